Background: an optimization exercise with open tools, aiming at small area and a short achievable clock period. Do not read the settings as production practice.
RTL that was checked went through simulation tests only; none was proved equivalent to the original.
The runs stand in the order in which they began. Some may have run side by side, so a run need not build on the results above it, and the first need not be the original design.
The series may have gaps, and a smaller design here may also do less where the tests do not look.
Function not checked in runs 2 and 3: the RTL went through the layout flow alone.
In runs 4 to 8 the design's own scripts or RTL, not TritonCTS, make the clock network.
The clock input has no modelled driver; a real chip could not lean on it and would need a root buffer or a full tree.
No activity file was given, so power comes from the tool's default toggle rates.

==> flow/design.v <==
module m21 (
  input   wire sel,
  input   wire a,
  input   wire b,
  output  wire o
);
  assign o = sel ? b : a;
endmodule
module m21x8 (
  input   wire sel,
  input   wire [7:0] a,
  input   wire [7:0] b,
  output  wire [7:0] o
);
genvar index;
  generate
    for (index = 0; index < 8;index = index + 1)
      begin: m21_slice
        m21 m21 (
                  .sel(sel),
                  .a(a[index]),
                  .b(b[index]),
                  .o(o[index])
                );
        end
    endgenerate
endmodule  
module m21x40 (
  input   wire sel,
  input   wire [39:0] a,
  input   wire [39:0] b,
  output  wire [39:0] o
);
genvar index;
  generate
    for (index = 0; index < 5;index = index + 1)
      begin: m21x8_slice
        m21x8 m21x8 (
                  .sel(sel),
                  .a(a[7 + (index * 8) : index * 8]),
                  .b(b[7 + (index * 8) : index * 8]),
                  .o(o[7 + (index * 8) : index * 8])
                );
        end
    endgenerate
endmodule  
module m21x48 (
  input   wire sel,
  input   wire [47:0] a,
  input   wire [47:0] b,
  output  wire [47:0] o
);
genvar index;
  generate
    for (index = 0; index < 6;index = index + 1)
      begin: m21x8_slice
        m21x8 m21x8 (
                  .sel(sel),
                  .a(a[7 + (index * 8) : index * 8]),
                  .b(b[7 + (index * 8) : index * 8]),
                  .o(o[7 + (index * 8) : index * 8])
                );
        end
    endgenerate
endmodule  
module input_flow_handler
	(
		input	wire clka,
		input	wire rsta,
		input	wire diff_pair_p,
		input	wire diff_pair_n,
		output	wire pipe_en
	);
        reg	diff_pair_p_reg;
        reg	diff_pair_n_reg;
        wire	pipe_enable;
always @(posedge clka)
	begin
		if (rsta)
			begin
				diff_pair_p_reg <= 1'b1;
				diff_pair_n_reg <= 1'b0;
 			end
		else
			begin
				if (pipe_enable)
					begin
						diff_pair_p_reg <= ~diff_pair_p_reg;
						diff_pair_n_reg <= ~diff_pair_n_reg;
					end
			end
	end
    assign 	pipe_enable = ((diff_pair_p ^ diff_pair_p_reg) & (diff_pair_n ^ diff_pair_n_reg)) ? 1'b1 : 1'b0;
    assign	pipe_en     = pipe_enable;
endmodule 
module output_flow_handler
	(
		input	wire clka,
		input	wire rsta,
		input	wire toggle,
		output	wire diff_pair_p,
    output	wire diff_pair_n
	);
reg	diff_pair_p_reg;
reg	diff_pair_n_reg;
always @(posedge clka)
	begin
		if (rsta)
			begin
				diff_pair_p_reg <= 1'b1;
				diff_pair_n_reg <= 1'b0;
 			end
		else
			begin
				if (toggle)
					begin
						diff_pair_p_reg <= ~diff_pair_p_reg;
						diff_pair_n_reg <= ~diff_pair_n_reg;
					end
			end
	end
assign diff_pair_p = diff_pair_p_reg;
assign diff_pair_n = diff_pair_n_reg;
endmodule 
module inport #(parameter X_LOCAL = 2, parameter Y_LOCAL = 2)
  (
      input   wire clka,
      input   wire rsta,
      input   wire [1:0]  diff_pair_din,
      input   wire [47:0] channel_din,
      output  wire        request_dout,
      output  wire        x_hit_dout,
      output  wire        y_hit_dout,
      output  wire [47:0] packet_dout
  );
        wire  request_unreg;
        reg [47:0]  input_pipe_reg;
        reg request_reg;
input_flow_handler inport_flow_handler
  	(
  		.clka       (clka),
  		.rsta       (rsta),
  		.diff_pair_p(diff_pair_din[1]),
  		.diff_pair_n(diff_pair_din[0]),
  		.pipe_en    (request_unreg)
  	);  
assign packet_dout  = input_pipe_reg[47:0];
assign request_dout = request_reg;
assign x_hit_dout = (input_pipe_reg[47:44] == X_LOCAL) ? 1'b1 : 1'b0;
assign y_hit_dout = (input_pipe_reg[43:40] == Y_LOCAL) ? 1'b1 : 1'b0;
        always @(posedge clka)
            if (request_unreg)
                input_pipe_reg <= channel_din;
        always @(posedge clka)
            request_reg <= request_unreg;
endmodule
module arbitro (
    input wire [2:0] pe_request_bundle,
    input wire [2:0] north_request_bundle,
    input wire [2:0] east_request_bundle,
    output reg [1:0] pe_cfg_bundle,
    output reg [2:0] south_cfg_bundle,
    output reg [2:0] west_cfg_bundle,
    output reg      r2pe_ack
  );
  localparam  MUX_EAST  = 3'b111;
  localparam  MUX_NORTH = 3'b101;
  localparam  MUX_PE    = 3'b001;
  localparam  MUX_NULL  = 3'b000;
  localparam  PE_NULL   = 2'b00;
  wire [2:0] request_vector;
  assign request_vector = {east_request_bundle[0], north_request_bundle[0], pe_request_bundle[0]};
always @(*)
  begin
  west_cfg_bundle  = MUX_NULL;
  south_cfg_bundle = MUX_NULL;
  pe_cfg_bundle    = PE_NULL;
  r2pe_ack         = 1'b0;
    case (request_vector)
      3'b000:  
        begin
        end
      3'b001:  
        begin
          r2pe_ack = 1'b1;
          case (pe_request_bundle[2:1])
            2'b00:  west_cfg_bundle  = MUX_PE;     
            2'b01:  west_cfg_bundle  = MUX_PE;     
            2'b10:  south_cfg_bundle = MUX_PE;     
            2'b11:
              begin
                r2pe_ack = 1'b0;
                south_cfg_bundle = MUX_NULL;   
              end
          endcase
        end
      3'b010:  
        case (north_request_bundle[2:1])
          2'b00:  west_cfg_bundle  = MUX_NORTH;  
          2'b01:  west_cfg_bundle  = MUX_NORTH;  
          2'b10:  south_cfg_bundle = MUX_NORTH;  
          2'b11:  pe_cfg_bundle    = 2'b01;      
        endcase
      3'b011:  
        begin
          r2pe_ack = 1'b1;
          case (north_request_bundle[2:1])
              2'b00:
                begin
                  west_cfg_bundle  = MUX_NORTH;  
                  south_cfg_bundle = MUX_PE;     
                end
            2'b01:
              begin
                west_cfg_bundle  = MUX_NORTH;  
                south_cfg_bundle = MUX_PE;     
              end
            2'b10:
              begin
                south_cfg_bundle = MUX_NORTH;  
                west_cfg_bundle  = MUX_PE;     
              end
            2'b11:
              begin
                west_cfg_bundle = MUX_PE;     
                pe_cfg_bundle   = 2'b01;      
              end
          endcase
        end
      3'b100:  
        case (east_request_bundle[2:1])
          2'b00:  west_cfg_bundle  = MUX_EAST;  
          2'b01:  west_cfg_bundle  = MUX_EAST;  
          2'b10:  south_cfg_bundle = MUX_EAST;  
          2'b11:  pe_cfg_bundle    = 2'b11;   
        endcase
      3'b101:  
        begin
          r2pe_ack = 1'b1;
          case (east_request_bundle[2:1])
            2'b00:
              begin
                west_cfg_bundle  = MUX_EAST;  
                south_cfg_bundle = MUX_PE;    
              end
            2'b01:
              begin
                west_cfg_bundle  = MUX_EAST;  
                south_cfg_bundle = MUX_PE;    
              end
            2'b10:
              begin
                south_cfg_bundle = MUX_EAST;  
                west_cfg_bundle  = MUX_PE;    
              end
            2'b11:
              begin
                west_cfg_bundle = MUX_PE;   
                pe_cfg_bundle   = 2'b11;    
              end
          endcase
        end
      3'b110:  
        case (east_request_bundle[2:1])
          2'b00:
            begin
              west_cfg_bundle  = MUX_EAST;   
              south_cfg_bundle = MUX_NORTH;  
            end
          2'b01:
            begin
              west_cfg_bundle  = MUX_EAST;   
              south_cfg_bundle = MUX_NORTH;  
            end
          2'b10:
            begin
              south_cfg_bundle = MUX_EAST;   
              west_cfg_bundle  = MUX_NORTH;  
            end
          2'b11:
            begin
              west_cfg_bundle  = MUX_NORTH;  
              pe_cfg_bundle   = 2'b11;       
            end
        endcase
      3'b111:  
        case (east_request_bundle[2:1])
          2'b00:
            begin
              west_cfg_bundle  = MUX_EAST;   
              south_cfg_bundle = MUX_NORTH;  
            end
          2'b01:
            begin
              west_cfg_bundle  = MUX_EAST;   
              if (north_request_bundle[2:1] == 2'b11)
                begin
                  south_cfg_bundle  = MUX_PE;  
                  pe_cfg_bundle     = 2'b01;   
                  r2pe_ack          = 1'b1;
                end
              else
                  south_cfg_bundle = MUX_NORTH;  
            end
          2'b10:
            begin
              west_cfg_bundle  = MUX_NORTH;  
              if (north_request_bundle[2:1] == 2'b11)
                begin
                  west_cfg_bundle = MUX_PE;  
                  pe_cfg_bundle   = 2'b01;   
                  r2pe_ack        = 1'b1;
                end
              else
                south_cfg_bundle = MUX_EAST;   
            end
          2'b11:
            begin
              if (north_request_bundle[2:1] == 2'b01)
                begin
                  west_cfg_bundle  = MUX_NORTH;  
                  south_cfg_bundle = MUX_PE;     
                end
              else
                begin
                  west_cfg_bundle  = MUX_PE;     
                  south_cfg_bundle = MUX_NORTH;   
                end
              pe_cfg_bundle   = 2'b11;       
              r2pe_ack        = 1'b1;
            end
        endcase
    endcase  
  end  
endmodule
module crossbar
	(
		input 	wire [47:0]	  north_channel,
		input 	wire [47:0]	  east_channel,
		input 	wire [47:0]	  pe_in_channel,
		input	wire [1:0]	south_ctrl,
		input	wire [1:0]	west_ctrl,
		input	wire 				pe_out_ctrl,
		output	wire [47:0]	  south_channel,
		output	wire [47:0]	  west_channel,
		output	wire [39:0]	  pe_out_channel
	);
	wire [47:0] south_mux0_output;
	m21x48 m21x48_south_mux0(
		.sel	(south_ctrl[0]),
		.a		(north_channel),
		.b		(east_channel),
		.o		(south_mux0_output)
	);  
	m21x48 m21x48_south_mux1(
		.sel	(south_ctrl[1]),
		.a		(pe_in_channel),
		.b		(south_mux0_output),
		.o		(south_channel)
	);  
	wire [47:0] west_mux0_output;
	m21x48 m21x48_west_mux0(
		.sel	(west_ctrl[0]),
		.a		(north_channel),
		.b		(east_channel),
		.o		(west_mux0_output)
	);  
	m21x48 m21x48_west_mux1(
		.sel	(west_ctrl[1]),
		.a		(pe_in_channel),
		.b		(west_mux0_output),
		.o		(west_channel)
	);  
	m21x40 m21x40_pe(
		.sel	(pe_out_ctrl),
		.a		(north_channel[39:0]),
		.b		(east_channel[39:0]),
		.o		(pe_out_channel)
	);  
endmodule
module outport
  (
      input   wire clka,
      input   wire rsta,
      input  wire        toggle_din,
      input  wire [47:0] crossbar_din,
      output wire [1:0]  diff_pair_dout,
      output wire [47:0] channel_dout
  );
reg [47:0]  output_pipe_reg;
always @(posedge clka)
  if (toggle_din)
    output_pipe_reg <= crossbar_din;
assign channel_dout = output_pipe_reg;
output_flow_handler output_flow_handler
	(
		.clka(clka),
		.rsta(rsta),
		.toggle(toggle_din),
		.diff_pair_p(diff_pair_dout[1]),
    .diff_pair_n(diff_pair_dout[0])
	);
endmodule
module pe_custom_outport
  (
      input   wire clka,
      input   wire rsta,
      input  wire        r2pe_ack_din,
      input  wire        toggle_din,
      input  wire [39:0] crossbar_din,
      output wire        r2pe_ack_dout,
      output wire [1:0]  diff_pair_dout,
      output wire [39:0] channel_dout
  );
reg [39:0]  output_pipe_reg;
reg         r2pe_ack_reg;
always @(posedge clka)
  if (toggle_din)
    begin
      output_pipe_reg <= crossbar_din;
      r2pe_ack_reg    <= r2pe_ack_din;
    end
assign channel_dout  = output_pipe_reg;
assign r2pe_ack_dout = r2pe_ack_reg;
output_flow_handler output_flow_handler
	(
		.clka(clka),
		.rsta(rsta),
		.toggle(toggle_din),
		.diff_pair_p(diff_pair_dout[1]),
    .diff_pair_n(diff_pair_dout[0])
	);
endmodule
module atto #(parameter X_LOCAL = 2, parameter Y_LOCAL = 2)
  (
    input   wire clka,
    input   wire rsta,
      input wire [47:0] north_channel_din,
      input wire [1:0]  north_diff_pair_din,
      input wire [47:0] east_channel_din,
      input wire [1:0]  east_diff_pair_din,
      input wire [47:0] pe_channel_din,
      input wire [1:0]  pe_diff_pair_din,
      output wire [47:0]  south_channel_dout,
      output wire [1:0]   south_diff_pair_dout,
      output wire [47:0]  west_channel_dout,
      output wire [1:0]   west_diff_pair_dout,
      output wire [39:0]  pe_channel_dout,
      output wire [1:0]   pe_diff_pair_dout,
      output wire         r2pe_ack_dout
  );
  wire [2:0]  north_request_bundle;
  wire [47:0] north_packet_reg;
    inport  #(
              .X_LOCAL  (X_LOCAL),
              .Y_LOCAL  (Y_LOCAL)
            )
    north_inport
      (
          .clka (clka),
          .rsta (rsta),
          .diff_pair_din  (north_diff_pair_din),
          .channel_din    (north_channel_din),
          .request_dout   (north_request_bundle[0]),
          .x_hit_dout     (north_request_bundle[2]),
          .y_hit_dout     (north_request_bundle[1]),
          .packet_dout    (north_packet_reg)
      );  
  wire [2:0]  east_request_bundle;
  wire [47:0] east_packet_reg;
    inport  #(
              .X_LOCAL  (X_LOCAL),
              .Y_LOCAL  (Y_LOCAL)
            )
    east_inport
      (
          .clka (clka),
          .rsta (rsta),
          .diff_pair_din  (east_diff_pair_din),
          .channel_din    (east_channel_din),
          .request_dout   (east_request_bundle[0]),
          .x_hit_dout     (east_request_bundle[2]),
          .y_hit_dout     (east_request_bundle[1]),
          .packet_dout    (east_packet_reg)
      );  
  wire [2:0]  pe_request_bundle;
  wire [47:0] pe_packet_reg;
  inport  #(
            .X_LOCAL  (X_LOCAL),
            .Y_LOCAL  (Y_LOCAL)
          )
  pe_inport
    (
        .clka (clka),
        .rsta (rsta),
        .diff_pair_din  (pe_diff_pair_din),
        .channel_din    (pe_channel_din),
        .request_dout   (pe_request_bundle[0]),
        .x_hit_dout     (pe_request_bundle[2]),
        .y_hit_dout     (pe_request_bundle[1]),
        .packet_dout    (pe_packet_reg)
    );  
wire [1:0] pe_cfg_bundle;
wire [2:0] south_cfg_bundle;
wire [2:0] west_cfg_bundle;
wire    r2pe_ack;
  arbitro arbiter(
      .pe_request_bundle    (pe_request_bundle),
      .north_request_bundle (north_request_bundle),
      .east_request_bundle  (east_request_bundle),
      .pe_cfg_bundle        (pe_cfg_bundle),
      .south_cfg_bundle     (south_cfg_bundle),
      .west_cfg_bundle      (west_cfg_bundle),
        .r2pe_ack           (r2pe_ack)
  );
wire [47:0] south_packet_out;
wire [47:0] west_packet_out;
wire [39:0] pe_packet_out;
  crossbar  crossbar
  	(
  		.north_channel  (north_packet_reg),
  		.east_channel   (east_packet_reg),
  		.pe_in_channel  (pe_packet_reg),
  		.south_ctrl     (south_cfg_bundle[2:1]),
  		.west_ctrl      (west_cfg_bundle[2:1]),
  		.pe_out_ctrl    (pe_cfg_bundle[1]),
  		.south_channel   (south_packet_out),
  		.west_channel    (west_packet_out),
  		.pe_out_channel  (pe_packet_out)
  	);
    outport south_outport
      (
          .clka (clka),
          .rsta (rsta),
          .toggle_din     (south_cfg_bundle[0]),
          .crossbar_din   (south_packet_out),
          .diff_pair_dout (south_diff_pair_dout),
          .channel_dout   (south_channel_dout)
      );
    outport west_outport
      (
          .clka (clka),
          .rsta (rsta),
          .toggle_din     (west_cfg_bundle[0]),
          .crossbar_din   (west_packet_out),
          .diff_pair_dout (west_diff_pair_dout),
          .channel_dout   (west_channel_dout)
      );
  pe_custom_outport pe_outport
    (
      .clka (clka),
      .rsta (rsta),
        .r2pe_ack_din   (r2pe_ack),
        .toggle_din     (pe_cfg_bundle[0]),
        .crossbar_din   (pe_packet_out),
        .r2pe_ack_dout  (r2pe_ack_dout),
        .diff_pair_dout (pe_diff_pair_dout),
        .channel_dout   (pe_channel_dout)
    );
endmodule
==> flow/run.sh <==
#!/bin/bash
# synth_recipe.tcl (not shown) runs the flow's synth.tcl, then flattens the netlist and writes it again
# the make line also repeats each setting of config.mk as NAME=value (left out here)
make -C /OpenROAD-flow-scripts/flow DESIGN_CONFIG=/design/flow/config.mk WORK_HOME=/design/flow/orfs CLKGATE_MAP_FILE= SYNTH_SCRIPT=/design/flow/synth_recipe.tcl finish
==> flow/config.mk <==
export PLATFORM = sky130hd
export DESIGN_NAME = atto
export DESIGN_NICKNAME = atto
export VERILOG_FILES = /design/flow/design.v
export SDC_FILE = /design/flow/constraint.sdc
export NUM_CORES = 4
export LEC_CHECK = 0
export CAP_MARGIN = 20
export CORE_MARGIN = 2
export CORE_UTILIZATION = 30
export SLEW_MARGIN = 20
==> flow/constraint.sdc <==
create_clock -name core_clock -period 3.2 [get_ports {clka}]
set_input_delay 0.6400 -clock core_clock [delete_from_list [all_inputs] [get_ports {clka}]]
set_output_delay 0.6400 -clock core_clock [all_outputs]
set_load 0.01 [all_outputs]
==> flow_metrics.tcl, run 1 <==
set metrics [dict create \
    status "complete, no violations" \
    synth_seq_area_share_pct 72.1 \
    max_capacitance_violation_count 0 \
    core_sq_mm 0.0398 \
    synth-warning-count 6 \
    area_delta_synth_final_pct 39.7 \
    report.final.hold_viol_count 0 \
    grt_use_met1_pct 19.8 \
    worstPathRequired_ns 3.48 \
    initial_core_util_pct 30.4 \
    grt.overflow.total 0 \
    drt_first_iter_violations 343 \
    cts.path.max_buffers 3 \
    max_slew.worst_pin.slew_ns 0.852 \
    min_delay_path_class "flop to flop" \
    dominantRegCellSynth "sky130_fd_sc_hd__edfxtp_1" \
    fmax_ghz 0.335 \
    setup_viol 0 \
    number_of_nets_produced_by_synthesis 875 \
    setup-tns-final_ns 0 \
    setup.worst_path.start_class "flop" \
    syn-instance-count 717 \
    dp_hpwl_um 21800 \
    cts-hold-fix-buffers 0 \
    synth_enable_flop_cells 281 \
    die_y_um 205 \
    netlist-cell-type-count 43 \
    grt_antenna_before_repair 0 \
    ant_nets 0 \
    top_level_ports 295 \
    static-leakage-power_nw 5.81 \
    worstPathArrival_ns 3.27 \
    grt_util_all_layers_pct 16.1 \
    cts_num_sinks 296 \
    die_width_um 205 \
    nets 1186 \
    post_cts.resized_instances 0 \
    floorplan.rows 73 \
    dr.pass1.iters 4 \
    numCtsBuffers 34 \
    gpl.final_weighted_congestion 0.760 \
    finClkSkew_ns 0.0199 \
    post-route-drc-count 0 \
    synth.avg_cell_area_sq_um 16.9 \
    vias 7190 \
    total_power_w 0.0110 \
    htreeDepth 2 \
    grt_start_max_net_pins 59 \
    commonest_non_fill_non_tap_cell_in_the_layout "sky130_fd_sc_hd__clkdlybuf4s50_1" \
    layout-drive-gt1-share_pct 17.0 \
    numPortBuffers 294 \
    synth.cell_area_sq_mm 0.0121 \
    critical_path.max_fanout 17 \
    unrepaired_setup_endpoints_after_global_routing "false" \
    postCtsSetupBuffers 0 \
    clk_pin_slew_ns 0.06 \
    detail_route.vias_per_cell 4.56 \
    floorplan.die_area_sq_mm 0.0420 \
    cts_tree "built" \
    clk-insertion-delay-late_ns 0.53 \
    type_of_element_capturing_the_critical_path "flop" \
    clockRootBuffer "sky130_fd_sc_hd__clkbuf_16" \
    async_set_or_reset_register_ratio_after_synthesis_pct 0 \
    routed_wire_length_per_instance_um 21.5 \
    period_minus_ws_final_ns 2.99 \
    layout.cells.most_common_list "sky130_fd_sc_hd__clkdlybuf4s50_1, sky130_fd_sc_hd__edfxtp_1, sky130_fd_sc_hd__mux2_2" \
    insertedDiodeCount 0 \
    post_route_utilization_pct 42.5 \
    min_period_over_period_pct 93.4 \
    ys_seq_elements 296 \
    met3_usage_pct 4.44 \
    routed_wirelength_um 33900 \
    grt_first_pass_wirelength_um 49000 \
    slew_headroom_pct 43.2 \
    hold_ws_ns 0.465 \
    power.density_cell_area_mw_per_mm2 649 \
    timing.final.max_slew_violations 0 \
    global_route.usage.met2_pct 27.2 \
    grt_pass1_vias 7623 \
    top_usage_layer "met2" \
    power.ir.vdd_worst_uv 329 \
    critical_path_class "flop to flop" \
]
[critical path: stages, from the launching register on]
cell	delay, ns
sky130_fd_sc_hd__edfxtp_1	0.40
sky130_fd_sc_hd__or4b_4	0.60
sky130_fd_sc_hd__ha_1	0.27
sky130_fd_sc_hd__nand4_1	0.13
sky130_fd_sc_hd__a21oi_1	0.08
sky130_fd_sc_hd__a32oi_4	0.26
sky130_fd_sc_hd__buf_4	0.34
sky130_fd_sc_hd__mux2_2	0.37
sky130_fd_sc_hd__mux2_1	0.28
[path summary, 6_finish.rpt]
check,endpoint,startpoint,slack (ns),depth (start not counted)
worst max-delay path,south_outport.output_pipe_reg[21],east_inport.input_pipe_reg[40],0.21,8
worst min register to register,pe_inport.inport_flow_handler.diff_pair_n_reg,pe_inport.inport_flow_handler.diff_pair_n_reg,0.47,2
worst min-delay path,pe_inport.inport_flow_handler.diff_pair_n_reg,pe_inport.inport_flow_handler.diff_pair_n_reg,0.47,2
worst max register to register,south_outport.output_pipe_reg[21],east_inport.input_pipe_reg[40],0.21,8
[Yosys cell counts, drive strengths merged (2+ instances only)]
library cell  instances  area, sq um
xnor2                 8         70.1
nor2                 60          225
o31ai                 2         15.0
mux2i                50          500
a31oi                 2         12.5
nand3                 3         15.0
mux2                139         1570
nor2b                 9         56.3
inv                   5         18.8
nand2                 8         30.0
clkbuf               15         56.3
a21oi                56          284
dfxtp                15          300
a211oi                4         45.1
nand2b                5         31.3
a211o                 3         26.3
o21ai                 2         10.0
ha                    6         75.1
edfxtp              281         8440
or4b                  2         20.0
nor4b                 4         56.3
buf                  26          175
[per-stage QoR]
| step | setup WS (ns) | area, sq um | cells |
|---|---|---|---|
| after floorplan | 0.0477 | 12200 | 717 |
| after global placement | 0.233 | 15900 | 1517 |
| after detailed placement | 0.155 | 15900 | 1517 |
| after CTS | 0.161 | 16900 | 1578 |
| after global routing | 0.0716 | 16900 | 1578 |
| final | 0.211 | 16900 | 1578 |
[area by class of cell]
cell class | count | area [sq um]
Clock buffer | 45 | 913
Multi-Input combinational cell | 375 | 3220
Fill cell | 3623 | 22900
Timing Repair Buffer | 316 | 3260
Tap cell | 525 | 657
Clock inverter | 16 | 126
Sequential cell | 296 | 8740
Inverter | 5 | 22.5
[layer usage]
layer | up-vias | part of all wire [%]
met5 | - | 0
met4 | 0 | 2.3
met3 | 46 | 7.3
met2 | 241 | 49
met1 | 3537 | 41
li1 | 3366 | -
[cells by family (layout without fill, tap and decap cells)]
logic type / after synthesis / count (layout) / share of synthesized area, %
buf+inv: 46 / 382 / 2.06
compound gates: 74 / 74 / 3.65
mux: 189 / 189 / 17.0
flops: 296 / 296 / 72.1
fa+ha+maj: 6 / 6 / 0.619
xor+xnor: 9 / 9 / 0.650
simple gates: 97 / 97 / 3.90
[power by group]
part           switching, W  leakage, nW  internal, W
registers          0.000243         2.75      0.00493
logic               0.00107         2.55      0.00106
clock network       0.00152        0.506      0.00217
total               0.00283         5.81      0.00816
==> run 2: changes to the inputs <==
==> flow/design.v (replaced) <==
module arbitro (
    input wire [2:0] pe_request_bundle,
    input wire [2:0] north_request_bundle,
    input wire [2:0] east_request_bundle,
    output reg [1:0] pe_cfg_bundle,
    output reg [2:0] south_cfg_bundle,
    output reg [2:0] west_cfg_bundle,
    output reg      r2pe_ack
  );
  localparam  MUX_EAST  = 3'b111;
  localparam  MUX_NORTH = 3'b101;
  localparam  MUX_PE    = 3'b001;
  localparam  MUX_NULL  = 3'b000;
  localparam  PE_NULL   = 2'b00;
  wire [2:0] request_vector;
  assign request_vector = {east_request_bundle[0], north_request_bundle[0], pe_request_bundle[0]};
always @(*)
  begin
  west_cfg_bundle  = MUX_NULL;
  south_cfg_bundle = MUX_NULL;
  pe_cfg_bundle    = PE_NULL;
  r2pe_ack         = 1'b0;
    case (request_vector)
      3'b000:  
        begin
        end
      3'b001:  
        begin
          r2pe_ack = 1'b1;
          case (pe_request_bundle[2:1])
            2'b00:  west_cfg_bundle  = MUX_PE;     
            2'b01:  west_cfg_bundle  = MUX_PE;     
            2'b10:  south_cfg_bundle = MUX_PE;     
            2'b11:
              begin
                r2pe_ack = 1'b0;
                south_cfg_bundle = MUX_NULL;   
              end
          endcase
        end
      3'b010:  
        case (north_request_bundle[2:1])
          2'b00:  west_cfg_bundle  = MUX_NORTH;  
          2'b01:  west_cfg_bundle  = MUX_NORTH;  
          2'b10:  south_cfg_bundle = MUX_NORTH;  
          2'b11:  pe_cfg_bundle    = 2'b01;      
        endcase
      3'b011:  
        begin
          r2pe_ack = 1'b1;
          case (north_request_bundle[2:1])
              2'b00:
                begin
                  west_cfg_bundle  = MUX_NORTH;  
                  south_cfg_bundle = MUX_PE;     
                end
            2'b01:
              begin
                west_cfg_bundle  = MUX_NORTH;  
                south_cfg_bundle = MUX_PE;     
              end
            2'b10:
              begin
                south_cfg_bundle = MUX_NORTH;  
                west_cfg_bundle  = MUX_PE;     
              end
            2'b11:
              begin
                west_cfg_bundle = MUX_PE;     
                pe_cfg_bundle   = 2'b01;      
              end
          endcase
        end
      3'b100:  
        case (east_request_bundle[2:1])
          2'b00:  west_cfg_bundle  = MUX_EAST;  
          2'b01:  west_cfg_bundle  = MUX_EAST;  
          2'b10:  south_cfg_bundle = MUX_EAST;  
          2'b11:  pe_cfg_bundle    = 2'b11;   
        endcase
      3'b101:  
        begin
          r2pe_ack = 1'b1;
          case (east_request_bundle[2:1])
            2'b00:
              begin
                west_cfg_bundle  = MUX_EAST;  
                south_cfg_bundle = MUX_PE;    
              end
            2'b01:
              begin
                west_cfg_bundle  = MUX_EAST;  
                south_cfg_bundle = MUX_PE;    
              end
            2'b10:
              begin
                south_cfg_bundle = MUX_EAST;  
                west_cfg_bundle  = MUX_PE;    
              end
            2'b11:
              begin
                west_cfg_bundle = MUX_PE;   
                pe_cfg_bundle   = 2'b11;    
              end
          endcase
        end
      3'b110:  
        case (east_request_bundle[2:1])
          2'b00:
            begin
              west_cfg_bundle  = MUX_EAST;   
              south_cfg_bundle = MUX_NORTH;  
            end
          2'b01:
            begin
              west_cfg_bundle  = MUX_EAST;   
              south_cfg_bundle = MUX_NORTH;  
            end
          2'b10:
            begin
              south_cfg_bundle = MUX_EAST;   
              west_cfg_bundle  = MUX_NORTH;  
            end
          2'b11:
            begin
              west_cfg_bundle  = MUX_NORTH;  
              pe_cfg_bundle   = 2'b11;       
            end
        endcase
      3'b111:  
        case (east_request_bundle[2:1])
          2'b00:
            begin
              west_cfg_bundle  = MUX_EAST;   
              south_cfg_bundle = MUX_NORTH;  
            end
          2'b01:
            begin
              west_cfg_bundle  = MUX_EAST;   
              if (north_request_bundle[2:1] == 2'b11)
                begin
                  south_cfg_bundle  = MUX_PE;  
                  pe_cfg_bundle     = 2'b01;   
                  r2pe_ack          = 1'b1;
                end
              else
                  south_cfg_bundle = MUX_NORTH;  
            end
          2'b10:
            begin
              west_cfg_bundle  = MUX_NORTH;  
              if (north_request_bundle[2:1] == 2'b11)
                begin
                  west_cfg_bundle = MUX_PE;  
                  pe_cfg_bundle   = 2'b01;   
                  r2pe_ack        = 1'b1;
                end
              else
                south_cfg_bundle = MUX_EAST;   
            end
          2'b11:
            begin
              if (north_request_bundle[2:1] == 2'b01)
                begin
                  west_cfg_bundle  = MUX_NORTH;  
                  south_cfg_bundle = MUX_PE;     
                end
              else
                begin
                  west_cfg_bundle  = MUX_PE;     
                  south_cfg_bundle = MUX_NORTH;   
                end
              pe_cfg_bundle   = 2'b11;       
              r2pe_ack        = 1'b1;
            end
        endcase
    endcase  
  end  
endmodule
module atto #(parameter X_LOCAL = 2, parameter Y_LOCAL = 2)
  (
    input   wire clka,
    input   wire rsta,
      input wire [47:0] north_channel_din,
      input wire [1:0]  north_diff_pair_din,
      input wire [47:0] east_channel_din,
      input wire [1:0]  east_diff_pair_din,
      input wire [47:0] pe_channel_din,
      input wire [1:0]  pe_diff_pair_din,
      output wire [47:0]  south_channel_dout,
      output wire [1:0]   south_diff_pair_dout,
      output wire [47:0]  west_channel_dout,
      output wire [1:0]   west_diff_pair_dout,
      output wire [39:0]  pe_channel_dout,
      output wire [1:0]   pe_diff_pair_dout,
      output wire         r2pe_ack_dout
  );
reg north_exp, east_exp, pe_exp;
wire north_acc = (north_diff_pair_din[1] ^ north_exp) & ~(north_diff_pair_din[0] ^ north_exp);
wire east_acc  = (east_diff_pair_din[1]  ^ east_exp)  & ~(east_diff_pair_din[0]  ^ east_exp);
wire pe_acc    = (pe_diff_pair_din[1]    ^ pe_exp)    & ~(pe_diff_pair_din[0]    ^ pe_exp);
always @(posedge clka)
  if (rsta)
    begin
      north_exp <= 1'b1;
      east_exp  <= 1'b1;
      pe_exp    <= 1'b1;
    end
  else
    begin
      north_exp <= north_exp ^ north_acc;
      east_exp  <= east_exp  ^ east_acc;
      pe_exp    <= pe_exp    ^ pe_acc;
    end
wire [1:0] pe_cfg;
wire [2:0] south_cfg;
wire [2:0] west_cfg;
wire       r2pe_ack;
arbitro arbiter (
    .pe_request_bundle    ({pe_channel_din[47:44] == X_LOCAL,
                            pe_channel_din[43:40] == Y_LOCAL,    pe_acc}),
    .north_request_bundle ({north_channel_din[47:44] == X_LOCAL,
                            north_channel_din[43:40] == Y_LOCAL, north_acc}),
    .east_request_bundle  ({east_channel_din[47:44] == X_LOCAL,
                            east_channel_din[43:40] == Y_LOCAL,  east_acc}),
    .pe_cfg_bundle        (pe_cfg),
    .south_cfg_bundle     (south_cfg),
    .west_cfg_bundle      (west_cfg),
    .r2pe_ack             (r2pe_ack)
  );
reg [47:0] north_flit, east_flit, pe_flit;
reg south_n, south_e, south_p, south_hold, south_tgl;
reg west_n,  west_e,  west_p,  west_hold,  west_tgl;
reg pe_n,    pe_e,             pe_hold,    pe_tgl;
reg pe_ack;
always @(posedge clka)
  begin
    north_flit <= north_channel_din;
    east_flit  <= east_channel_din;
    pe_flit    <= pe_channel_din;
    south_n    <= south_cfg == 3'b101;
    south_e    <= south_cfg == 3'b111;
    south_p    <= south_cfg == 3'b001;
    south_hold <= ~south_cfg[0];
    south_tgl  <=  south_cfg[0];
    west_n     <= west_cfg == 3'b101;
    west_e     <= west_cfg == 3'b111;
    west_p     <= west_cfg == 3'b001;
    west_hold  <= ~west_cfg[0];
    west_tgl   <=  west_cfg[0];
    pe_n       <= pe_cfg == 2'b01;
    pe_e       <= pe_cfg == 2'b11;
    pe_hold    <= ~pe_cfg[0];
    pe_tgl     <=  pe_cfg[0];
    pe_ack     <= r2pe_ack;
  end
reg [47:0] south_q, west_q;
reg [39:0] pe_q;
reg        ack_q;
reg [1:0]  south_dp, west_dp, pe_dp;
always @(posedge clka)
  begin
    south_q <= ({48{south_n}} & north_flit) | ({48{south_e}} & east_flit)
             | ({48{south_p}} & pe_flit)    | ({48{south_hold}} & south_q);
    west_q  <= ({48{west_n}}  & north_flit) | ({48{west_e}}  & east_flit)
             | ({48{west_p}}  & pe_flit)    | ({48{west_hold}}  & west_q);
    pe_q    <= ({40{pe_n}} & north_flit[39:0]) | ({40{pe_e}} & east_flit[39:0])
             | ({40{pe_hold}} & pe_q);
    ack_q   <= (pe_tgl & pe_ack) | (pe_hold & ack_q);
  end
always @(posedge clka)
  if (rsta)
    begin
      south_dp <= 2'b10;
      west_dp  <= 2'b10;
      pe_dp    <= 2'b10;
    end
  else
    begin
      south_dp <= south_dp ^ {2{south_tgl}};
      west_dp  <= west_dp  ^ {2{west_tgl}};
      pe_dp    <= pe_dp    ^ {2{pe_tgl}};
    end
assign south_channel_dout   = south_q;
assign south_diff_pair_dout = south_dp;
assign west_channel_dout    = west_q;
assign west_diff_pair_dout  = west_dp;
assign pe_channel_dout      = pe_q;
assign pe_diff_pair_dout    = pe_dp;
assign r2pe_ack_dout        = ack_q;
endmodule
==> run 2 against run 1 <==
Effect of this change: still clean on timing, DRC and antenna; sequential power down 7.9%; worst setup slack better by 0.33 ns; area after synthesis shrank 21%; worst hold slack worse by 0.0081 ns; fmax grew 13%; non-clock buffer count rose by 4; combinational power fell by 4%; die area is 21% lower.
==> flow_metrics.tcl, run 2 <==
set metrics [dict create \
    status "complete, no violations" \
    top_level_ports 295 \
    grt_first_pass_wirelength_um 46900 \
    grt_start_max_net_pins 41 \
    yosys-top-cells-area "sky130_fd_sc_hd__dfxtp_1, sky130_fd_sc_hd__a22oi_1, sky130_fd_sc_hd__a222oi_1" \
    async_set_or_reset_register_ratio_after_synthesis_pct 0 \
    period_minus_ws_final_ns 2.66 \
    number_of_nets_produced_by_synthesis 999 \
    netlist.top_cell.by_area "sky130_fd_sc_hd__dfxtp_1" \
    grt_pass1_vias 8003 \
    min_period_over_period_pct 83.0 \
    grt_util_all_layers_pct 18.2 \
    grt.overflow.total 0 \
    clk_pin_slew_ns 0.06 \
    ys_seq_elements 305 \
    floorplan.die_area_sq_mm 0.0332 \
    gpl.final_weighted_congestion 0.865 \
    core_sq_mm 0.0314 \
    htreeDepth 2 \
    synth_top_family_by_area "compound AO/OA/AOI/OAI gates" \
    drt_first_iter_violations 576 \
    timing.critical_path.from "east_channel_din[40]" \
    crit_slowest_cell "sky130_fd_sc_hd__or4_1" \
    hold_ws_ns 0.457 \
    min-delay-start "pe_q[28]" \
    die_width_um 182 \
    syn-instance-count 841 \
    layout-drive-gt1-share_pct 9.36 \
    synthAdderAreaFrac_pct 1.10 \
    critical_path.max_fanout 4 \
    worst_slack_ns 0.544 \
    type_of_element_capturing_the_critical_path "flop" \
    power.ir.vdd_worst_uv 439 \
    synth.cell_area_sq_mm 0.00953 \
    dr.pass1.iters 7 \
    dominantRegCellSynth "sky130_fd_sc_hd__dfxtp_1" \
    post-route-drc-count 0 \
    routed_wirelength_um 30900 \
    dp_hpwl_um 20600 \
    cts_num_sinks 305 \
    nets 1299 \
    ant_nets 0 \
    min_delay_path_class "flop to flop" \
    floorplan.rows 65 \
    fmax_ghz 0.376 \
    detail_route.vias_per_cell 4.94 \
    max_capacitance_violation_count 0 \
    initial_core_util_pct 30.4 \
    critical_path_class "input port to flop" \
    timing.final.max_slew_violations 0 \
    met2_length_um 14600 \
    report.final.hold_viol_count 0 \
    worstPathArrival_ns 3.07 \
    yosys.area_share.xor_xnor_pct 0.643 \
    routed_wire_length_per_instance_um 19.7 \
    setup_viol 0 \
    unrepaired_setup_endpoints_after_global_routing "false" \
    clockRootBuffer "sky130_fd_sc_hd__clkbuf_16" \
    slew_headroom_pct 25.0 \
    top_layer "met4" \
    layout.cells.most_common_list "sky130_fd_sc_hd__dfxtp_1, sky130_fd_sc_hd__clkdlybuf4s50_1, sky130_fd_sc_hd__a22oi_1" \
    synth_seq_area_share_pct 64.1 \
    static-leakage-power_nw 5.90 \
    area_delta_synth_final_pct 47.7 \
    finClkSkew_ns 0.0109 \
    synth_enable_flop_cells 0 \
    synth.avg_cell_area_sq_um 11.3 \
    power.density_cell_area_mw_per_mm2 754 \
    insertedDiodeCount 0 \
    most_instantiated_cells_after_synthesis "sky130_fd_sc_hd__dfxtp_1, sky130_fd_sc_hd__a22oi_1, sky130_fd_sc_hd__nand2_1" \
    cts.path.max_buffers 3 \
    postCtsSetupBuffers 0 \
    die_y_um 182 \
    routedLengthMet1_um 13400 \
    synth-warning-count 2 \
    numPortBuffers 294 \
    cts-hold-fix-buffers 0 \
    worst_path_largest_cell_delay_ns 0.51 \
    post_cts.resized_instances 0 \
    netlist.area_leader.share_pct 64.1 \
    max_slew.worst_pin.slew_ns 1.12 \
    synth_simple_gate_area_share_pct 7.67 \
    detailroute.wirelength.met3_um 2260 \
    synth_compound_area_share_pct 22.0 \
    yosys.cell_count.top_type "sky130_fd_sc_hd__dfxtp_1" \
    setup.worst_path.start_class "input port" \
    preCtsSetupSlack_ns -0.0172 \
    cts_tree "built" \
    vias 7747 \
    post_synth_mux_area_share_pct 0.315 \
    clk-insertion-delay-late_ns 0.50 \
    netlist-cell-type-count 53 \
    cp_cell_sequence "clkdlybuf4s50_1 -> nor4b_1 -> buf_4 -> inv_1 -> ha_1 -> or4_1 -> a21oi_1 -> a221oi_1 -> a21o_1 -> a211oi_2" \
    grt_antenna_before_repair 0 \
    worstPathRequired_ns 3.61 \
    numCtsBuffers 35 \
]
[run 2: cell types whose count changed after synthesis, moves of 42 or more]
| cell | before | now |
|---|---|---|
| sky130_fd_sc_hd__mux2_2 | 99 | 0 |
| sky130_fd_sc_hd__edfxtp_1 | 281 | 0 |
| sky130_fd_sc_hd__mux2i_1 | 50 | 3 |
| sky130_fd_sc_hd__dfxtp_1 | 15 | 305 |
| sky130_fd_sc_hd__a22oi_1 | 1 | 193 |
| sky130_fd_sc_hd__nand2_1 | 8 | 103 |
| sky130_fd_sc_hd__a21oi_1 | 55 | 4 |
| sky130_fd_sc_hd__nor2_1 | 60 | 12 |
| sky130_fd_sc_hd__inv_1 | 5 | 47 |
[run 2: layout make-up]
| class | count | area, sq um |
|---|---|---|
| Clock inverter | 12 | 101 |
| Tap cell | 402 | 503 |
| Clock buffer | 49 | 1020 |
| Timing Repair Buffer | 320 | 3140 |
| Sequential cell | 305 | 6120 |
| Multi-Input combinational cell | 432 | 3020 |
| Fill cell | 2942 | 17300 |
| Inverter | 47 | 176 |
[run 2: worst max-delay path: cells and delay by family]
family / cells / cell delay, ns
buf+inv: 3 / 0.70
simple gates: 2 / 0.92
compound gates: 4 / 0.62
fa+ha+maj: 1 / 0.19
[run 2: layer usage]
metal	global-route usage (%)	up-vias
met3	3.91	49
met2	30.8	291
li1	-	3710
met1	23.3	3697
met4	5.42	0
met5	0	-
[run 2: metrics by stage]
stage | instance area [sq um] | power (W) | util, % | cells | TNS [ns]
after global placement | 13000 | 0.00687 | 41.3 | 1506 | -0.0252
after detailed placement | 13000 | 0.00688 | 41.3 | 1506 | -0.0172
after CTS | 14100 | 0.0107 | 44.9 | 1567 | 0
after floorplan | 9530 | 0.00552 | - | 841 | 0
after global routing | 14100 | 0.0111 | 44.9 | 1567 | 0
final | 14100 | 0.0106 | 44.9 | 1567 | 0
[run 2: power by group]
part	total, W	switching [W]	internal, W
registers	0.00476	0.000400	0.00436
logic	0.00204	0.000835	0.00120
clock network	0.00383	0.00151	0.00231
[run 2: path summary, 6_finish.rpt]
check	endpoint	slack (ns)	cells after the start
hold reg to reg	pe_q[28]	0.46	2
hold / removal	pe_q[28]	0.46	2
setup / recovery	south_p	0.54	10
setup reg to reg	south_p	1.45	5
[run 2: cells by family (layout without fill, tap and decap cells)]
kind of cell / Yosys count / after routing
fa+ha+maj: 9 / 9
xor+xnor: 7 / 7
mux: 3 / 3
simple gates: 152 / 152
compound gates: 261 / 261
buf+inv: 104 / 428
flops: 305 / 305
==> run 3: changes to the inputs <==
==> flow/flow/run.sh (new file) <==
#!/bin/bash
# Standard ORFS layout, with the port buffers that buffer_ports inserts made
# of the smallest buffer (repair may still resize them).
set -euo pipefail
export BUFFER_PORTS_ARGS="-buffer_cell sky130_fd_sc_hd__buf_1"
bash standard.sh > standard_flow.log 2>&1
==> flow/standard.sh (new file) <==
#!/bin/bash
# synth_recipe.tcl (not shown) runs the flow's synth.tcl, then flattens the netlist and writes it again
# the make line also repeats each setting of config.mk as NAME=value (left out here)
make -C /OpenROAD-flow-scripts/flow DESIGN_CONFIG=/design/flow/config.mk WORK_HOME=/design/flow/orfs CLKGATE_MAP_FILE= SYNTH_SCRIPT=/design/flow/synth_recipe.tcl "${@:-finish}"
--- a/flow/config.mk
+++ b/flow/config.mk
@@ -9,3 +9,3 @@
 export CORE_MARGIN = 2
-export CORE_UTILIZATION = 30
+export CORE_UTILIZATION = 60
 export SLEW_MARGIN = 20
removed: flow/run.sh
==> run 3 against run 2 <==
Effect of this change: first-iteration DRC count grew 30%; non-clock buffer count shrank 18; clock skew decreased by 0.0046 ns; cell count shrank 14%; highest routed layer is now met5; critical path type unchanged; synthesized cell count is the same; core utilization is 30 points higher; largest power group unchanged; via count rose by 0.53%; clock power shrank 7.8%.
==> flow_metrics.tcl, run 3 <==
set metrics [dict create \
    synth_seq_area_share_pct 64.1 \
    synth.avg_cell_area_sq_um 11.3 \
    syn-instance-count 841 \
    cts-hold-fix-buffers 0 \
    worst_path_largest_cell_delay_ns 0.51 \
    nets 1275 \
    path_buf_inv 3 \
    max_slew.worst_pin.slew_ns 1.07 \
    numPortBuffers 294 \
    slew_headroom_pct 28.6 \
    gpl.final_weighted_congestion 0.906 \
    critical_path_class "input port to flop" \
    report.final.hold_viol_count 0 \
    total_power_w 0.00963 \
    setup-tns-final_ns 0 \
    yosys-top-cells-area "sky130_fd_sc_hd__dfxtp_1, sky130_fd_sc_hd__a22oi_1, sky130_fd_sc_hd__a222oi_1" \
    post_cts.resized_instances 0 \
    drt_first_iter_violations 746 \
    critical_path.max_fanout 8 \
    fmax_ghz 0.459 \
    preCtsSetupSlack_ns 0.482 \
    worst_hold_path.endpoint "east_flit[6]" \
    floorplan.rows 46 \
    cp_top_family "simple AND/OR/NAND/NOR gates" \
    clockRootBuffer "sky130_fd_sc_hd__clkbuf_16" \
    timing.final.max_slew_violations 0 \
    timing.rr.end "south_p" \
    min_period_over_period_pct 68.1 \
    worst_r2r_path_depth 5 \
    die_width_um 130 \
    finClkSkew_ns 0.00634 \
    core_sq_mm 0.0157 \
    netlist-cell-type-count 53 \
    netlist.top_cell.by_area "sky130_fd_sc_hd__dfxtp_1" \
    layout-drive-gt1-share_pct 7.22 \
    unrepaired_setup_endpoints_after_global_routing "false" \
    status "complete, no violations" \
    routed_wirelength_um 26800 \
    dominantRegCellSynth "sky130_fd_sc_hd__dfxtp_1" \
    met2_length_um 12900 \
    yosys.cell_count.top_type "sky130_fd_sc_hd__dfxtp_1" \
    power.density_cell_area_mw_per_mm2 820 \
    min_delay_path_class "input port to flop" \
    dr.pass1.iters 6 \
    type_of_element_capturing_the_critical_path "flop" \
    routed_wire_length_per_instance_um 19.8 \
    synth-warning-count 2 \
    static-leakage-power_nw 4.97 \
    number_of_nets_produced_by_synthesis 999 \
    postCtsSetupBuffers 0 \
    layout.cells.most_common_list "sky130_fd_sc_hd__dfxtp_1, sky130_fd_sc_hd__buf_1, sky130_fd_sc_hd__a22oi_1" \
    area_delta_synth_final_pct 23.3 \
    ys_seq_elements 305 \
    htreeDepth 1 \
    cts.path.max_buffers 3 \
    vias 7788 \
    dp_hpwl_um 16900 \
    routedLengthMet1_um 10300 \
    detailroute.wirelength.met3_um 2590 \
    setup_viol 0 \
    period_minus_ws_final_ns 2.18 \
    most_instantiated_cells_after_synthesis "sky130_fd_sc_hd__dfxtp_1, sky130_fd_sc_hd__a22oi_1, sky130_fd_sc_hd__nand2_1" \
    top_layer "met5" \
    power.ir.vdd_worst_uv 612 \
    post_route_utilization_pct 74.8 \
    ant_nets 0 \
    initial_core_util_pct 60.7 \
    cp_cell_sequence "buf_1 -> nor4b_1 -> buf_4 -> inv_1 -> ha_1 -> or4_1 -> a21oi_1 -> a221oi_1 -> a21o_1 -> a211oi_2" \
    grt_first_pass_wirelength_um 39300 \
    min-delay-start "east_channel_din[6]" \
    max_capacitance_violation_count 0 \
    clk-insertion-delay-late_ns 0.53 \
    synth_enable_flop_cells 0 \
    placed_area_sq_mm 0.0108 \
    top_level_ports 295 \
    min_delay_path_depth 1 \
    numCtsBuffers 29 \
    grt_pass1_vias 7315 \
    setup.worst_path.start_class "input port" \
    worstPathArrival_ns 2.63 \
    grt_util_all_layers_pct 30.1 \
    grt_antenna_before_repair 3 \
    synth.cell_area_sq_mm 0.00953 \
    detail_route.vias_per_cell 5.75 \
    cts_num_sinks 305 \
    design_area_sq_mm 0.0118 \
    die_y_um 130 \
    clk_pin_slew_ns 0.06 \
    floorplan.die_area_sq_mm 0.0169 \
    grt.overflow.total 0 \
    async_set_or_reset_register_ratio_after_synthesis_pct 0 \
    netlist.area_leader.share_pct 64.1 \
    reg2reg_setup_slack_ns 1.45 \
    worstPathRequired_ns 3.65 \
    worst_slack_ns 1.02 \
    post-route-drc-count 0 \
    crit_slowest_cell "sky130_fd_sc_hd__or4_1" \
    cts_tree "built" \
    grt_start_max_net_pins 49 \
]
==> run 3: how the worst max path moves through the flow <==
stage | start | end | cells after the start
after floorplan | east_channel_din[44] | south_p | 8
after global placement | east_channel_din[40] | south_p | 10
after detailed placement | east_channel_din[40] | south_p | 10
after CTS | east_channel_din[40] | south_p | 10
after global routing | east_channel_din[44] | south_p | 9
final | east_channel_din[40] | south_p | 10
==> run 3: worst register-to-register path, delay by kind of cell, from the launching register on <==
kind / cells / cell delay, ns
and+or+nand+nor: 4 / 1.12
DFF: 1 / 0.33
AOI/OAI and AO/OA: 1 / 0.21
==> run 3: area by class of cell <==
cell class	count	area, sq um
Clock inverter	12	190
Sequential cell	305	6130
Multi-Input combinational cell	432	3020
Timing Repair Buffer	302	1160
Inverter	47	176
Fill cell	1195	3960
Clock buffer	38	800
Tap cell	216	270
Antenna cell	2	5.00
==> run 3: kinds of logic after synthesis <==
group                    after synthesis  synth area share [%]
flip-flops                           305                  64.1
AO/OA/AOI/OAI                        261                  22.0
AND/OR/NAND/NOR                      152                  7.67
buffers and inverters                104                  4.25
adder cells (fa/ha/maj)                9                  1.10
XOR/XNOR                               7                 0.643
multiplexers                           3                 0.315
==> run 3: metal layers <==
| layer | vias up | global-route usage, % |
|---|---|---|
| met5 | - | 0 |
| met4 | 2 | 10.6 |
| met3 | 76 | 8.00 |
| met2 | 379 | 51.5 |
| met1 | 3669 | 36.9 |
| li1 | 3662 | - |
==> run 3: power by group <==
part | leakage, nW | internal (W) | total, W | switching, W
Combinational | 1.92 | 0.000545 | 0.00132 | 0.000775
Clock | 0.491 | 0.00215 | 0.00353 | 0.00138
Sequential | 2.56 | 0.00436 | 0.00479 | 0.000432
Total | 4.97 | 0.00705 | 0.00963 | 0.00259
==> run 3: per-stage QoR <==
step	hold WS, ns	instances
after floorplan	0.433	841
after global placement	0.443	1302
after detailed placement	0.447	1302
after CTS	0.180	1352
after global routing	0.185	1352
final	0.196	1354
==> run 4: changes to the inputs <==
==> flow/design.v (replaced) <==
module g_inv   (input wire a, output wire y);                 assign y = ~a;                 endmodule
module g_nand2 (input wire a, b, output wire y);              assign y = ~(a & b);           endmodule
module g_nand3 (input wire a, b, c, output wire y);           assign y = ~(a & b & c);       endmodule
module g_nand4 (input wire a, b, c, d, output wire y);        assign y = ~(a & b & c & d);   endmodule
module g_nor2  (input wire a, b, output wire y);              assign y = ~(a | b);           endmodule
module g_nor3  (input wire a, b, c, output wire y);           assign y = ~(a | b | c);       endmodule
module g_nor2b (input wire a, b_n, output wire y);            assign y = ~(a | ~b_n);        endmodule
module g_nand2b (input wire a_n, b, output wire y);           assign y = ~(~a_n & b);        endmodule
module g_mux2i (input wire a0, a1, s, output wire y);         assign y = ~(s ? a1 : a0);     endmodule
module g_and2  (input wire a, b, output wire y);              assign y = a & b;              endmodule
module g_or2   (input wire a, b, output wire y);              assign y = a | b;              endmodule
module g_a222oi (input wire a1, a2, b1, b2, c1, c2, output wire y);
  assign y = ~((a1 & a2) | (b1 & b2) | (c1 & c2));
endmodule
module accept (
    input  wire [1:0] pair,
    input  wire       expected,
    output wire       acc,
    output wire       acc_n
  );
  wire u, v, u_n, v_n;
  g_nor2b  g_u  (.a(pair[1]), .b_n(pair[0]), .y(u));      
  g_nor2b  g_v  (.a(pair[0]), .b_n(pair[1]), .y(v));      
  g_nand2b g_un (.a_n(pair[1]), .b(pair[0]), .y(u_n));    
  g_nand2b g_vn (.a_n(pair[0]), .b(pair[1]), .y(v_n));    
  g_mux2i  g_an (.a0(v),   .a1(u),   .s(expected), .y(acc_n));
  g_mux2i  g_ap (.a0(v_n), .a1(u_n), .s(expected), .y(acc));
endmodule
module pair_match #(parameter [1:0] V = 2'b00) (
    input  wire [1:0] f,
    output wire       m,
    output wire       m_n
  );
  generate
    if (V == 2'b11) begin : v11
      g_and2   g_m  (.a(f[0]), .b(f[1]), .y(m));
      g_nand2  g_mn (.a(f[0]), .b(f[1]), .y(m_n));
    end else if (V == 2'b10) begin : v10
      g_nor2b  g_m  (.a(f[0]), .b_n(f[1]), .y(m));
      g_nand2b g_mn (.a_n(f[0]), .b(f[1]), .y(m_n));
    end else if (V == 2'b01) begin : v01
      g_nor2b  g_m  (.a(f[1]), .b_n(f[0]), .y(m));
      g_nand2b g_mn (.a_n(f[1]), .b(f[0]), .y(m_n));
    end else begin : v00
      g_nor2   g_m  (.a(f[0]), .b(f[1]), .y(m));
      g_or2    g_mn (.a(f[0]), .b(f[1]), .y(m_n));
    end
  endgenerate
endmodule
module hit #(parameter [3:0] V = 4'd2) (
    input  wire [3:0] f,
    output wire       hit,
    output wire       hit_n
  );
  wire lo, lo_n, hi, hi_n;
  pair_match #(.V(V[1:0])) m_lo (.f(f[1:0]), .m(lo), .m_n(lo_n));
  pair_match #(.V(V[3:2])) m_hi (.f(f[3:2]), .m(hi), .m_n(hi_n));
  g_nor2  g_h  (.a(lo_n), .b(hi_n), .y(hit));
  g_nand2 g_hn (.a(lo),   .b(hi),   .y(hit_n));
endmodule
module arbitro (
    input  wire an, an_n, ae, ae_n, ap, ap_n, nx, nx_n, ny, ny_n, ex, ex_n, ey, ey_n, px, px_n, py, py_n,
    output wire south_n_n, south_e, south_p_n, west_n, west_e, west_p_n, pe_n, pe_e
  );
  wire w1;
  wire w2;
  wire w3;
  wire w4;
  wire w5;
  wire w6;
  wire w7;
  wire w8;
  wire w9;
  wire w10;
  wire w11;
  wire w12;
  wire w13;
  wire w14;
  wire w15;
  wire w16;
  wire w17;
  wire w18;
  wire w19;
  wire w20;
  wire w21;
  wire w22;
  wire w23;
  wire w24;
  wire w25;
  wire w26;
  wire w27;
  wire w28;
  wire w29;
  wire w30;
  wire w31;
  wire w32;
  wire w33;
  wire w34;
  wire w35;
  wire w36;
  wire w37;
  wire w38;
  wire w39;
  wire w40;
  wire w41;
  wire w42;
  wire w43;
  wire w44;
  wire w45;
  wire w46;
  wire w47;
  wire w48;
  wire w49;
  wire w50;
  wire w51;
  g_nand4 g1 (an, ae, ex_n, ey_n, w1);
  g_nand4 g2 (an, ae_n, nx, ny_n, w2);
  g_nand4 g3 (an, ae, nx_n, ex_n, w3);
  g_nand4 g4 (an, ae, ap_n, ex_n, w4);
  g_nor3 g5 (ap_n, ny, ey_n, w5);
  g_nand3 g6 (an, ae, w5, w6);
  g_nor3 g7 (nx_n, ex_n, ey_n, w7);
  g_nand4 g8 (an, ae, ap, w7, w8);
  g_nand3 g9 (w1, w2, w3, w9);
  g_nand3 g10 (w4, w6, w8, w10);
  g_nor2 g11 (w9, w10, w11);
  g_nand4 g12 (ae, ny_n, ex, ey_n, w12);
  g_nand4 g13 (ae, nx_n, ex, ey_n, w13);
  g_nand4 g14 (ae, ap_n, ex, ey_n, w14);
  g_nand4 g15 (an_n, ae, ex, ey_n, w15);
  g_nand4 g16 (w12, w13, w14, w15, w16);
  g_nand4 g17 (an, ae_n, ap, nx_n, w17);
  g_nand4 g18 (an_n, ae, ap, ex_n, w18);
  g_nor3 g19 (ny_n, ex, ey_n, w19);
  g_nand4 g20 (ae, ap, nx, w19, w20);
  g_nor3 g21 (ny_n, ex_n, ey_n, w21);
  g_nand4 g22 (an, ap, nx_n, w21, w22);
  g_nor3 g23 (ap_n, px_n, py, w23);
  g_nand3 g24 (an_n, ae_n, w23, w24);
  g_nand3 g25 (w17, w18, w20, w25);
  g_nand2 g26 (w22, w24, w26);
  g_nor2 g27 (w25, w26, w27);
  g_nand3 g28 (an, ae_n, nx_n, w28);
  g_nor3 g29 (ny, ex_n, ey, w29);
  g_nand3 g30 (an, ae, w29, w30);
  g_nand4 g31 (an, ae, ap_n, ex, w31);
  g_nand4 g32 (an, nx_n, ny, ex, w32);
  g_nand4 g33 (w28, w30, w31, w32, w33);
  g_nor2 g34 (ae_n, ex, w34);
  g_nand4 g35 (an_n, ae_n, ap, px_n, w35);
  g_nor3 g36 (ny, ex_n, ey_n, w36);
  g_nand3 g37 (ae, ap, w36, w37);
  g_nand4 g38 (an, ae_n, ap, nx, w38);
  g_nand4 g39 (an_n, ae, ap, ex, w39);
  g_nor3 g40 (nx_n, ny_n, ex_n, w40);
  g_nand3 g41 (an, ap, w40, w41);
  g_nand3 g42 (w35, w37, w38, w42);
  g_nand2 g43 (w39, w41, w43);
  g_nor2 g44 (w42, w43, w44);
  g_nand4 g45 (an, ae_n, nx, ny, w45);
  g_nor3 g46 (ny_n, ex_n, ey, w46);
  g_nand4 g47 (an, ap, nx, w46, w47);
  g_nor3 g48 (ny_n, ex, ey_n, w48);
  g_nand4 g49 (an, ap, nx, w48, w49);
  g_nand3 g50 (w45, w47, w49, w50);
  g_nor3 g51 (ae_n, ex_n, ey_n, w51);
  assign south_n_n = w11;
  assign south_e = w16;
  assign south_p_n = w27;
  assign west_n = w33;
  assign west_e = w34;
  assign west_p_n = w44;
  assign pe_n = w50;
  assign pe_e = w51;
endmodule
module out_next3 #(parameter W = 48) (
    input  wire [W-1:0] a, b, c, q,
    input  wire         sa, sb, sc, hold,
    output wire [W-1:0] d
  );
  genvar i;
  generate
    for (i = 0; i < W; i = i + 1) begin : bit_
      wire y1, y2;
      g_a222oi g_abc (.a1(sa), .a2(a[i]), .b1(sb), .b2(b[i]), .c1(sc), .c2(c[i]), .y(y1));
      g_nand2  g_q   (.a(hold), .b(q[i]), .y(y2));
      g_nand2  g_d   (.a(y1), .b(y2), .y(d[i]));
    end
  endgenerate
endmodule
module out_next2 #(parameter W = 40) (
    input  wire [W-1:0] a, b, q,
    input  wire         sa, sb, hold,
    output wire [W-1:0] d
  );
  genvar i;
  generate
    for (i = 0; i < W; i = i + 1) begin : bit_
      wire y;
      g_a222oi g_abq (.a1(sa), .a2(a[i]), .b1(sb), .b2(b[i]), .c1(hold), .c2(q[i]), .y(y));
      g_inv    g_d   (.a(y), .y(d[i]));
    end
  endgenerate
endmodule
module atto #(parameter X_LOCAL = 2, parameter Y_LOCAL = 2)
  (
    input   wire clka,
    input   wire rsta,
      input wire [47:0] north_channel_din,
      input wire [1:0]  north_diff_pair_din,
      input wire [47:0] east_channel_din,
      input wire [1:0]  east_diff_pair_din,
      input wire [47:0] pe_channel_din,
      input wire [1:0]  pe_diff_pair_din,
      output wire [47:0]  south_channel_dout,
      output wire [1:0]   south_diff_pair_dout,
      output wire [47:0]  west_channel_dout,
      output wire [1:0]   west_diff_pair_dout,
      output wire [39:0]  pe_channel_dout,
      output wire [1:0]   pe_diff_pair_dout,
      output wire         r2pe_ack_dout
  );
reg  n_exp, e_exp, p_exp;
wire an, ae, ap, an_n, ae_n, ap_n;
accept n_accept (.pair(north_diff_pair_din), .expected(n_exp), .acc(an), .acc_n(an_n));
accept e_accept (.pair(east_diff_pair_din),  .expected(e_exp), .acc(ae), .acc_n(ae_n));
accept p_accept (.pair(pe_diff_pair_din),    .expected(p_exp), .acc(ap), .acc_n(ap_n));
always @(posedge clka)
  if (rsta)
    begin
      n_exp <= 1'b1;
      e_exp <= 1'b1;
      p_exp <= 1'b1;
    end
  else
    begin
      n_exp <= n_exp ^ an;
      e_exp <= e_exp ^ ae;
      p_exp <= p_exp ^ ap;
    end
wire nx, ny, ex, ey, px, py, nx_n, ny_n, ex_n, ey_n, px_n, py_n;
hit #(.V(X_LOCAL)) n_xhit (.f(north_channel_din[47:44]), .hit(nx), .hit_n(nx_n));
hit #(.V(Y_LOCAL)) n_yhit (.f(north_channel_din[43:40]), .hit(ny), .hit_n(ny_n));
hit #(.V(X_LOCAL)) e_xhit (.f(east_channel_din[47:44]),  .hit(ex), .hit_n(ex_n));
hit #(.V(Y_LOCAL)) e_yhit (.f(east_channel_din[43:40]),  .hit(ey), .hit_n(ey_n));
hit #(.V(X_LOCAL)) p_xhit (.f(pe_channel_din[47:44]),    .hit(px), .hit_n(px_n));
hit #(.V(Y_LOCAL)) p_yhit (.f(pe_channel_din[43:40]),    .hit(py), .hit_n(py_n));
wire south_n_n, south_e, south_p_n, west_n, west_e, west_p_n, pe_n, pe_e;
arbitro arbiter (
    .an(an), .an_n(an_n), .ae(ae), .ae_n(ae_n), .ap(ap), .ap_n(ap_n),
    .nx(nx), .nx_n(nx_n), .ny(ny), .ny_n(ny_n),
    .ex(ex), .ex_n(ex_n), .ey(ey), .ey_n(ey_n),
    .px(px), .px_n(px_n), .py(py), .py_n(py_n),
    .south_n_n(south_n_n), .south_e(south_e), .south_p_n(south_p_n),
    .west_n(west_n), .west_e(west_e), .west_p_n(west_p_n),
    .pe_n(pe_n), .pe_e(pe_e)
  );
reg [47:0] n_flit, e_flit, p_flit;
reg s_n_n, s_e, s_p_n;
reg w_n, w_e, w_p_n;
reg p_n, p_e;
reg p_ack;
always @(posedge clka)
  begin
    n_flit <= north_channel_din;
    e_flit <= east_channel_din;
    p_flit <= pe_channel_din;
    s_n_n  <= south_n_n;
    s_e    <= south_e;
    s_p_n  <= south_p_n;
    w_n    <= west_n;
    w_e    <= west_e;
    w_p_n  <= west_p_n;
    p_n    <= pe_n;
    p_e    <= pe_e;
    p_ack  <= ap;
  end
wire sn = ~s_n_n, se = s_e, sp = ~s_p_n;
wire wn = w_n,    we = w_e, wp = ~w_p_n;
wire pn = p_n,    pe = p_e;
wire s_tgl = sn | se | sp;
wire w_tgl = wn | we | wp;
wire p_tgl = pn | pe;
reg [47:0] s_q, w_q;
reg [39:0] p_q;
reg        ack_q;
reg [1:0]  s_dp, w_dp, p_dp;
wire [47:0] s_d, w_d;
wire [39:0] p_d;
wire        ack_d;
out_next3 #(.W(48)) s_next (.a(n_flit), .b(e_flit), .c(p_flit), .q(s_q),
                            .sa(sn), .sb(se), .sc(sp), .hold(~s_tgl), .d(s_d));
out_next3 #(.W(48)) w_next (.a(n_flit), .b(e_flit), .c(p_flit), .q(w_q),
                            .sa(wn), .sb(we), .sc(wp), .hold(~w_tgl), .d(w_d));
out_next2 #(.W(40)) p_next (.a(n_flit[39:0]), .b(e_flit[39:0]), .q(p_q),
                            .sa(pn), .sb(pe), .hold(~p_tgl), .d(p_d));
out_next2 #(.W(1))  a_next (.a(p_ack), .b(p_ack), .q(ack_q),
                            .sa(pn), .sb(pe), .hold(~p_tgl), .d(ack_d));
always @(posedge clka)
  begin
    s_q   <= s_d;
    w_q   <= w_d;
    p_q   <= p_d;
    ack_q <= ack_d;
  end
always @(posedge clka)
  if (rsta)
    begin
      s_dp <= 2'b10;
      w_dp <= 2'b10;
      p_dp <= 2'b10;
    end
  else
    begin
      s_dp <= s_dp ^ {2{s_tgl}};
      w_dp <= w_dp ^ {2{w_tgl}};
      p_dp <= p_dp ^ {2{p_tgl}};
    end
assign south_channel_dout   = s_q;
assign south_diff_pair_dout = s_dp;
assign west_channel_dout    = w_q;
assign west_diff_pair_dout  = w_dp;
assign pe_channel_dout      = p_q;
assign pe_diff_pair_dout    = p_dp;
assign r2pe_ack_dout        = ack_q;
endmodule
==> flow/flow/run.sh (replaced) <==
#!/bin/bash
# The standard ORFS layout (standard.sh), with two changes:
#  - the port buffers that buffer_ports inserts are the smallest buffer,
#    sky130_fd_sc_hd__buf_1 (repair may still resize them);
#  - the clock tree is built by flow/cts_tree.tcl, run as the CTS step's
#    PRE hook: two balanced levels of buffers (4 driven by the clock port,
#    then leaves over k-means clusters of the flip-flops), in place of
#    clock_tree_synthesis. The rest of the CTS step (legalisation, timing
#    repair) and all other steps are ORFS's own.
# ORFS writes each tool's log under orfs/logs/; make's output goes to
# standard_flow.log here.
set -euo pipefail
export BUFFER_PORTS_ARGS="-buffer_cell sky130_fd_sc_hd__buf_1"
export PRE_CTS_TCL=$PWD/flow/cts_tree.tcl
bash standard.sh "$@" > standard_flow.log 2>&1
==> flow/flow/cts_tree.tcl (new file) <==
# Clock tree of two levels, built in place of clock_tree_synthesis (sourced as
# the CTS step's PRE hook, PRE_CTS_TCL):
# clka -> K1 root buffers -> K2 leaf buffers -> flip-flops.
# Leaves cluster the flip-flops by position (k-means), roots cluster the leaves.
proc tree_kmeans {pts K iters} {
  # pts: list of {x y}; returns list of assignments and centroids
  set n [llength $pts]
  set sorted [lsort -real -index 0 $pts]
  set cents {}
  for {set k 0} {$k < $K} {incr k} {
    # init: spread along a serpentine of x-sorted points
    lappend cents [lindex $sorted [expr {int(($k + 0.5) * $n / $K)}]]
  }
  for {set it 0} {$it < $iters} {incr it} {
    set asg {}
    set sx [lrepeat $K 0.0]; set sy [lrepeat $K 0.0]; set sc [lrepeat $K 0]
    foreach p $pts {
      lassign $p x y
      set best 0; set bd 1e18
      for {set k 0} {$k < $K} {incr k} {
        lassign [lindex $cents $k] kx ky
        set d [expr {hypot($x - $kx, $y - $ky)}]
        if {$d < $bd} { set bd $d; set best $k }
      }
      lappend asg $best
      lset sx $best [expr {[lindex $sx $best] + $x}]
      lset sy $best [expr {[lindex $sy $best] + $y}]
      lset sc $best [expr {[lindex $sc $best] + 1}]
    }
    for {set k 0} {$k < $K} {incr k} {
      if {[lindex $sc $k] > 0} {
        lset cents $k [list [expr {[lindex $sx $k] / [lindex $sc $k]}] [expr {[lindex $sy $k] / [lindex $sc $k]}]]
      }
    }
  }
  return [list $asg $cents $sc]
}

proc build_clock_tree {clk_name K1 K2 root_cell leaf_cell} {
  set block [ord::get_db_block]
  set db [ord::get_db]
  set clknet [$block findNet $clk_name]
  set sinks {}
  set pts {}
  foreach it [$clknet getITerms] {
    set inst [$it getInst]
    set bb [$inst getBBox]
    lappend sinks $it
    lappend pts [list [expr {([$bb xMin] + [$bb xMax]) / 2.0}] [expr {([$bb yMin] + [$bb yMax]) / 2.0}]]
  }
  lassign [tree_kmeans $pts $K2 40] asg2 cents2 sc2
  puts "clock tree: [llength $sinks] sinks, leaf clusters $sc2"
  lassign [tree_kmeans $cents2 $K1 40] asg1 cents1 sc1
  puts "clock tree: root clusters $sc1"
  set rmaster [$db findMaster $root_cell]
  set lmaster [$db findMaster $leaf_cell]
  for {set k 0} {$k < $K1} {incr k} {
    set inst [odb::dbInst_create $block $rmaster "clkroot_$k"]
    lassign [lindex $cents1 $k] x y
    $inst setLocation [expr {int($x)}] [expr {int($y)}]
    $inst setPlacementStatus PLACED
    set net [odb::dbNet_create $block "clknet_root_$k"]
    $net setSigType CLOCK
    [$inst findITerm A] connect $clknet
    [$inst findITerm X] connect $net
    set rnet($k) $net
  }
  for {set k 0} {$k < $K2} {incr k} {
    set inst [odb::dbInst_create $block $lmaster "clkleaf_$k"]
    lassign [lindex $cents2 $k] x y
    $inst setLocation [expr {int($x)}] [expr {int($y)}]
    $inst setPlacementStatus PLACED
    set net [odb::dbNet_create $block "clknet_leaf_$k"]
    $net setSigType CLOCK
    [$inst findITerm A] connect $rnet([lindex $asg1 $k])
    [$inst findITerm X] connect $net
    set lnet($k) $net
  }
  set i 0
  foreach it $sinks {
    $it disconnect
    $it connect $lnet([lindex $asg2 $i])
    incr i
  }
}

build_clock_tree clka 4 24 sky130_fd_sc_hd__clkbuf_16 sky130_fd_sc_hd__clkbuf_8
# the tree is built: the flow's own clock tree synthesis is not run
proc clock_tree_synthesis {args} { puts "clock_tree_synthesis skipped: clock tree built by cts_tree.tcl" }
--- a/flow/config.mk
+++ b/flow/config.mk
@@ -10,2 +10,5 @@
 export CORE_UTILIZATION = 60
+export SETUP_SLACK_MARGIN = 1.85
 export SLEW_MARGIN = 20
+export SYNTH_HIERARCHICAL = 1
+export SYNTH_MINIMUM_KEEP_SIZE = 0
==> run 4 against run 3 <==
Effect of this change: global-route usage rose by 4.9 points; design area is 13% higher; critical path depth is 9 lower; routed wire length rose by 27%; first-iteration DRC count grew 110%; largest cell class unchanged.
==> flow_metrics.tcl, run 4 <==
set metrics [dict create \
    status "complete, no violations" \
    crit_slowest_cell "sky130_fd_sc_hd__dfxtp_2" \
    clk_pin_slew_ns 0.10 \
    setup.worst_path.start_class "flop" \
    grt_pass1_vias 7875 \
    grt_util_all_layers_pct 35.0 \
    slew_headroom_pct 63.5 \
    timing.critical_path.from "p_q[26]" \
    min-delay-start "pe_channel_din[8]" \
    worst_hold_path.endpoint "p_flit[8]" \
    top_layer "met4" \
    met2_length_um 16300 \
    min_delay_path_class "input port to flop" \
    syn-instance-count 799 \
    gpl.final_weighted_congestion 0.839 \
    max_slew.worst_pin.slew_ns 0.547 \
    setup-tns-final_ns 0 \
    worstPathArrival_ns 0.81 \
    drt_first_iter_violations 1533 \
    grt.overflow.total 0 \
    grt_start_max_net_pins 49 \
    synth.avg_cell_area_sq_um 11.5 \
    layout.cells.most_common_list "sky130_fd_sc_hd__nand2_1, sky130_fd_sc_hd__buf_6, sky130_fd_sc_hd__dfxtp_2" \
    floorplan.rows 45 \
    cp_cell_sequence "buf_4" \
    worstPathRequired_ns 2.56 \
    die_y_um 127 \
    numPortBuffers 294 \
    min_period_over_period_pct 45.2 \
    floorplan.die_area_sq_mm 0.0163 \
    vias 9055 \
    dr.pass1.iters 11 \
    dp_hpwl_um 16000 \
    reg2reg_setup_slack_ns 1.79 \
    grt_antenna_before_repair 1 \
    max_capacitance_violation_count 0 \
    min_delay_path_depth 1 \
    grt_first_pass_wirelength_um 44200 \
    die_width_um 127 \
    fmax_ghz 0.691 \
    commonest_non_fill_non_tap_cell_in_the_layout "sky130_fd_sc_hd__nand2_1" \
    path_buf_inv 1 \
    timing.final.max_slew_violations 0 \
    detail_route.vias_per_cell 6.55 \
    ant_nets 0 \
    detailroute.wirelength.met3_um 4380 \
    post-route-drc-count 0 \
    worst_path_largest_cell_delay_ns 0.33 \
    synth.cell_area_sq_mm 0.00915 \
    hold_ws_ns 0.391 \
    routed_wirelength_um 34100 \
    unrepaired_setup_endpoints_after_global_routing "true" \
    number_of_nets_produced_by_synthesis 951 \
    critical_path.max_fanout 2 \
    critical_path_class "flop to output pin" \
    area_delta_synth_final_pct 44.8 \
    worst_r2r_path_depth 5 \
    finClkSkew_ns 0.0644 \
    routedLengthMet1_um 11600 \
    layout-drive-gt1-share_pct 38.7 \
    fillCellCount 717 \
    power.ir.vdd_worst_uv 527 \
    synth-warning-count 7 \
    report.final.hold_viol_count 0 \
    clk-insertion-delay-late_ns 0.33 \
    initial_core_util_pct 60.9 \
    core_sq_mm 0.0150 \
    period_minus_ws_final_ns 1.45 \
    type_of_element_capturing_the_critical_path "output pin" \
    static-leakage-power_nw 6.03 \
    power.density_cell_area_mw_per_mm2 729 \
    setup_viol 0 \
    cp_top_family "flip-flops" \
    timing.rr.end "w_q[4]" \
    top_level_ports 295 \
    nets 1346 \
    regToRegStartpoint "w_p_n" \
    routed_wire_length_per_instance_um 24.7 \
]
## run 4: routing by layer
metal | vias to the layer above | GRT usage (%)
met3 | 154 | 5.07
met1 | 4302 | 45.7
met4 | 0 | 13.2
met2 | 788 | 59.1
li1 | 3811 | -
met5 | - | 0
## run 4: worst max-delay path by stage
stage	end	cells past startpoint
6_report	pe_channel_dout[26]	1
5_1_grt	pe_channel_dout[26]	1
4_1_cts	w_p_n	7
3_5_place_dp	s_n_n	7
3_3_place_gp	w_dp[0]	3
2_1_floorplan	w_dp[0]	2
## run 4: cell type report
class                   count  area, sq um  share of cell area [%]
diodes                      2         5.00                  0.0378
repair buffers            362         2960                    22.3
multi-input cells         459         3240                    24.5
well taps                 188          235                    1.78
inverters                  44          188                    1.42
flip-flops and latches    299         6190                    46.7
plain buffers              28          430                    3.25
## run 4: through the flow
stage	setup slack (ns)	cell area (sq um)	total power, W	instances	utilization (%)
2_1_floorplan	1.23	9290	0.00564	799	-
3_3_place_gp	1.35	10600	0.00637	1282	70.7
3_5_place_dp	1.31	10600	0.00641	1282	70.7
4_1_cts	1.59	11600	0.00817	1341	77.4
5_1_grt	1.74	13200	0.00997	1380	88.1
6_report	1.75	13200	0.00965	1382	88.1
## run 4: repair_timing
action	4_1_cts	5_1_grt
setup endpoints to repair	153	267
buffers inserted	26	38
cloned	5	1
hold buffers	0	0
pin swaps	10	13
resized for setup	45	614
## run 4: report_power, final
| group | switching, W | total (W) | internal, W | leakage [nW] |
|---|---|---|---|---|
| Sequential | 0.000496 | 0.00495 | 0.00445 | 2.54 |
| Combinational | 0.00125 | 0.00270 | 0.00145 | 3.27 |
| Clock | 0.00111 | 0.00201 | 0.000900 | 0.222 |
==> run 5: changes to the inputs <==
==> flow/design.v (replaced) <==
module g_inv   (input wire a, output wire y);                 assign y = ~a;                 endmodule
module g_nand2 (input wire a, b, output wire y);              assign y = ~(a & b);           endmodule
module g_nand3 (input wire a, b, c, output wire y);           assign y = ~(a & b & c);       endmodule
module g_nand4 (input wire a, b, c, d, output wire y);        assign y = ~(a & b & c & d);   endmodule
module g_nor2  (input wire a, b, output wire y);              assign y = ~(a | b);           endmodule
module g_nor3  (input wire a, b, c, output wire y);           assign y = ~(a | b | c);       endmodule
module g_nor2b (input wire a, b_n, output wire y);            assign y = ~(a | ~b_n);        endmodule
module g_nand2b (input wire a_n, b, output wire y);           assign y = ~(~a_n & b);        endmodule
module g_mux2i (input wire a0, a1, s, output wire y);         assign y = ~(s ? a1 : a0);     endmodule
module g_and2  (input wire a, b, output wire y);              assign y = a & b;              endmodule
module g_or2   (input wire a, b, output wire y);              assign y = a | b;              endmodule
module g_a222oi (input wire a1, a2, b1, b2, c1, c2, output wire y);
  assign y = ~((a1 & a2) | (b1 & b2) | (c1 & c2));
endmodule
module g_buf   (input wire a, output wire y);                 assign y = a;                  endmodule
module g_and3  (input wire a, b, c, output wire y);           assign y = a & b & c;          endmodule
module g_and4  (input wire a, b, c, d, output wire y);        assign y = a & b & c & d;      endmodule
module g_a22oi (input wire a1, a2, b1, b2, output wire y);    assign y = ~((a1 & a2) | (b1 & b2)); endmodule
module accept_pos (
    input  wire [1:0] pair,
    input  wire       expected,
    output wire       y            
  );
  wire u_n, v_n;
  g_nand2b g_un (.a_n(pair[1]), .b(pair[0]), .y(u_n));    
  g_nand2b g_vn (.a_n(pair[0]), .b(pair[1]), .y(v_n));    
  g_mux2i  g_y  (.a0(v_n), .a1(u_n), .s(expected), .y(y));
endmodule
module accept_neg (
    input  wire [1:0] pair,
    input  wire       expected,
    output wire       y            
  );
  wire u, v;
  g_nor2b  g_u  (.a(pair[1]), .b_n(pair[0]), .y(u));      
  g_nor2b  g_v  (.a(pair[0]), .b_n(pair[1]), .y(v));      
  g_mux2i  g_y  (.a0(v), .a1(u), .s(expected), .y(y));
endmodule
module pair_eq #(parameter [1:0] V = 2'b00) (
    input  wire [1:0] f,
    output wire       m
  );
  generate
    if (V == 2'b11) begin : v11
      g_and2   g_m (.a(f[0]), .b(f[1]), .y(m));
    end else if (V == 2'b10) begin : v10
      g_nor2b  g_m (.a(f[0]), .b_n(f[1]), .y(m));
    end else if (V == 2'b01) begin : v01
      g_nor2b  g_m (.a(f[1]), .b_n(f[0]), .y(m));
    end else begin : v00
      g_nor2   g_m (.a(f[0]), .b(f[1]), .y(m));
    end
  endgenerate
endmodule
module pair_ne #(parameter [1:0] V = 2'b00) (
    input  wire [1:0] f,
    output wire       m_n
  );
  generate
    if (V == 2'b11) begin : v11
      g_nand2  g_m (.a(f[0]), .b(f[1]), .y(m_n));
    end else if (V == 2'b10) begin : v10
      g_nand2b g_m (.a_n(f[0]), .b(f[1]), .y(m_n));
    end else if (V == 2'b01) begin : v01
      g_nand2b g_m (.a_n(f[1]), .b(f[0]), .y(m_n));
    end else begin : v00
      g_or2    g_m (.a(f[0]), .b(f[1]), .y(m_n));
    end
  endgenerate
endmodule
module hit_pos #(parameter [3:0] V = 4'd2) (
    input  wire [3:0] f,
    output wire       y
  );
  generate
    if (V[3:2] == 2'b00 && V[1:0] == 2'b00) begin : both00
      wire lo_n;
      g_or2  g_lo (.a(f[0]), .b(f[1]), .y(lo_n));
      g_nor3 g_y  (.a(lo_n), .b(f[2]), .c(f[3]), .y(y));
    end else if (V[3:2] == 2'b00) begin : hi00
      wire lo_n;
      pair_ne #(.V(V[1:0])) m_lo (.f(f[1:0]), .m_n(lo_n));
      g_nor3 g_y (.a(lo_n), .b(f[2]), .c(f[3]), .y(y));
    end else if (V[1:0] == 2'b00) begin : lo00
      wire hi_n;
      pair_ne #(.V(V[3:2])) m_hi (.f(f[3:2]), .m_n(hi_n));
      g_nor3 g_y (.a(hi_n), .b(f[0]), .c(f[1]), .y(y));
    end else begin : none00
      wire lo_n, hi_n;
      pair_ne #(.V(V[1:0])) m_lo (.f(f[1:0]), .m_n(lo_n));
      pair_ne #(.V(V[3:2])) m_hi (.f(f[3:2]), .m_n(hi_n));
      g_nor2 g_y (.a(lo_n), .b(hi_n), .y(y));
    end
  endgenerate
endmodule
module hit_neg #(parameter [3:0] V = 4'd2) (
    input  wire [3:0] f,
    output wire       y
  );
  wire lo, hi;
  pair_eq #(.V(V[1:0])) m_lo (.f(f[1:0]), .m(lo));
  pair_eq #(.V(V[3:2])) m_hi (.f(f[3:2]), .m(hi));
  g_nand2 g_y (.a(lo), .b(hi), .y(y));
endmodule
module arb_products #(parameter X_LOCAL = 2, parameter Y_LOCAL = 2) (
    input  wire [1:0] north_pair, east_pair, pe_pair,
    input  wire       north_exp,  east_exp,  pe_exp,
    input  wire [7:0] north_dest, east_dest, pe_dest,
    output wire [28:0] p_n
  );
  wire ae_n_0;
  wire ae_n_1;
  wire ae_0;
  wire ae_1;
  wire ae_2;
  wire an_n_0;
  wire an_0;
  wire an_1;
  wire an_2;
  wire ap_n_0;
  wire ap_0;
  wire ap_1;
  wire ap_2;
  wire ex_n_0;
  wire ex_n_1;
  wire ex_0;
  wire ex_1;
  wire ey_n_0;
  wire ey_n_1;
  wire ey_0;
  wire nx_n_0;
  wire nx_n_1;
  wire nx_0;
  wire ny_n_0;
  wire ny_n_1;
  wire ny_0;
  wire px_n_0;
  wire py_0;
  wire w1;
  wire w2;
  wire w3;
  wire w4;
  wire w5;
  wire w6;
  wire w7;
  wire w8;
  wire w9;
  wire w10;
  wire w11;
  wire w12;
  wire w13;
  wire w14;
  wire w15;
  wire w16;
  wire w17;
  wire w18;
  wire w19;
  wire w20;
  wire w21;
  wire w22;
  wire w23;
  wire w24;
  wire w25;
  wire w26;
  wire w27;
  wire w28;
  wire w29;
  wire w30;
  wire w31;
  wire w32;
  wire w33;
  wire w34;
  wire w35;
  wire w36;
  wire w37;
  wire w38;
  wire w39;
  wire w40;
  wire w41;
  wire w42;
  wire w43;
  accept_neg d_ae_n_0 (.pair(east_pair), .expected(east_exp), .y(ae_n_0));
  accept_neg d_ae_n_1 (.pair(east_pair), .expected(east_exp), .y(ae_n_1));
  accept_pos d_ae_0 (.pair(east_pair), .expected(east_exp), .y(ae_0));
  accept_pos d_ae_1 (.pair(east_pair), .expected(east_exp), .y(ae_1));
  accept_pos d_ae_2 (.pair(east_pair), .expected(east_exp), .y(ae_2));
  accept_neg d_an_n_0 (.pair(north_pair), .expected(north_exp), .y(an_n_0));
  accept_pos d_an_0 (.pair(north_pair), .expected(north_exp), .y(an_0));
  accept_pos d_an_1 (.pair(north_pair), .expected(north_exp), .y(an_1));
  accept_pos d_an_2 (.pair(north_pair), .expected(north_exp), .y(an_2));
  accept_neg d_ap_n_0 (.pair(pe_pair), .expected(pe_exp), .y(ap_n_0));
  accept_pos d_ap_0 (.pair(pe_pair), .expected(pe_exp), .y(ap_0));
  accept_pos d_ap_1 (.pair(pe_pair), .expected(pe_exp), .y(ap_1));
  accept_pos d_ap_2 (.pair(pe_pair), .expected(pe_exp), .y(ap_2));
  hit_neg #(.V(X_LOCAL)) d_ex_n_0 (.f(east_dest[7:4]), .y(ex_n_0));
  hit_neg #(.V(X_LOCAL)) d_ex_n_1 (.f(east_dest[7:4]), .y(ex_n_1));
  hit_pos #(.V(X_LOCAL)) d_ex_0 (.f(east_dest[7:4]), .y(ex_0));
  hit_pos #(.V(X_LOCAL)) d_ex_1 (.f(east_dest[7:4]), .y(ex_1));
  hit_neg #(.V(Y_LOCAL)) d_ey_n_0 (.f(east_dest[3:0]), .y(ey_n_0));
  hit_neg #(.V(Y_LOCAL)) d_ey_n_1 (.f(east_dest[3:0]), .y(ey_n_1));
  hit_pos #(.V(Y_LOCAL)) d_ey_0 (.f(east_dest[3:0]), .y(ey_0));
  hit_neg #(.V(X_LOCAL)) d_nx_n_0 (.f(north_dest[7:4]), .y(nx_n_0));
  hit_neg #(.V(X_LOCAL)) d_nx_n_1 (.f(north_dest[7:4]), .y(nx_n_1));
  hit_pos #(.V(X_LOCAL)) d_nx_0 (.f(north_dest[7:4]), .y(nx_0));
  hit_neg #(.V(Y_LOCAL)) d_ny_n_0 (.f(north_dest[3:0]), .y(ny_n_0));
  hit_neg #(.V(Y_LOCAL)) d_ny_n_1 (.f(north_dest[3:0]), .y(ny_n_1));
  hit_pos #(.V(Y_LOCAL)) d_ny_0 (.f(north_dest[3:0]), .y(ny_0));
  hit_neg #(.V(X_LOCAL)) d_px_n_0 (.f(pe_dest[7:4]), .y(px_n_0));
  hit_pos #(.V(Y_LOCAL)) d_py_0 (.f(pe_dest[3:0]), .y(py_0));
  g_nand4 g1 (an_0, ae_0, ex_n_0, ey_n_0, w1);
  g_nand4 g2 (an_1, ae_n_0, nx_0, ny_n_0, w2);
  g_nand4 g3 (an_2, ae_1, nx_n_0, ex_n_1, w3);
  g_nand4 g4 (an_0, ae_2, ap_n_0, ex_n_0, w4);
  g_nor2 g5 (ny_0, ey_n_1, w5);
  g_nand4 g6 (an_1, ae_0, ap_0, w5, w6);
  g_nor3 g7 (nx_n_1, ex_n_1, ey_n_0, w7);
  g_nand4 g8 (an_2, ae_1, ap_1, w7, w8);
  g_nand4 g9 (ae_2, ny_n_1, ex_0, ey_n_1, w9);
  g_nand4 g10 (ae_0, nx_n_0, ex_1, ey_n_0, w10);
  g_nand4 g11 (ae_1, ap_n_0, ex_0, ey_n_1, w11);
  g_nand4 g12 (an_n_0, ae_2, ex_1, ey_n_0, w12);
  g_nand4 g13 (an_0, ae_n_1, ap_2, nx_n_1, w13);
  g_nand4 g14 (an_n_0, ae_0, ap_0, ex_n_0, w14);
  g_nor2 g15 (nx_n_0, ny_n_0, w15);
  g_nor2 g16 (ex_0, ey_n_1, w16);
  g_nand4 g17 (ae_1, ap_1, w15, w16, w17);
  g_nor2 g18 (nx_0, ny_n_1, w18);
  g_nor2 g19 (ex_n_1, ey_n_0, w19);
  g_nand4 g20 (an_1, ap_2, w18, w19, w20);
  g_nor2 g21 (px_n_0, py_0, w21);
  g_nand4 g22 (an_n_0, ae_n_0, ap_0, w21, w22);
  g_nand3 g23 (an_2, ae_n_1, nx_n_1, w23);
  g_nor3 g24 (ny_0, ex_n_0, ey_0, w24);
  g_nand3 g25 (an_0, ae_2, w24, w25);
  g_nand4 g26 (an_1, ae_0, ap_n_0, ex_1, w26);
  g_nand4 g27 (an_2, nx_n_0, ny_0, ex_0, w27);
  g_nand2 g28 (ae_1, ex_n_1, w28);
  g_nand4 g29 (an_n_0, ae_n_0, ap_1, px_n_0, w29);
  g_nor3 g30 (ny_0, ex_n_0, ey_n_1, w30);
  g_nand3 g31 (ae_2, ap_2, w30, w31);
  g_nand4 g32 (an_0, ae_n_1, ap_0, nx_0, w32);
  g_nand4 g33 (an_n_0, ae_0, ap_1, ex_1, w33);
  g_nor3 g34 (nx_n_1, ny_n_0, ex_n_1, w34);
  g_nand3 g35 (an_1, ap_2, w34, w35);
  g_nand4 g36 (an_2, ae_n_0, nx_0, ny_0, w36);
  g_nor2 g37 (nx_n_0, ny_n_1, w37);
  g_nor2 g38 (ex_n_0, ey_0, w38);
  g_nand4 g39 (an_0, ap_0, w37, w38, w39);
  g_nor2 g40 (nx_n_1, ny_n_0, w40);
  g_nor2 g41 (ex_0, ey_n_0, w41);
  g_nand4 g42 (an_1, ap_1, w40, w41, w42);
  g_nand3 g43 (ae_1, ex_1, ey_0, w43);
  assign p_n[0] = w1;
  assign p_n[1] = w2;
  assign p_n[2] = w3;
  assign p_n[3] = w4;
  assign p_n[4] = w6;
  assign p_n[5] = w8;
  assign p_n[6] = w9;
  assign p_n[7] = w10;
  assign p_n[8] = w11;
  assign p_n[9] = w12;
  assign p_n[10] = w13;
  assign p_n[11] = w14;
  assign p_n[12] = w17;
  assign p_n[13] = w20;
  assign p_n[14] = w22;
  assign p_n[15] = w23;
  assign p_n[16] = w25;
  assign p_n[17] = w26;
  assign p_n[18] = w27;
  assign p_n[19] = w28;
  assign p_n[20] = w29;
  assign p_n[21] = w31;
  assign p_n[22] = w32;
  assign p_n[23] = w33;
  assign p_n[24] = w35;
  assign p_n[25] = w36;
  assign p_n[26] = w39;
  assign p_n[27] = w42;
  assign p_n[28] = w43;
endmodule
module arb_selects (
    input  wire [28:0] p_n,
    output wire [2:0] south_n, south_e, south_p, west_n, west_e, west_p, pe_n, pe_e, south_hold, west_hold, pe_hold
  );
  wire v1;
  wire v2;
  wire v3;
  wire v4;
  wire v5;
  wire v6;
  wire v7;
  wire v8;
  wire v9;
  wire v10;
  wire v11;
  wire v12;
  wire v13;
  wire v14;
  wire v15;
  wire v16;
  wire v17;
  wire v18;
  wire v19;
  wire v20;
  wire v21;
  wire v22;
  wire v23;
  wire v24;
  wire v25;
  wire v26;
  wire v27;
  wire v28;
  wire v29;
  wire v30;
  wire v31;
  wire v32;
  wire v33;
  wire v34;
  wire v35;
  wire v36;
  wire v37;
  wire v38;
  wire v39;
  wire v40;
  wire v41;
  wire v42;
  wire v43;
  wire v44;
  wire v45;
  wire v46;
  wire v47;
  wire v48;
  wire v49;
  wire v50;
  g_and3 h1 (p_n[0], p_n[1], p_n[2], v1);
  g_and3 h2 (p_n[3], p_n[4], p_n[5], v2);
  g_nand2 h3 (v1, v2, v3);
  g_nand2 h4 (v1, v2, v4);
  g_nand2 h5 (v1, v2, v5);
  g_nand4 h6 (p_n[6], p_n[7], p_n[8], p_n[9], v6);
  g_nand4 h7 (p_n[6], p_n[7], p_n[8], p_n[9], v7);
  g_nand4 h8 (p_n[6], p_n[7], p_n[8], p_n[9], v8);
  g_and3 h9 (p_n[10], p_n[11], p_n[12], v9);
  g_and2 h10 (p_n[13], p_n[14], v10);
  g_nand2 h11 (v9, v10, v11);
  g_nand2 h12 (v9, v10, v12);
  g_nand2 h13 (v9, v10, v13);
  g_nand4 h14 (p_n[15], p_n[16], p_n[17], p_n[18], v14);
  g_nand4 h15 (p_n[15], p_n[16], p_n[17], p_n[18], v15);
  g_nand4 h16 (p_n[15], p_n[16], p_n[17], p_n[18], v16);
  g_inv h17 (p_n[19], v17);
  g_inv h18 (p_n[19], v18);
  g_inv h19 (p_n[19], v19);
  g_and3 h20 (p_n[20], p_n[21], p_n[22], v20);
  g_and2 h21 (p_n[23], p_n[24], v21);
  g_nand2 h22 (v20, v21, v22);
  g_nand2 h23 (v20, v21, v23);
  g_nand2 h24 (v20, v21, v24);
  g_nand3 h25 (p_n[25], p_n[26], p_n[27], v25);
  g_nand3 h26 (p_n[25], p_n[26], p_n[27], v26);
  g_nand3 h27 (p_n[25], p_n[26], p_n[27], v27);
  g_inv h28 (p_n[28], v28);
  g_inv h29 (p_n[28], v29);
  g_inv h30 (p_n[28], v30);
  g_and4 h31 (p_n[0], p_n[1], p_n[2], p_n[3], v31);
  g_and4 h32 (p_n[4], p_n[5], p_n[6], p_n[7], v32);
  g_and4 h33 (p_n[8], p_n[9], p_n[10], p_n[11], v33);
  g_and3 h34 (p_n[12], p_n[13], p_n[14], v34);
  g_nand2 h35 (v31, v32, v35);
  g_nand2 h36 (v33, v34, v36);
  g_nor2 h37 (v35, v36, v37);
  g_nor2 h38 (v35, v36, v38);
  g_nor2 h39 (v35, v36, v39);
  g_nand4 h40 (p_n[15], p_n[16], p_n[17], p_n[18], v40);
  g_nand4 h41 (p_n[19], p_n[20], p_n[21], p_n[22], v41);
  g_nand2 h42 (p_n[23], p_n[24], v42);
  g_nor3 h43 (v40, v41, v42, v43);
  g_nor3 h44 (v40, v41, v42, v44);
  g_nor3 h45 (v40, v41, v42, v45);
  g_nand2 h46 (p_n[25], p_n[26], v46);
  g_nand2 h47 (p_n[27], p_n[28], v47);
  g_nor2 h48 (v46, v47, v48);
  g_nor2 h49 (v46, v47, v49);
  g_nor2 h50 (v46, v47, v50);
  assign south_n = {v5, v4, v3};
  assign south_e = {v8, v7, v6};
  assign south_p = {v13, v12, v11};
  assign west_n = {v16, v15, v14};
  assign west_e = {v19, v18, v17};
  assign west_p = {v24, v23, v22};
  assign pe_n = {v27, v26, v25};
  assign pe_e = {v30, v29, v28};
  assign south_hold = {v39, v38, v37};
  assign west_hold = {v45, v44, v43};
  assign pe_hold = {v50, v49, v48};
endmodule
module out_next3 #(parameter W = 48, parameter K = 3) (
    input  wire [W-1:0] a, b, c, q,
    input  wire [K-1:0] sa, sb, sc, hold,
    output wire [W-1:0] d
  );
  genvar i;
  generate
    for (i = 0; i < W; i = i + 1) begin : bit_
      wire y1, y2;
      localparam k = i * K / W;
      g_a22oi g_ab (.a1(sa[k]), .a2(a[i]), .b1(sb[k]), .b2(b[i]), .y(y1));
      g_a22oi g_cq (.a1(sc[k]), .a2(c[i]), .b1(hold[k]), .b2(q[i]), .y(y2));
      g_nand2 g_d  (.a(y1), .b(y2), .y(d[i]));
    end
  endgenerate
endmodule
module out_next2 #(parameter W = 40, parameter K = 3) (
    input  wire [W-1:0] a, b, q,
    input  wire [K-1:0] sa, sb, hold,
    output wire [W-1:0] d
  );
  genvar i;
  generate
    for (i = 0; i < W; i = i + 1) begin : bit_
      wire y1, y2;
      localparam k = i * K / W;
      g_a22oi g_ab (.a1(sa[k]), .a2(a[i]), .b1(sb[k]), .b2(b[i]), .y(y1));
      g_nand2 g_q  (.a(hold[k]), .b(q[i]), .y(y2));
      g_nand2 g_d  (.a(y1), .b(y2), .y(d[i]));
    end
  endgenerate
endmodule
module atto #(parameter X_LOCAL = 2, parameter Y_LOCAL = 2)
  (
    input   wire clka,
    input   wire rsta,
      input wire [47:0] north_channel_din,
      input wire [1:0]  north_diff_pair_din,
      input wire [47:0] east_channel_din,
      input wire [1:0]  east_diff_pair_din,
      input wire [47:0] pe_channel_din,
      input wire [1:0]  pe_diff_pair_din,
      output wire [47:0]  south_channel_dout,
      output wire [1:0]   south_diff_pair_dout,
      output wire [47:0]  west_channel_dout,
      output wire [1:0]   west_diff_pair_dout,
      output wire [39:0]  pe_channel_dout,
      output wire [1:0]   pe_diff_pair_dout,
      output wire         r2pe_ack_dout
  );
reg  n_exp, e_exp, p_exp;
wire an = (north_diff_pair_din[1] ^ n_exp) & ~(north_diff_pair_din[0] ^ n_exp);
wire ae = (east_diff_pair_din[1]  ^ e_exp) & ~(east_diff_pair_din[0]  ^ e_exp);
wire ap = (pe_diff_pair_din[1]    ^ p_exp) & ~(pe_diff_pair_din[0]    ^ p_exp);
always @(posedge clka)
  if (rsta)
    begin
      n_exp <= 1'b1;
      e_exp <= 1'b1;
      p_exp <= 1'b1;
    end
  else
    begin
      n_exp <= n_exp ^ an;
      e_exp <= e_exp ^ ae;
      p_exp <= p_exp ^ ap;
    end
wire [28:0] prod_n;
arb_products #(.X_LOCAL(X_LOCAL), .Y_LOCAL(Y_LOCAL)) products (
    .north_pair(north_diff_pair_din), .east_pair(east_diff_pair_din), .pe_pair(pe_diff_pair_din),
    .north_exp(n_exp), .east_exp(e_exp), .pe_exp(p_exp),
    .north_dest(north_channel_din[47:40]), .east_dest(east_channel_din[47:40]),
    .pe_dest(pe_channel_din[47:40]),
    .p_n(prod_n)
  );
reg [47:0] n_flit, e_flit, p_flit;
reg [28:0] prod_n_q;
always @(posedge clka)
  begin
    n_flit   <= north_channel_din;
    e_flit   <= east_channel_din;
    p_flit   <= pe_channel_din;
    prod_n_q <= prod_n;
  end
wire [2:0] sn, se, sp, wn, we, wp, pn, pe, s_hold, w_hold, p_hold;
arb_selects selects (
    .p_n(prod_n_q),
    .south_n(sn), .south_e(se), .south_p(sp),
    .west_n(wn),  .west_e(we),  .west_p(wp),
    .pe_n(pn),    .pe_e(pe),
    .south_hold(s_hold), .west_hold(w_hold), .pe_hold(p_hold)
  );
reg [47:0] s_q, w_q;
reg [39:0] p_q;
reg        ack_q;
reg [1:0]  s_dp, w_dp, p_dp;
wire [47:0] s_d, w_d;
wire [39:0] p_d;
wire        ack_d;
out_next3 #(.W(48)) s_next (.a(n_flit), .b(e_flit), .c(p_flit), .q(s_q),
                            .sa(sn), .sb(se), .sc(sp), .hold(s_hold), .d(s_d));
out_next3 #(.W(48)) w_next (.a(n_flit), .b(e_flit), .c(p_flit), .q(w_q),
                            .sa(wn), .sb(we), .sc(wp), .hold(w_hold), .d(w_d));
out_next2 #(.W(40)) p_next (.a(n_flit[39:0]), .b(e_flit[39:0]), .q(p_q),
                            .sa(pn), .sb(pe), .hold(p_hold), .d(p_d));
wire p_ack = sp[0] | wp[0];
out_next2 #(.W(1), .K(1)) a_next (.a(p_ack), .b(p_ack), .q(ack_q),
                            .sa(pn[0]), .sb(pe[0]), .hold(p_hold[0]), .d(ack_d));
always @(posedge clka)
  begin
    s_q   <= s_d;
    w_q   <= w_d;
    p_q   <= p_d;
    ack_q <= ack_d;
  end
always @(posedge clka)
  if (rsta)
    begin
      s_dp <= 2'b10;
      w_dp <= 2'b10;
      p_dp <= 2'b10;
    end
  else
    begin
      s_dp <= s_dp ^ {2{~s_hold[0]}};
      w_dp <= w_dp ^ {2{~w_hold[0]}};
      p_dp <= p_dp ^ {2{~p_hold[0]}};
    end
assign south_channel_dout   = s_q;
assign south_diff_pair_dout = s_dp;
assign west_channel_dout    = w_q;
assign west_diff_pair_dout  = w_dp;
assign pe_channel_dout      = p_q;
assign pe_diff_pair_dout    = p_dp;
assign r2pe_ack_dout        = ack_q;
endmodule
==> flow/flow/run.sh (replaced) <==
#!/bin/bash
# The standard ORFS layout (standard.sh), with these changes:
#  - each logic gate of the synthesised netlist starts at its cell's smallest
#    drive strength (flow/downsize.tcl, the floorplan step's PRE hook);
#  - the port buffers that buffer_ports inserts are the smallest buffer,
#    sky130_fd_sc_hd__buf_1 (repair may still resize them);
#  - the clock tree is built by flow/cts_tree.tcl, run as the CTS step's
#    PRE hook: two balanced levels of inverters (4 driven by the clock port,
#    then leaves over k-means clusters of the flip-flops), in place of
#    clock_tree_synthesis; the same hook makes each output port's buffer a
#    buf_2 and keeps it and the flip-flop driving it out of timing repair
#    (set_dont_touch). The rest of the CTS step (legalisation, timing
#    repair) and all other steps are ORFS's own.
# ORFS writes each tool's log under orfs/logs/; make's output goes to
# standard_flow.log here.
set -euo pipefail
export BUFFER_PORTS_ARGS="-buffer_cell sky130_fd_sc_hd__buf_1"
export PRE_FLOORPLAN_TCL=$PWD/flow/downsize.tcl
export PRE_CTS_TCL=$PWD/flow/cts_tree.tcl
bash standard.sh "$@" > standard_flow.log 2>&1
--- a/flow/flow/cts_tree.tcl
+++ b/flow/flow/cts_tree.tcl
@@ -2,4 +2,6 @@
 # the CTS step's PRE hook, PRE_CTS_TCL):
-# clka -> K1 root buffers -> K2 leaf buffers -> flip-flops.
+# clka -> K1 root cells -> K2 leaf cells -> flip-flops.
 # Leaves cluster the flip-flops by position (k-means), roots cluster the leaves.
+# The cells are buffers or inverters; with inverters at both levels the
+# flip-flops still see clka's rising edge, after two short stages.
 proc tree_kmeans {pts K iters} {
@@ -38,2 +40,9 @@
 
+proc cell_output {inst} {
+  foreach it [$inst getITerms] {
+    if {[$it isOutputSignal]} { return $it }
+  }
+  error "no output on [$inst getName]"
+}
+
 proc build_clock_tree {clk_name K1 K2 root_cell leaf_cell} {
@@ -64,3 +73,3 @@
     [$inst findITerm A] connect $clknet
-    [$inst findITerm X] connect $net
+    [cell_output $inst] connect $net
     set rnet($k) $net
@@ -75,3 +84,3 @@
     [$inst findITerm A] connect $rnet([lindex $asg1 $k])
-    [$inst findITerm X] connect $net
+    [cell_output $inst] connect $net
     set lnet($k) $net
@@ -86,4 +95,39 @@
 
-build_clock_tree clka 4 24 sky130_fd_sc_hd__clkbuf_16 sky130_fd_sc_hd__clkbuf_8
-# the tree is built: the flow's own clock tree synthesis is not run
+proc fix_output_drivers {buf_cell} {
+  set block [ord::get_db_block]
+  set master [[ord::get_db] findMaster $buf_cell]
+  set nb 0; set nf 0; set keep {}
+  foreach bt [$block getBTerms] {
+    if {[$bt getIoType] ne "OUTPUT"} { continue }
+    set net [$bt getNet]
+    foreach it [$net getITerms] {
+      if {![$it isOutputSignal]} { continue }
+      set inst [$it getInst]
+      if {[string match "*buf*" [[$inst getMaster] getName]]} {
+        $inst swapMaster $master
+        lappend keep [$inst getName]
+        incr nb
+        set in [[$inst findITerm A] getNet]
+        foreach it2 [$in getITerms] {
+          if {[$it2 isOutputSignal] && [string match "*df*" [[[$it2 getInst] getMaster] getName]]} {
+            lappend keep [[$it2 getInst] getName]
+            incr nf
+          }
+        }
+      }
+    }
+  }
+  # power and ground pins of the new masters (before set_dont_touch, which
+  # global_connect would skip)
+  global_connect
+  foreach name $keep { set_dont_touch [get_cells $name] }
+  puts "output drivers: $nb buffers made $buf_cell, $nf flip-flops kept"
+}
+
+build_clock_tree clka 4 16 sky130_fd_sc_hd__inv_16 sky130_fd_sc_hd__clkinv_8
+fix_output_drivers sky130_fd_sc_hd__buf_2
+# The tree is built: the flow's own clock tree synthesis is not run, nor
+# repair_clock_inverters (it would clone the tree's inverters next to each
+# flip-flop).
 proc clock_tree_synthesis {args} { puts "clock_tree_synthesis skipped: clock tree built by cts_tree.tcl" }
+proc repair_clock_inverters {args} { puts "repair_clock_inverters skipped: clock tree built by cts_tree.tcl" }
==> flow/flow/downsize.tcl (new file) <==
# Sourced as the floorplan step's PRE hook (PRE_FLOORPLAN_TCL): every logic
# gate of the synthesised netlist (not the flip-flops) is set to the smallest
# drive strength of its cell; the flow's timing repair then sizes up the gates
# on critical paths. Technology mapping, run on small modules, otherwise
# picks larger strengths than the design needs.
proc downsize_gates {} {
  set db [ord::get_db]
  set block [ord::get_db_block]
  set smallest [dict create]
  foreach lib [$db getLibs] {
    foreach m [$lib getMasters] {
      set name [$m getName]
      if {![regexp {^(sky130_fd_sc_hd__[a-z0-9]+)_([0-9]+)$} $name -> base size]} { continue }
      if {[dict exists $smallest $base]} {
        lassign [dict get $smallest $base] s0 m0
        if {$size < $s0} { dict set smallest $base [list $size $m] }
      } else {
        dict set smallest $base [list $size $m]
      }
    }
  }
  set n 0
  foreach inst [$block getInsts] {
    set name [[$inst getMaster] getName]
    if {![regexp {^(sky130_fd_sc_hd__([a-z0-9]+))_([0-9]+)$} $name -> base short size]} { continue }
    if {[regexp {^(df|edf|sdf|dl|sdl|einv|ebuf|conb|tap|fill|decap|diode)} $short]} { continue }
    lassign [dict get $smallest $base] s0 m0
    if {$s0 < $size} {
      $inst swapMaster $m0
      incr n
    }
  }
  puts "downsize_gates: $n gates set to their smallest strength"
}
downsize_gates
--- a/flow/config.mk
+++ b/flow/config.mk
@@ -9,4 +9,4 @@
 export CORE_MARGIN = 2
-export CORE_UTILIZATION = 60
-export SETUP_SLACK_MARGIN = 1.85
+export CORE_UTILIZATION = 50
+export SETUP_SLACK_MARGIN = 1.65
 export SLEW_MARGIN = 20
==> run 5 against run 4 <==
Effect of this change: largest power group unchanged; clock power decreased by 16%; clock skew shrank 0.010 ns; worst hold slack gained 0.042 ns; highest routed layer is now met5; design area is 6.7% lower; still clean.
==> flow_metrics.tcl, run 5 <==
set metrics [dict create \
    floorplan.rows 52 \
    critical_path.max_fanout 17 \
    report.final.hold_viol_count 0 \
    synth-warning-count 7 \
    dr.pass1.iters 5 \
    power.ir.vdd_worst_uv 342 \
    numPortBuffers 294 \
    top_level_ports 295 \
    timing.final.max_slew_violations 0 \
    design_area_sq_mm 0.0124 \
    timing.rr.end "ack_q" \
    placed_area_sq_mm 0.0115 \
    detail_route.vias_per_cell 5.44 \
    post-route-drc-count 0 \
    worst_r2r_path_depth 5 \
    setup.worst_path.start_class "flop" \
    routed_wire_length_per_instance_um 19.0 \
    vias 8359 \
    grt_first_pass_wirelength_um 44200 \
    fmax_ghz 0.629 \
    met2_length_um 13500 \
    die_y_um 147 \
    syn-instance-count 989 \
    hold_ws_ns 0.432 \
    grt_util_all_layers_pct 25.7 \
    routedLengthMet1_um 12500 \
    dp_hpwl_um 20300 \
    routed_wirelength_um 29200 \
    min_period_over_period_pct 49.7 \
    ant_nets 0 \
    grt_pass1_vias 7903 \
    worstPathArrival_ns 1.61 \
    floorplan.die_area_sq_mm 0.0215 \
    critical_path_class "flop to flop" \
    slew_headroom_pct 52.6 \
    drt_first_iter_violations 526 \
    nets 1417 \
    gpl.final_weighted_congestion 0.853 \
    worst_hold_path.endpoint "p_q[4]" \
    layout.cells.most_common_list "sky130_fd_sc_hd__dfxtp_1, sky130_fd_sc_hd__a22oi_1, sky130_fd_sc_hd__nand2_1" \
    initial_core_util_pct 50.5 \
    die_width_um 147 \
    regToRegStartpoint "prod_n_q[20]" \
    min-delay-start "p_q[4]" \
    commonest_non_fill_non_tap_cell_in_the_layout "sky130_fd_sc_hd__dfxtp_1" \
    finClkSkew_ns 0.0540 \
    grt.overflow.total 0 \
    status "complete, no violations" \
    static-leakage-power_nw 5.51 \
    layout-drive-gt1-share_pct 18.7 \
    power.density_cell_area_mw_per_mm2 657 \
    grt_antenna_before_repair 6 \
    unrepaired_setup_endpoints_after_global_routing "true" \
    period_minus_ws_final_ns 1.59 \
    clk_pin_slew_ns 0.08 \
    core_sq_mm 0.0201 \
    setup_viol 0 \
    worstPathRequired_ns 3.22 \
    clk-insertion-delay-late_ns 0.15 \
    type_of_element_capturing_the_critical_path "flop" \
    max_capacitance_violation_count 0 \
    number_of_nets_produced_by_synthesis 1141 \
    min_delay_path_depth 2 \
    top_layer "met5" \
    reg2reg_setup_slack_ns 1.61 \
    grt_start_max_net_pins 26 \
    max_slew.worst_pin.slew_ns 0.710 \
    detailroute.wirelength.met3_um 2320 \
    min_delay_path_class "flop to flop" \
    setup-tns-final_ns 0 \
]
[run 5: cell types whose count changed in the layout (fill, tap and decap cells not counted), sizes merged, moves of 8 or more]
cell	change
a22oi	+233
a222oi	-137
buf	-43
inv	-34
clkbuf	-29
dfxtp	+20
clkinv	+16
nand2b	+14
nor2	+9
nand4	+8
[run 5: timing repair]
item	4_1_cts	5_1_grt
pin swaps	4	4
gates resized for setup	52	7
hold buffers	0	0
endpoints found under the setup margin	152	81
setup buffers	8	5
[run 5: worst max path at each step]
stage	slack (ns)	start	end	depth (start not counted)
6_report	1.61	prod_n_q[20]	ack_q	5
5_1_grt	1.49	prod_n_q[20]	ack_q	5
4_1_cts	1.51	prod_n_q[12]	ack_q	5
3_5_place_dp	1.35	prod_n_q[20]	ack_q	5
3_3_place_gp	1.39	east_diff_pair_din[0]	prod_n_q[17]	4
2_1_floorplan	1.72	prod_n_q[8]	s_dp[1]	6
[run 5: area by class of cell]
| type | instances | area (sq um) |
|---|---|---|
| multi-input combinational | 601 | 3750 |
| sequential | 319 | 6390 |
| tap | 270 | 338 |
| inverter | 26 | 363 |
| fill | 1801 | 7740 |
| timing repair buffer | 317 | 1510 |
| antenna | 4 | 10.0 |
[run 5: metrics by stage]
step	power [W]	std cells	setup WS [ns]	utilization, %
after floorplan	0.00565	989	1.72	-
after global placement	0.00632	1500	1.39	57.0
after detailed placement	0.00634	1500	1.35	57.0
after CTS	0.00783	1528	1.51	61.0
after global routing	0.00853	1537	1.49	61.5
final	0.00811	1537	1.61	61.5
[run 5: critical path: stages (launching register included)]
cell and delay (ns):
sky130_fd_sc_hd__dfxtp_1 0.35, sky130_fd_sc_hd__and3_1 0.26, sky130_fd_sc_hd__nand2_2 0.31, sky130_fd_sc_hd__or2_0 0.33, sky130_fd_sc_hd__a22oi_1 0.17, sky130_fd_sc_hd__nand2_1 0.07
[run 5: routing by layer]
layer  track usage, %  vias to the layer above
li1                 -                     4065
met1             35.1                     3876
met2             42.3                      349
met3             4.59                       65
met4             7.28                        4
met5                0                        -
[run 5: power breakdown]
group          internal (W)  switching [W]  leakage (nW)
Combinational      0.000688       0.000944          2.70
Clock              0.000312        0.00138         0.149
Sequential          0.00450       0.000294          2.67
==> run 6: changes to the inputs <==
--- a/flow/design.v
+++ b/flow/design.v
@@ -108,3 +108,3 @@
     input  wire [7:0] north_dest, east_dest, pe_dest,
-    output wire [28:0] p_n
+    output wire [32:0] p_n
   );
@@ -116,2 +116,3 @@
   wire an_n_0;
+  wire an_n_1;
   wire an_0;
@@ -137,2 +138,3 @@
   wire px_n_0;
+  wire px_0;
   wire py_0;
@@ -181,2 +183,6 @@
   wire w43;
+  wire w44;
+  wire w45;
+  wire w46;
+  wire w47;
   accept_neg d_ae_n_0 (.pair(east_pair), .expected(east_exp), .y(ae_n_0));
@@ -187,2 +193,3 @@
   accept_neg d_an_n_0 (.pair(north_pair), .expected(north_exp), .y(an_n_0));
+  accept_neg d_an_n_1 (.pair(north_pair), .expected(north_exp), .y(an_n_1));
   accept_pos d_an_0 (.pair(north_pair), .expected(north_exp), .y(an_0));
@@ -208,2 +215,3 @@
   hit_neg #(.V(X_LOCAL)) d_px_n_0 (.f(pe_dest[7:4]), .y(px_n_0));
+  hit_pos #(.V(X_LOCAL)) d_px_0 (.f(pe_dest[7:4]), .y(px_0));
   hit_pos #(.V(Y_LOCAL)) d_py_0 (.f(pe_dest[3:0]), .y(py_0));
@@ -222,3 +230,3 @@
   g_nand4 g13 (an_0, ae_n_1, ap_2, nx_n_1, w13);
-  g_nand4 g14 (an_n_0, ae_0, ap_0, ex_n_0, w14);
+  g_nand4 g14 (an_n_1, ae_0, ap_0, ex_n_0, w14);
   g_nor2 g15 (nx_n_0, ny_n_0, w15);
@@ -237,3 +245,3 @@
   g_nand2 g28 (ae_1, ex_n_1, w28);
-  g_nand4 g29 (an_n_0, ae_n_0, ap_1, px_n_0, w29);
+  g_nand4 g29 (an_n_1, ae_n_0, ap_1, px_n_0, w29);
   g_nor3 g30 (ny_0, ex_n_0, ey_n_1, w30);
@@ -252,2 +260,6 @@
   g_nand3 g43 (ae_1, ex_1, ey_0, w43);
+  g_nand3 g44 (an_n_1, ae_n_1, ap_n_0, w44);
+  g_nand3 g45 (ae_n_0, ap_n_0, nx_0, w45);
+  g_nand3 g46 (an_n_0, ap_n_0, ex_0, w46);
+  g_nand3 g47 (an_n_1, ae_n_1, px_0, w47);
   assign p_n[0] = w1;
@@ -281,6 +293,10 @@
   assign p_n[28] = w43;
+  assign p_n[29] = w44;
+  assign p_n[30] = w45;
+  assign p_n[31] = w46;
+  assign p_n[32] = w47;
 endmodule
 module arb_selects (
-    input  wire [28:0] p_n,
-    output wire [2:0] south_n, south_e, south_p, west_n, west_e, west_p, pe_n, pe_e, south_hold, west_hold, pe_hold
+    input  wire [32:0] p_n,
+    output wire [3:0] south_n, south_e, south_p, west_n, west_e, west_p, pe_n, pe_e, south_hold, west_hold, pe_hold
   );
@@ -336,2 +352,10 @@
   wire v50;
+  wire v51;
+  wire v52;
+  wire v53;
+  wire v54;
+  wire v55;
+  wire v56;
+  wire v57;
+  wire v58;
   g_and3 h1 (p_n[0], p_n[1], p_n[2], v1);
@@ -341,58 +365,66 @@
   g_nand2 h5 (v1, v2, v5);
-  g_nand4 h6 (p_n[6], p_n[7], p_n[8], p_n[9], v6);
+  g_nand2 h6 (v1, v2, v6);
   g_nand4 h7 (p_n[6], p_n[7], p_n[8], p_n[9], v7);
   g_nand4 h8 (p_n[6], p_n[7], p_n[8], p_n[9], v8);
-  g_and3 h9 (p_n[10], p_n[11], p_n[12], v9);
-  g_and2 h10 (p_n[13], p_n[14], v10);
-  g_nand2 h11 (v9, v10, v11);
-  g_nand2 h12 (v9, v10, v12);
-  g_nand2 h13 (v9, v10, v13);
-  g_nand4 h14 (p_n[15], p_n[16], p_n[17], p_n[18], v14);
-  g_nand4 h15 (p_n[15], p_n[16], p_n[17], p_n[18], v15);
-  g_nand4 h16 (p_n[15], p_n[16], p_n[17], p_n[18], v16);
-  g_inv h17 (p_n[19], v17);
-  g_inv h18 (p_n[19], v18);
-  g_inv h19 (p_n[19], v19);
-  g_and3 h20 (p_n[20], p_n[21], p_n[22], v20);
-  g_and2 h21 (p_n[23], p_n[24], v21);
-  g_nand2 h22 (v20, v21, v22);
-  g_nand2 h23 (v20, v21, v23);
-  g_nand2 h24 (v20, v21, v24);
-  g_nand3 h25 (p_n[25], p_n[26], p_n[27], v25);
-  g_nand3 h26 (p_n[25], p_n[26], p_n[27], v26);
-  g_nand3 h27 (p_n[25], p_n[26], p_n[27], v27);
-  g_inv h28 (p_n[28], v28);
-  g_inv h29 (p_n[28], v29);
-  g_inv h30 (p_n[28], v30);
-  g_and4 h31 (p_n[0], p_n[1], p_n[2], p_n[3], v31);
-  g_and4 h32 (p_n[4], p_n[5], p_n[6], p_n[7], v32);
-  g_and4 h33 (p_n[8], p_n[9], p_n[10], p_n[11], v33);
-  g_and3 h34 (p_n[12], p_n[13], p_n[14], v34);
-  g_nand2 h35 (v31, v32, v35);
-  g_nand2 h36 (v33, v34, v36);
-  g_nor2 h37 (v35, v36, v37);
-  g_nor2 h38 (v35, v36, v38);
-  g_nor2 h39 (v35, v36, v39);
-  g_nand4 h40 (p_n[15], p_n[16], p_n[17], p_n[18], v40);
-  g_nand4 h41 (p_n[19], p_n[20], p_n[21], p_n[22], v41);
-  g_nand2 h42 (p_n[23], p_n[24], v42);
-  g_nor3 h43 (v40, v41, v42, v43);
-  g_nor3 h44 (v40, v41, v42, v44);
-  g_nor3 h45 (v40, v41, v42, v45);
-  g_nand2 h46 (p_n[25], p_n[26], v46);
-  g_nand2 h47 (p_n[27], p_n[28], v47);
-  g_nor2 h48 (v46, v47, v48);
-  g_nor2 h49 (v46, v47, v49);
-  g_nor2 h50 (v46, v47, v50);
-  assign south_n = {v5, v4, v3};
-  assign south_e = {v8, v7, v6};
-  assign south_p = {v13, v12, v11};
-  assign west_n = {v16, v15, v14};
-  assign west_e = {v19, v18, v17};
-  assign west_p = {v24, v23, v22};
-  assign pe_n = {v27, v26, v25};
-  assign pe_e = {v30, v29, v28};
-  assign south_hold = {v39, v38, v37};
-  assign west_hold = {v45, v44, v43};
-  assign pe_hold = {v50, v49, v48};
+  g_nand4 h9 (p_n[6], p_n[7], p_n[8], p_n[9], v9);
+  g_nand4 h10 (p_n[6], p_n[7], p_n[8], p_n[9], v10);
+  g_and3 h11 (p_n[10], p_n[11], p_n[12], v11);
+  g_and2 h12 (p_n[13], p_n[14], v12);
+  g_nand2 h13 (v11, v12, v13);
+  g_nand2 h14 (v11, v12, v14);
+  g_nand2 h15 (v11, v12, v15);
+  g_nand2 h16 (v11, v12, v16);
+  g_nand4 h17 (p_n[15], p_n[16], p_n[17], p_n[18], v17);
+  g_nand4 h18 (p_n[15], p_n[16], p_n[17], p_n[18], v18);
+  g_nand4 h19 (p_n[15], p_n[16], p_n[17], p_n[18], v19);
+  g_nand4 h20 (p_n[15], p_n[16], p_n[17], p_n[18], v20);
+  g_inv h21 (p_n[19], v21);
+  g_inv h22 (p_n[19], v22);
+  g_inv h23 (p_n[19], v23);
+  g_inv h24 (p_n[19], v24);
+  g_and3 h25 (p_n[20], p_n[21], p_n[22], v25);
+  g_and2 h26 (p_n[23], p_n[24], v26);
+  g_nand2 h27 (v25, v26, v27);
+  g_nand2 h28 (v25, v26, v28);
+  g_nand2 h29 (v25, v26, v29);
+  g_nand2 h30 (v25, v26, v30);
+  g_nand3 h31 (p_n[25], p_n[26], p_n[27], v31);
+  g_nand3 h32 (p_n[25], p_n[26], p_n[27], v32);
+  g_nand3 h33 (p_n[25], p_n[26], p_n[27], v33);
+  g_nand3 h34 (p_n[25], p_n[26], p_n[27], v34);
+  g_inv h35 (p_n[28], v35);
+  g_inv h36 (p_n[28], v36);
+  g_inv h37 (p_n[28], v37);
+  g_inv h38 (p_n[28], v38);
+  g_and4 h39 (p_n[0], p_n[1], p_n[2], p_n[3], v39);
+  g_and4 h40 (p_n[4], p_n[5], p_n[6], p_n[7], v40);
+  g_and4 h41 (p_n[8], p_n[9], p_n[10], p_n[11], v41);
+  g_and3 h42 (p_n[12], p_n[13], p_n[14], v42);
+  g_nand2 h43 (v39, v40, v43);
+  g_nand2 h44 (v41, v42, v44);
+  g_nor2 h45 (v43, v44, v45);
+  g_nor2 h46 (v43, v44, v46);
+  g_nor2 h47 (v43, v44, v47);
+  g_nor2 h48 (v43, v44, v48);
+  g_nand4 h49 (p_n[29], p_n[30], p_n[31], p_n[32], v49);
+  g_nand4 h50 (p_n[29], p_n[30], p_n[31], p_n[32], v50);
+  g_nand4 h51 (p_n[29], p_n[30], p_n[31], p_n[32], v51);
+  g_nand4 h52 (p_n[29], p_n[30], p_n[31], p_n[32], v52);
+  g_nand2 h53 (p_n[25], p_n[26], v53);
+  g_nand2 h54 (p_n[27], p_n[28], v54);
+  g_nor2 h55 (v53, v54, v55);
+  g_nor2 h56 (v53, v54, v56);
+  g_nor2 h57 (v53, v54, v57);
+  g_nor2 h58 (v53, v54, v58);
+  assign south_n = {v6, v5, v4, v3};
+  assign south_e = {v10, v9, v8, v7};
+  assign south_p = {v16, v15, v14, v13};
+  assign west_n = {v20, v19, v18, v17};
+  assign west_e = {v24, v23, v22, v21};
+  assign west_p = {v30, v29, v28, v27};
+  assign pe_n = {v34, v33, v32, v31};
+  assign pe_e = {v38, v37, v36, v35};
+  assign south_hold = {v48, v47, v46, v45};
+  assign west_hold = {v52, v51, v50, v49};
+  assign pe_hold = {v58, v57, v56, v55};
 endmodule
@@ -465,3 +497,3 @@
     end
-wire [28:0] prod_n;
+wire [32:0] prod_n;
 arb_products #(.X_LOCAL(X_LOCAL), .Y_LOCAL(Y_LOCAL)) products (
@@ -474,3 +506,4 @@
 reg [47:0] n_flit, e_flit, p_flit;
-reg [28:0] prod_n_q;
+reg [32:0] prod_n_q;
+reg        p_ack;
 always @(posedge clka)
@@ -481,4 +514,5 @@
     prod_n_q <= prod_n;
+    p_ack    <= ap;
   end
-wire [2:0] sn, se, sp, wn, we, wp, pn, pe, s_hold, w_hold, p_hold;
+wire [3:0] sn, se, sp, wn, we, wp, pn, pe, s_hold, w_hold, p_hold;
 arb_selects selects (
@@ -497,9 +531,8 @@
 wire        ack_d;
-out_next3 #(.W(48)) s_next (.a(n_flit), .b(e_flit), .c(p_flit), .q(s_q),
+out_next3 #(.W(48), .K(4)) s_next (.a(n_flit), .b(e_flit), .c(p_flit), .q(s_q),
                             .sa(sn), .sb(se), .sc(sp), .hold(s_hold), .d(s_d));
-out_next3 #(.W(48)) w_next (.a(n_flit), .b(e_flit), .c(p_flit), .q(w_q),
+out_next3 #(.W(48), .K(4)) w_next (.a(n_flit), .b(e_flit), .c(p_flit), .q(w_q),
                             .sa(wn), .sb(we), .sc(wp), .hold(w_hold), .d(w_d));
-out_next2 #(.W(40)) p_next (.a(n_flit[39:0]), .b(e_flit[39:0]), .q(p_q),
+out_next2 #(.W(40), .K(4)) p_next (.a(n_flit[39:0]), .b(e_flit[39:0]), .q(p_q),
                             .sa(pn), .sb(pe), .hold(p_hold), .d(p_d));
-wire p_ack = sp[0] | wp[0];
 out_next2 #(.W(1), .K(1)) a_next (.a(p_ack), .b(p_ack), .q(ack_q),
--- a/flow/config.mk
+++ b/flow/config.mk
@@ -10,3 +10,3 @@
 export CORE_UTILIZATION = 50
-export SETUP_SLACK_MARGIN = 1.65
+export SETUP_SLACK_MARGIN = 1.78
 export SLEW_MARGIN = 20
==> run 6 against run 5 <==
Effect of this change: die area rose by 2.4%; clock power barely moved; critical path depth fell by 1; still clean on timing, DRC and antenna; first-iteration DRC count rose by 23%; synthesized cell count rose by 3.8%; worst setup slack improved by 0.19 ns; design area rose by 6.3%; cell count rose by 1.5%; worst hold slack got worse by 0.0014 ns; sequential share of layout area fell by 2.2 points; sequential cell count rose by 5; power rose by 1.3%.
==> flow_metrics.tcl, run 6 <==
set metrics [dict create \
    min_delay_path_class "flop to flop" \
    worstPathRequired_ns 3.21 \
    drt_first_iter_violations 647 \
    synth-warning-count 7 \
    period_minus_ws_final_ns 1.40 \
    syn-instance-count 1027 \
    grt_pass1_vias 8212 \
    power_frac_clock_pct 20.6 \
    die_y_um 148 \
    setup_viol 0 \
    cp_top_family "simple AND/OR/NAND/NOR gates" \
    type_of_element_capturing_the_critical_path "flop" \
    grt_first_pass_wirelength_um 45100 \
    max_slew.worst_pin.slew_ns 0.537 \
    static-leakage-power_nw 5.92 \
    numPortBuffers 294 \
    top_level_ports 295 \
    p_sw_w 0.00263 \
    grt_util_all_layers_pct 25.6 \
    cts-hold-fix-buffers 0 \
    design_area_sq_mm 0.0131 \
    cp_cell_sequence "and3_1 -> nand2_2 -> a22oi_1 -> nand2_1" \
    die_width_um 148 \
    vias 8551 \
    ant_nets 0 \
    detail_route.vias_per_cell 5.48 \
    gpl.final_weighted_congestion 0.873 \
    report.final.hold_viol_count 0 \
    clk-insertion-delay-late_ns 0.14 \
    fillCellCount 1725 \
    max_capacitance_violation_count 0 \
    swShare_pct 32.0 \
    post-route-drc-count 0 \
    floorplan.die_area_sq_mm 0.0220 \
    grt_start_max_net_pins 30 \
    unrepaired_setup_endpoints_after_global_routing "true" \
    power.ir.vdd_worst_uv 307 \
    placed_area_sq_mm 0.0116 \
    grt_antenna_before_repair 0 \
    critical_path_class "flop to flop" \
    worstPathArrival_ns 1.41 \
    finClkSkew_ns 0.0362 \
    internal_power_w 0.00559 \
    critical_path.max_fanout 12 \
    worst_path_largest_cell_delay_ns 0.36 \
    setup.worst_path.start_class "flop" \
    status "complete, no violations" \
    clk_pin_slew_ns 0.08 \
    initial_core_util_pct 51.1 \
    grt.overflow.total 0 \
    layout.cells.most_common_list "sky130_fd_sc_hd__dfxtp_1, sky130_fd_sc_hd__a22oi_1, sky130_fd_sc_hd__nand2_1" \
    dp_hpwl_um 20400 \
    fmax_ghz 0.715 \
    path_buf_inv 0 \
    number_of_nets_produced_by_synthesis 1179 \
    floorplan.rows 52 \
    nets 1442 \
    commonest_non_fill_non_tap_cell_in_the_layout "sky130_fd_sc_hd__dfxtp_1" \
    routed_wire_length_per_instance_um 18.9 \
    sequentialPowerShare_pct 59.1 \
    dr.pass1.iters 5 \
    power.density_cell_area_mw_per_mm2 626 \
    routed_wirelength_um 29500 \
    reg2reg_setup_slack_ns 1.80 \
    share_comb_of_total_power_pct 20.3 \
    setup-tns-final_ns 0 \
    min_period_over_period_pct 43.7 \
    timing.final.max_slew_violations 0 \
    layout-drive-gt1-share_pct 25.0 \
    core_sq_mm 0.0204 \
    slew_headroom_pct 64.2 \
    crit_slowest_cell "sky130_fd_sc_hd__dfxtp_1" \
]
## run 6: cell type report
class | instances | area (sq um) | area share (%)
Antenna cell | 2 | 5.00 | 0.0381
Inverter | 28 | 370 | 2.82
Multi-Input combinational cell | 617 | 4300 | 32.7
Sequential cell | 324 | 6500 | 49.5
Tap cell | 270 | 338 | 2.57
Timing Repair Buffer | 319 | 1620 | 12.4
## run 6: power by group through the flow
stage                     registers (W)  clock network (W)  logic [W]
after floorplan                 0.00510                  0   0.000603
after global placement          0.00494                  0    0.00138
after detailed placement        0.00494                  0    0.00141
after CTS                       0.00495            0.00133    0.00165
after global routing            0.00492            0.00190    0.00183
final                           0.00485            0.00170    0.00167
## run 6: per-stage QoR
step	hold WS (ns)	setup slack [ns]	std cells	power, W	utilization (%)
after global routing	0.449	1.70	1558	0.00864	64.5
after floorplan	0.443	1.80	1027	0.00570	-
after detailed placement	0.429	1.36	1517	0.00635	57.0
after global placement	0.422	1.41	1517	0.00633	57.0
after CTS	0.424	1.66	1554	0.00792	63.8
final	0.431	1.80	1560	0.00822	64.5
## run 6: worst paths after layout
path,to,depth (start not counted),start
setup / recovery,s_q[1],4,prod_n_q[4]
setup reg to reg,s_q[1],4,prod_n_q[4]
hold / removal,p_q[16],2,p_q[16]
hold reg to reg,p_q[16],2,p_q[16]
## run 6: layer usage
layer	vias to the layer above	wire length [um]	track usage (%)
li1	4161	-	-
met1	4010	12300	34.8
met2	330	14300	44.4
met3	50	2140	2.67
met4	0	719	5.48
met5	-	0	0
## run 6: tightest hold or removal path: cells and delay by family (launching register included)
kind | cells | cell delay (ns)
flops | 1 | 0.30
simple gates | 2 | 0.09
## run 6: what timing repair did
item,4_1_cts,5_1_grt
endpoints found under the setup margin,170,154
pin swaps,34,0
gates cloned,0,1
resized for setup,169,40
hold endpoints to repair,0,0
setup buffers,17,3
==> run 7: changes to the inputs <==
--- a/flow/design.v
+++ b/flow/design.v
@@ -18,22 +18,2 @@
 module g_a22oi (input wire a1, a2, b1, b2, output wire y);    assign y = ~((a1 & a2) | (b1 & b2)); endmodule
-module accept_pos (
-    input  wire [1:0] pair,
-    input  wire       expected,
-    output wire       y            
-  );
-  wire u_n, v_n;
-  g_nand2b g_un (.a_n(pair[1]), .b(pair[0]), .y(u_n));    
-  g_nand2b g_vn (.a_n(pair[0]), .b(pair[1]), .y(v_n));    
-  g_mux2i  g_y  (.a0(v_n), .a1(u_n), .s(expected), .y(y));
-endmodule
-module accept_neg (
-    input  wire [1:0] pair,
-    input  wire       expected,
-    output wire       y            
-  );
-  wire u, v;
-  g_nor2b  g_u  (.a(pair[1]), .b_n(pair[0]), .y(u));      
-  g_nor2b  g_v  (.a(pair[0]), .b_n(pair[1]), .y(v));      
-  g_mux2i  g_y  (.a0(v), .a1(u), .s(expected), .y(y));
-endmodule
 module pair_eq #(parameter [1:0] V = 2'b00) (
@@ -104,2 +84,11 @@
 endmodule
+module accept_pre (
+    input  wire [1:0] pair,
+    output wire       u, v, u_n, v_n
+  );
+  g_nor2b  g_u  (.a(pair[1]), .b_n(pair[0]), .y(u));      
+  g_nor2b  g_v  (.a(pair[0]), .b_n(pair[1]), .y(v));      
+  g_nand2b g_un (.a_n(pair[1]), .b(pair[0]), .y(u_n));    
+  g_nand2b g_vn (.a_n(pair[0]), .b(pair[1]), .y(v_n));    
+endmodule
 module arb_products #(parameter X_LOCAL = 2, parameter Y_LOCAL = 2) (
@@ -111,2 +100,6 @@
   wire ae_n_0;
+  wire east_u;
+  wire east_v;
+  wire east_u_n;
+  wire east_v_n;
   wire ae_n_1;
@@ -116,2 +109,6 @@
   wire an_n_0;
+  wire north_u;
+  wire north_v;
+  wire north_u_n;
+  wire north_v_n;
   wire an_n_1;
@@ -121,2 +118,6 @@
   wire ap_n_0;
+  wire pe_u;
+  wire pe_v;
+  wire pe_u_n;
+  wire pe_v_n;
   wire ap_0;
@@ -187,16 +188,19 @@
   wire w47;
-  accept_neg d_ae_n_0 (.pair(east_pair), .expected(east_exp), .y(ae_n_0));
-  accept_neg d_ae_n_1 (.pair(east_pair), .expected(east_exp), .y(ae_n_1));
-  accept_pos d_ae_0 (.pair(east_pair), .expected(east_exp), .y(ae_0));
-  accept_pos d_ae_1 (.pair(east_pair), .expected(east_exp), .y(ae_1));
-  accept_pos d_ae_2 (.pair(east_pair), .expected(east_exp), .y(ae_2));
-  accept_neg d_an_n_0 (.pair(north_pair), .expected(north_exp), .y(an_n_0));
-  accept_neg d_an_n_1 (.pair(north_pair), .expected(north_exp), .y(an_n_1));
-  accept_pos d_an_0 (.pair(north_pair), .expected(north_exp), .y(an_0));
-  accept_pos d_an_1 (.pair(north_pair), .expected(north_exp), .y(an_1));
-  accept_pos d_an_2 (.pair(north_pair), .expected(north_exp), .y(an_2));
-  accept_neg d_ap_n_0 (.pair(pe_pair), .expected(pe_exp), .y(ap_n_0));
-  accept_pos d_ap_0 (.pair(pe_pair), .expected(pe_exp), .y(ap_0));
-  accept_pos d_ap_1 (.pair(pe_pair), .expected(pe_exp), .y(ap_1));
-  accept_pos d_ap_2 (.pair(pe_pair), .expected(pe_exp), .y(ap_2));
+  accept_pre d_east_pre (.pair(east_pair), .u(east_u), .v(east_v), .u_n(east_u_n), .v_n(east_v_n));
+  g_mux2i d_ae_n_0 (.a0(east_v), .a1(east_u), .s(east_exp), .y(ae_n_0));    
+  g_mux2i d_ae_n_1 (.a0(east_v), .a1(east_u), .s(east_exp), .y(ae_n_1));    
+  g_mux2i d_ae_0 (.a0(east_v_n), .a1(east_u_n), .s(east_exp), .y(ae_0));    
+  g_mux2i d_ae_1 (.a0(east_v_n), .a1(east_u_n), .s(east_exp), .y(ae_1));    
+  g_mux2i d_ae_2 (.a0(east_v_n), .a1(east_u_n), .s(east_exp), .y(ae_2));    
+  accept_pre d_north_pre (.pair(north_pair), .u(north_u), .v(north_v), .u_n(north_u_n), .v_n(north_v_n));
+  g_mux2i d_an_n_0 (.a0(north_v), .a1(north_u), .s(north_exp), .y(an_n_0));    
+  g_mux2i d_an_n_1 (.a0(north_v), .a1(north_u), .s(north_exp), .y(an_n_1));    
+  g_mux2i d_an_0 (.a0(north_v_n), .a1(north_u_n), .s(north_exp), .y(an_0));    
+  g_mux2i d_an_1 (.a0(north_v_n), .a1(north_u_n), .s(north_exp), .y(an_1));    
+  g_mux2i d_an_2 (.a0(north_v_n), .a1(north_u_n), .s(north_exp), .y(an_2));    
+  accept_pre d_pe_pre (.pair(pe_pair), .u(pe_u), .v(pe_v), .u_n(pe_u_n), .v_n(pe_v_n));
+  g_mux2i d_ap_n_0 (.a0(pe_v), .a1(pe_u), .s(pe_exp), .y(ap_n_0));    
+  g_mux2i d_ap_0 (.a0(pe_v_n), .a1(pe_u_n), .s(pe_exp), .y(ap_0));    
+  g_mux2i d_ap_1 (.a0(pe_v_n), .a1(pe_u_n), .s(pe_exp), .y(ap_1));    
+  g_mux2i d_ap_2 (.a0(pe_v_n), .a1(pe_u_n), .s(pe_exp), .y(ap_2));    
   hit_neg #(.V(X_LOCAL)) d_ex_n_0 (.f(east_dest[7:4]), .y(ex_n_0));
==> run 7 against run 6 <==
Effect of this change: still clean; register-to-register slack barely moved; routed wire length fell by 0.59%; critical path depth did not move; worst setup slack improved by 0.0026 ns; sequential share of layout area rose by 0.77 points; die area fell by 0.93%; sequential power barely moved; worst hold slack improved by 0.0033 ns; largest power group unchanged.
==> flow_metrics.tcl, run 7 <==
set metrics [dict create \
    static-leakage-power_nw 5.84 \
    top_level_ports 295 \
    drt_first_iter_violations 656 \
    total_power_w 0.00818 \
    critical_path.max_fanout 12 \
    gpl.final_weighted_congestion 0.825 \
    grt_first_pass_wirelength_um 44300 \
    core_sq_mm 0.0202 \
    die_y_um 148 \
    unrepaired_setup_endpoints_after_global_routing "true" \
    critical_path_class "flop to flop" \
    preCtsSetupSlack_ns 1.41 \
    syn-instance-count 1011 \
    ant_nets 0 \
    slew_headroom_pct 62.3 \
    clk_pin_slew_ns 0.08 \
    finClkSkew_ns 0.0310 \
    grt_util_all_layers_pct 25.3 \
    fmax_ghz 0.716 \
    min_delay_path_class "flop to flop" \
    power.density_cell_area_mw_per_mm2 632 \
    report.final.hold_viol_count 0 \
    max_slew.worst_pin.slew_ns 0.564 \
    layout.cells.most_common_list "sky130_fd_sc_hd__dfxtp_1, sky130_fd_sc_hd__a22oi_1, sky130_fd_sc_hd__nand2_1" \
    dr.pass1.iters 5 \
    final-seq-area_sq_mm 0.00650 \
    setup_viol 0 \
    multi_input_area_sq_mm 0.00409 \
    fillCellCount 1755 \
    grt_antenna_before_repair 0 \
    floorplan.rows 52 \
    grt_start_max_net_pins 30 \
    status "complete, no violations" \
    worst_slack_ns 1.80 \
    layout-drive-gt1-share_pct 24.3 \
    power.ir.vdd_worst_uv 311 \
    initial_core_util_pct 51.0 \
    synth-warning-count 7 \
    post_route_utilization_pct 64.0 \
    layout.cells.non_filler 1546 \
    setup.worst_path.start_class "flop" \
    floorplan.die_area_sq_mm 0.0218 \
    detail_route.vias_per_cell 5.52 \
    routed_wirelength_um 29300 \
    setup-tns-final_ns 0 \
    worst_r2r_path_depth 4 \
    nets 1429 \
    max_capacitance_violation_count 0 \
    numPortBuffers 294 \
    min_delay_path_depth 2 \
    clk-insertion-delay-late_ns 0.13 \
    period_minus_ws_final_ns 1.40 \
    dp_hpwl_um 20300 \
    grt.overflow.total 0 \
    worstPathArrival_ns 1.42 \
    die_width_um 148 \
    commonest_non_fill_non_tap_cell_in_the_layout "sky130_fd_sc_hd__dfxtp_1" \
    place_inst 1501 \
    worstPathRequired_ns 3.22 \
    routed_wire_length_per_instance_um 18.9 \
    grt_pass1_vias 8114 \
    vias 8539 \
    timing.final.max_slew_violations 0 \
    number_of_nets_produced_by_synthesis 1163 \
    type_of_element_capturing_the_critical_path "flop" \
    min_period_over_period_pct 43.6 \
    post-route-drc-count 0 \
]
## run 7: cell types whose count changed in the layout (fill, tap and decap cells not counted), moves of 3 or more
cell,delta
sky130_fd_sc_hd__nand2b_4,-11
sky130_fd_sc_hd__nand3_1,+5
sky130_fd_sc_hd__nand3_2,-5
sky130_fd_sc_hd__nor2b_1,-3
sky130_fd_sc_hd__buf_4,+5
## run 7: layout make-up
| class | count | share of cell area, % |
|---|---|---|
| tap | 270 | 2.61 |
| sequential | 324 | 50.3 |
| multi-input combinational | 601 | 31.6 |
| antenna | 1 | 0.0193 |
| timing repair buffer | 322 | 12.7 |
| inverter | 28 | 2.86 |
## run 7: path summary, 6_finish.rpt
| path | start | end | slack, ns |
|---|---|---|---|
| worst max-delay path | prod_n_q[1] | s_q[12] | 1.80 |
| worst min-delay path | p_q[6] | p_q[6] | 0.43 |
| worst max register to register | prod_n_q[1] | s_q[12] | 1.80 |
| worst min register to register | p_q[6] | p_q[6] | 0.43 |
## run 7: power breakdown
| part | switching [W] | total [W] | internal, W |
|---|---|---|---|
| Clock | 0.00137 | 0.00168 | 0.000312 |
| Combinational | 0.000943 | 0.00166 | 0.000712 |
| Sequential | 0.000294 | 0.00485 | 0.00456 |
| Total | 0.00260 | 0.00818 | 0.00558 |
## run 7: stage by stage
step                instance area, sq um  hold WS, ns
floorplan                          10300        0.443
global placement                   11500        0.423
detailed placement                 11500        0.429
CTS                                12700        0.424
global route                       12900        0.448
finish                             12900        0.434
## run 7: metal layers
layer  GRT usage (%)  share of wire [%]  up-vias
met4            5.48                2.2        0
met5               0                  0        -
met1            34.5                 42     4041
met2            43.5                 49      336
met3            3.18                7.0       49
li1                -                  -     4113
## run 7: critical path, stage by stage, from the launching register on
cell and delay (ns):
sky130_fd_sc_hd__dfxtp_2 0.35, sky130_fd_sc_hd__and3_1 0.31, sky130_fd_sc_hd__nand2_2 0.27, sky130_fd_sc_hd__a22oi_1 0.28
sky130_fd_sc_hd__nand2_1 0.07
## run 7: repair_timing
action / 4_1_cts / 5_1_grt
endpoints found under the setup margin: 153 / 135
pin swaps: 34 / 4
buffers inserted: 17 / 6
cloned: 0 / 1
gates resized for setup: 146 / 55
hold buffers: 0 / 0
==> run 8: changes to the inputs <==
--- a/flow/flow/run.sh
+++ b/flow/flow/run.sh
@@ -10,3 +10,3 @@
 #    clock_tree_synthesis; the same hook makes each output port's buffer a
-#    buf_2 and keeps it and the flip-flop driving it out of timing repair
+#    buf_1 and keeps it and the flip-flop driving it out of timing repair
 #    (set_dont_touch). The rest of the CTS step (legalisation, timing
--- a/flow/flow/cts_tree.tcl
+++ b/flow/flow/cts_tree.tcl
@@ -127,3 +127,3 @@
 build_clock_tree clka 4 16 sky130_fd_sc_hd__inv_16 sky130_fd_sc_hd__clkinv_8
-fix_output_drivers sky130_fd_sc_hd__buf_2
+fix_output_drivers sky130_fd_sc_hd__buf_1
 # The tree is built: the flow's own clock tree synthesis is not run, nor
==> run 8 against run 7 <==
Effect of this change: still clean; sequential cell count unchanged; sequential power about the same; clock power about the same; register-to-register slack about the same; first-iteration DRC count down 1.5%; via count down 0.50%; cell count down 0.13%; critical endpoint is now s_q[44]; largest power group unchanged.
==> flow_metrics.tcl, run 8 <==
set metrics [dict create \
    worst_path_largest_cell_delay_ns 0.36 \
    worstPathArrival_ns 1.42 \
    synth-warning-count 7 \
    gpl.final_weighted_congestion 0.825 \
    cp_num_cells 4 \
    syn-instance-count 1011 \
    number_of_nets_produced_by_synthesis 1163 \
    min_period_over_period_pct 44.0 \
    worstPathRequired_ns 3.21 \
    sequentialPowerShare_pct 60.1 \
    routed_wirelength_um 29200 \
    grt_antenna_before_repair 0 \
    regToRegStartpoint "prod_n_q[1]" \
    status "complete, no violations" \
    critical_path.max_fanout 12 \
    setup-tns-final_ns 0 \
    grt_start_max_net_pins 30 \
    unrepaired_setup_endpoints_after_global_routing "true" \
    numPortBuffers 294 \
    setup_viol 0 \
    finClkSkew_ns 0.0299 \
    core_sq_mm 0.0202 \
    floorplan.rows 52 \
    layout-drive-gt1-share_pct 12.6 \
    timing.critical_path.from "prod_n_q[1]" \
    dr.pass1.iters 5 \
    power.density_cell_area_mw_per_mm2 635 \
    static-leakage-power_nw 5.33 \
    die_y_um 148 \
    grt_util_all_layers_pct 25.3 \
    share_comb_of_total_power_pct 19.1 \
    post-route-drc-count 0 \
    period_minus_ws_final_ns 1.41 \
    type_of_element_capturing_the_critical_path "flop" \
    floorplan.die_area_sq_mm 0.0218 \
    top_level_ports 295 \
    cp_cell_sequence "and3_1 -> nand2_2 -> a22oi_1 -> nand2_1" \
    timing.rr.end "s_q[44]" \
    die_width_um 148 \
    min_delay_path_class "flop to flop" \
    power.ir.vdd_worst_uv 307 \
    grt.overflow.total 0 \
    cp_top_family "simple AND/OR/NAND/NOR gates" \
    crit_slowest_cell "sky130_fd_sc_hd__dfxtp_1" \
    clk-insertion-delay-late_ns 0.13 \
    initial_core_util_pct 51.0 \
    clk_pin_slew_ns 0.07 \
    commonest_non_fill_non_tap_cell_in_the_layout "sky130_fd_sc_hd__dfxtp_1" \
    swShare_pct 32.4 \
    p_sw_w 0.00262 \
    cts-hold-fix-buffers 0 \
    max_capacitance_violation_count 0 \
    power_frac_clock_pct 20.8 \
    nets 1427 \
    routed_wire_length_per_instance_um 18.9 \
    reg2reg_setup_slack_ns 1.79 \
    path_buf_inv 0 \
    detail_route.vias_per_cell 5.50 \
    grt_pass1_vias 8093 \
    max_slew.worst_pin.slew_ns 0.584 \
    timing.final.max_slew_violations 0 \
    vias 8496 \
    internal_power_w 0.00547 \
    fmax_ghz 0.710 \
    report.final.hold_viol_count 0 \
    layout.cells.most_common_list "sky130_fd_sc_hd__dfxtp_1, sky130_fd_sc_hd__buf_1, sky130_fd_sc_hd__a22oi_1" \
    slew_headroom_pct 61.0 \
    critical_path_class "flop to flop" \
    grt_first_pass_wirelength_um 44300 \
    drt_first_iter_violations 646 \
    worst_r2r_path_depth 4 \
    setup.worst_path.start_class "flop" \
    dp_hpwl_um 20300 \
    ant_nets 0 \
    critical_path.endpoint "s_q[44]" \
    post_route_utilization_pct 62.9 \
]
run 8: layout make-up:
| cell class | count | area, sq um |
|---|---|---|
| sequential | 324 | 6500 |
| timing repair buffer | 320 | 1450 |
| fill | 1783 | 7500 |
| tap | 270 | 338 |
| multi-input combinational | 601 | 4080 |
| antenna | 1 | 2.50 |
| inverter | 28 | 370 |
run 8: per-layer routing:
layer  wire length [um]  GRT usage (%)  up-vias  share of wire, %
met1              12500           34.6     4037                43
li1                   -              -     4120                 -
met4                496           5.19        0               1.7
met3               1920           3.21       39               6.6
met5                  0              0        -                 0
met2              14300           43.5      300                49
run 8: timing repair:
item / in CTS / in global routing
gates cloned: 0 / 1
gates resized for setup: 146 / 49
pin swaps: 34 / 3
setup endpoints to repair: 153 / 135
setup buffers: 17 / 4
run 8: worst min path at each step:
stage	startpoint	slack (ns)	depth (start not counted)	end
global route	p_q[0]	0.45	2	p_q[0]
floorplan	p_ack	0.44	2	ack_q
finish	p_q[11]	0.44	2	p_q[11]
global placement	p_q[23]	0.42	2	p_q[23]
detailed placement	p_q[8]	0.43	2	p_q[8]
CTS	p_q[16]	0.43	2	p_q[16]
run 8: per-stage QoR:
stage	instances	cell area, sq um	setup WS [ns]	hold slack, ns	power [W]
6_report	1544	12700	1.79	0.436	0.00809
5_1_grt	1543	12700	1.71	0.450	0.00850
4_1_cts	1538	12600	1.63	0.428	0.00779
3_5_place_dp	1501	11500	1.41	0.429	0.00635
3_3_place_gp	1501	11500	1.36	0.423	0.00632
2_1_floorplan	1011	10300	1.77	0.443	0.00570
run 8: worst register-to-register path, delay by kind of cell (launching register included):
kind	cells	cell delay [ns]
AO/OA/AOI/OAI	1	0.27
flip-flops	1	0.36
AND/OR/NAND/NOR	3	0.67
run 8: power groups by stage:
stage | sequential, W | combinational [W] | clock, W
floorplan | 0.00510 | 0.000600 | 0
global placement | 0.00494 | 0.00138 | 0
detailed placement | 0.00494 | 0.00141 | 0
CTS | 0.00496 | 0.00151 | 0.00133
global route | 0.00492 | 0.00169 | 0.00189
finish | 0.00487 | 0.00155 | 0.00168

afterwards: timing with drivers on the ports:
In the flow no input, the clock included, has a driving cell. The finished layouts below were timed again as built, in two steps.
Step 1, drivers: a clkbuf_16 drives clka and a buf_2 each remaining input, both assumed.
Step 2 times the ports against the registers' clock, not the clock port: input delays grow and output delays shrink by t, the midpoint of the rising clock arrivals with the driver on.
Slacks: no drivers / after step 1 / after step 2; pairs: no drivers / after step 1.
| run | t (ns) | setup WS [ns] | worst register clock-pin slew, ns |
|---|---|---|---|
| run 1 | 0.573 | 0.211 / 0.211 / 0.211 | 0.06 / 0.06 |
| run 2 | 0.538 | 0.544 / 0.569 / 0.031 | 0.06 / 0.06 |
| run 3 | 0.573 | 1.020 / 1.043 / 0.470 | 0.06 / 0.06 |
| run 4 | 0.404 | 1.753 / 1.647 / 1.517 | 0.11 / 0.11 |
| run 5 | 0.317 | 1.610 / 1.616 / 1.563 | 0.09 / 0.09 |
| run 6 | 0.318 | 1.801 / 1.703 / 1.702 | 0.10 / 0.10 |
| run 7 | 0.315 | 1.804 / 1.723 / 1.701 | 0.09 / 0.09 |
| run 8 | 0.318 | 1.792 / 1.637 / 1.690 | 0.09 / 0.09 |
After both steps every run listed still meets setup and hold. For run 3, which loses most, drivers alone change the setup slack by +0.023 ns; drivers and shift together by -0.550 ns.
